What follows belongs to an exercise in optimizing a design on an open flow for small area, a short achievable clock period and few clock cycles per item; a production flow would make more cautious choices.
RTL that was checked went through simulation tests only; none was proved equivalent to the original.
Runs are listed by start time; runs that overlapped did not see each other's results, and the first one shown may already differ from the original design.
Not every run is shown, and edits may drop behaviour that the tests do not exercise.
For runs 3, 5, 6, 8, 12, 14 and 16 to 19, only the layout was checked, not whether the RTL still works.
No activity file was given, so power comes from the tool's default toggle rates.

## run.sh

```bash
#!/bin/bash
# synth_recipe.tcl (not shown) runs the flow's synth.tcl, then flattens the netlist and writes it again
# the make line also repeats each setting of config.mk as NAME=value (left out here)
make -C /OpenROAD-flow-scripts/flow DESIGN_CONFIG=/design/flow/config.mk WORK_HOME=/design/flow/orfs CLKGATE_MAP_FILE= SYNTH_SCRIPT=/design/flow/synth_recipe.tcl finish
```

## constraint.sdc

```tcl
create_clock -name core_clock -period 8.0 [get_ports {clock}]
set_input_delay 1.6000 -clock core_clock [delete_from_list [all_inputs] [get_ports {clock}]]
set_output_delay 1.6000 -clock core_clock [all_outputs]
set_load 0.01 [all_outputs]
```

## config.mk

```make
export PLATFORM = sky130hd
export DESIGN_NAME = DIV
export DESIGN_NICKNAME = DIV
export VERILOG_FILES = /design/flow/design.v
export SDC_FILE = /design/flow/constraint.sdc
export NUM_CORES = 4
export LEC_CHECK = 0
export CAP_MARGIN = 20
export CORE_MARGIN = 2
export CORE_UTILIZATION = 40
export SLEW_MARGIN = 20
```

## design.v

```verilog
module DIV (
  input clock, reset,
  input flush,
  output in_ready,
  input in_valid,
  input in_sign,
  input [31:0] in_a, in_b,
  input out_ready,
  output out_valid,
  output [31:0] out_quot,
  output [31:0] out_rem
);
  parameter ST_HOLD = 6'b111111;
  parameter ST_IDLE = 6'd32;
  reg [5:0] state, state_next;
  wire st_hold = state == ST_HOLD;
  wire st_idle = state == ST_IDLE;
  reg [63:0] a, a_next;
  reg [31:0] b, b_next;
  reg qs, qs_next;
  reg rs, rs_next;
  reg [31:0] q, q_next;
  wire [32:0] rem = a[63:31] - {1'b0, b};
  always @(posedge clock) begin
    if (reset) begin
      state <= ST_IDLE;
    end else begin
      state <= state_next;
      a <= a_next;
      b <= b_next;
      qs <= qs_next;
      rs <= rs_next;
      q <= q_next;
    end
  end
  wire in_as = in_a[31] & in_sign;
  wire in_bs = in_b[31] & in_sign;
  always_comb begin
    state_next = state;
    a_next = a;
    b_next = b;
    qs_next = qs;
    rs_next = rs;
    q_next = q;
    if (in_ready & in_valid) begin
      state_next = flush ? ST_IDLE : 6'd31;
      a_next = {32'b0, ({32{in_as}} ^ in_a) + {31'b0, in_as}};
      b_next = ({32{in_bs}} ^ in_b) + {31'b0, in_bs};
      qs_next = (in_a[31] ^ in_b[31]) & in_sign;
      rs_next = in_a[31] & in_sign;
    end
    if (st_idle) begin
      if (in_valid) ;
    end else if (st_hold) begin
      if (flush | out_ready) begin
        state_next = ST_IDLE;
      end
    end else begin
      if (flush) begin
        state_next = ST_IDLE;
      end else begin
        state_next = state - 1;
        a_next = rem[32] ? {a[62:0], 1'b0} : {rem[31:0], a[30:0], 1'b0};
        q_next = {q[30:0], ~rem[32]};
      end
    end
  end
  assign in_ready = st_idle;
  assign out_valid = st_hold;
  assign out_quot = ({32{qs}} ^ q) + {31'b0, qs};
  assign out_rem  = ({32{rs}} ^ a[63:32]) + {31'b0, rs};
endmodule
```

==> reports/qor.csv, run 1 <==
metric,value,unit
status,no timing/DRC/antenna violations,
crit_type,register to output pin,
fmax,163,MHz
drc_errors,0,
crit_arrival,4.52,ns
hp-class,register to register,
end_kind,output pin,
cts_tree,built,
vias,10900,
powerDensity,366,nW/um^2
cp_max_fo,46,
seq_area_frac_synth,32.6,%
wl_per_cell,16.4,um
rsz0062_at_grt,false,
synth.cell_area,12300,um^2
ys_ff_latch,136,
grt_pass1_vias,10100,
synthArstFlopShare,0,%
antenna_cells,0,
cp.required,6.40,ns
numCtsBuffers,17,
avgSynthCellArea,8.58,um^2
synthTopCellsByArea,"edfxtp_1 32%, xnor2_1 9.4%, a21oi_1 5.1%",
drive_gt1_share,5.69,%
yosys_warnings,1,
dr.pass1.iters,5,
grt.overflow.total,0,
initial_core_util,40.4,%
fin_tns_setup,0,ns
final_nets,1630,
synth.distinct_cells,93,
io_pins,136,
dp.cells,1894,
drtIter0Drc,756,
clock_latency,0.42,ns
fin_crit,6.12,ns
via_per_inst,5.67,
post_cts_buffers,0,
p_leak,0.00529,uW
hold_viol_final,0,
post_cts_hold_buffer_count,0,
synthCells,1438,
cap_violations,0,
io_buffers,135,
cts_max_path_buffers,2,
ir_drop,0.174,mV
antenna_found_initial,0,
start_kind,register,
core-area,30500,um^2
post_cts_resized,0,
post-synth-top-count-cell,xnor2_1,
post-dp-hpwl,23600,um
fp.dieH,180,um
drtAntennaViolNets,0,
grt_pass1_wl,51800,um
yosys.area.top_type_share,31.7,%
stdcell_count,1926,
rows,64,
grt_start_max_net_pins,72,
htree_levels,4,
grt_usage,19.1,%
setup_viol,0,
yosysTopAreaCell,edfxtp_1,
synth_edf_count,130,
drv_slew,0,
period_share,76.5,%
yosys_most_used_dff,edfxtp_1,
tightest_slew,1.02,ns
slew_headroom,31.7,%
area_delta_synth_final,17.8,%
fin_skew,0.0132,ns
die_area,32300,um^2
wl,31600,um
cts.reportedPaths.clkPinSlew,0.06,ns
cts_root_buf,clkbuf_16,
routabilityCongestion,0.920,
ys_top_cells_by_count,"132 x xnor2_1, 130 x edfxtp_1, 125 x a21oi_1",
cts.sinks,136,
die_w,180,um
[area by class of cell]
| type | instances | area [um^2] |
|---|---|---|
| clock buffer | 17 | 425 |
| timing repair buffer | 149 | 1460 |
| clock inverter | 15 | 145 |
| fill | 2968 | 16000 |
| inverter | 71 | 267 |
| tap | 396 | 495 |
| sequential | 136 | 4020 |
| multi-input combinational | 1142 | 7710 |
[power by group]
| part | total [uW] | switching [uW] | internal [uW] |
|---|---|---|---|
| clock | 760 | 326 | 434 |
| combinational | 3050 | 1730 | 1330 |
| sequential | 1510 | 339 | 1170 |
| total | 5320 | 2390 | 2930 |
[worst max-delay path, stage by stage (launching register included)]
cell and delay [ns]:
edfxtp_1 0.78, buf_4 0.51, or4b_1 0.49, o22ai_2 0.18, nand4_1 0.30, nor2_2 0.27
o211ai_1 0.20, o31a_1 0.29, o22ai_1 0.21, xnor2_1 0.24, clkdlybuf4s50_1 0.61
[cell usage in the layout, fill, tap and decap left out, drive strengths merged, types with 28 or more instances in the layout]
| master | instances |
|---|---|
| o21ai | 68 |
| ha | 42 |
| a21oi | 125 |
| o22ai | 31 |
| xnor2 | 133 |
| xor2 | 63 |
| clkdlybuf4s50 | 135 |
| nor2 | 109 |
| inv | 74 |
| nand3 | 83 |
| nand2 | 96 |
| edfxtp | 130 |
| a31oi | 28 |
[layer usage]
metal	vias to the layer above	track usage (%)	share of wire, %	routed length (um)
met5	-	0	0	0
met4	0	4.03	1.2	364
met3	21	1.66	4.4	1390
met2	296	30.9	46	14400
met1	5162	27.9	49	15500
li1	5450	-	-	-
[path summary, 6_finish.rpt]
path	start	end	slack, ns	cells past startpoint
setup reg to reg	a[42]$_DFFE_PN_	a[55]$_DFFE_PN_	3.70	11
hold / removal	q[0]$_DFFE_PP_	q[1]$_DFFE_PP_	0.46	0
setup / recovery	rs$_DFFE_PP_	out_rem[30]	1.88	10
hold reg to reg	q[0]$_DFFE_PP_	q[1]$_DFFE_PP_	0.46	0
[per-stage QoR]
stage | cell area, um^2 | power, uW | utilization [%] | hold slack, ns | worst slack (ns)
2_1_floorplan | 12300 | 3530 | - | 0.424 | 3.40
3_3_place_gp | 14000 | 4510 | 45.7 | 0.436 | 2.43
3_5_place_dp | 14000 | 4560 | 45.7 | 0.440 | 2.35
4_1_cts | 14500 | 5330 | 47.6 | 0.460 | 1.88
5_1_grt | 14500 | 5730 | 47.6 | 0.475 | 1.62
6_report | 14500 | 5320 | 47.6 | 0.456 | 1.88
[registers in the layout, indices dropped and copies added, names as in the netlist]
signal / flops
state: 6
a: 64
qs: 1
b: 32
rs: 1
q: 32
[kinds of logic (layout without fill, tap and decap cells)]
family / Yosys count / in the layout / synth area share (%)
simple gates: 476 / 476 / 20.3
compound gates: 399 / 399 / 21.0
xor+xnor: 196 / 196 / 14.0
buf+inv: 160 / 252 / 5.03
fa+ha+maj: 43 / 43 / 4.42
mux: 28 / 28 / 2.59
flops: 136 / 136 / 32.6
Testbench counts, summed over its fixed seeds: cycles 13,056, items 384.
==> run 2: changes to the inputs <==
==> design.v (replaced) <==
module DIV (
  input clock, reset,
  input flush,
  output in_ready,
  input in_valid,
  input in_sign,
  input [31:0] in_a, in_b,
  input out_ready,
  output out_valid,
  output [31:0] out_quot,
  output [31:0] out_rem
);
  localparam [1:0] ST_IDLE = 2'd0, ST_PREP = 2'd1, ST_ITER = 2'd2, ST_DONE = 2'd3;
  reg [1:0] state;
  reg [31:0] r;      
  reg [32:0] e;      
  reg [31:0] q;
  reg [5:0] cnt;     
  reg bs, qs, rs;
  function automatic [5:0] clz32(input [31:0] x);
    reg [15:0] v1; reg [15:0] p1;
    reg [7:0] v2;  reg [15:0] p2;
    reg [3:0] v3;  reg [11:0] p3;
    reg [1:0] v4;  reg [7:0] p4;
    integer i;
    begin
      for (i = 0; i < 16; i = i + 1) begin
        v1[i] = x[2*i+1] | x[2*i];
        p1[i] = ~x[2*i+1];
      end
      for (i = 0; i < 8; i = i + 1) begin
        v2[i] = v1[2*i+1] | v1[2*i];
        p2[2*i+1] = ~v1[2*i+1];
        p2[2*i]   = v1[2*i+1] ? p1[2*i+1] : p1[2*i];
      end
      for (i = 0; i < 4; i = i + 1) begin
        v3[i] = v2[2*i+1] | v2[2*i];
        p3[3*i+2]  = ~v2[2*i+1];
        p3[3*i+:2] = v2[2*i+1] ? p2[4*i+2+:2] : p2[4*i+:2];
      end
      for (i = 0; i < 2; i = i + 1) begin
        v4[i] = v3[2*i+1] | v3[2*i];
        p4[4*i+3]  = ~v3[2*i+1];
        p4[4*i+:3] = v3[2*i+1] ? p3[6*i+3+:3] : p3[6*i+:3];
      end
      clz32[5] = ~(v4[1] | v4[0]);
      clz32[4] = ~v4[1] & v4[0];
      clz32[3:0] = v4[1] ? p4[7:4] : (p4[3:0] & {4{v4[0]}});
    end
  endfunction
  function automatic [31:0] cneg(input s, input [31:0] x);
    reg [31:0] p;
    begin
      p = x;
      p = p | (p << 1);
      p = p | (p << 2);
      p = p | (p << 4);
      p = p | (p << 8);
      p = p | (p << 16);
      cneg = x ^ ({32{s}} & {p[30:0], 1'b0});
    end
  endfunction
  function automatic [34:0] add35(input [34:0] a, input [34:0] b, input ci);
    reg [34:0] p, g, gg, pp, c;
    integer l, i, j;
    begin
      p = a ^ b;
      g = a & b;
      g[0] = g[0] | (p[0] & ci);
      gg = g; pp = p;
      for (l = 0; l < 6; l = l + 1)
        for (i = 34; i >= 0; i = i - 1)
          if (((i >> l) & 1) == 1) begin
            j = ((i >> l) << l) - 1;
            gg[i] = gg[i] | (pp[i] & gg[j]);
            pp[i] = pp[i] & pp[j];
          end
      c = {gg[33:0], ci};
      add35 = p ^ c;
    end
  endfunction
  wire st_idle = state == ST_IDLE;
  wire st_done = state == ST_DONE;
  assign in_ready = st_idle | (st_done & out_ready);
  assign out_valid = st_done;
  wire acc = in_ready & in_valid;
  wire in_as = in_a[31] & in_sign;
  wire in_bs = in_b[31] & in_sign;
  wire [31:0] absa = cneg(in_as, in_a);
  wire [31:0] bx = in_b ^ {32{in_bs}};
  wire [6:0] sh = {1'b0, clz32(bx)} - {1'b0, clz32(absa)};   
  reg [32:0] bsh;
  integer k;
  always @* begin
    bsh = {e[31:0], bs};
    for (k = 1; k < 6; k = k + 1)
      if (cnt[k]) bsh = (bsh << (1 << k)) | ({33{bs}} & ~({33{1'b1}} << (1 << k)));
  end
  wire cin = ~bs;
  wire [34:0] ex0 = {2'b11, e};
  wire [34:0] ex1 = {3'b111, e[32:1]};
  wire [34:0] ra = {3'b000, r};
  wire [34:0] d1 = add35(ra, ex0, cin);
  wire [34:0] d2 = add35(ra, ex1, cin);
  wire [34:0] cs_s = ra ^ ex0 ^ ex1;
  wire [34:0] cs_c = (ra & ex0) | (ra & ex1) | (ex0 & ex1);
  wire [34:0] d3 = add35(cs_s, {cs_c[33:0], cin}, cin);
  wire q1 = ~d1[34];
  wire q2 = q1 ? ~d3[34] : ~d2[34];
  wire [31:0] rn = q1 ? (q2 ? d3[31:0] : d1[31:0]) : (q2 ? d2[31:0] : r);
  always @(posedge clock) begin
    if (reset | flush) begin
      state <= ST_IDLE;
    end else if (acc) begin
      state <= sh[6] ? ST_DONE : ST_PREP;
      r <= absa;
      e <= {1'b0, bx};
      q <= 32'b0;
      cnt <= sh[5:0];
      bs <= in_bs;
      qs <= (in_a[31] ^ in_b[31]) & in_sign;
      rs <= in_as;
    end else begin
      case (state)
        ST_PREP: begin
          e <= ~bsh;
          cnt <= {1'b0, cnt[5:1]};
          state <= ST_ITER;
        end
        ST_ITER: begin
          r <= rn;
          q <= {q[29:0], q1, q2};
          e <= {2'b11, e[32:2]};
          cnt <= cnt - 6'd1;
          if (cnt == 6'd0) state <= ST_DONE;
        end
        ST_DONE: begin
          if (out_ready) state <= ST_IDLE;
        end
        default: ;
      endcase
    end
  end
  assign out_quot = cneg(qs, q);
  assign out_rem  = cneg(rs, r);
endmodule
==> run 2 against run 1 <==
Effect of this change:
- non-clock buffer count grew 9
- wire length grew 54%
- count of clock-buffer cells in the layout shrank 7
- first-iteration DRC count grew 42%
- cell area grew 15%
- combinational power shrank 63%
- critical path type unchanged
- sequential cell count shrank 28
- sequential share of layout area shrank 8.5 points
- setup slack lost 0.56 ns
- register-to-register slack lost 1.6 ns
==> reports/qor.csv, run 2 <==
metric,value,unit,change
status,no timing/DRC/antenna violations,,unchanged
fin_tns_setup,0,ns,unchanged
final_common_cell,nand2_1,,was clkdlybuf4s50_1
regToRegSetupSlack,2.12,ns,was 3.70 ns
crit_type,register to output pin,,unchanged
routabilityCongestion,0.981,,was 0.920
cts_max_path_buffers,2,,unchanged
stdcell_count,2325,,was 1926
post_cts_buffers,0,,unchanged
yosys.area.top_type_share,21.7,%,was 31.7%
cp_max_fo,8,,was 46
die_area,38300,um^2,was 32300 um^2
drtIter0Drc,1071,,was 756
p_leak,0.00627,uW,was 0.00529 uW
grt_usage,25.2,%,was 19.1%
htree_levels,3,,was 4
rsz0062_at_grt,false,,unchanged
synth.distinct_cells,78,,was 93
numCtsBuffers,9,,was 17
place_area,16500,um^2,was 14000 um^2
final_cell_mix,"169 x nand2_1, 151 x xnor2_1, 136 x o21ai_0",,"was 135 x clkdlybuf4s50_1, 132 x xnor2_1, 130 x edfxtp_1"
dr.pass1.iters,5,,unchanged
ff2ff_path_depth,15,,was 11
setup.worst_path.end,out_rem[29],,was out_rem[30]
reg.largest.list,"e: 33 flops, q: 32 flops, r: 32 flops",,"was a: 64 flops, b: 32 flops, q: 32 flops"
io_buffers,135,,unchanged
yosysTopAreaCell,edfxtp_1,,unchanged
start_kind,register,,unchanged
drive_gt1_share,4.37,%,was 5.69%
seq_area_frac_synth,21.9,%,was 32.6%
fmax,150,MHz,was 163 MHz
wl,48800,um,was 31600 um
via_per_inst,5.99,,was 5.67
cp.required,6.40,ns,about the same
tightest_slew,1.04,ns,was 1.02 ns
yosys_most_used_dff,edfxtp_1,,unchanged
wl_per_cell,21.0,um,was 16.4 um
antenna_found_initial,6,,was 0
post_cts_hold_buffer_count,0,,unchanged
power,2330,uW,was 5320 uW
synthCells,1770,,was 1438
largest_register_ff_count,33,,was 64
cts.sinks,108,,was 136
io_pins,136,,unchanged
setup_viol,0,,unchanged
grt.overflow.total,0,,unchanged
fp.dieH,196,um,was 180 um
top_register,e,,was a
hp-class,register to register,,unchanged
design_area,16800,um^2,was 14500 um^2
post-dp-hpwl,38000,um,was 23600 um
dp.cells,2304,,was 1894
slew_headroom,30.7,%,was 31.7%
synth.cell_area,14700,um^2,was 12300 um^2
setup.worst_path.start,r[2]$_DFFE_PP_,,was rs$_DFFE_PP_
rows,70,,was 64
drv_slew,0,,unchanged
postLayoutCoreUtil,46.2,%,was 47.6%
r2r_end,r[26]$_DFFE_PP_,,was a[55]$_DFFE_PN_
r2r-start,bs$_DFFE_PP_,,was a[42]$_DFFE_PN_
cts_tree,built,,unchanged
area_delta_synth_final,14.2,%,was 17.8%
final_nets,2071,,was 1630
post-synth-top-count-cell,nand2_1,,was xnor2_1
grt_pass1_vias,13000,,was 10.1k
synthTopCellsByArea,"edfxtp_1 22%, xnor2_1 9.0%, ha_1 8.8%",,"was edfxtp_1 32%, xnor2_1 9.4%, a21oi_1 5.1%"
cts_root_buf,clkbuf_16,,unchanged
die_w,196,um,was 180 um
synth_edf_count,106,,was 130
end_kind,output pin,,unchanged
fin_crit,6.68,ns,was 6.12 ns
fin_skew,0.0137,ns,was 0.0132 ns
clock_latency,0.37,ns,was 0.42 ns
synthArstFlopShare,0,%,unchanged
powerDensity,139,nW/um^2,was 366 nW/um^2
cts.reportedPaths.clkPinSlew,0.09,ns,was 0.06 ns
initial_core_util,40.4,%,about the same
grt_start_max_net_pins,54,,was 72
avgSynthCellArea,8.30,um^2,was 8.58 um^2
post_cts_resized,0,,unchanged
period_share,83.5,%,was 76.5%
ir_drop,0.0874,mV,was 0.174 mV
yosys_warnings,1,,unchanged
cap_violations,0,,unchanged
crit_arrival,5.08,ns,was 4.52 ns
vias,13900,,was 10.9k
ys_top_cells_by_count,"170 x nand2_1, 151 x xnor2_1, 136 x o21ai_0",,"was 132 x xnor2_1, 130 x edfxtp_1, 125 x a21oi_1"
hold_viol_final,0,,unchanged
grt_pass1_wl,74900,um,was 51800 um
ys_ff_latch,108,,was 136
drtAntennaViolNets,0,,unchanged
core-area,36300,um^2,was 30500 um^2
drc_errors,0,,unchanged
==> run 2: critical path: stages, from the launching register on <==
cell,delay [ns]
edfxtp_1,0.58
or4_1,0.66
nor4_2,0.35
nand4_1,0.24
nor4_1,0.80
nand2b_1,0.26
or4_1,0.65
o41ai_1,0.42
xnor2_1,0.17
clkdlybuf4s50_1,0.56
==> run 2: report_power, final <==
part / total, uW / leakage, uW / internal, uW / switching [uW]
clock: 466 / 0.000134 / 219 / 247
sequential: 744 / 0.000993 / 675 / 68.5
combinational: 1120 / 0.00515 / 477 / 640
total: 2330 / 0.00627 / 1370 / 955
==> run 2: cell type report <==
class | count | area [um^2]
clock buffer | 10 | 229
antenna | 4 | 10.0
multi-input combinational | 1488 | 10800
clock inverter | 6 | 60.1
inverter | 83 | 312
sequential | 108 | 3220
tap | 468 | 586
timing repair buffer | 158 | 1530
fill | 3570 | 19600
==> run 2: per-stage QoR <==
| step | hold WS (ns) | setup WS [ns] |
|---|---|---|
| 2_1_floorplan | 0.554 | 0.599 |
| 3_3_place_gp | 0.592 | 1.36 |
| 3_5_place_dp | 0.602 | 1.28 |
| 4_1_cts | 0.623 | 1.25 |
| 5_1_grt | 0.642 | 0.898 |
| 6_report | 0.614 | 1.32 |
==> run 2: logic make-up (layout without fill, tap and decap cells) <==
group / count (synthesis) / after routing / synth area share, %
mux: 70 / 70 / 5.28
simple gates: 549 / 549 / 18.2
other cells: 0 / 4 / 0
xor+xnor: 200 / 200 / 11.9
fa+ha+maj: 153 / 153 / 15.6
flops: 108 / 108 / 21.9
buf+inv: 174 / 257 / 4.51
compound gates: 516 / 516 / 22.5
==> run 2: how the worst min path moves through the flow <==
| stage | startpoint | end | slack (ns) | cells past startpoint |
|---|---|---|---|---|
| 6_report | q[10]$_SDFFCE_PP0P_ | q[12]$_SDFFCE_PP0P_ | 0.61 | 1 |
| 5_1_grt | q[29]$_SDFFCE_PP0P_ | q[31]$_SDFFCE_PP0P_ | 0.64 | 1 |
| 4_1_cts | q[10]$_SDFFCE_PP0P_ | q[12]$_SDFFCE_PP0P_ | 0.62 | 1 |
| 3_5_place_dp | q[10]$_SDFFCE_PP0P_ | q[12]$_SDFFCE_PP0P_ | 0.60 | 1 |
| 3_3_place_gp | q[29]$_SDFFCE_PP0P_ | q[31]$_SDFFCE_PP0P_ | 0.59 | 1 |
| 2_1_floorplan | state[0]$_SDFFE_PN0P_ | state[0]$_SDFFE_PN0P_ | 0.55 | 2 |
==> run 2: per-layer routing <==
metal	GRT usage, %	vias to the layer above	share of wire, %	wire (um)
met5	0	-	0	0
li1	-	6654	-	-
met1	35.5	6678	46	22400
met3	3.94	55	7.0	3410
met2	39.7	533	45	22000
met4	7.21	0	2.1	1020
Testbench counts for the RTL of run 2, summed over its fixed seeds: cycles 1,780, items 384.
==> run 3: changes to the inputs <==
--- a/design.v
+++ b/design.v
@@ -18,2 +18,3 @@
   reg [5:0] cnt;     
+  reg [5:0] lza;     
   reg bs, qs, rs;
@@ -90,3 +91,6 @@
   wire [31:0] bx = in_b ^ {32{in_bs}};
-  wire [6:0] sh = {1'b0, clz32(bx)} - {1'b0, clz32(absa)};   
+  wire [5:0] lzb_in = clz32(bx);
+  wire [5:0] lza_in = clz32(absa);
+  wire none = lzb_in < lza_in;     
+  wire [5:0] sh = cnt - lza;       
   reg [32:0] bsh;
@@ -96,3 +100,3 @@
     for (k = 1; k < 6; k = k + 1)
-      if (cnt[k]) bsh = (bsh << (1 << k)) | ({33{bs}} & ~({33{1'b1}} << (1 << k)));
+      if (sh[k]) bsh = (bsh << (1 << k)) | ({33{bs}} & ~({33{1'b1}} << (1 << k)));
   end
@@ -114,3 +118,3 @@
     end else if (acc) begin
-      state <= sh[6] ? ST_DONE : ST_PREP;
+      state <= none ? ST_DONE : ST_PREP;
       r <= absa;
@@ -118,3 +122,4 @@
       q <= 32'b0;
-      cnt <= sh[5:0];
+      cnt <= lzb_in;
+      lza <= lza_in;
       bs <= in_bs;
@@ -126,3 +131,3 @@
           e <= ~bsh;
-          cnt <= {1'b0, cnt[5:1]};
+          cnt <= {1'b0, sh[5:1]};
           state <= ST_ITER;
==> run 3 against run 2 <==
Effect of this change:
- still clean on timing, DRC and antenna
- core utilization increased by 1.3 points
- area after synthesis increased by 2.2%
- global-route usage increased by 0.31 points
- total power increased by 31%
- via count increased by 2.1%
- critical path type unchanged
- critical endpoint is now out_rem[28]
- highest routed layer unchanged
==> reports/qor.csv, run 3 <==
metric,value,unit,change
p_leak,0.00655,uW,was 0.00627 uW
grt_pass1_vias,13400,,was 13.0k
clock_latency,0.44,ns,was 0.37 ns
post_cts_buffers,0,,unchanged
synth.distinct_cells,72,,was 78
area_delta_synth_final,16.4,%,was 14.2%
synthTopCellsByArea,"edfxtp_1 22%, xnor2_1 8.9%, ha_1 8.8%",,"was edfxtp_1 22%, xnor2_1 9.0%, ha_1 8.8%"
grt_pass1_wl,76500,um,was 74900 um
grt.overflow.total,0,,unchanged
rsz0062_at_grt,false,,unchanged
final_common_cell,nand2_1,,unchanged
routabilityCongestion,0.921,,was 0.981
dr.pass1.iters,5,,unchanged
reg.largest.list,"e: 33 flops, q: 32 flops, r: 32 flops",,unchanged
synthArstFlopShare,0,%,unchanged
slowest_delay,0.62,ns,was 0.80 ns
slowest_stage,or4_4,,was nor4_1
wl_per_cell,21.0,um,about the same
ir_drop,0.165,mV,was 0.0874 mV
hp-class,register to register,,unchanged
yosys_warnings,1,,unchanged
cts_root_buf,clkbuf_16,,unchanged
drtAntennaViolNets,0,,unchanged
status,no timing/DRC/antenna violations,,unchanged
rows,70,,unchanged
synth.cell_area,15000,um^2,was 14700 um^2
fin_tns_setup,0,ns,unchanged
drv_slew,0,,unchanged
cp_max_fo,8,,unchanged
drtIter0Drc,1115,,was 1071
wl,49900,um,was 48800 um
slew_headroom,26.3,%,was 30.7%
cts.sinks,114,,was 108
fp.dieH,198,um,was 196 um
yosys.area.top_type_share,22.4,%,was 21.7%
hold_viol_final,0,,unchanged
powerDensity,175,nW/um^2,was 139 nW/um^2
antenna_found_initial,0,,was 6
crit_chain,or4_4 -> nor4_4 -> nand3_2 -> or4_4 -> or3_4 -> or4_4 -> or3_1 -> or3_1 -> o31ai_1 -> xnor2_1 -> clkdlybuf4s50_1,,was or4_1 -> nor4_2 -> nand4_1 -> nor4_1 -> nand2b_1 -> or4_1 -> o41ai_1 -> xnor2_1 -> clkdlybuf4s50_1
vias,14200,,was 13.9k
ys_top_cells_by_count,"177 x nand2_1, 152 x xnor2_1, 148 x a21oi_1",,"was 170 x nand2_1, 151 x xnor2_1, 136 x o21ai_0"
post-synth-top-count-cell,nand2_1,,unchanged
seq_area_frac_synth,22.7,%,was 21.9%
io_buffers,135,,unchanged
cts_max_path_buffers,2,,unchanged
antenna_cells,0,,was 4
via_per_inst,5.98,,was 5.99
avgSynthCellArea,8.31,um^2,was 8.30 um^2
start_kind,register,,unchanged
grt_start_max_net_pins,71,,was 54
yosysTopAreaCell,edfxtp_1,,unchanged
fmax,147,MHz,was 150 MHz
drive_gt1_share,5.40,%,was 4.37%
setup.worst_path.start,r[2]$_DFFE_PP_,,unchanged
post-dp-hpwl,38200,um,was 38000 um
r2r-start,bs$_DFFE_PP_,,unchanged
grt_usage,25.5,%,was 25.2%
post_cts_resized,0,,unchanged
largest_register_ff_count,33,,unchanged
power,3050,uW,was 2330 uW
tightest_slew,1.11,ns,was 1.04 ns
fin_skew,0.0132,ns,was 0.0137 ns
htree_levels,4,,was 3
hp-start,state[0]$_SDFFE_PN0P_,,was q[10]$_SDFFCE_PP0P_
final_cell_mix,"176 x nand2_1, 150 x xnor2_1, 147 x a21oi_1",,"was 169 x nand2_1, 151 x xnor2_1, 136 x o21ai_0"
io_pins,136,,unchanged
numCtsBuffers,17,,was 9
initial_core_util,40.8,%,was 40.4%
cap_violations,0,,unchanged
crit_arrival,5.19,ns,was 5.08 ns
setup_viol,0,,unchanged
fin_crit,6.79,ns,was 6.68 ns
die_area,39100,um^2,was 38300 um^2
die_w,198,um,was 196 um
synthCells,1806,,was 1770
core-area,36800,um^2,was 36300 um^2
top_register,e,,unchanged
cp.required,6.40,ns,about the same
synth_edf_count,112,,was 106
cts_tree,built,,unchanged
final_nets,2120,,was 2071
drc_errors,0,,unchanged
yosys_most_used_dff,edfxtp_1,,unchanged
postLayoutCoreUtil,47.5,%,was 46.2%
end_kind,output pin,,unchanged
ys_ff_latch,114,,was 108
period_share,84.9,%,was 83.5%
post_cts_hold_buffer_count,0,,unchanged
cts.reportedPaths.clkPinSlew,0.06,ns,was 0.09 ns
crit_type,register to output pin,,unchanged
crit_path_frequent_cell,or4_4,,was or4_1
run 3: cell count changes after synthesis, moves of 9 or more:
cell and change:
nor2_1 +16, a31oi_1 +10, o21ai_0 -25, nand3_1 +9
mux2i_1 -11, nor3b_1 +12, clkbuf_1 +14, buf_1 -13
o21a_1 +11, o221ai_1 +11, a21oi_1 +14
run 3: kinds of logic (layout without fill, tap and decap cells):
| group | count (synthesis) | count (layout) | synth area share (%) |
|---|---|---|---|
| AND/OR/NAND/NOR | 591 | 591 | 19.2 |
| adder cells (fa/ha/maj) | 156 | 156 | 15.5 |
| XOR/XNOR | 199 | 199 | 11.6 |
| buffers and inverters | 173 | 274 | 4.39 |
| flip-flops | 114 | 114 | 22.7 |
| multiplexers | 59 | 59 | 4.72 |
| AO/OA/AOI/OAI | 514 | 514 | 21.9 |
run 3: stage by stage:
step                worst slack [ns]  area (um^2)  hold slack (ns)  instances
floorplan                       2.34        15000            0.553       1806
global placement                1.35        16800            0.579       2341
detailed placement              1.21        16800            0.593       2341
CTS                             1.15        17400            0.606       2373
global route                   0.964        17500            0.625       2375
finish                          1.21        17500            0.603       2375
run 3: critical path: cells and delay by family (launching register included):
family | cells | cell delay, ns
compound gates | 1 | 0.28
xor+xnor | 1 | 0.15
buf+inv | 1 | 0.55
flops | 1 | 0.56
simple gates | 8 | 3.22
run 3: path summary, 6_finish.rpt:
path / end / cells past startpoint / slack (ns)
max: out_rem[28] / 11 / 1.21
min: state[0]$_SDFFE_PN0P_ / 2 / 0.60
max reg2reg: r[8]$_DFFE_PP_ / 14 / 2.25
min reg2reg: state[0]$_SDFFE_PN0P_ / 2 / 0.60
run 3: routing by layer:
| layer | up-vias | part of all wire (%) | global-route usage, % |
|---|---|---|---|
| met4 | 0 | 2.5 | 7.88 |
| met3 | 71 | 6.8 | 2.30 |
| met5 | - | 0 | 0 |
| li1 | 6792 | - | - |
| met2 | 568 | 45 | 40.7 |
| met1 | 6783 | 45 | 36.4 |
run 3: where the power goes:
part / internal, uW / switching, uW / total [uW]
clock network: 463 / 335 / 798
registers: 727 / 84.5 / 811
logic: 607 / 835 / 1440
total: 1800 / 1250 / 3050
run 3: layout make-up:
cell class / instances / area (um^2)
Clock buffer: 18 / 429
Tap cell: 468 / 586
Clock inverter: 14 / 153
Sequential cell: 114 / 3400
Fill cell: 3578 / 19300
Multi-Input combinational cell: 1519 / 11000
Timing Repair Buffer: 161 / 1570
Inverter: 81 / 304
==> run 4: changes to the inputs <==
--- a/design.v
+++ b/design.v
@@ -18,3 +18,2 @@
   reg [5:0] cnt;     
-  reg [5:0] lza;     
   reg bs, qs, rs;
@@ -91,6 +90,3 @@
   wire [31:0] bx = in_b ^ {32{in_bs}};
-  wire [5:0] lzb_in = clz32(bx);
-  wire [5:0] lza_in = clz32(absa);
-  wire none = lzb_in < lza_in;     
-  wire [5:0] sh = cnt - lza;       
+  wire [6:0] sh = {1'b0, clz32(bx)} - {1'b0, clz32(absa)};   
   reg [32:0] bsh;
@@ -100,3 +96,3 @@
     for (k = 1; k < 6; k = k + 1)
-      if (sh[k]) bsh = (bsh << (1 << k)) | ({33{bs}} & ~({33{1'b1}} << (1 << k)));
+      if (cnt[k]) bsh = (bsh << (1 << k)) | ({33{bs}} & ~({33{1'b1}} << (1 << k)));
   end
@@ -118,3 +114,3 @@
     end else if (acc) begin
-      state <= none ? ST_DONE : ST_PREP;
+      state <= sh[6] ? ST_DONE : ST_PREP;
       r <= absa;
@@ -122,4 +118,3 @@
       q <= 32'b0;
-      cnt <= lzb_in;
-      lza <= lza_in;
+      cnt <= sh[5:0];
       bs <= in_bs;
@@ -131,3 +126,3 @@
           e <= ~bsh;
-          cnt <= {1'b0, sh[5:1]};
+          cnt <= {1'b0, cnt[5:1]};
           state <= ST_ITER;
--- a/config.mk
+++ b/config.mk
@@ -10,2 +10,3 @@
 export CORE_UTILIZATION = 40
+export SETUP_SLACK_MARGIN = 3.5
 export SLEW_MARGIN = 20
==> run 4 against run 3 <==
Effect of this change:
- combinational power decreased by 12%
- via count increased by 2.0%
- cell area increased by 6.2%
- register-to-register slack improved by 1.3 ns
- still clean on timing, DRC and antenna
- total power decreased by 19%
- critical path depth decreased by 1
- non-clock buffer count increased by 107
==> reports/qor.csv, run 4 <==
metric,value,unit,change
cts_max_path_buffers,2,,unchanged
grt.overflow.total,0,,unchanged
ff2ff_path_depth,15,,was 14
seq_area,3220,um^2,was 3400 um^2
p_clk_share,18.8,%,was 26.1%
start_kind,register,,unchanged
core-area,36300,um^2,was 36800 um^2
cts_root_buf,clkbuf_16,,unchanged
p_switching,1030,uW,was 1250 uW
powerDensity,133,nW/um^2,was 175 nW/um^2
crit_arrival,3.74,ns,was 5.19 ns
yosys.area.top_type_share,21.7,%,was 22.4%
vias,14500,,was 14.2k
synth_edf_count,106,,was 112
drtIter0Drc,1258,,was 1115
met2_length,23900,um,was 22500 um
via_per_inst,5.96,,was 5.98
period_share,66.8,%,was 84.9%
area_delta_synth_final,26.3,%,was 16.4%
synthCells,1770,,was 1806
grt_start_max_net_pins,57,,was 71
io_buffers,135,,unchanged
die_area,38300,um^2,was 39100 um^2
power_frac_seq,29.8,%,was 26.6%
post-synth-top-count-cell,nand2_1,,unchanged
fillers,3423,,was 3578
ir_drop,0.0934,mV,was 0.165 mV
io_pins,136,,unchanged
multi_input_comb_area,11800,um^2,was 11000 um^2
yosysTopAreaCell,edfxtp_1,,unchanged
rows,70,,unchanged
hold_viol_final,0,,unchanged
die_w,196,um,was 198 um
ys_top_cells_by_count,"170 x nand2_1, 151 x xnor2_1, 136 x o21ai_0",,"was 177 x nand2_1, 152 x xnor2_1, 148 x a21oi_1"
cts.sinks,108,,was 114
clock_latency,0.39,ns,was 0.44 ns
setup_viol,0,,unchanged
status,no timing/DRC/antenna violations,,unchanged
post-dp-hpwl,38300,um,was 38200 um
wl_met3,3570,um,was 3410 um
cp.required,6.40,ns,about the same
grt_pass1_wl,79300,um,was 76500 um
avgSynthCellArea,8.30,um^2,was 8.31 um^2
final_nets,2182,,was 2120
yosys_most_used_dff,edfxtp_1,,unchanged
highest_layer,met4,,unchanged
cts_tree,built,,unchanged
p_leak,0.00711,uW,was 0.00655 uW
fp.dieH,196,um,was 198 um
crit_type,register to output pin,,unchanged
drtAntennaViolNets,0,,unchanged
grt_pass1_vias,13900,,was 13.4k
seq_area_frac_synth,21.9,%,was 22.7%
final_cell_mix,"156 x nand2_1, 146 x xnor2_1, 125 x nor2_1, 125 x a21oi_1, 111 x buf_4",,"was 176 x nand2_1, 150 x xnor2_1, 147 x a21oi_1"
wl,51700,um,was 49900 um
internal-power,1440,uW,was 1800 uW
fin_skew,0.0139,ns,was 0.0132 ns
cts.reportedPaths.clkPinSlew,0.09,ns,was 0.06 ns
drive_gt1_share,19.2,%,was 5.40%
synthArstFlopShare,0,%,unchanged
power,2470,uW,was 3050 uW
numCtsBuffers,9,,was 17
synth.distinct_cells,78,,was 72
drc_errors,0,,unchanged
grt_usage,26.6,%,was 25.5%
cp_max_fo,3,,was 8
fmax,187,MHz,was 147 MHz
tightest_slew,0.893,ns,was 1.11 ns
cap_violations,0,,unchanged
largest_register_ff_count,33,,unchanged
htree_levels,3,,was 4
drv_slew,0,,unchanged
p_comb_share,51.4,%,was 47.3%
end_kind,output pin,,unchanged
wl_met1,22700,um,about the same
top_register,e,,unchanged
reg.largest.list,"e: 33 flops, q: 32 flops, r: 32 flops",,unchanged
wl_per_cell,21.2,um,was 21.0 um
fin_tns_setup,0,ns,unchanged
hold_depth,1,,was 2
antenna_found_initial,1,,was 0
hp-class,register to register,,unchanged
rsz0062_at_grt,true,,was false
routabilityCongestion,0.943,,was 0.921
synthTopCellsByArea,"edfxtp_1 22%, xnor2_1 9.0%, ha_1 8.8%",,"was edfxtp_1 22%, xnor2_1 8.9%, ha_1 8.8%"
antenna_cells,0,,unchanged
synth.cell_area,14700,um^2,was 15000 um^2
swShare,41.6,%,was 41.1%
dr.pass1.iters,7,,was 5
yosys_warnings,1,,unchanged
ys_ff_latch,108,,was 114
slew_headroom,40.4,%,was 26.3%
final_common_cell,nand2_1,,unchanged
initial_core_util,40.4,%,was 40.8%
fin_crit,5.34,ns,was 6.79 ns
-- run 4: kinds of logic (layout without fill, tap and decap cells) --
| family | count (synthesis) | in the layout | share of synthesized area, % |
|---|---|---|---|
| DFF | 108 | 108 | 21.9 |
| muxes | 70 | 70 | 5.28 |
| and+or+nand+nor | 549 | 549 | 18.2 |
| buffers and inverters | 174 | 368 | 4.51 |
| AOI/OAI and AO/OA | 516 | 516 | 22.5 |
| adders and majority gates | 153 | 153 | 15.6 |
| xor gates and xnor gates | 200 | 200 | 11.9 |
-- run 4: worst paths after layout --
kind / startpoint / end / slack [ns]
max: q[2]$_SDFFCE_PP0P_ / out_quot[31] / 2.66
min: q[27]$_SDFFCE_PP0P_ / q[29]$_SDFFCE_PP0P_ / 0.61
min reg2reg: q[27]$_SDFFCE_PP0P_ / q[29]$_SDFFCE_PP0P_ / 0.61
max reg2reg: r[1]$_DFFE_PP_ / r[19]$_DFFE_PP_ / 3.53
-- run 4: power groups by stage --
| stage | logic, uW | registers (uW) | clock network (uW) |
|---|---|---|---|
| after CTS | 1200 | 737 | 471 |
| after floorplan | 778 | 726 | 0 |
| after global placement | 1090 | 755 | 0 |
| after detailed placement | 1100 | 755 | 0 |
| final | 1270 | 737 | 466 |
| after global routing | 1380 | 742 | 488 |
-- run 4: metrics by stage --
stage               std cells  hold slack, ns  setup WS [ns]  util (%)  area, um^2
floorplan                1770           0.554           2.96         -       14900
global placement         2302           0.588           1.65      45.7       16600
detailed placement       2302           0.596           1.40      45.7       16600
CTS                      2407           0.618           2.54      49.6       18000
global route             2432           0.648           2.50      51.0       18500
finish                   2432           0.615           2.66      51.0       18500
-- run 4: cell type report --
cell class              instances  area share (%)
clock inverters                 6           0.304
flip-flops and latches        108            17.4
well taps                     468            3.16
clock buffers                  10            1.23
repair inverters                1          0.0270
multi-input cells            1488            63.6
inverters                      83            1.79
repair buffers                268            12.5
-- run 4: timing repair --
item                                    CTS  global route
pin swaps                                68            57
setup buffers                            87            24
hold buffers                              0             0
endpoints found under the setup margin  114            98
gates cloned                              2             0
resized for setup                       355           109
-- run 4: per-layer routing --
| layer | up-vias | global-route usage [%] |
|---|---|---|
| met4 | 0 | 9.25 |
| met5 | - | 0 |
| li1 | 6880 | - |
| met2 | 517 | 43.2 |
| met3 | 84 | 4.97 |
| met1 | 7024 | 35.5 |
-- run 4: critical path: stages, from the launching register on --
cell and delay, ns:
edfxtp_1 0.43, or4_4 0.56, nor4_4 0.19, nand4_2 0.16
or4_4 0.46, nand2b_4 0.16, or4_4 0.55, or4_4 0.44
o21ai_2 0.14, xnor2_1 0.12, buf_2 0.14
Testbench counts for the RTL of run 4, summed over its fixed seeds: cycles 1,780, items 384.
==> run 5: changes to the inputs <==
--- a/design.v
+++ b/design.v
@@ -12,4 +12,5 @@
 );
-  localparam [1:0] ST_IDLE = 2'd0, ST_PREP = 2'd1, ST_ITER = 2'd2, ST_DONE = 2'd3;
-  reg [1:0] state;
+  localparam [2:0] ST_IDLE = 3'd0, ST_PREP = 3'd1, ST_ITER = 3'd2, ST_FIX = 3'd3,
+                   ST_DONE = 3'd4;
+  reg [2:0] state;
   reg [31:0] r;      
@@ -90,3 +91,4 @@
   wire [31:0] bx = in_b ^ {32{in_bs}};
-  wire [6:0] sh = {1'b0, clz32(bx)} - {1'b0, clz32(absa)};   
+  wire [31:0] va = in_as ? {~in_a[30:0], 1'b1} : in_a;
+  wire [6:0] sh = {1'b0, clz32(bx)} - {1'b0, clz32(va)};   
   reg [32:0] bsh;
@@ -115,3 +117,3 @@
       state <= sh[6] ? ST_DONE : ST_PREP;
-      r <= absa;
+      r <= sh[6] ? in_a : absa;
       e <= {1'b0, bx};
@@ -134,3 +136,8 @@
           cnt <= cnt - 6'd1;
-          if (cnt == 6'd0) state <= ST_DONE;
+          if (cnt == 6'd0) state <= (qs | rs) ? ST_FIX : ST_DONE;
+        end
+        ST_FIX: begin
+          q <= cneg(qs, q);
+          r <= cneg(rs, r);
+          state <= ST_DONE;
         end
@@ -143,4 +150,4 @@
   end
-  assign out_quot = cneg(qs, q);
-  assign out_rem  = cneg(rs, r);
+  assign out_quot = q;
+  assign out_rem  = r;
 endmodule
--- a/config.mk
+++ b/config.mk
@@ -10,3 +10,3 @@
 export CORE_UTILIZATION = 40
-export SETUP_SLACK_MARGIN = 3.5
+export SETUP_SLACK_MARGIN = 3.0
 export SLEW_MARGIN = 20
==> run 5 against run 4 <==
Effect of this change:
- still clean
- non-clock buffer count decreased by 57
- final cell count is 2.5% lower
- cell area decreased by 2.6%
- worst hold slack better by 0.043 ns
- count of clock-buffer cells in the layout shrank 1
- sequential power is 8.1% higher
- setup slack better by 0.090 ns
- sequential cell count grew 1
- critical path type is now primary input to register
- largest cell class unchanged
- largest power group unchanged
- highest routed layer unchanged
==> reports/qor.csv, run 5 <==
metric,value,unit,change
status,no timing/DRC/antenna violations,,unchanged
post_cts_hold_buffer_count,0,,unchanged
ys_ff_latch,109,,was 108
hp-class,register to register,,unchanged
stdcell_count,2371,,was 2432
fp.dieH,196,um,about the same
p_leak,0.00690,uW,was 0.00711 uW
cts_root_buf,clkbuf_16,,unchanged
drtAntennaViolNets,0,,unchanged
drtIter0Drc,1664,,was 1258
core-area,36400,um^2,was 36300 um^2
yosys.area.top_type_share,21.6,%,was 21.7%
yosysTopAreaCell,edfxtp_1,,unchanged
grt_usage,27.9,%,was 26.6%
drive_gt1_share,14.3,%,was 19.2%
largest_register_ff_count,33,,unchanged
tightest_slew,1.08,ns,was 0.893 ns
routabilityCongestion,0.999,,was 0.943
via_per_inst,6.34,,was 5.96
dr.pass1.iters,6,,was 7
wl,54800,um,was 51700 um
regToRegSetupSlack,3.12,ns,was 3.53 ns
post-dp-hpwl,39800,um,was 38300 um
period_share,65.7,%,was 66.8%
synth_edf_count,106,,unchanged
yosys_most_used_dff,edfxtp_1,,unchanged
synth.cell_area,14800,um^2,was 14700 um^2
rows,70,,unchanged
seq_area_frac_synth,22.0,%,was 21.9%
final_cell_mix,"148 x nand2_1, 140 x o21ai_0, 131 x a21oi_1",,"was 156 x nand2_1, 146 x xnor2_1, 125 x nor2_1, 125 x a21oi_1, 111 x buf_4"
fin_tns_setup,0,ns,unchanged
drv_slew,0,,unchanged
dp.cells,2296,,was 2302
slew_headroom,27.8,%,was 40.4%
drc_errors,0,,unchanged
powerDensity,146,nW/um^2,was 133 nW/um^2
crit_arrival,5.38,ns,was 3.74 ns
htree_levels,3,,unchanged
hold_depth,1,,unchanged
die_area,38400,um^2,was 38300 um^2
top_register,e,,unchanged
die_w,196,um,about the same
yosys_warnings,1,,unchanged
vias,15000,,was 14.5k
fillers,3446,,was 3423
fin_skew,0.0188,ns,was 0.0139 ns
grt.overflow.total,0,,unchanged
crit_path_frequent_cell,o21a_1,,was or4_4
ff2ff_path_depth,13,,was 15
start_kind,primary input,,was register
slowest_delay,0.48,ns,was 0.56 ns
synthCells,1758,,was 1770
ys_top_cells_by_count,"168 x o21ai_0, 158 x nand2_1, 141 x a21oi_1",,"was 170 x nand2_1, 151 x xnor2_1, 136 x o21ai_0"
area_delta_synth_final,22.5,%,was 26.3%
cts.sinks,109,,was 108
grt_pass1_wl,83200,um,was 79300 um
cp_max_fo,8,,was 3
antenna_found_initial,0,,was 1
hold_end,state[2]$_SDFFE_PN0P_,,was q[29]$_SDFFCE_PP0P_
r2r_end,r[14]$_DFFE_PP_,,was r[19]$_DFFE_PP_
end_kind,register,,was output pin
synthArstFlopShare,0,%,unchanged
grt_start_max_net_pins,65,,was 57
rsz0062_at_grt,true,,unchanged
cp.required,8.12,ns,was 6.40 ns
numCtsBuffers,9,,unchanged
reg.largest.list,"e: 33 flops, q: 32 flops, r: 32 flops",,unchanged
fin_crit,5.25,ns,was 5.34 ns
io_pins,136,,unchanged
cts_tree,built,,unchanged
cts.reportedPaths.clkPinSlew,0.10,ns,was 0.09 ns
slowest_stage,or4_1,,was or4_4
r2r-start,r[4]$_DFFE_PP_,,was r[1]$_DFFE_PP_
setup_viol,0,,unchanged
initial_core_util,40.5,%,was 40.4%
wl_per_cell,23.1,um,was 21.2 um
cts_max_path_buffers,2,,unchanged
final_common_cell,nand2_1,,unchanged
io_buffers,135,,unchanged
avgSynthCellArea,8.39,um^2,was 8.30 um^2
final_nets,2115,,was 2182
ir_drop,0.130,mV,was 0.0934 mV
post-synth-top-count-cell,o21ai_0,,was nand2_1
hold_viol_final,0,,unchanged
synth.distinct_cells,76,,was 78
cap_violations,0,,unchanged
clock_latency,0.38,ns,was 0.39 ns
grt_pass1_vias,14100,,was 13.9k
fmax,190,MHz,was 187 MHz
crit_type,primary input to register,,was register to output pin
synthTopCellsByArea,"edfxtp_1 22%, ha_1 8.3%, fa_1 6.8%",,"was edfxtp_1 22%, xnor2_1 9.0%, ha_1 8.8%"
hp-start,state[2]$_SDFFE_PN0P_,,was q[27]$_SDFFCE_PP0P_
[run 5: metrics by stage]
stage                     setup WS, ns  cell area (um^2)  utilization (%)  power (uW)  hold slack, ns
final                             2.75             18100             49.6        2640           0.657
after global routing              2.54             18100             49.6        2800           0.683
after CTS                         2.80             17500             48.1        2590           0.650
after detailed placement         0.920             16700             45.7        2060           0.632
after global placement           0.998             16700             45.7        2040           0.627
after floorplan                   2.93             14900                -        1670           0.564
[run 5: worst max-delay path, delay by kind of cell]
family / cells / cell delay, ns
adders and majority gates: 2 / 0.36
xor gates and xnor gates: 1 / 0.13
and+or+nand+nor: 7 / 1.03
AOI/OAI and AO/OA: 9 / 1.38
buffers and inverters: 6 / 0.86
[run 5: cells by family after synthesis]
logic type	share of synthesized area, %
adders and majority gates	15.1
and+or+nand+nor	16.4
AOI/OAI and AO/OA	25.8
buffers and inverters	4.20
muxes	5.11
xor gates and xnor gates	11.3
DFF	22.0
[run 5: what timing repair did]
action / CTS / global route
resized for setup: 167 / 101
setup endpoints to repair: 39 / 65
pin swaps: 57 / 46
setup buffers: 27 / 25
cloned: 5 / 1
[run 5: worst max path at each step]
stage	start	end	slack (ns)
CTS	in_a[10]	r[5]$_DFFE_PP_	2.80
finish	in_b[22]	r[5]$_DFFE_PP_	2.75
floorplan	in_a[8]	r[17]$_DFFE_PP_	2.93
global placement	in_b[31]	r[17]$_DFFE_PP_	1.0
detailed placement	in_b[31]	r[21]$_DFFE_PP_	0.92
global route	in_b[12]	r[5]$_DFFE_PP_	2.54
[run 5: final cells by class]
type | count | area (um^2) | area share, %
multi-input combinational | 1487 | 11500 | 63.9
sequential | 109 | 3240 | 17.9
timing repair buffer | 211 | 2030 | 11.2
tap | 468 | 586 | 3.24
inverter | 76 | 324 | 1.79
clock buffer | 9 | 225 | 1.25
clock inverter | 7 | 86.3 | 0.478
timing repair inverter | 3 | 33.8 | 0.187
antenna | 1 | 2.50 | 0.0138
[run 5: per-layer routing]
metal  track usage, %  wire, um  part of all wire, %
met5                0         0                    0
met4             9.18      1730                  3.2
met3             2.84      3750                  6.8
met2             45.3     25400                   46
met1             39.1     23900                   44
[run 5: power by group]
part           total [uW]  leakage, uW  switching [uW]  internal, uW
Sequential            797      0.00100             101           696
Clock                 501     0.000151             274           227
Combinational        1350      0.00575             767           578
==> run 6: changes to the inputs <==
--- a/design.v
+++ b/design.v
@@ -91,4 +91,3 @@
   wire [31:0] bx = in_b ^ {32{in_bs}};
-  wire [31:0] va = in_as ? {~in_a[30:0], 1'b1} : in_a;
-  wire [6:0] sh = {1'b0, clz32(bx)} - {1'b0, clz32(va)};   
+  wire [6:0] sh = {1'b0, clz32(bx)} - {1'b0, clz32(absa)};   
   reg [32:0] bsh;
==> run 6 against run 5 <==
Effect of this change:
- sequential share of layout area decreased by 0.49 points
- core utilization increased by 0.91 points
- wire length increased by 1.9%
- global-route usage increased by 0.28 points
- die area increased by 1.6%
- critical path type unchanged
- highest routed layer unchanged
==> reports/qor.csv, run 6 <==
metric,value,unit,change
status,no timing/DRC/antenna violations,,unchanged
drv_slew,0,,unchanged
fin_tns_setup,0,ns,unchanged
grt_usage,28.2,%,was 27.9%
power_frac_seq,30.4,%,was 30.2%
cts_root_buf,clkbuf_16,,unchanged
final_common_cell,o21ai_0,,was nand2_1
hp-class,register to register,,unchanged
drtIter0Drc,1465,,was 1664
synthTopCellsByArea,"edfxtp_1 21%, ha_1 8.2%, xnor2_1 6.8%",,"was edfxtp_1 22%, ha_1 8.3%, fa_1 6.8%"
wl,55900,um,was 54800 um
critPathBufInv,5,,was 6
post_cts_hold_buffer_count,0,,unchanged
die_w,198,um,was 196 um
io_pins,136,,unchanged
setup_viol,0,,unchanged
highest_layer,met4,,unchanged
grt_pass1_wl,84700,um,was 83200 um
yosys_warnings,1,,unchanged
initial_core_util,40.7,%,was 40.5%
cap_violations,0,,unchanged
synth_edf_count,106,,unchanged
dr.pass1.iters,6,,unchanged
fmax,163,MHz,was 190 MHz
met2_length,26200,um,was 25400 um
yosys.area.top_type_share,21.2,%,was 21.6%
yosysTopAreaCell,edfxtp_1,,unchanged
fin_crit,6.12,ns,was 5.25 ns
grt_start_max_net_pins,76,,was 65
wl_met1,23900,um,about the same
ir_drop,0.120,mV,was 0.130 mV
rsz0062_at_grt,true,,unchanged
internal-power,1450,uW,was 1500 uW
cts.reportedPaths.clkPinSlew,0.09,ns,was 0.10 ns
slowest_stage,or4_4,,was or4_1
avgSynthCellArea,8.10,um^2,was 8.39 um^2
seq_area_frac_synth,21.6,%,was 22.0%
place_area,16800,um^2,was 16700 um^2
area_delta_synth_final,24.0,%,was 22.5%
p_leak,0.00707,uW,was 0.00690 uW
powerDensity,134,nW/um^2,was 146 nW/um^2
wl_per_cell,22.6,um,was 23.1 um
cts.sinks,109,,unchanged
swShare,42.1,%,was 43.2%
synthCells,1849,,was 1758
io_buffers,135,,unchanged
largest_register_ff_count,33,,unchanged
slowest_delay,0.59,ns,was 0.48 ns
cts_tree,built,,unchanged
numCtsBuffers,9,,unchanged
synthArstFlopShare,0,%,unchanged
ys_ff_latch,109,,unchanged
drive_gt1_share,15.6,%,was 14.3%
core-area,36800,um^2,was 36400 um^2
start_kind,primary input,,unchanged
die_area,39000,um^2,was 38400 um^2
wl_met3,3660,um,was 3750 um
cp_max_fo,8,,unchanged
tightest_slew,1.10,ns,was 1.08 ns
drc_errors,0,,unchanged
grt_pass1_vias,14500,,was 14.1k
p_comb_share,50.4,%,was 50.9%
antenna_found_initial,0,,unchanged
synth.distinct_cells,79,,was 76
end_kind,register,,unchanged
crit_path_frequent_cell,nor2_4,,was o21a_1
clock_latency,0.40,ns,was 0.38 ns
fin_skew,0.0128,ns,was 0.0188 ns
hold_viol_final,0,,unchanged
yosys_most_used_dff,edfxtp_1,,unchanged
post-dp-hpwl,41400,um,was 39800 um
post-synth-top-count-cell,o21ai_0,,unchanged
cp_top_family,compound AO/OA/AOI/OAI gates,,unchanged
grt.overflow.total,0,,unchanged
fp.dieH,198,um,was 196 um
postLayoutCoreUtil,50.5,%,was 49.6%
via_per_inst,6.18,,was 6.34
cp.required,8.15,ns,was 8.12 ns
crit_type,primary input to register,,unchanged
drtAntennaViolNets,0,,unchanged
top_register,e,,unchanged
cts_max_path_buffers,2,,unchanged
rows,70,,unchanged
ys_top_cells_by_count,"186 x o21ai_0, 165 x nand2_1, 153 x nor2_1",,"was 168 x o21ai_0, 158 x nand2_1, 141 x a21oi_1"
synth.cell_area,15000,um^2,was 14800 um^2
final_nets,2218,,was 2115
period_share,76.6,%,was 65.7%
routabilityCongestion,0.926,,was 0.999
antenna_cells,0,,was 1
p_clk_share,19.2,%,was 18.9%
p_switching,1050,uW,was 1140 uW
crit_arrival,6.27,ns,was 5.38 ns
htree_levels,3,,unchanged
final_cell_mix,"166 x o21ai_0, 153 x nand2_1, 129 x nor2_1",,"was 148 x nand2_1, 140 x o21ai_0, 131 x a21oi_1"
slew_headroom,26.4,%,was 27.8%
vias,15300,,was 15.0k
reg.largest.list,"e: 33 flops, q: 32 flops, r: 32 flops",,unchanged
design_area,18600,um^2,was 18100 um^2
-- run 6: cell count changes in the layout (fill, tap and decap cells not counted), sizes merged, moves of 8 or more --
cell           before  now
dlymetal6s2s       14    1
o21ai             172  189
o31a                9    1
nor2              117  153
mux4               17    5
inv                79   67
o22ai              27   35
dlygate4sd2        14    5
buf                83  124
clkdlybuf4s50      83  108
nor3               39   52
-- run 6: area by class of cell --
cell class	instances	area (um^2)
fill	3530	18200
multi-input combinational	1564	11900
sequential	109	3240
timing repair buffer	248	2320
tap	468	586
inverter	67	255
clock buffer	9	225
clock inverter	7	51.3
timing repair inverter	1	5.00
-- run 6: logic make-up after synthesis --
kind of cell	after synthesis	share of synthesized area, %
simple gates	559	18.0
mux	47	3.62
compound gates	611	25.8
buf+inv	176	4.43
flops	109	21.6
xor+xnor	198	11.6
fa+ha+maj	149	14.9
-- run 6: timing repair --
| item | CTS | global route |
|---|---|---|
| gates cloned | 3 | 0 |
| buffers inserted | 48 | 34 |
| endpoints found under the setup margin | 60 | 40 |
| pin swaps | 59 | 44 |
| endpoints found under the hold margin | 0 | 0 |
| resized for setup | 193 | 84 |
-- run 6: routing by layer --
metal,global-route usage [%],vias up
met5,0,-
met4,11.2,0
met3,4.06,124
met2,46.9,638
met1,36.9,7384
li1,-,7126
-- run 6: power by group through the flow --
stage | Sequential (uW) | Clock [uW] | Combinational [uW]
global route | 764 | 503 | 1370
global placement | 775 | 0 | 1100
floorplan | 749 | 0 | 778
detailed placement | 775 | 0 | 1110
CTS | 761 | 484 | 1180
finish | 759 | 481 | 1260
-- run 6: tightest hold or removal path, delay by kind of cell, from the launching register on --
kind,cells,cell delay (ns)
simple gates,1,0.06
compound gates,1,0.06
flops,1,0.41
-- run 6: worst paths after layout --
check                                    startpoint             endpoint  slack (ns)  cells after the start
worst max-delay path                       in_a[11]       r[1]$_DFFE_PP_        1.88                     26
worst min-delay path            q[23]$_SDFFCE_PP0P_  q[25]$_SDFFCE_PP0P_        0.64                      2
worst max register to register       e[1]$_DFFE_PP_      r[11]$_DFFE_PP_        2.79                     15
worst min register to register  q[23]$_SDFFCE_PP0P_  q[25]$_SDFFCE_PP0P_        0.64                      2
-- run 6: metrics by stage --
stage | cells | total power, uW | hold slack (ns) | worst slack [ns]
after CTS | 2438 | 2420 | 0.643 | 2.03
after global routing | 2473 | 2630 | 0.677 | 1.70
final | 2473 | 2500 | 0.641 | 1.88
after floorplan | 1849 | 1530 | 0.559 | 1.71
after detailed placement | 2371 | 1890 | 0.627 | 0.468
after global placement | 2371 | 1870 | 0.621 | 0.574
==> run 7: changes to the inputs <==
--- a/design.v
+++ b/design.v
@@ -12,5 +12,4 @@
 );
-  localparam [2:0] ST_IDLE = 3'd0, ST_PREP = 3'd1, ST_ITER = 3'd2, ST_FIX = 3'd3,
-                   ST_DONE = 3'd4;
-  reg [2:0] state;
+  localparam [1:0] ST_IDLE = 2'd0, ST_PREP = 2'd1, ST_ITER = 2'd2, ST_DONE = 2'd3;
+  reg [1:0] state;
   reg [31:0] r;      
@@ -116,3 +115,3 @@
       state <= sh[6] ? ST_DONE : ST_PREP;
-      r <= sh[6] ? in_a : absa;
+      r <= absa;
       e <= {1'b0, bx};
@@ -135,8 +134,3 @@
           cnt <= cnt - 6'd1;
-          if (cnt == 6'd0) state <= (qs | rs) ? ST_FIX : ST_DONE;
-        end
-        ST_FIX: begin
-          q <= cneg(qs, q);
-          r <= cneg(rs, r);
-          state <= ST_DONE;
+          if (cnt == 6'd0) state <= ST_DONE;
         end
@@ -149,4 +143,4 @@
   end
-  assign out_quot = q;
-  assign out_rem  = r;
+  assign out_quot = cneg(qs, q);
+  assign out_rem  = cneg(rs, r);
 endmodule
--- a/config.mk
+++ b/config.mk
@@ -10,3 +10,3 @@
 export CORE_UTILIZATION = 40
-export SETUP_SLACK_MARGIN = 3.0
+export SETUP_SLACK_MARGIN = 2.5
 export SLEW_MARGIN = 20
==> run 7 against run 6 <==
Effect of this change:
- global-route usage decreased by 2.8 points
- register-to-register slack worse by 0.09 ns
- final cell count fell by 4.7%
- total power fell by 6.0%
- core utilization is 2.9 points lower
- via count is 7.6% lower
- largest power group unchanged
==> reports/qor.csv, run 7 <==
metric,value,unit,change
rows,70,,unchanged
ys_top_cells_by_count,"170 x nand2_1, 151 x xnor2_1, 136 x o21ai_0",,"was 186 x o21ai_0, 165 x nand2_1, 153 x nor2_1"
wl,49100,um,was 55900 um
rsz0062_at_grt,true,,unchanged
yosys.area.top_type_share,21.7,%,was 21.2%
grt_pass1_vias,13200,,was 14.5k
tightest_slew,0.940,ns,was 1.10 ns
crit_arrival,3.84,ns,was 6.27 ns
p_leak,0.00665,uW,was 0.00707 uW
dr.pass1.iters,5,,was 6
post-dp-hpwl,37700,um,was 41400 um
cap_violations,0,,unchanged
top_register,e,,unchanged
status,no timing/DRC/antenna violations,,unchanged
via_per_inst,5.99,,was 6.18
hold_viol_final,0,,unchanged
cts_root_buf,clkbuf_16,,unchanged
core-area,36300,um^2,was 36800 um^2
fin_skew,0.0108,ns,was 0.0128 ns
largest_register_ff_count,33,,unchanged
die_area,38300,um^2,was 39000 um^2
fin_crit,5.44,ns,was 6.12 ns
vias,14100,,was 15.3k
cp.required,6.40,ns,was 8.15 ns
clock_latency,0.38,ns,was 0.40 ns
synth.cell_area,14700,um^2,was 15000 um^2
synthArstFlopShare,0,%,unchanged
post_cts_hold_buffer_count,0,,unchanged
cts_max_path_buffers,2,,unchanged
fillers,3551,,was 3530
ys_ff_latch,108,,was 109
cts.reportedPaths.clkPinSlew,0.08,ns,was 0.09 ns
synthTopCellsByArea,"edfxtp_1 22%, xnor2_1 9.0%, ha_1 8.8%",,"was edfxtp_1 21%, ha_1 8.2%, xnor2_1 6.8%"
powerDensity,136,nW/um^2,was 134 nW/um^2
ir_drop,0.134,mV,was 0.120 mV
seq_area_frac_synth,21.9,%,was 21.6%
cts.sinks,108,,was 109
area_delta_synth_final,17.8,%,was 24.0%
io_pins,136,,unchanged
post-synth-top-count-cell,nand2_1,,was o21ai_0
postLayoutCoreUtil,47.6,%,was 50.5%
reg.largest.list,"e: 33 flops, q: 32 flops, r: 32 flops",,unchanged
grt_start_max_net_pins,60,,was 76
start_kind,register,,was primary input
cts_tree,built,,unchanged
setup_viol,0,,unchanged
antenna_found_initial,0,,unchanged
io_buffers,135,,unchanged
fmax,184,MHz,was 163 MHz
numCtsBuffers,9,,unchanged
grt_usage,25.4,%,was 28.2%
htree_levels,3,,unchanged
period_share,67.9,%,was 76.6%
initial_core_util,40.4,%,was 40.7%
grt_pass1_wl,76000,um,was 84700 um
crit_type,register to output pin,,was primary input to register
synthCells,1770,,was 1849
drc_errors,0,,unchanged
avgSynthCellArea,8.30,um^2,was 8.10 um^2
routabilityCongestion,0.987,,was 0.926
fin_tns_setup,0,ns,unchanged
grt.overflow.total,0,,unchanged
final_common_cell,nand2_1,,was o21ai_0
fp.dieH,196,um,was 198 um
final_nets,2106,,was 2218
wl_per_cell,20.8,um,was 22.6 um
drtAntennaViolNets,0,,unchanged
drv_slew,0,,unchanged
die_w,196,um,was 198 um
slew_headroom,37.3,%,was 26.4%
synth_edf_count,106,,unchanged
drive_gt1_share,8.53,%,was 15.6%
hp-class,register to register,,unchanged
drtIter0Drc,1307,,was 1465
yosys_warnings,1,,unchanged
yosysTopAreaCell,edfxtp_1,,unchanged
end_kind,output pin,,was register
final_cell_mix,"168 x nand2_1, 149 x xnor2_1, 131 x a21oi_1",,"was 166 x o21ai_0, 153 x nand2_1, 129 x nor2_1"
cp_max_fo,6,,was 8
synth.distinct_cells,78,,was 79
yosys_most_used_dff,edfxtp_1,,unchanged
## run 7: cell count changes after synthesis, moves of 24 or more
cell,delta
clkbuf_1,-24
o21ai_0,-50
nor2_1,-24
xor2_1,-33
and2_1,+26
xnor2_1,+35
o22ai_1,-29
## run 7: per-layer routing
layer / global-route usage (%) / part of all wire (%)
met3: 1.78 / 6.2
met2: 41.9 / 47
met1: 36.6 / 45
met4: 5.06 / 1.4
met5: 0 / 0
## run 7: critical path, stage by stage (launching register included)
cell and delay [ns]:
edfxtp_1 0.45, or4_4 0.60, nor4_4 0.31, nand4_1 0.13, buf_4 0.17, nor4_4 0.32, nand2b_1 0.15, or4_4 0.49
buf_4 0.16, o31ai_2 0.24, xnor2_1 0.14, dlygate4sd2_1 0.28
## run 7: cell type report
cell class	count	area [um^2]	share of cell area [%]
Multi-Input combinational cell	1488	11100	64.1
Sequential cell	108	3220	18.6
Timing Repair Buffer	192	1790	10.3
Tap cell	468	586	3.38
Inverter	83	320	1.85
Clock buffer	10	229	1.32
Clock inverter	6	56.3	0.325
Timing Repair inverter	1	5.00	0.0289
Antenna cell	1	2.50	0.0145
## run 7: logic make-up after synthesis
group	synth area share (%)
buffers and inverters	4.51
AND/OR/NAND/NOR	18.2
AO/OA/AOI/OAI	22.5
multiplexers	5.28
adder cells (fa/ha/maj)	15.6
XOR/XNOR	11.9
flip-flops	21.9
## run 7: power by group
part | switching (uW) | internal [uW] | leakage, uW | total [uW]
sequential | 64.6 | 675 | 0.000993 | 740
clock | 252 | 219 | 0.000137 | 471
combinational | 655 | 484 | 0.00552 | 1140
## run 7: worst paths after layout
kind / startpoint / end / slack [ns] / depth (start not counted)
setup reg to reg: r[1]$_DFFE_PP_ / r[26]$_DFFE_PP_ / 2.70 / 16
hold reg to reg: q[10]$_SDFFCE_PP0P_ / q[12]$_SDFFCE_PP0P_ / 0.62 / 1
setup / recovery: r[1]$_DFFE_PP_ / out_rem[28] / 2.56 / 11
hold / removal: q[10]$_SDFFCE_PP0P_ / q[12]$_SDFFCE_PP0P_ / 0.62 / 1
## run 7: per-stage QoR
step	hold WS [ns]	std cells	power [uW]	worst slack, ns	area, um^2
after CTS	0.618	2339	2330	2.34	17000
after detailed placement	0.604	2306	1850	1.26	16500
after floorplan	0.554	1770	1500	2.50	14700
final	0.615	2357	2350	2.56	17300
after global routing	0.654	2356	2500	2.36	17300
after global placement	0.585	2306	1840	1.34	16500
## run 7: repair_timing
action,CTS,global route
pin swaps,12,23
hold endpoints to repair,0,0
setup endpoints to repair,45,21
setup buffers,16,16
cloned,1,0
resized for setup,64,40
Testbench counts for the RTL of run 7, summed over its fixed seeds: cycles 1,780, items 384.
==> run 8: changes to the inputs <==
--- a/design.v
+++ b/design.v
@@ -114,7 +114,7 @@
     end else if (acc) begin
-      state <= sh[6] ? ST_DONE : ST_PREP;
+      state <= sh[6] ? ST_DONE : (sh[5:1] == 5'd0) ? ST_ITER : ST_PREP;
       r <= absa;
-      e <= {1'b0, bx};
+      e <= (sh[5:1] == 5'd0) ? ~{1'b0, bx, in_bs} : {1'b0, bx};
       q <= 32'b0;
-      cnt <= sh[5:0];
+      cnt <= (sh[5:1] == 5'd0) ? 6'd0 : sh[5:0];
       bs <= in_bs;
==> flow/run.sh (new file) <==
#!/bin/bash
# The standard layout, with the port buffers made from buf_4 cells instead of
# the resizer's default choice (a slow delay buffer), so that the fixed input
# and output delays are not lengthened further by the port buffers.
set -euo pipefail
export BUFFER_PORTS_ARGS="-buffer_cell sky130_fd_sc_hd__buf_4"
bash standard.sh > standard.log 2>&1
==> standard.sh (new file) <==
#!/bin/bash
# synth_recipe.tcl (not shown) runs the flow's synth.tcl, then flattens the netlist and writes it again
# the make line also repeats each setting of config.mk as NAME=value (left out here)
make -C /OpenROAD-flow-scripts/flow DESIGN_CONFIG=/design/flow/config.mk WORK_HOME=/design/flow/orfs CLKGATE_MAP_FILE= SYNTH_SCRIPT=/design/flow/synth_recipe.tcl "${@:-finish}"
removed: run.sh
==> run 8 against run 7 <==
Effect of this change:
- still clean
- die area up 1.2%
- cell area increased by 2.3%
- setup slack got worse by 1.1 ns
- wire length up 5.7%
- worst hold slack got worse by 0.042 ns
- count of clock-buffer cells in the layout decreased by 1
- first-iteration DRC count rose by 2.4%
- sequential power rose by 3.0%
- area after synthesis is 1.2% higher
==> reports/qor.csv, run 8 <==
metric,value,unit,change
status,no timing/DRC/antenna violations,,unchanged
initial_core_util,40.6,%,was 40.4%
period_share,82.0,%,was 67.9%
via_per_inst,6.14,,was 5.99
io_pins,136,,unchanged
hp-class,register to register,,unchanged
rsz0062_at_grt,true,,unchanged
swShare,42.2,%,was 41.3%
dr.pass1.iters,6,,was 5
die_w,197,um,was 196 um
setup_viol,0,,unchanged
cts_max_path_buffers,2,,unchanged
cts.sinks,108,,unchanged
ff2ff_path_depth,15,,was 16
routabilityCongestion,0.915,,was 0.987
grt_start_max_net_pins,58,,was 60
fmax,152,MHz,was 184 MHz
cp.required,8.23,ns,was 6.40 ns
grt_pass1_vias,13600,,was 13.2k
start_kind,primary input,,was register
post_cts_hold_buffer_count,0,,unchanged
top_register,e,,unchanged
ys_ff_latch,108,,unchanged
cts_tree,built,,unchanged
fin_crit,6.56,ns,was 5.44 ns
post-synth-top-count-cell,nand2_1,,unchanged
vias,14600,,was 14.1k
place_area,16400,um^2,was 16500 um^2
synth.distinct_cells,72,,was 78
io_buffers,135,,unchanged
design_area,17700,um^2,was 17300 um^2
final_common_cell,buf_4,,was nand2_1
yosysTopAreaCell,edfxtp_1,,unchanged
cap_violations,0,,unchanged
postLayoutCoreUtil,48.4,%,was 47.6%
p_comb_share,50.3,%,was 48.5%
hold_viol_final,0,,unchanged
core-area,36600,um^2,was 36300 um^2
ys_top_cells_by_count,"152 x nand2_1, 150 x o21ai_0, 132 x nor2_1",,"was 170 x nand2_1, 151 x xnor2_1, 136 x o21ai_0"
antenna_cells,0,,was 1
synth.cell_area,14900,um^2,was 14700 um^2
cp_max_fo,6,,unchanged
synthTopCellsByArea,"edfxtp_1 21%, ha_1 8.7%, xnor2_1 7.1%",,"was edfxtp_1 22%, xnor2_1 9.0%, ha_1 8.8%"
synthCells,1775,,was 1770
drtIter0Drc,1339,,was 1307
reg.largest.list,"e: 33 flops, q: 32 flops, r: 32 flops",,unchanged
hold_depth,2,,was 1
ir_drop,0.0975,mV,was 0.134 mV
yosys.area.top_type_share,21.4,%,was 21.7%
powerDensity,146,nW/um^2,was 136 nW/um^2
cts.reportedPaths.clkPinSlew,0.09,ns,was 0.08 ns
seq_area_frac_synth,21.7,%,was 21.9%
slew_headroom,31.4,%,was 37.3%
final_cell_mix,"194 x buf_4, 148 x nand2_1, 131 x o21ai_0",,"was 168 x nand2_1, 149 x xnor2_1, 131 x a21oi_1"
synthArstFlopShare,0,%,unchanged
p_clk_share,20.3,%,was 20.0%
wl,51900,um,was 49100 um
grt_usage,26.1,%,was 25.4%
largest_register_ff_count,33,,unchanged
drv_slew,0,,unchanged
internal-power,1500,uW,was 1380 uW
fin_skew,0.0172,ns,was 0.0108 ns
synth_edf_count,106,,unchanged
p_switching,1090,uW,was 971 uW
cts_root_buf,clkbuf_16,,unchanged
end_kind,register,,was output pin
clock_latency,0.38,ns,about the same
power_frac_seq,29.5,%,was 31.5%
wl_per_cell,21.8,um,was 20.8 um
crit_type,primary input to register,,was register to output pin
die_area,38700,um^2,was 38300 um^2
crit_arrival,6.79,ns,was 3.84 ns
post-dp-hpwl,39300,um,was 37700 um
rows,70,,unchanged
antenna_found_initial,0,,unchanged
drc_errors,0,,unchanged
area_delta_synth_final,19.1,%,was 17.8%
avgSynthCellArea,8.38,um^2,was 8.30 um^2
fp.dieH,197,um,was 196 um
timing.hold.ws,0.573,ns,was 0.615 ns
yosys_warnings,1,,unchanged
yosys_most_used_dff,edfxtp_1,,unchanged
tightest_slew,1.03,ns,was 0.940 ns
grt_pass1_wl,78900,um,was 76000 um
htree_levels,3,,unchanged
fin_tns_setup,0,ns,unchanged
p_leak,0.00698,uW,was 0.00665 uW
drtAntennaViolNets,0,,unchanged
drive_gt1_share,18.3,%,was 8.53%
final_nets,2129,,was 2106
grt.overflow.total,0,,unchanged
numCtsBuffers,9,,unchanged
run 8: power groups by stage:
stage	Sequential (uW)	Clock [uW]	Combinational (uW)
2_1_floorplan	737	0	851
3_3_place_gp	777	0	1170
3_5_place_dp	777	0	1180
4_1_cts	762	531	1240
5_1_grt	767	541	1420
6_report	762	524	1300
run 8: cell type report:
| class | count | area [um^2] |
|---|---|---|
| clock buffer | 9 | 225 |
| clock inverter | 7 | 108 |
| fill | 3547 | 18900 |
| inverter | 70 | 263 |
| multi-input combinational | 1508 | 11600 |
| sequential | 108 | 3220 |
| tap | 468 | 586 |
| timing repair buffer | 209 | 1720 |
run 8: path summary, 6_finish.rpt:
| check | end | slack [ns] | start |
|---|---|---|---|
| worst min register to register | state[0]$_SDFFE_PN0P_ | 0.57 | state[0]$_SDFFE_PN0P_ |
| worst max register to register | r[4]$_DFFE_PP_ | 2.74 | bs$_DFFE_PP_ |
| worst max-delay path | e[7]$_DFFE_PP_ | 1.44 | in_a[13] |
| worst min-delay path | state[0]$_SDFFE_PN0P_ | 0.57 | state[0]$_SDFFE_PN0P_ |
run 8: logic make-up (layout without fill, tap and decap cells):
group                    after synthesis  count (layout)  synth area share [%]
AO/OA/AOI/OAI                        535             535                  22.9
multiplexers                         115             115                  8.20
flip-flops                           108             108                  21.7
XOR/XNOR                             171             171                  10.1
buffers and inverters                159             295                  4.09
adder cells (fa/ha/maj)              153             153                  15.4
AND/OR/NAND/NOR                      534             534                  17.7
run 8: critical path: stages:
cell      delay [ns]
buf_8           0.09
or4_4           0.54
or4_4           0.55
buf_4           0.16
buf_4           0.13
nor4_4          0.33
a21oi_1         0.16
xnor2_2         0.21
nand3_1         0.22
nor2_2          0.21
o211ai_1        0.17
a22o_1          0.22
ha_1            0.30
nor2b_4         0.13
o21ai_2         0.15
a21boi_2        0.09
o21ai_2         0.17
a21boi_2        0.11
o21ai_4         0.31
buf_12          0.19
mux2i_2         0.23
mux2_2          0.36
a31oi_1         0.13
run 8: metal layers:
metal | up-vias | routed length [um] | part of all wire, % | track usage [%]
met4 | 0 | 1280 | 2.5 | 7.94
met1 | 7071 | 23000 | 44 | 36.3
met3 | 83 | 3730 | 7.2 | 3.49
met2 | 588 | 23900 | 46 | 42.3
met5 | - | 0 | 0 | 0
li1 | 6864 | - | - | -
run 8: what timing repair did:
action,CTS,global route
endpoints found under the setup margin,46,45
gates cloned,2,1
endpoints found under the hold margin,0,0
buffers inserted,35,11
resized for setup,42,59
pin swaps,18,14
run 8: per-stage QoR:
stage,setup WS [ns],total power (uW),instances
floorplan,1.49,1590,1775
global placement,0.894,1950,2313
detailed placement,0.735,1960,2313
CTS,1.58,2530,2366
global route,1.32,2730,2379
finish,1.44,2590,2379
==> run 9: changes to the inputs <==
--- a/design.v
+++ b/design.v
@@ -114,7 +114,7 @@
     end else if (acc) begin
-      state <= sh[6] ? ST_DONE : (sh[5:1] == 5'd0) ? ST_ITER : ST_PREP;
+      state <= sh[6] ? ST_DONE : ST_PREP;
       r <= absa;
-      e <= (sh[5:1] == 5'd0) ? ~{1'b0, bx, in_bs} : {1'b0, bx};
+      e <= {1'b0, bx};
       q <= 32'b0;
-      cnt <= (sh[5:1] == 5'd0) ? 6'd0 : sh[5:0];
+      cnt <= sh[5:0];
       bs <= in_bs;
--- a/config.mk
+++ b/config.mk
@@ -10,3 +10,3 @@
 export CORE_UTILIZATION = 40
-export SETUP_SLACK_MARGIN = 2.5
+export SETUP_SLACK_MARGIN = 3.0
 export SLEW_MARGIN = 20
==> run 9 against run 8 <==
Effect of this change:
- total power fell by 7.6%
- sequential share of layout area grew 0.18 points
- clock skew fell by 0.0025 ns
- core utilization down 0.13 points
- critical path depth fell by 13
==> reports/qor.csv, run 9 <==
metric,value,unit,change
drc_errors,0,,unchanged
final_common_cell,buf_4,,unchanged
seq_area_frac_synth,21.9,%,was 21.7%
end_kind,output pin,,was register
clock_latency,0.38,ns,about the same
rows,70,,unchanged
io_buffers,135,,unchanged
cts_root_buf,clkbuf_16,,unchanged
cts.reportedPaths.clkPinSlew,0.08,ns,was 0.09 ns
drive_gt1_share,18.6,%,was 18.3%
dr.pass1.iters,5,,was 6
fin_tns_setup,0,ns,unchanged
crit_type,register to output pin,,was primary input to register
io_pins,136,,unchanged
start_kind,register,,was primary input
setup.worst_path.end,out_quot[31],,was e[7]$_DFFE_PP_
ff2ff_path_depth,15,,unchanged
cp_max_fo,4,,was 6
avgSynthCellArea,8.30,um^2,was 8.38 um^2
r2r_end,r[26]$_DFFE_PP_,,was r[4]$_DFFE_PP_
grt.overflow.total,0,,unchanged
ir_drop,0.102,mV,was 0.0975 mV
grt_usage,25.0,%,was 26.1%
internal-power,1420,uW,was 1500 uW
p_switching,971,uW,was 1090 uW
area_delta_synth_final,19.4,%,was 19.1%
yosys_most_used_dff,edfxtp_1,,unchanged
grt_start_max_net_pins,77,,was 58
regToRegSetupSlack,3.21,ns,was 2.74 ns
p_leak,0.00689,uW,was 0.00698 uW
dp.cells,2299,,was 2313
wl_met3,3120,um,was 3730 um
routabilityCongestion,0.954,,was 0.915
cts_tree,built,,unchanged
via_per_inst,5.94,,was 6.14
ys_ff_latch,108,,unchanged
ys_top_cells_by_count,"170 x nand2_1, 151 x xnor2_1, 136 x o21ai_0",,"was 152 x nand2_1, 150 x o21ai_0, 132 x nor2_1"
crit_arrival,3.68,ns,was 6.79 ns
hold_viol_final,0,,unchanged
power,2390,uW,was 2590 uW
design_area,17500,um^2,was 17700 um^2
wl_met1,22200,um,was 23000 um
timing.hold.ws,0.628,ns,was 0.573 ns
period_share,66.0,%,was 82.0%
stdcell_count,2392,,was 2379
powerDensity,136,nW/um^2,was 146 nW/um^2
slowest_stage,or4_4,,unchanged
tightest_slew,0.966,ns,was 1.03 ns
wl_per_cell,20.5,um,was 21.8 um
fp.dieH,196,um,was 197 um
post_cts_hold_buffer_count,0,,unchanged
die_area,38300,um^2,was 38700 um^2
largest_register_ff_count,33,,unchanged
core-area,36300,um^2,was 36600 um^2
swShare,40.6,%,was 42.2%
r2r-start,r[0]$_DFFE_PP_,,was bs$_DFFE_PP_
synth.distinct_cells,78,,was 72
cts.sinks,108,,unchanged
power_frac_seq,30.9,%,was 29.5%
drv_slew,0,,unchanged
slew_headroom,35.6,%,was 31.4%
yosysTopAreaCell,edfxtp_1,,unchanged
p_comb_share,48.1,%,was 50.3%
initial_core_util,40.4,%,was 40.6%
hp-class,register to register,,unchanged
wl,48900,um,was 51900 um
antenna_cells,0,,unchanged
antenna_found_initial,0,,unchanged
vias,14200,,was 14.6k
slowest_delay,0.57,ns,was 0.55 ns
final_nets,2142,,was 2129
met2_length,22300,um,was 23900 um
rsz0062_at_grt,true,,unchanged
setup_viol,0,,unchanged
fmax,189,MHz,was 152 MHz
post-dp-hpwl,37200,um,was 39300 um
synth_edf_count,106,,unchanged
cp.required,6.40,ns,was 8.23 ns
path_depth,10,,was 23
place_area,16200,um^2,was 16400 um^2
status,no timing/DRC/antenna violations,,unchanged
crit_chain,or4_4 -> nor4_4 -> nand4_2 -> or4_4 -> nand2b_4 -> or4_4 -> or4_4 -> o21ai_2 -> xnor2_1 -> buf_4,,was buf_8 -> or4_4 -> or4_4 -> buf_4 -> buf_4 -> nor4_4 -> a21oi_1 -> xnor2_2 -> nand3_1 -> nor2_2 -> o211ai_1 -> a22o_1 -> ha_1 -> nor2b_4 -> o21ai_2 -> a21boi_2 -> o21ai_2 -> a21boi_2 -> o21ai_4 -> buf_12 -> mux2i_2 -> mux2_2 -> a31oi_1
fin_crit,5.28,ns,was 6.56 ns
critPathBufInv,1,,was 4
post-synth-top-count-cell,nand2_1,,unchanged
highest_layer,met4,,unchanged
reg.largest.list,"e: 33 flops, q: 32 flops, r: 32 flops",,unchanged
crit_path_frequent_cell,or4_4,,
yosys_warnings,1,,unchanged
die_w,196,um,was 197 um
drtIter0Drc,1210,,was 1339
p_clk_share,21.0,%,was 20.3%
numCtsBuffers,9,,unchanged
cts_max_path_buffers,2,,unchanged
drtAntennaViolNets,0,,unchanged
cp_top_family,simple AND/OR/NAND/NOR gates,,unchanged
yosys.area.top_type_share,21.7,%,was 21.4%
synthCells,1770,,was 1775
setup.worst_path.start,q[2]$_SDFFCE_PP0P_,,was in_a[13]
synthArstFlopShare,0,%,unchanged
synth.cell_area,14700,um^2,was 14900 um^2
htree_levels,3,,unchanged
fin_skew,0.0147,ns,was 0.0172 ns
synthTopCellsByArea,"edfxtp_1 22%, xnor2_1 9.0%, ha_1 8.8%",,"was edfxtp_1 21%, ha_1 8.7%, xnor2_1 7.1%"
cap_violations,0,,unchanged
final_cell_mix,"218 x buf_4, 163 x nand2_1, 146 x xnor2_1",,"was 194 x buf_4, 148 x nand2_1, 131 x o21ai_0"
grt_pass1_wl,75500,um,was 78900 um
grt_pass1_vias,13300,,was 13.6k
top_register,e,,unchanged
==> run 9: changes by cell type after synthesis, sizes merged, moves of 8 or more <==
cell	delta
xnor2	+31
a211oi	-9
nor2b	-11
or4	-8
nor4	+8
inv	+13
mux2i	-39
nor3	-8
nand3	+15
o21ai	-14
nand2	+18
o22ai	-10
==> run 9: cell type report <==
| class | instances | area, um^2 |
|---|---|---|
| sequential | 108 | 3220 |
| clock inverter | 7 | 88.8 |
| multi-input combinational | 1488 | 11300 |
| clock buffer | 9 | 225 |
| tap | 468 | 586 |
| timing repair buffer | 228 | 1770 |
| inverter | 83 | 324 |
| fill | 3563 | 18800 |
| timing repair inverter | 1 | 5.00 |
==> run 9: layer usage <==
metal	up-vias	GRT usage, %
li1	6806	-
met1	6815	35.6
met2	506	39.6
met3	79	2.99
met4	0	8.06
met5	-	0
==> run 9: cell families (layout without fill, tap and decap cells) <==
group	count (synthesis)	after routing	share of synthesized area (%)
XOR/XNOR	200	200	11.9
adder cells (fa/ha/maj)	153	153	15.6
AO/OA/AOI/OAI	516	516	22.5
buffers and inverters	174	328	4.51
flip-flops	108	108	21.9
multiplexers	70	70	5.28
AND/OR/NAND/NOR	549	549	18.2
==> run 9: how the worst min path moves through the flow <==
stage,start,endpoint,slack [ns],depth (start not counted)
finish,q[29]$_SDFFCE_PP0P_,q[31]$_SDFFCE_PP0P_,0.63,1
global route,q[29]$_SDFFCE_PP0P_,q[31]$_SDFFCE_PP0P_,0.66,1
CTS,q[27]$_SDFFCE_PP0P_,q[29]$_SDFFCE_PP0P_,0.63,1
detailed placement,q[24]$_SDFFCE_PP0P_,q[26]$_SDFFCE_PP0P_,0.61,1
global placement,q[27]$_SDFFCE_PP0P_,q[29]$_SDFFCE_PP0P_,0.59,1
floorplan,state[0]$_SDFFE_PN0P_,state[0]$_SDFFE_PN0P_,0.55,2
==> run 9: power by group through the flow <==
| stage | clock network (uW) | registers, uW | logic, uW |
|---|---|---|---|
| 2_1_floorplan | 0 | 725 | 776 |
| 3_3_place_gp | 0 | 756 | 1060 |
| 3_5_place_dp | 0 | 757 | 1070 |
| 4_1_cts | 506 | 741 | 1100 |
| 5_1_grt | 525 | 743 | 1270 |
| 6_report | 501 | 739 | 1150 |
==> run 9: through the flow <==
stage	setup WS, ns	utilization (%)
floorplan	2.95	-
global placement	1.81	44.5
detailed placement	1.70	44.5
CTS	2.54	46.7
global route	2.57	48.3
finish	2.72	48.3
==> run 9: repair_timing <==
action	in CTS	in global routing
endpoints found under the hold margin	0	0
pin swaps	32	47
endpoints found under the setup margin	88	43
cloned	1	0
gates resized for setup	48	55
setup buffers	34	40
==> run 9: worst register-to-register path: stages, from the launching register on <==
cell      delay (ns)
edfxtp_1        0.47
buf_4           0.22
fa_1            0.43
fa_1            0.47
a211oi_1        0.30
o211ai_1        0.26
a22oi_2         0.23
buf_4           0.17
a31oi_2         0.19
a41oi_2         0.36
o21a_1          0.20
buf_6           0.25
mux2i_4         0.31
buf_12          0.22
mux2_2          0.39
o221ai_1        0.15
Testbench counts for the RTL of run 9, summed over its fixed seeds: cycles 1,780, items 384.
==> run 10: changes to the inputs <==
--- a/config.mk
+++ b/config.mk
@@ -10,3 +10,3 @@
 export CORE_UTILIZATION = 40
-export SETUP_SLACK_MARGIN = 3.0
+export SETUP_SLACK_MARGIN = 2.0
 export SLEW_MARGIN = 20
==> run 10 against run 9 <==
Effect of this change:
- die area is the same
- total power shrank 3.3%
- largest cell class unchanged
- wire length is 0.66% lower
- clock power is 6.0% lower
- critical path depth rose by 7
- final cell count is 2.9% lower
- cell area decreased by 6.0%
- via count down 2.0%
- core utilization shrank 2.9 points
- global-route usage is 0.20 points higher
- combinational power shrank 4%
==> reports/qor.csv, run 10 <==
metric,value,unit,change
status,no timing/DRC/antenna violations,,unchanged
synth_edf_count,106,,unchanged
cap_violations,0,,unchanged
cts_tree,built,,unchanged
p_leak,0.00640,uW,was 0.00689 uW
final_nets,2072,,was 2142
grt_start_max_net_pins,52,,was 77
final_cell_mix,"167 x nand2_1, 157 x buf_4, 151 x xnor2_1",,"was 218 x buf_4, 163 x nand2_1, 146 x xnor2_1"
dr.pass1.iters,5,,unchanged
grt.overflow.total,0,,unchanged
fin_crit,5.66,ns,was 5.28 ns
yosys.area.top_type_share,21.7,%,unchanged
ys_top_cells_by_count,"170 x nand2_1, 151 x xnor2_1, 136 x o21ai_0",,unchanged
numCtsBuffers,9,,unchanged
tightest_slew,1.07,ns,was 0.966 ns
cts_max_path_buffers,2,,unchanged
via_per_inst,5.99,,was 5.94
final_common_cell,nand2_1,,was buf_4
place_area,16100,um^2,was 16200 um^2
regToRegSetupSlack,2.53,ns,was 3.21 ns
post-dp-hpwl,37600,um,was 37200 um
drc_errors,0,,unchanged
end_kind,register,,was output pin
grt_pass1_vias,13200,,was 13.3k
drtIter0Drc,1278,,was 1210
routabilityCongestion,0.925,,was 0.954
avgSynthCellArea,8.30,um^2,unchanged
ir_drop,0.0826,mV,was 0.102 mV
period_share,70.8,%,was 66.0%
antenna_found_initial,1,,was 0
yosys_most_used_dff,edfxtp_1,,unchanged
fmax,177,MHz,was 189 MHz
powerDensity,140,nW/um^2,was 136 nW/um^2
fin_tns_setup,0,ns,unchanged
drtAntennaViolNets,0,,unchanged
design_area,16500,um^2,was 17500 um^2
grt_pass1_wl,75600,um,was 75500 um
cts.sinks,108,,unchanged
vias,13900,,was 14.2k
grt_usage,25.2,%,was 25.0%
cp_max_fo,8,,was 4
synthTopCellsByArea,"edfxtp_1 22%, xnor2_1 9.0%, ha_1 8.8%",,unchanged
top_register,e,,unchanged
fin_skew,0.0110,ns,was 0.0147 ns
ys_ff_latch,108,,unchanged
post-synth-top-count-cell,nand2_1,,unchanged
io_buffers,135,,unchanged
synth.cell_area,14700,um^2,unchanged
crit_arrival,5.77,ns,was 3.68 ns
core-area,36300,um^2,unchanged
area_delta_synth_final,12.3,%,was 19.4%
yosys_warnings,1,,unchanged
die_w,196,um,unchanged
drv_slew,0,,unchanged
initial_core_util,40.4,%,unchanged
hp-class,register to register,,unchanged
fp.dieH,196,um,unchanged
hold_viol_final,0,,unchanged
wl,48600,um,was 48900 um
rows,70,,unchanged
reg.largest.list,"e: 33 flops, q: 32 flops, r: 32 flops",,unchanged
wl_per_cell,20.9,um,was 20.5 um
htree_levels,3,,unchanged
cp.required,8.11,ns,was 6.40 ns
slew_headroom,28.4,%,was 35.6%
synth.distinct_cells,78,,unchanged
die_area,38300,um^2,unchanged
yosysTopAreaCell,edfxtp_1,,unchanged
crit_type,primary input to register,,was register to output pin
largest_register_ff_count,33,,unchanged
setup_viol,0,,unchanged
cts_root_buf,clkbuf_16,,unchanged
io_pins,136,,unchanged
synthArstFlopShare,0,%,unchanged
cts.reportedPaths.clkPinSlew,0.08,ns,about the same
start_kind,primary input,,was register
rsz0062_at_grt,true,,unchanged
clock_latency,0.37,ns,was 0.38 ns
drive_gt1_share,12.1,%,was 18.6%
post_cts_hold_buffer_count,0,,unchanged
synthCells,1770,,unchanged
seq_area_frac_synth,21.9,%,unchanged
-- run 10: cell types whose count changed in the layout (fill, tap and decap cells not counted), sizes merged --
cell,before,now
diode,0,1
inv,84,85
bufinv,1,0
buf,228,158
-- run 10: per-stage QoR --
step	power (uW)	std cells	utilization (%)	setup WS [ns]	hold WS, ns
2_1_floorplan	1500	1770	-	2.05	0.554
3_3_place_gp	1820	2300	44.3	1.74	0.585
3_5_place_dp	1830	2300	44.3	1.64	0.593
4_1_cts	2300	2316	45.1	2.02	0.613
5_1_grt	2450	2322	45.4	2.00	0.641
6_report	2310	2323	45.4	2.34	0.610
-- run 10: final timing paths --
kind,start,cells after the start,endpoint
max,in_a[2],17,cnt[5]$_DFFE_PP_
min,q[27]$_SDFFCE_PP0P_,1,q[29]$_SDFFCE_PP0P_
max reg2reg,bs$_DFFE_PP_,13,r[5]$_DFFE_PP_
min reg2reg,q[27]$_SDFFCE_PP0P_,1,q[29]$_SDFFCE_PP0P_
-- run 10: cells by family after synthesis --
| family | count (synthesis) | synth area share [%] |
|---|---|---|
| compound gates | 516 | 22.5 |
| xor+xnor | 200 | 11.9 |
| mux | 70 | 5.28 |
| buf+inv | 174 | 4.51 |
| flops | 108 | 21.9 |
| simple gates | 549 | 18.2 |
| fa+ha+maj | 153 | 15.6 |
-- run 10: repair_timing --
action,4_1_cts,5_1_grt
cloned,0,1
endpoints found under the setup margin,7,14
gates resized for setup,1,8
pin swaps,0,3
setup buffers,0,4
-- run 10: worst max-delay path: stages --
cell	delay, ns
buf_4	0.15
nor4_4	0.44
nand4_1	0.34
o41ai_1	0.49
xor2_1	0.36
o21ai_0	0.19
nor2_1	0.29
nand3_1	0.17
a41o_1	0.28
a21oi_1	0.26
ha_1	0.29
a21o_1	0.16
a21o_1	0.19
a21o_1	0.17
a21oi_1	0.16
xor2_1	0.15
o21ai_0	0.08
-- run 10: cell type report --
class | count | area [um^2]
antenna | 1 | 2.50
multi-input combinational | 1488 | 10900
clock inverter | 7 | 66.3
fill | 3580 | 19900
clock buffer | 9 | 225
sequential | 108 | 3220
timing repair inverter | 1 | 5.00
tap | 468 | 586
inverter | 83 | 319
timing repair buffer | 158 | 1190
-- run 10: power by group --
part / switching, uW / internal (uW)
clock network: 251 / 220
registers: 68.1 / 675
logic: 638 / 459
total: 957 / 1350
-- run 10: routing by layer --
metal | vias to the layer above | part of all wire, % | global-route usage (%)
met5 | - | 0 | 0
li1 | 6657 | - | -
met1 | 6635 | 45 | 36.1
met2 | 556 | 46 | 40.6
met3 | 74 | 6.8 | 2.52
met4 | 0 | 2.2 | 7.01
==> run 11: changes to the inputs <==
--- a/config.mk
+++ b/config.mk
@@ -9,4 +9,5 @@
 export CORE_MARGIN = 2
-export CORE_UTILIZATION = 40
-export SETUP_SLACK_MARGIN = 2.0
+export CORE_UTILIZATION = 60
+export PLACE_DENSITY = 0.75
+export SETUP_SLACK_MARGIN = 2.5
 export SLEW_MARGIN = 20
==> run 11 against run 10 <==
Effect of this change:
- combinational power about the same
- highest routed layer is now met5
- critical endpoint is now state[1]$_SDFFE_PN0P_
- critical path depth increased by 1
- synthesized cell count is the same
- setup slack improved by 0.25 ns
- sequential cell count is the same
- maximum frequency grew 4.5%
- cell area rose by 1.1%
- die area down 33%
==> reports/qor.csv, run 11 <==
metric,value,unit,change
grt_usage,35.6,%,was 25.2%
r2r_end,r[19]$_DFFE_PP_,,was r[5]$_DFFE_PP_
final_cell_mix,"179 x buf_4, 167 x nand2_1, 151 x xnor2_1",,"was 167 x nand2_1, 157 x buf_4, 151 x xnor2_1"
dp.cells,2156,,was 2300
multi_input_comb_area,11000,um^2,was 10900 um^2
cts.reportedPaths.clkPinSlew,0.09,ns,was 0.08 ns
grt.overflow.total,0,,unchanged
via_per_inst,6.54,,was 5.99
reg.largest.list,"e: 33 flops, q: 32 flops, r: 32 flops",,unchanged
die_area,25700,um^2,was 38300 um^2
routabilityCongestion,0.971,,was 0.925
synthArstFlopShare,0,%,unchanged
status,no timing/DRC/antenna violations,,unchanged
crit_type,primary input to register,,unchanged
cp_max_fo,7,,was 8
hp-class,register to register,,unchanged
top_register,e,,unchanged
cap_violations,0,,unchanged
hold_depth,1,,unchanged
drive_gt1_share,14.5,%,was 12.1%
start_kind,primary input,,unchanged
synth_edf_count,106,,unchanged
grt_pass1_wl,73100,um,was 75600 um
synth.cell_area,14700,um^2,unchanged
post-synth-top-count-cell,nand2_1,,unchanged
cts_max_path_buffers,2,,unchanged
yosys.area.top_type_share,21.7,%,unchanged
synthCells,1770,,unchanged
setup_viol,0,,unchanged
cts.sinks,108,,unchanged
fin_tns_setup,0,ns,unchanged
fp.dieH,160,um,was 196 um
timing.hold.ws,0.624,ns,was 0.610 ns
stdcell_count,2204,,was 2323
seq_area,3220,um^2,unchanged
tightest_slew,0.979,ns,was 1.07 ns
wl,46600,um,was 48600 um
cts_root_buf,clkbuf_16,,unchanged
fmax,185,MHz,was 177 MHz
final_nets,2097,,was 2072
initial_core_util,60.8,%,was 40.4%
io_buffers,135,,unchanged
grt_pass1_vias,13500,,was 13.2k
hold_viol_final,0,,unchanged
drv_slew,0,,unchanged
clock_latency,0.38,ns,was 0.37 ns
drtAntennaViolNets,0,,unchanged
largest_register_ff_count,33,,unchanged
post-dp-hpwl,35500,um,was 37600 um
drc_errors,0,,unchanged
slew_headroom,34.7,%,was 28.4%
ir_drop,0.116,mV,was 0.0826 mV
core-area,24200,um^2,was 36300 um^2
die_w,160,um,was 196 um
numCtsBuffers,9,,unchanged
synthTopCellsByArea,"edfxtp_1 22%, xnor2_1 9.0%, ha_1 8.8%",,unchanged
final_common_cell,buf_4,,was nand2_1
postLayoutCoreUtil,69.0,%,was 45.4%
yosysTopAreaCell,edfxtp_1,,unchanged
cts_tree,built,,unchanged
io_pins,136,,unchanged
vias,14400,,was 13.9k
period_share,67.7,%,was 70.8%
hp-start,q[17]$_SDFFCE_PP0P_,,was q[27]$_SDFFCE_PP0P_
r2r-start,r[8]$_DFFE_PP_,,was bs$_DFFE_PP_
powerDensity,139,nW/um^2,was 140 nW/um^2
yosys_warnings,1,,unchanged
fin_skew,0.0121,ns,was 0.0110 ns
power,2320,uW,was 2310 uW
ff2ff_path_depth,14,,was 13
crit_arrival,5.71,ns,was 5.77 ns
dr.pass1.iters,5,,unchanged
grt_start_max_net_pins,50,,was 52
fillers,2037,,was 3580
htree_levels,3,,unchanged
p_leak,0.00656,uW,was 0.00640 uW
wl_per_cell,21.2,um,was 20.9 um
post_cts_hold_buffer_count,0,,unchanged
fin_crit,5.42,ns,was 5.66 ns
ys_ff_latch,108,,unchanged
antenna_found_initial,3,,was 1
cp.required,8.30,ns,was 8.11 ns
regToRegSetupSlack,2.69,ns,was 2.53 ns
ys_top_cells_by_count,"170 x nand2_1, 151 x xnor2_1, 136 x o21ai_0",,unchanged
end_kind,register,,unchanged
rows,57,,was 70
area_delta_synth_final,13.5,%,was 12.3%
seq_area_frac_synth,21.9,%,unchanged
avgSynthCellArea,8.30,um^2,unchanged
synth.distinct_cells,78,,unchanged
hold_end,q[19]$_SDFFCE_PP0P_,,was q[29]$_SDFFCE_PP0P_
yosys_most_used_dff,edfxtp_1,,unchanged
drtIter0Drc,1619,,was 1278
rsz0062_at_grt,true,,unchanged
-- run 11: cell counts after synthesis --
No cell type changed its count.
-- run 11: layout make-up --
| cell class | instances | area share, % |
|---|---|---|
| tap | 324 | 2.43 |
| inverter | 83 | 1.91 |
| multi-input combinational | 1489 | 66.2 |
| timing repair inverter | 1 | 0.0300 |
| timing repair buffer | 182 | 8.36 |
| clock inverter | 7 | 0.413 |
| clock buffer | 9 | 1.35 |
| antenna | 1 | 0.0150 |
| sequential | 108 | 19.3 |
-- run 11: layer usage --
metal	vias up	GRT usage [%]	part of all wire [%]
met1	6893	48.7	42
met4	4	12.0	3.1
met5	-	0	0.056
li1	6728	-	-
met2	682	57.8	46
met3	107	5.58	9.0
-- run 11: per-stage QoR --
step,cell area [um^2],setup slack (ns)
4_1_cts,16400,2.50
6_report,16700,2.58
5_1_grt,16700,2.36
2_1_floorplan,14700,2.50
3_5_place_dp,15900,1.71
3_3_place_gp,15900,1.79
-- run 11: how the worst max path moves through the flow --
stage,start,to,slack (ns),cells past startpoint
2_1_floorplan,in_a[10],cnt[4]$_DFFE_PP_,2.50,17
3_3_place_gp,in_a[10],cnt[5]$_DFFE_PP_,1.79,17
3_5_place_dp,in_a[10],cnt[5]$_DFFE_PP_,1.71,17
4_1_cts,in_a[2],state[1]$_SDFFE_PN0P_,2.50,18
5_1_grt,in_a[0],cnt[5]$_DFFE_PP_,2.36,17
6_report,in_a[0],state[1]$_SDFFE_PN0P_,2.58,18
-- run 11: logic make-up after synthesis --
family	Yosys count	share of synthesized area, %
adders and majority gates	153	15.6
and+or+nand+nor	549	18.2
buffers and inverters	174	4.51
muxes	70	5.28
xor gates and xnor gates	200	11.9
DFF	108	21.9
AOI/OAI and AO/OA	516	22.5
-- run 11: power by group --
| group | total, uW | switching, uW | internal, uW |
|---|---|---|---|
| registers | 739 | 64.1 | 675 |
| logic | 1110 | 645 | 466 |
| clock network | 468 | 247 | 221 |
| total | 2320 | 956 | 1360 |
-- run 11: what timing repair did --
action | 4_1_cts | 5_1_grt
cloned | 1 | 1
buffers inserted | 13 | 14
setup endpoints to repair | 20 | 29
pin swaps | 7 | 11
gates resized for setup | 14 | 22
-- run 11: worst max-delay path: stages --
cell       delay, ns
buf_4           0.16
nor4_4          0.41
and4_4          0.33
o21ai_0         0.11
o22a_1          0.26
nor4_2          0.35
o221a_2         0.27
o2111ai_1       0.20
a221oi_2        0.35
ha_1            0.20
inv_1           0.06
fa_1            0.40
a21o_1          0.20
a21oi_1         0.23
nor2b_1         0.08
o21ai_0         0.22
a22oi_1         0.12
nor3_1          0.19
==> run 12: changes to the inputs <==
--- a/design.v
+++ b/design.v
@@ -91,8 +91,8 @@
   wire [6:0] sh = {1'b0, clz32(bx)} - {1'b0, clz32(absa)};   
-  reg [32:0] bsh;
+  reg [32:0] esh;
   integer k;
   always @* begin
-    bsh = {e[31:0], bs};
-    for (k = 1; k < 6; k = k + 1)
-      if (cnt[k]) bsh = (bsh << (1 << k)) | ({33{bs}} & ~({33{1'b1}} << (1 << k)));
+    esh = e;
+    for (k = 0; k < 5; k = k + 1)
+      if (cnt[k]) esh = (esh << (2 << k)) | ({33{~bs}} & ~({33{1'b1}} << (2 << k)));
   end
@@ -114,7 +114,7 @@
     end else if (acc) begin
-      state <= sh[6] ? ST_DONE : ST_PREP;
+      state <= sh[6] ? ST_DONE : (sh[5:1] == 5'd0) ? ST_ITER : ST_PREP;
       r <= absa;
-      e <= {1'b0, bx};
+      e <= ~{bx, in_bs};
       q <= 32'b0;
-      cnt <= sh[5:0];
+      cnt <= {1'b0, sh[5:1]};
       bs <= in_bs;
@@ -125,4 +125,3 @@
         ST_PREP: begin
-          e <= ~bsh;
-          cnt <= {1'b0, cnt[5:1]};
+          e <= esh;
           state <= ST_ITER;
--- a/config.mk
+++ b/config.mk
@@ -9,4 +9,3 @@
 export CORE_MARGIN = 2
-export CORE_UTILIZATION = 60
-export PLACE_DENSITY = 0.75
+export CORE_UTILIZATION = 40
 export SETUP_SLACK_MARGIN = 2.5
==> run 12 against run 11 <==
Effect of this change:
- sequential cell count stayed put
- largest power group unchanged
- synthesized cell count increased by 1.1%
- still clean
- total power is 12% higher
- maximum frequency fell by 9.3%
- count of clock-buffer cells in the layout unchanged
- largest cell class unchanged
- non-clock buffer count increased by 9
- first-iteration DRC count shrank 17%
- wire length grew 8.0%
==> reports/qor.csv, run 12 <==
metric,value,unit,change
final_nets,2103,,was 2097
ys_top_cells_by_count,"154 x xnor2_1, 137 x nand2_1, 136 x a21oi_1",,"was 170 x nand2_1, 151 x xnor2_1, 136 x o21ai_0"
powerDensity,151,nW/um^2,was 139 nW/um^2
grt_start_max_net_pins,67,,was 50
wl,50400,um,was 46600 um
p_switching,1120,uW,was 956 uW
routabilityCongestion,0.956,,was 0.971
period_share,74.7,%,was 67.7%
post-dp-hpwl,38300,um,was 35500 um
cap_violations,0,,unchanged
cts.reportedPaths.clkPinSlew,0.08,ns,was 0.09 ns
tightest_slew,0.985,ns,was 0.979 ns
fmax,167,MHz,was 185 MHz
final_common_cell,buf_4,,unchanged
wl_per_cell,21.4,um,was 21.2 um
fillers,3631,,was 2037
setup.worst_path.start,q[2]$_SDFFCE_PP0P_,,was in_a[0]
synthArstFlopShare,0,%,unchanged
antenna_found_initial,0,,was 3
clock_latency,0.38,ns,about the same
cts_root_buf,clkbuf_16,,unchanged
synth.cell_area,14900,um^2,was 14700 um^2
fin_crit,5.97,ns,was 5.42 ns
die_w,197,um,was 160 um
cp.required,6.40,ns,was 8.30 ns
grt_pass1_wl,77600,um,was 73100 um
hp-class,register to register,,unchanged
p_leak,0.00663,uW,was 0.00656 uW
cp_max_fo,3,,was 7
slowest_stage,or4_4,,was nor4_4
met2_usage,40.5,%,was 57.8%
cts_max_path_buffers,2,,unchanged
drtAntennaViolNets,0,,unchanged
path_depth,11,,was 18
busiest_layer,met2,,unchanged
crit_chain,or4_4 -> nor4_4 -> or3b_4 -> or4_4 -> or3_4 -> or4_4 -> or2_4 -> or3_4 -> o31ai_4 -> xnor2_1 -> buf_4,,was buf_4 -> nor4_4 -> and4_4 -> o21ai_0 -> o22a_1 -> nor4_2 -> o221a_2 -> o2111ai_1 -> a221oi_2 -> ha_1 -> inv_1 -> fa_1 -> a21o_1 -> a21oi_1 -> nor2b_1 -> o21ai_0 -> a22oi_1 -> nor3_1
io_pins,136,,unchanged
htree_levels,3,,unchanged
critPathBufInv,1,,was 2
slowest_delay,0.57,ns,was 0.41 ns
synth.distinct_cells,84,,was 78
io_buffers,135,,unchanged
grt_util_met1,37.1,%,was 48.7%
p_comb_share,51.3,%,was 47.9%
setup.worst_path.end,out_quot[31],,was state[1]$_SDFFE_PN0P_
yosysTopAreaCell,edfxtp_1,,unchanged
ff2ff_path_depth,15,,was 14
area_delta_synth_final,14.9,%,was 13.5%
power_frac_seq,30.1,%,was 31.9%
final_cell_mix,"187 x buf_4, 152 x xnor2_1, 136 x a21oi_1",,"was 179 x buf_4, 167 x nand2_1, 151 x xnor2_1"
r2r_end,r[15]$_DFFE_PP_,,was r[19]$_DFFE_PP_
dp.cells,2304,,was 2156
p_clk_share,18.7,%,was 20.2%
yosys_most_used_dff,edfxtp_1,,unchanged
power,2590,uW,was 2320 uW
numCtsBuffers,9,,unchanged
post-synth-top-count-cell,xnor2_1,,was nand2_1
fin_tns_setup,0,ns,unchanged
die_area,38900,um^2,was 25700 um^2
regToRegSetupSlack,2.67,ns,was 2.69 ns
r2r-start,bs$_DFFE_PP_,,was r[8]$_DFFE_PP_
setup_viol,0,,unchanged
place_area,16300,um^2,was 15900 um^2
rows,70,,was 57
yosys_warnings,1,,unchanged
top_register,e,,unchanged
start_kind,register,,was primary input
reg.largest.list,"e: 33 flops, q: 32 flops, r: 32 flops",,unchanged
synth_edf_count,106,,unchanged
design_area,17200,um^2,was 16700 um^2
cts.sinks,108,,unchanged
use_met3,2.99,%,was 5.58%
seq_area_frac_synth,21.6,%,was 21.9%
swShare,43.3,%,was 41.2%
internal-power,1470,uW,was 1360 uW
hold_viol_final,0,,unchanged
via_per_inst,6.12,,was 6.54
timing.hold.ws,0.619,ns,was 0.624 ns
crit_path_frequent_cell,or4_4,,was o21ai_0
largest_register_ff_count,33,,unchanged
core-area,36700,um^2,was 24200 um^2
crit_arrival,4.37,ns,was 5.71 ns
ys_ff_latch,108,,unchanged
vias,14400,,about the same
drtIter0Drc,1347,,was 1619
rsz0062_at_grt,true,,unchanged
initial_core_util,40.7,%,was 60.8%
avgSynthCellArea,8.35,um^2,was 8.30 um^2
synthTopCellsByArea,"edfxtp_1 21%, xnor2_1 9.0%, ha_1 8.5%",,"was edfxtp_1 22%, xnor2_1 9.0%, ha_1 8.8%"
status,no timing/DRC/antenna violations,,unchanged
cp_top_family,simple AND/OR/NAND/NOR gates,,was compound AO/OA/AOI/OAI gates
drc_errors,0,,unchanged
yosys.area.top_type_share,21.3,%,was 21.7%
grt.overflow.total,0,,unchanged
fp.dieH,197,um,was 160 um
crit_type,register to output pin,,was primary input to register
synthCells,1789,,was 1770
grt_usage,25.7,%,was 35.6%
slew_headroom,32.6,%,was 34.7%
end_kind,output pin,,was register
fin_skew,0.0126,ns,was 0.0121 ns
drive_gt1_share,15.7,%,was 14.5%
drv_slew,0,,unchanged
dr.pass1.iters,6,,was 5
stdcell_count,2355,,was 2204
grt_pass1_vias,13500,,about the same
cts_tree,built,,unchanged
antenna_cells,0,,was 1
ir_drop,0.0826,mV,was 0.116 mV
-- run 12: cell types whose count changed after synthesis, sizes merged, moves of 11 or more --
cell / before / now
a21o: 24 / 49
o21ai: 138 / 127
or4: 8 / 19
o22ai: 6 / 19
mux2i: 58 / 34
inv: 82 / 53
a31oi: 16 / 28
nand2: 170 / 137
clkbuf: 72 / 89
-- run 12: logic make-up (layout without fill, tap and decap cells) --
logic type,Yosys count,after routing,synth area share (%)
AO/OA/AOI/OAI,589,589,25.9
XOR/XNOR,198,198,11.6
adder cells (fa/ha/maj),151,151,15.2
buffers and inverters,163,261,4.15
flip-flops,108,108,21.6
multiplexers,46,46,3.41
AND/OR/NAND/NOR,534,534,18.2
-- run 12: how the worst min path moves through the flow --
| stage | start | to | cells past startpoint |
|---|---|---|---|
| finish | q[17]$_SDFFCE_PP0P_ | q[19]$_SDFFCE_PP0P_ | 1 |
| global route | q[17]$_SDFFCE_PP0P_ | q[19]$_SDFFCE_PP0P_ | 1 |
| CTS | q[17]$_SDFFCE_PP0P_ | q[19]$_SDFFCE_PP0P_ | 1 |
| detailed placement | q[17]$_SDFFCE_PP0P_ | q[19]$_SDFFCE_PP0P_ | 1 |
| global placement | q[17]$_SDFFCE_PP0P_ | q[19]$_SDFFCE_PP0P_ | 1 |
| floorplan | q[21]$_SDFFCE_PP0P_ | q[23]$_SDFFCE_PP0P_ | 1 |
-- run 12: repair_timing --
action	CTS	global route
resized for setup	27	31
hold buffers	0	0
endpoints found under the setup margin	44	52
gates cloned	0	0
buffers inserted	22	12
pin swaps	9	14
-- run 12: stage by stage --
stage          utilization, %  setup WS, ns
6_report                 46.8          2.03
3_5_place_dp             44.5          1.59
4_1_cts                  46.1          2.02
2_1_floorplan               -          2.51
5_1_grt                  46.8          1.89
3_3_place_gp             44.5          1.71
-- run 12: cell type report --
class                   count  area [um^2]  share of cell area [%]
clock inverters             7         78.8                   0.459
inverters                  54          208                    1.21
multi-input cells        1518        11400                    66.4
clock buffers               9          225                    1.31
flip-flops and latches    108         3220                    18.8
repair buffers            191         1450                    8.46
well taps                 468          586                    3.41
-- run 12: power groups by stage --
stage	Sequential, uW	Combinational, uW	Clock [uW]
finish	779	1330	484
global route	785	1460	508
global placement	793	1270	0
floorplan	753	928	0
detailed placement	794	1280	0
CTS	778	1300	490
-- run 12: layer usage --
metal | vias up | part of all wire (%)
met5 | - | 0
met1 | 6969 | 46
met2 | 530 | 45
met3 | 44 | 6.6
met4 | 0 | 1.9
li1 | 6868 | -
==> run 13: changes to the inputs <==
--- a/design.v
+++ b/design.v
@@ -91,8 +91,8 @@
   wire [6:0] sh = {1'b0, clz32(bx)} - {1'b0, clz32(absa)};   
-  reg [32:0] esh;
+  reg [32:0] bsh;
   integer k;
   always @* begin
-    esh = e;
-    for (k = 0; k < 5; k = k + 1)
-      if (cnt[k]) esh = (esh << (2 << k)) | ({33{~bs}} & ~({33{1'b1}} << (2 << k)));
+    bsh = {e[31:0], bs};
+    for (k = 1; k < 6; k = k + 1)
+      if (cnt[k]) bsh = (bsh << (1 << k)) | ({33{bs}} & ~({33{1'b1}} << (1 << k)));
   end
@@ -114,7 +114,7 @@
     end else if (acc) begin
-      state <= sh[6] ? ST_DONE : (sh[5:1] == 5'd0) ? ST_ITER : ST_PREP;
+      state <= sh[6] ? ST_DONE : ST_PREP;
       r <= absa;
-      e <= ~{bx, in_bs};
+      e <= {1'b0, bx};
       q <= 32'b0;
-      cnt <= {1'b0, sh[5:1]};
+      cnt <= sh[5:0];
       bs <= in_bs;
@@ -125,3 +125,4 @@
         ST_PREP: begin
-          e <= esh;
+          e <= ~bsh;
+          cnt <= {1'b0, cnt[5:1]};
           state <= ST_ITER;
==> run 13 against run 12 <==
Effect of this change:
- largest cell class unchanged
- largest power group unchanged
- clock skew is 0.0064 ns lower
- register-to-register slack better by 0.13 ns
- wire length shrank 2.1%
- area after synthesis fell by 1.7%
- final cell count down 0.64%
- count of clock-buffer cells in the layout up 1
- critical path type unchanged
- critical endpoint unchanged
- cell area decreased by 2.3%
- first-iteration DRC count decreased by 14%
- maximum frequency increased by 12%
==> reports/qor.csv, run 13 <==
metric,value,unit,change
status,no timing/DRC/antenna violations,,unchanged
setup_viol,0,,unchanged
slowest_stage,or4_4,,unchanged
yosys_warnings,1,,unchanged
drc_errors,0,,unchanged
wl_per_cell,21.1,um,was 21.4 um
synthTopCellsByArea,"edfxtp_1 22%, xnor2_1 9.0%, ha_1 8.8%",,"was edfxtp_1 21%, xnor2_1 9.0%, ha_1 8.5%"
yosys.area_share.simple,18.2,%,about the same
crit_arrival,3.74,ns,was 4.37 ns
post-dp-hpwl,38000,um,was 38300 um
hold_viol_final,0,,unchanged
drtIter0Drc,1153,,was 1347
drv_slew,0,,unchanged
crit_chain,or4_4 -> nor4_4 -> nand4_2 -> or4_4 -> nand2b_4 -> or4_4 -> or4_4 -> o21ai_2 -> xnor2_1 -> buf_4,,was or4_4 -> nor4_4 -> or3b_4 -> or4_4 -> or3_4 -> or4_4 -> or2_4 -> or3_4 -> o31ai_4 -> xnor2_1 -> buf_4
fin_tns_setup,0,ns,unchanged
initial_core_util,40.4,%,was 40.7%
core-area,36300,um^2,was 36700 um^2
cp_top_family,simple AND/OR/NAND/NOR gates,,unchanged
final_cell_mix,"173 x buf_4, 166 x nand2_1, 150 x xnor2_1",,"was 187 x buf_4, 152 x xnor2_1, 136 x a21oi_1"
grt_pass1_vias,13300,,was 13.5k
design_area,16800,um^2,was 17200 um^2
synthMuxAreaShare,5.28,%,was 3.41%
cap_violations,0,,unchanged
r2r_end,r[1]$_DFFE_PP_,,was r[15]$_DFFE_PP_
r2r-start,bs$_DFFE_PP_,,unchanged
grt_start_max_net_pins,72,,was 67
area_delta_synth_final,14.2,%,was 14.9%
fin_skew,0.00620,ns,was 0.0126 ns
seq_area_frac_synth,21.9,%,was 21.6%
cts.reportedPaths.clkPinSlew,0.08,ns,about the same
htree_levels,3,,unchanged
synth.distinct_cells,78,,was 84
tightest_slew,0.867,ns,was 0.985 ns
synth_top_family_by_area,compound AO/OA/AOI/OAI gates,,unchanged
fp.dieH,196,um,was 197 um
antenna_cells,0,,unchanged
place_area,16100,um^2,was 16300 um^2
antenna_found_initial,0,,unchanged
period_share,66.8,%,was 74.7%
drive_gt1_share,14.0,%,was 15.7%
wl,49300,um,was 50400 um
die_w,196,um,was 197 um
die_area,38300,um^2,was 38900 um^2
met2_usage,41.2,%,was 40.5%
rows,70,,unchanged
cp.required,6.40,ns,about the same
power,2330,uW,was 2590 uW
rsz0062_at_grt,false,,was true
drtAntennaViolNets,0,,unchanged
end_kind,output pin,,unchanged
via_per_inst,5.96,,was 6.12
dr.pass1.iters,7,,was 6
yosys_most_used_dff,edfxtp_1,,unchanged
powerDensity,139,nW/um^2,was 151 nW/um^2
yosysTopAreaCell,edfxtp_1,,unchanged
timing.hold.ws,0.603,ns,was 0.619 ns
crit_type,register to output pin,,unchanged
ff2ff_path_depth,13,,was 15
yosys.area.top_type_share,21.7,%,was 21.3%
final_common_cell,buf_4,,unchanged
synth_compound_area_share,22.5,%,was 25.9%
cts_max_path_buffers,2,,unchanged
slew_headroom,42.2,%,was 32.6%
start_kind,register,,unchanged
cts.sinks,108,,unchanged
clock_latency,0.38,ns,about the same
crit_path_frequent_cell,or4_4,,unchanged
final_nets,2090,,was 2103
hp-start,state[0]$_SDFFE_PN0P_,,was q[17]$_SDFFCE_PP0P_
synth_edf_count,106,,unchanged
ir_drop,0.0705,mV,was 0.0826 mV
ys_ff_latch,108,,unchanged
cts_tree,built,,unchanged
reg.largest.list,"e: 33 flops, q: 32 flops, r: 32 flops",,unchanged
use_met3,4.75,%,was 2.99%
fillers,3567,,was 3631
critPathBufInv,1,,unchanged
io_buffers,135,,unchanged
vias,13900,,was 14.4k
io_pins,136,,unchanged
synthArstFlopShare,0,%,unchanged
synth_xor_area_share,11.9,%,was 11.6%
synth.cell_area,14700,um^2,was 14900 um^2
post_cts_hold_buffer_count,0,,unchanged
busiest_layer,met2,,unchanged
routabilityCongestion,0.973,,was 0.956
largest_register_ff_count,33,,unchanged
fmax,187,MHz,was 167 MHz
grt_util_met1,34.7,%,was 37.1%
grt_pass1_wl,75800,um,was 77600 um
fin_crit,5.34,ns,was 5.97 ns
synthAdderAreaFrac,15.6,%,was 15.2%
ys_top_cells_by_count,"170 x nand2_1, 151 x xnor2_1, 136 x o21ai_0",,"was 154 x xnor2_1, 137 x nand2_1, 136 x a21oi_1"
grt.overflow.total,0,,unchanged
synthCells,1770,,was 1789
cp_max_fo,6,,was 3
numCtsBuffers,9,,unchanged
cts_root_buf,clkbuf_16,,unchanged
slowest_delay,0.59,ns,was 0.57 ns
hold_end,state[0]$_SDFFE_PN0P_,,was q[19]$_SDFFCE_PP0P_
top_register,e,,unchanged
p_leak,0.00653,uW,was 0.00663 uW
post-synth-top-count-cell,nand2_1,,was xnor2_1
regToRegSetupSlack,2.80,ns,was 2.67 ns
hold_depth,2,,was 1
avgSynthCellArea,8.30,um^2,was 8.35 um^2
hp-class,register to register,,unchanged
grt_usage,25.4,%,was 25.7%
==> run 13: worst max path at each step <==
stage	start	end	cells after the start
after floorplan	in_a[10]	cnt[4]$_DFFE_PP_	17
after global placement	in_sign	cnt[5]$_DFFE_PP_	17
after detailed placement	in_sign	state[1]$_SDFFE_PN0P_	20
after CTS	q[3]$_SDFFCE_PP0P_	out_quot[31]	10
after global routing	q[3]$_SDFFCE_PP0P_	out_quot[31]	10
final	q[3]$_SDFFCE_PP0P_	out_quot[31]	10
==> run 13: cells by family after synthesis <==
logic type,after synthesis
XOR/XNOR,200
multiplexers,70
buffers and inverters,174
AND/OR/NAND/NOR,549
adder cells (fa/ha/maj),153
AO/OA/AOI/OAI,516
flip-flops,108
==> run 13: metal layers <==
metal	vias to the layer above	part of all wire [%]
li1	6680	-
met1	6668	44
met2	532	46
met3	69	7.6
met4	0	2.0
met5	-	0
==> run 13: where the power goes <==
part           leakage, uW  switching, uW  internal, uW
logic              0.00540            651           466
registers         0.000993           68.7           675
clock network     0.000136            250           219
==> run 13: tightest hold or removal path, cell delays in order, from the launching register on <==
cell	delay [ns]
dfxtp_1	0.36
o22ai_1	0.12
a211oi_1	0.08
==> run 13: metrics by stage <==
step	setup slack (ns)	util [%]	instances
after floorplan	2.50	-	1770
after global placement	1.74	44.3	2300
after detailed placement	1.68	44.3	2300
after CTS	2.49	45.6	2331
after global routing	2.51	46.1	2340
final	2.66	46.1	2340
==> run 13: area by class of cell <==
cell class / count / area, um^2 / share of cell area, %
Tap cell: 468 / 586 / 3.49
Clock inverter: 6 / 58.8 / 0.351
Timing Repair inverter: 2 / 10.0 / 0.0597
Timing Repair Buffer: 175 / 1330 / 7.92
Multi-Input combinational cell: 1488 / 11000 / 65.7
Clock buffer: 10 / 229 / 1.37
Sequential cell: 108 / 3220 / 19.2
Inverter: 83 / 320 / 1.91
==> run 13: repair_timing <==
action | in CTS | in global routing
resized for setup | 13 | 23
pin swaps | 9 | 5
cloned | 0 | 2
setup endpoints to repair | 57 | 62
buffers inserted | 15 | 5
Testbench counts for the RTL of run 13, summed over its fixed seeds: cycles 1,780, items 384.
==> run 14: changes to the inputs <==
--- a/design.v
+++ b/design.v
@@ -12,4 +12,5 @@
 );
-  localparam [1:0] ST_IDLE = 2'd0, ST_PREP = 2'd1, ST_ITER = 2'd2, ST_DONE = 2'd3;
-  reg [1:0] state;
+  localparam [2:0] ST_IDLE = 3'd0, ST_PREP = 3'd1, ST_ITER = 3'd2, ST_FIX = 3'd3,
+                   ST_DONE = 3'd4;
+  reg [2:0] state;
   reg [31:0] r;      
@@ -91,8 +92,8 @@
   wire [6:0] sh = {1'b0, clz32(bx)} - {1'b0, clz32(absa)};   
-  reg [32:0] bsh;
+  reg [32:0] esh;
   integer k;
   always @* begin
-    bsh = {e[31:0], bs};
-    for (k = 1; k < 6; k = k + 1)
-      if (cnt[k]) bsh = (bsh << (1 << k)) | ({33{bs}} & ~({33{1'b1}} << (1 << k)));
+    esh = e;
+    for (k = 0; k < 5; k = k + 1)
+      if (cnt[k]) esh = (esh << (2 << k)) | ({33{~bs}} & ~({33{1'b1}} << (2 << k)));
   end
@@ -114,7 +115,7 @@
     end else if (acc) begin
-      state <= sh[6] ? ST_DONE : ST_PREP;
+      state <= sh[6] ? (in_as ? ST_FIX : ST_DONE) : (sh[5:1] == 5'd0) ? ST_ITER : ST_PREP;
       r <= absa;
-      e <= {1'b0, bx};
+      e <= ~{bx, in_bs};
       q <= 32'b0;
-      cnt <= sh[5:0];
+      cnt <= {1'b0, sh[5:1]};
       bs <= in_bs;
@@ -125,4 +126,3 @@
         ST_PREP: begin
-          e <= ~bsh;
-          cnt <= {1'b0, cnt[5:1]};
+          e <= esh;
           state <= ST_ITER;
@@ -134,3 +134,8 @@
           cnt <= cnt - 6'd1;
-          if (cnt == 6'd0) state <= ST_DONE;
+          if (cnt == 6'd0) state <= (qs | rs) ? ST_FIX : ST_DONE;
+        end
+        ST_FIX: begin
+          q <= cneg(qs, q);
+          r <= cneg(rs, r);
+          state <= ST_DONE;
         end
@@ -143,4 +148,4 @@
   end
-  assign out_quot = cneg(qs, q);
-  assign out_rem  = cneg(rs, r);
+  assign out_quot = q;
+  assign out_rem  = r;
 endmodule
==> run 14 against run 13 <==
Effect of this change:
- still clean
- final cell count increased by 4.1%
- area after synthesis increased by 4.0%
- clock power rose by 11%
- setup slack lost 0.049 ns
- via count is 10% higher
- wire length rose by 14%
- critical path type is now register to register
==> reports/qor.csv, run 14 <==
metric,value,unit,change
grt_usage,28.1,%,was 25.4%
io_pins,136,,unchanged
yosys_most_used_dff,edfxtp_1,,unchanged
met2_length,26200,um,was 22800 um
vias,15400,,was 13.9k
wl_met3,3490,um,was 3750 um
hp-class,register to register,,unchanged
rsz0062_at_grt,true,,was false
wl_met1,23400,um,was 21800 um
synth.cell_area,15300,um^2,was 14700 um^2
numCtsBuffers,9,,unchanged
largest_register_ff_count,33,,unchanged
p_leak,0.00657,uW,was 0.00653 uW
start_kind,register,,unchanged
grt_start_max_net_pins,69,,was 72
dr.pass1.iters,5,,was 7
final_cell_mix,"172 x buf_4, 159 x a21oi_1, 152 x nand2_1",,"was 173 x buf_4, 166 x nand2_1, 150 x xnor2_1"
wl_per_cell,23.0,um,was 21.1 um
crit_path_frequent_cell,a21o_1,,was or4_4
p_comb_share,51.8,%,was 47.9%
hold_viol_final,0,,unchanged
die_area,39800,um^2,was 38300 um^2
internal-power,1580,uW,was 1360 uW
routabilityCongestion,0.934,,was 0.973
slowest_delay,0.96,ns,was 0.59 ns
post_cts_hold_buffer_count,0,,unchanged
cp.required,8.21,ns,was 6.40 ns
synthTopCellsByArea,"edfxtp_1 21%, ha_1 7.9%, fa_1 6.6%",,"was edfxtp_1 22%, xnor2_1 9.0%, ha_1 8.8%"
timing.hold.ws,0.597,ns,was 0.603 ns
avgSynthCellArea,8.25,um^2,was 8.30 um^2
final_common_cell,buf_4,,unchanged
synthCells,1851,,was 1770
clock_latency,0.39,ns,was 0.38 ns
fp.dieH,199,um,was 196 um
fmax,185,MHz,was 187 MHz
via_per_inst,6.31,,was 5.96
status,no timing/DRC/antenna violations,,unchanged
drc_errors,0,,unchanged
p_switching,1180,uW,was 969 uW
cap_violations,0,,unchanged
crit_type,register to register,,was register to output pin
initial_core_util,40.6,%,was 40.4%
yosys.area.top_type_share,20.8,%,was 21.7%
cts.reportedPaths.clkPinSlew,0.07,ns,was 0.08 ns
drtIter0Drc,1532,,was 1153
core-area,37700,um^2,was 36300 um^2
slowest_stage,o21ai_1,,was or4_4
tightest_slew,1.20,ns,was 0.867 ns
cts_root_buf,clkbuf_16,,unchanged
cts.sinks,109,,was 108
grt.overflow.total,0,,unchanged
wl,56100,um,was 49300 um
die_w,199,um,was 196 um
seq_area_frac_synth,21.2,%,was 21.9%
cp_max_fo,16,,was 6
drive_gt1_share,14.4,%,was 14.0%
synth_edf_count,106,,unchanged
fin_crit,5.39,ns,was 5.34 ns
fin_tns_setup,0,ns,unchanged
post-synth-top-count-cell,a21oi_1,,was nand2_1
grt_pass1_vias,14600,,was 13.3k
reg.largest.list,"e: 33 flops, q: 32 flops, r: 32 flops",,unchanged
post-dp-hpwl,42100,um,was 38000 um
crit_arrival,5.60,ns,was 3.74 ns
rows,71,,was 70
top_register,e,,unchanged
synth.distinct_cells,85,,was 78
end_kind,register,,was output pin
io_buffers,135,,unchanged
crit_chain,ha_1 -> a21o_1 -> a21o_1 -> a221o_1 -> a221oi_1 -> a21boi_0 -> o21ai_1 -> nand2_1 -> a2111oi_0 -> a211oi_1 -> a22oi_1,,was or4_4 -> nor4_4 -> nand4_2 -> or4_4 -> nand2b_4 -> or4_4 -> or4_4 -> o21ai_2 -> xnor2_1 -> buf_4
ys_ff_latch,109,,was 108
cts_max_path_buffers,2,,unchanged
final_nets,2137,,was 2090
drv_slew,0,,unchanged
swShare,42.8,%,was 41.6%
period_share,67.4,%,was 66.8%
cts_tree,built,,unchanged
regToRegSetupSlack,2.61,ns,was 2.80 ns
power,2760,uW,was 2330 uW
setup_viol,0,,unchanged
drtAntennaViolNets,0,,unchanged
synthArstFlopShare,0,%,unchanged
yosysTopAreaCell,edfxtp_1,,unchanged
p_clk_share,18.8,%,was 20.1%
ir_drop,0.119,mV,was 0.0705 mV
htree_levels,3,,unchanged
slew_headroom,19.5,%,was 42.2%
antenna_cells,0,,unchanged
powerDensity,159,nW/um^2,was 139 nW/um^2
power_frac_seq,29.4,%,was 31.9%
grt_pass1_wl,85300,um,was 75800 um
antenna_found_initial,1,,was 0
area_delta_synth_final,13.2,%,was 14.2%
yosys_warnings,1,,unchanged
ys_top_cells_by_count,"161 x a21oi_1, 155 x nand2_1, 135 x nor2_1",,"was 170 x nand2_1, 151 x xnor2_1, 136 x o21ai_0"
fin_skew,0.0167,ns,was 0.00620 ns
highest_layer,met4,,unchanged
-- run 14: worst max-delay path: cells and delay by family, from the launching register on --
family / cells / cell delay (ns)
AO/OA/AOI/OAI: 9 / 3.21
AND/OR/NAND/NOR: 1 / 0.83
flip-flops: 1 / 0.75
adder cells (fa/ha/maj): 1 / 0.41
-- run 14: final timing paths --
kind,to,startpoint,depth (start not counted)
hold reg to reg,state[2]$_SDFFE_PN0P_,state[2]$_SDFFE_PN0P_,2
hold / removal,state[2]$_SDFFE_PN0P_,state[2]$_SDFFE_PN0P_,2
setup / recovery,r[10]$_DFFE_PP_,e[17]$_DFFE_PP_,11
setup reg to reg,r[10]$_DFFE_PP_,e[17]$_DFFE_PP_,11
-- run 14: area by class of cell --
class | instances | area, um^2
Clock buffer | 9 | 225
Inverter | 56 | 219
Fill cell | 3783 | 20400
Sequential cell | 109 | 3240
Tap cell | 511 | 639
Multi-Input combinational cell | 1571 | 11600
Timing Repair inverter | 1 | 5.00
Clock inverter | 7 | 87.6
Timing Repair Buffer | 173 | 1300
-- run 14: logic make-up after synthesis --
group / synth area share [%]
xor gates and xnor gates: 9.92
DFF: 21.2
buffers and inverters: 4.28
and+or+nand+nor: 18.4
AOI/OAI and AO/OA: 28.2
adders and majority gates: 14.4
muxes: 3.62
-- run 14: per-layer routing --
layer | vias to the layer above | GRT usage (%)
met3 | 128 | 3.19
met4 | 0 | 13.9
li1 | 7151 | -
met1 | 7473 | 35.9
met5 | - | 0
met2 | 623 | 47.1
-- run 14: metrics by stage --
step | worst slack [ns] | std cells | instance area (um^2) | utilization (%)
2_1_floorplan | 2.50 | 1851 | 15300 | -
3_3_place_gp | 1.85 | 2406 | 16700 | 44.3
3_5_place_dp | 1.80 | 2406 | 16700 | 44.3
4_1_cts | 2.56 | 2427 | 17100 | 45.3
5_1_grt | 2.42 | 2437 | 17300 | 45.9
6_report | 2.61 | 2437 | 17300 | 45.9
-- run 14: what timing repair did --
item / CTS / global route
endpoints found under the hold margin: 0 / 0
pin swaps: 4 / 14
cloned: 0 / 3
gates resized for setup: 6 / 41
buffers inserted: 5 / 7
endpoints found under the setup margin: 3 / 6
-- run 14: power groups by stage --
stage / Sequential (uW) / Combinational (uW) / Clock (uW)
after CTS: 809 / 1400 / 522
final: 811 / 1430 / 519
after global routing: 819 / 1570 / 541
after floorplan: 786 / 986 / 0
after detailed placement: 822 / 1390 / 0
after global placement: 821 / 1370 / 0
==> run 15: changes to the inputs <==
--- a/design.v
+++ b/design.v
@@ -12,5 +12,4 @@
 );
-  localparam [2:0] ST_IDLE = 3'd0, ST_PREP = 3'd1, ST_ITER = 3'd2, ST_FIX = 3'd3,
-                   ST_DONE = 3'd4;
-  reg [2:0] state;
+  localparam [1:0] ST_IDLE = 2'd0, ST_PREP = 2'd1, ST_ITER = 2'd2, ST_DONE = 2'd3;
+  reg [1:0] state;
   reg [31:0] r;      
@@ -92,8 +91,8 @@
   wire [6:0] sh = {1'b0, clz32(bx)} - {1'b0, clz32(absa)};   
-  reg [32:0] esh;
+  reg [32:0] bsh;
   integer k;
   always @* begin
-    esh = e;
-    for (k = 0; k < 5; k = k + 1)
-      if (cnt[k]) esh = (esh << (2 << k)) | ({33{~bs}} & ~({33{1'b1}} << (2 << k)));
+    bsh = {e[31:0], bs};
+    for (k = 1; k < 6; k = k + 1)
+      if (cnt[k]) bsh = (bsh << (1 << k)) | ({33{bs}} & ~({33{1'b1}} << (1 << k)));
   end
@@ -115,7 +114,7 @@
     end else if (acc) begin
-      state <= sh[6] ? (in_as ? ST_FIX : ST_DONE) : (sh[5:1] == 5'd0) ? ST_ITER : ST_PREP;
+      state <= sh[6] ? ST_DONE : ST_PREP;
       r <= absa;
-      e <= ~{bx, in_bs};
+      e <= {1'b0, bx};
       q <= 32'b0;
-      cnt <= {1'b0, sh[5:1]};
+      cnt <= sh[5:0];
       bs <= in_bs;
@@ -126,3 +125,4 @@
         ST_PREP: begin
-          e <= esh;
+          e <= ~bsh;
+          cnt <= {1'b0, cnt[5:1]};
           state <= ST_ITER;
@@ -134,8 +134,3 @@
           cnt <= cnt - 6'd1;
-          if (cnt == 6'd0) state <= (qs | rs) ? ST_FIX : ST_DONE;
-        end
-        ST_FIX: begin
-          q <= cneg(qs, q);
-          r <= cneg(rs, r);
-          state <= ST_DONE;
+          if (cnt == 6'd0) state <= ST_DONE;
         end
@@ -148,4 +143,4 @@
   end
-  assign out_quot = q;
-  assign out_rem  = r;
+  assign out_quot = cneg(qs, q);
+  assign out_rem  = cneg(rs, r);
 endmodule
--- a/config.mk
+++ b/config.mk
@@ -7,3 +7,3 @@
 export LEC_CHECK = 0
-export CAP_MARGIN = 20
+export CAP_MARGIN = 5
 export CORE_MARGIN = 2
@@ -11,2 +11,2 @@
 export SETUP_SLACK_MARGIN = 2.5
-export SLEW_MARGIN = 20
+export SLEW_MARGIN = 5
==> run 15 against run 14 <==
Effect of this change:
- non-clock buffer count up 1
- combinational power down 22%
- register-to-register slack better by 0.20 ns
- total power down 16%
- critical path type is now register to output pin
- die area down 3.8%
- sequential share of layout area up 0.48 points
- synthesized cell count down 4.4%
- still clean
- clock skew down 0.0092 ns
- sequential power down 8.0%
- global-route usage down 2.7 points
==> reports/qor.csv, run 15 <==
metric,value,unit,change
synth_xor_area_share,11.9,%,was 9.92%
synth.distinct_cells,78,,was 85
via_per_inst,5.97,,was 6.31
setup_viol,0,,unchanged
busiest_layer,met2,,unchanged
seq_area,3220,um^2,was 3240 um^2
final_common_cell,buf_4,,unchanged
synthAdderAreaFrac,15.6,%,was 14.4%
final_nets,2089,,was 2137
drive_gt1_share,14.0,%,was 14.4%
vias,14000,,was 15.4k
io_buffers,135,,unchanged
grt_util_met1,34.7,%,was 35.9%
r2r-start,bs$_DFFE_PP_,,was e[17]$_DFFE_PP_
ys_top_cells_by_count,"170 x nand2_1, 151 x xnor2_1, 136 x o21ai_0",,"was 161 x a21oi_1, 155 x nand2_1, 135 x nor2_1"
grt_usage,25.4,%,was 28.1%
wl_per_cell,21.1,um,was 23.0 um
synth.cell_area,14700,um^2,was 15300 um^2
powerDensity,139,nW/um^2,was 159 nW/um^2
status,no timing/DRC/antenna violations,,unchanged
fmax,187,MHz,was 185 MHz
cts_root_buf,clkbuf_16,,unchanged
numCtsBuffers,9,,unchanged
rows,70,,was 71
ir_drop,0.0708,mV,was 0.119 mV
synth_compound_area_share,22.5,%,was 28.2%
core-area,36300,um^2,was 37700 um^2
cp_max_fo,6,,was 16
end_kind,output pin,,was register
cap_violations,0,,unchanged
antenna_cells,0,,unchanged
cts.reportedPaths.clkPinSlew,0.08,ns,was 0.07 ns
setup.worst_path.start,q[3]$_SDFFCE_PP0P_,,was e[17]$_DFFE_PP_
drtIter0Drc,1172,,was 1532
die_w,196,um,was 199 um
synthCells,1770,,was 1851
synth_edf_count,106,,unchanged
initial_core_util,40.4,%,was 40.6%
cp_top_family,simple AND/OR/NAND/NOR gates,,was compound AO/OA/AOI/OAI gates
crit_type,register to output pin,,was register to register
grt_pass1_vias,13300,,was 14.6k
synthTopCellsByArea,"edfxtp_1 22%, xnor2_1 9.0%, ha_1 8.8%",,"was edfxtp_1 21%, ha_1 7.9%, fa_1 6.6%"
hp-class,register to register,,unchanged
cts_tree,built,,unchanged
die_area,38300,um^2,was 39800 um^2
ys_ff_latch,108,,was 109
synth_top_family_by_area,compound AO/OA/AOI/OAI gates,,unchanged
io_pins,136,,unchanged
hold_viol_final,0,,unchanged
final_cell_mix,"174 x buf_4, 166 x nand2_1, 150 x xnor2_1",,"was 172 x buf_4, 159 x a21oi_1, 152 x nand2_1"
start_kind,register,,unchanged
yosys_warnings,1,,unchanged
reg.largest.list,"e: 33 flops, q: 32 flops, r: 32 flops",,unchanged
use_met3,4.75,%,was 3.19%
htree_levels,3,,unchanged
critPathBufInv,1,,was 0
yosys.area.top_type_share,21.7,%,was 20.8%
cp.required,6.40,ns,was 8.21 ns
slew_headroom,24.6,%,was 19.5%
clock_latency,0.38,ns,was 0.39 ns
rsz0062_at_grt,false,,was true
cts_max_path_buffers,2,,unchanged
dr.pass1.iters,5,,unchanged
fp.dieH,196,um,was 199 um
dp_slack,1.68,ns,was 1.80 ns
seq_area_frac_synth,21.9,%,was 21.2%
multi_input_comb_area,11000,um^2,was 11600 um^2
post-synth-top-count-cell,nand2_1,,was a21oi_1
crit_path_frequent_cell,or4_4,,was a21o_1
yosysTopAreaCell,edfxtp_1,,unchanged
crit_arrival,3.75,ns,was 5.60 ns
drv_slew,0,,unchanged
area_delta_synth_final,14.0,%,was 13.2%
period_share,66.8,%,was 67.4%
post-dp-hpwl,38000,um,was 42100 um
synthMuxAreaShare,5.28,%,was 3.62%
drtAntennaViolNets,0,,unchanged
top_register,e,,unchanged
grt_start_max_net_pins,72,,was 69
largest_register_ff_count,33,,unchanged
setup_slack,2.65,ns,was 2.61 ns
yosys.area_share.simple,18.2,%,was 18.4%
p_leak,0.00652,uW,was 0.00657 uW
grt.overflow.total,0,,unchanged
post_cts_hold_buffer_count,0,,unchanged
fin_crit,5.35,ns,was 5.39 ns
routabilityCongestion,0.973,,was 0.934
cts.sinks,108,,was 109
yosys_most_used_dff,edfxtp_1,,unchanged
wl,49400,um,was 56100 um
fin_skew,0.00758,ns,was 0.0167 ns
fillers,3572,,was 3783
synthArstFlopShare,0,%,unchanged
hp-start,state[0]$_SDFFE_PN0P_,,was state[2]$_SDFFE_PN0P_
crit_chain,or4_4 -> nor4_4 -> nand4_2 -> or4_4 -> nand2b_4 -> or4_4 -> or4_4 -> o21ai_2 -> xnor2_1 -> buf_4,,was ha_1 -> a21o_1 -> a21o_1 -> a221o_1 -> a221oi_1 -> a21boi_0 -> o21ai_1 -> nand2_1 -> a2111oi_0 -> a211oi_1 -> a22oi_1
slowest_stage,or4_4,,was o21ai_1
tightest_slew,1.13,ns,was 1.20 ns
slowest_delay,0.59,ns,was 0.96 ns
fin_tns_setup,0,ns,unchanged
avgSynthCellArea,8.30,um^2,was 8.25 um^2
grt_pass1_wl,75800,um,was 85300 um
drc_errors,0,,unchanged
antenna_found_initial,0,,was 1
met2_usage,41.2,%,was 47.1%
run 15: cell types whose count changed after synthesis, moves of 17 or more:
cell      change
and2_1       +27
mux2i_1      +22
a21oi_1      -27
xor2_1       -27
o22ai_1      -21
clkbuf_1     -22
xnor2_1      +54
a22oi_1      -17
inv_1        +25
run 15: logic make-up (layout without fill, tap and decap cells):
kind of cell	Yosys count	after routing
compound gates	516	516
flops	108	108
simple gates	549	549
fa+ha+maj	153	153
xor+xnor	200	200
mux	70	70
buf+inv	174	275
run 15: worst register-to-register path, cell delays in order (launching register included):
cell and delay, ns:
edfxtp_1 0.58, inv_1 0.30, fa_1 0.47, fa_1 0.48
a211oi_1 0.30, o211ai_1 0.23, a22oi_2 0.39, a31oi_1 0.33
a41oi_2 0.39, o21a_1 0.24, mux2i_2 0.40, buf_4 0.36
mux2i_1 0.30, o221ai_1 0.15
run 15: area by class of cell:
class	count	share of cell area [%]
timing repair inverter	2	0.0598
multi-input combinational	1488	65.8
inverter	83	1.91
clock buffer	10	1.37
clock inverter	6	0.351
timing repair buffer	174	7.80
tap	468	3.50
sequential	108	19.2
run 15: final timing paths:
check,endpoint,slack [ns],cells past startpoint
worst max register to register,r[1]$_DFFE_PP_,2.81,13
worst min register to register,state[0]$_SDFFE_PN0P_,0.61,2
worst max-delay path,out_quot[31],2.65,10
worst min-delay path,state[0]$_SDFFE_PN0P_,0.61,2
run 15: power by group:
group,internal (uW),total [uW],switching (uW),leakage (uW)
Clock,219,469,250,0.000136
Combinational,465,1110,648,0.00539
Sequential,675,746,70.8,0.000993
Total,1360,2330,970,0.00652
run 15: routing by layer:
metal	up-vias	share of wire (%)
met5	-	0
met4	0	1.9
met3	62	7.6
met2	526	46
met1	6687	44
li1	6681	-
run 15: through the flow:
stage / utilization [%] / hold WS [ns] / power (uW) / cell area, um^2 / instances
after global placement: 44.3 / 0.588 / 1820 / 16100 / 2300
after detailed placement: 44.3 / 0.590 / 1830 / 16100 / 2300
after CTS: 45.6 / 0.609 / 2310 / 16600 / 2331
final: 46.1 / 0.606 / 2330 / 16700 / 2339
after global routing: 46.1 / 0.639 / 2470 / 16700 / 2339
after floorplan: - / 0.554 / 1500 / 14700 / 1770
run 15: timing repair:
item,CTS,global route
resized for setup,13,23
pin swaps,9,5
setup buffers,15,6
hold endpoints to repair,0,0
endpoints found under the setup margin,57,62
gates cloned,0,2
Testbench counts for the RTL of run 15, summed over its fixed seeds: cycles 1,780, items 384.
==> run 16: changes to the inputs <==
--- a/design.v
+++ b/design.v
@@ -12,4 +12,5 @@
 );
-  localparam [1:0] ST_IDLE = 2'd0, ST_PREP = 2'd1, ST_ITER = 2'd2, ST_DONE = 2'd3;
-  reg [1:0] state;
+  localparam [2:0] ST_IDLE = 3'd0, ST_PREP = 3'd1, ST_ITER = 3'd2, ST_FIX = 3'd3,
+                   ST_DONE = 3'd4;
+  reg [2:0] state;
   reg [31:0] r;      
@@ -91,8 +92,8 @@
   wire [6:0] sh = {1'b0, clz32(bx)} - {1'b0, clz32(absa)};   
-  reg [32:0] bsh;
+  reg [32:0] esh;
   integer k;
   always @* begin
-    bsh = {e[31:0], bs};
-    for (k = 1; k < 6; k = k + 1)
-      if (cnt[k]) bsh = (bsh << (1 << k)) | ({33{bs}} & ~({33{1'b1}} << (1 << k)));
+    esh = e;
+    for (k = 0; k < 5; k = k + 1)
+      if (cnt[k]) esh = (esh << (2 << k)) | ({33{~bs}} & ~({33{1'b1}} << (2 << k)));
   end
@@ -114,7 +115,7 @@
     end else if (acc) begin
-      state <= sh[6] ? ST_DONE : ST_PREP;
+      state <= sh[6] ? (in_as ? ST_FIX : ST_DONE) : (sh[5:1] == 5'd0) ? ST_ITER : ST_PREP;
       r <= absa;
-      e <= {1'b0, bx};
+      e <= ~{bx, in_bs};
       q <= 32'b0;
-      cnt <= sh[5:0];
+      cnt <= {1'b0, sh[5:1]};
       bs <= in_bs;
@@ -125,4 +126,3 @@
         ST_PREP: begin
-          e <= ~bsh;
-          cnt <= {1'b0, cnt[5:1]};
+          e <= esh;
           state <= ST_ITER;
@@ -134,3 +134,8 @@
           cnt <= cnt - 6'd1;
-          if (cnt == 6'd0) state <= ST_DONE;
+          if (cnt == 6'd0) state <= (qs | rs) ? ST_FIX : ST_DONE;
+        end
+        ST_FIX: begin
+          q <= cneg(qs, q);
+          r <= cneg(rs, r);
+          state <= ST_DONE;
         end
@@ -143,4 +148,4 @@
   end
-  assign out_quot = cneg(qs, q);
-  assign out_rem  = cneg(rs, r);
+  assign out_quot = q;
+  assign out_rem  = r;
 endmodule
--- a/config.mk
+++ b/config.mk
@@ -7,6 +7,6 @@
 export LEC_CHECK = 0
-export CAP_MARGIN = 5
+export CAP_MARGIN = 20
 export CORE_MARGIN = 2
 export CORE_UTILIZATION = 40
-export SETUP_SLACK_MARGIN = 2.5
-export SLEW_MARGIN = 5
+export SETUP_SLACK_MARGIN = 3.25
+export SLEW_MARGIN = 20
==> run 16 against run 15 <==
Effect of this change:
- clock power down 3%
- sequential power up 7.9%
- area after synthesis up 4.0%
==> reports/qor.csv, run 16 <==
metric,value,unit,change
status,no timing/DRC/antenna violations,,unchanged
cp.required,8.28,ns,was 6.40 ns
p_comb_share,55.1,%,was 47.8%
synthArstFlopShare,0,%,unchanged
via_per_inst,6.31,,was 5.97
core-area,37700,um^2,was 36300 um^2
post-dp-hpwl,41900,um,was 38000 um
crit_type,primary input to register,,was register to output pin
antenna_cells,0,,unchanged
fin_crit,4.96,ns,was 5.35 ns
p_leak,0.00705,uW,was 0.00652 uW
drv_slew,0,,unchanged
die_area,39800,um^2,was 38300 um^2
vias,15900,,was 14.0k
yosysTopAreaCell,edfxtp_1,,unchanged
ys_top_cells_by_count,"161 x a21oi_1, 155 x nand2_1, 135 x nor2_1",,"was 170 x nand2_1, 151 x xnor2_1, 136 x o21ai_0"
start_kind,primary input,,was register
seq_area_frac_synth,21.2,%,was 21.9%
yosys_warnings,1,,unchanged
dp_slack,1.61,ns,was 1.68 ns
rows,71,,was 70
drc_errors,0,,unchanged
numCtsBuffers,9,,unchanged
grt_usage,29.0,%,was 25.4%
powerDensity,152,nW/um^2,was 139 nW/um^2
final_common_cell,buf_4,,unchanged
fmax,202,MHz,was 187 MHz
yosys.area.top_type_share,20.8,%,was 21.7%
setup_viol,0,,unchanged
hold_viol_final,0,,unchanged
io_buffers,135,,unchanged
cts_tree,built,,unchanged
cts.reportedPaths.clkPinSlew,0.08,ns,about the same
cts_max_path_buffers,2,,unchanged
multi_input_comb_area,12000,um^2,was 11000 um^2
final_cell_mix,"221 x buf_4, 156 x a21oi_1, 148 x nand2_1",,"was 174 x buf_4, 166 x nand2_1, 150 x xnor2_1"
routabilityCongestion,0.983,,was 0.973
htree_levels,3,,unchanged
grt.overflow.total,0,,unchanged
synth_edf_count,106,,unchanged
largest_register_ff_count,33,,unchanged
rsz0062_at_grt,true,,was false
grt_pass1_vias,15100,,was 13.3k
p_clk_share,16.2,%,was 20.1%
swShare,43.8,%,was 41.6%
wl,58400,um,was 49400 um
period_share,62.0,%,was 66.8%
ys_ff_latch,109,,was 108
cap_violations,0,,unchanged
drtAntennaViolNets,0,,unchanged
ir_drop,0.0975,mV,was 0.0708 mV
cts_root_buf,clkbuf_16,,unchanged
antenna_found_initial,0,,unchanged
cts.sinks,109,,was 108
crit_arrival,5.24,ns,was 3.75 ns
fin_tns_setup,0,ns,unchanged
tightest_slew,0.996,ns,was 1.13 ns
seq_area,3240,um^2,was 3220 um^2
synth.cell_area,15300,um^2,was 14700 um^2
hp-class,register to register,,unchanged
internal-power,1580,uW,was 1360 uW
die_w,199,um,was 196 um
cp_max_fo,6,,unchanged
initial_core_util,40.6,%,was 40.4%
drtIter0Drc,1487,,was 1172
synthCells,1851,,was 1770
end_kind,register,,was output pin
clock_latency,0.39,ns,was 0.38 ns
area_delta_synth_final,20.7,%,was 14.0%
post_cts_hold_buffer_count,0,,unchanged
final_nets,2215,,was 2089
post-synth-top-count-cell,a21oi_1,,was nand2_1
drive_gt1_share,20.1,%,was 14.0%
p_switching,1230,uW,was 970 uW
fin_skew,0.0207,ns,was 0.00758 ns
io_pins,136,,unchanged
fillers,3719,,was 3572
fp.dieH,199,um,was 196 um
setup_slack,3.04,ns,was 2.65 ns
grt_pass1_wl,88300,um,was 75800 um
synthTopCellsByArea,"edfxtp_1 21%, ha_1 7.9%, fa_1 6.6%",,"was edfxtp_1 22%, xnor2_1 9.0%, ha_1 8.8%"
slew_headroom,33.6,%,was 24.6%
power_frac_seq,28.7,%,was 32.0%
top_register,e,,unchanged
wl_per_cell,23.2,um,was 21.1 um
avgSynthCellArea,8.25,um^2,was 8.30 um^2
synth.distinct_cells,85,,was 78
dr.pass1.iters,6,,was 5
grt_start_max_net_pins,75,,was 72
reg.largest.list,"e: 33 flops, q: 32 flops, r: 32 flops",,unchanged
yosys_most_used_dff,edfxtp_1,,unchanged
-- run 16: layout make-up --
class,instances,share of cell area (%)
inverters,56,1.23
flip-flops and latches,109,17.6
clock inverters,6,0.204
multi-input cells,1574,65.1
well taps,511,3.47
clock buffers,10,1.24
repair buffers,249,11.1
-- run 16: power groups by stage --
| stage | clock network, uW | logic, uW | registers, uW |
|---|---|---|---|
| final | 455 | 1550 | 805 |
| after global routing | 481 | 1690 | 812 |
| after CTS | 464 | 1480 | 807 |
| after detailed placement | 0 | 1390 | 828 |
| after global placement | 0 | 1370 | 829 |
| after floorplan | 0 | 991 | 786 |
-- run 16: metal layers --
metal  up-vias  track usage (%)  share of wire [%]
met3       123             3.38                6.1
met4         0             12.6                4.0
li1       7323                -                  -
met1      7771             36.7                 41
met2       664             49.9                 49
met5         -                0                  0
-- run 16: timing repair --
action | 4_1_cts | 5_1_grt
gates resized for setup | 107 | 39
setup endpoints to repair | 72 | 37
cloned | 3 | 0
pin swaps | 53 | 23
buffers inserted | 68 | 25
-- run 16: cell families (layout without fill, tap and decap cells) --
| logic type | Yosys count | in the layout | share of synthesized area (%) |
|---|---|---|---|
| AOI/OAI and AO/OA | 643 | 643 | 28.2 |
| xor gates and xnor gates | 173 | 173 | 9.92 |
| adders and majority gates | 146 | 146 | 14.4 |
| and+or+nand+nor | 560 | 563 | 18.4 |
| DFF | 109 | 109 | 21.2 |
| muxes | 49 | 49 | 3.62 |
| buffers and inverters | 171 | 321 | 4.28 |
-- run 16: path summary, 6_finish.rpt --
check                                             end  slack [ns]  cells after the start                   from
worst max register to register        r[27]$_DFFE_PP_        3.38                     14         e[4]$_DFFE_PP_
worst max-delay path            state[0]$_SDFFE_PN0P_        3.04                     20                in_a[1]
worst min register to register  state[2]$_SDFFE_PN0P_        0.60                      2  state[2]$_SDFFE_PN0P_
worst min-delay path            state[2]$_SDFFE_PN0P_        0.60                      2  state[2]$_SDFFE_PN0P_
-- run 16: critical path, stage by stage --
cell and delay (ns):
buf_12 0.11, nor4_4 0.26, buf_4 0.19, nand4_1 0.11, buf_6 0.17, or4_1 0.43
o21a_1 0.18, o22ai_1 0.20, o21ai_2 0.12, a2111o_1 0.45, nand2_1 0.10, fa_2 0.21
nor2b_2 0.05, o21ai_2 0.14, buf_4 0.15, nand3_4 0.08, nand2b_4 0.08, nand4b_1 0.11
or3_1 0.33, o21a_1 0.18
-- run 16: per-stage QoR --
stage	instance area [um^2]	power, uW	cells	hold WS [ns]	utilization (%)
2_1_floorplan	15400	1780	1851	0.539	-
3_3_place_gp	16700	2200	2402	0.583	44.3
3_5_place_dp	16700	2220	2403	0.591	44.3
4_1_cts	18000	2750	2490	0.609	47.9
5_1_grt	18400	2980	2515	0.628	48.9
6_report	18400	2810	2515	0.600	48.9
==> run 17: changes to the inputs <==
--- a/design.v
+++ b/design.v
@@ -12,5 +12,4 @@
 );
-  localparam [2:0] ST_IDLE = 3'd0, ST_PREP = 3'd1, ST_ITER = 3'd2, ST_FIX = 3'd3,
-                   ST_DONE = 3'd4;
-  reg [2:0] state;
+  localparam [1:0] ST_IDLE = 2'd0, ST_PREP = 2'd1, ST_ITER = 2'd2, ST_DONE = 2'd3;
+  reg [1:0] state;
   reg [31:0] r;      
@@ -115,3 +114,3 @@
     end else if (acc) begin
-      state <= sh[6] ? (in_as ? ST_FIX : ST_DONE) : (sh[5:1] == 5'd0) ? ST_ITER : ST_PREP;
+      state <= sh[6] ? ST_DONE : (sh[5:1] == 5'd0) ? ST_ITER : ST_PREP;
       r <= absa;
@@ -134,8 +133,3 @@
           cnt <= cnt - 6'd1;
-          if (cnt == 6'd0) state <= (qs | rs) ? ST_FIX : ST_DONE;
-        end
-        ST_FIX: begin
-          q <= cneg(qs, q);
-          r <= cneg(rs, r);
-          state <= ST_DONE;
+          if (cnt == 6'd0) state <= ST_DONE;
         end
@@ -148,4 +142,4 @@
   end
-  assign out_quot = q;
-  assign out_rem  = r;
+  assign out_quot = cneg(qs, q);
+  assign out_rem  = cneg(rs, r);
 endmodule
--- a/config.mk
+++ b/config.mk
@@ -10,3 +10,3 @@
 export CORE_UTILIZATION = 40
-export SETUP_SLACK_MARGIN = 3.25
+export SETUP_SLACK_MARGIN = 3.0
 export SLEW_MARGIN = 20
==> run 17 against run 16 <==
Effect of this change:
- critical path depth decreased by 9
- first-iteration DRC count down 2.0%
- combinational power decreased by 11%
- critical path type is now register to output pin
- register-to-register slack got worse by 0.28 ns
- still clean on timing, DRC and antenna
- largest cell class unchanged
- final cell count decreased by 5.2%
- worst hold slack gained 0.018 ns
- sequential cell count fell by 1
==> reports/qor.csv, run 17 <==
metric,value,unit,change
drtAntennaViolNets,0,,unchanged
yosys.area.top_type_share,21.3,%,was 20.8%
synthTopCellsByArea,"edfxtp_1 21%, xnor2_1 9.0%, ha_1 8.5%",,"was edfxtp_1 21%, ha_1 7.9%, fa_1 6.6%"
period_share,73.6,%,was 62.0%
drv_slew,0,,unchanged
p_switching,1150,uW,was 1230 uW
wl_per_cell,21.8,um,was 23.2 um
hold_viol_final,0,,unchanged
synth.cell_area,14900,um^2,was 15300 um^2
htree_levels,3,,unchanged
slew_headroom,35.5,%,was 33.6%
p_comb_share,52.3,%,was 55.1%
post-dp-hpwl,38700,um,was 41900 um
place_area,16400,um^2,was 16700 um^2
powerDensity,148,nW/um^2,was 152 nW/um^2
setup_viol,0,,unchanged
power_frac_seq,29.5,%,was 28.7%
crit_type,register to output pin,,was primary input to register
ys_ff_latch,108,,was 109
fin_tns_setup,0,ns,unchanged
seq_area_frac_synth,21.6,%,was 21.2%
cp_top_family,simple AND/OR/NAND/NOR gates,,unchanged
yosys_warnings,1,,unchanged
routabilityCongestion,0.950,,was 0.983
die_area,38900,um^2,was 39800 um^2
crit_chain,or4_4 -> nor4_4 -> or3b_4 -> or3_4 -> or4_4 -> nand2b_4 -> or4_4 -> or3_4 -> o31ai_4 -> xnor2_1 -> buf_4,,was buf_12 -> nor4_4 -> buf_4 -> nand4_1 -> buf_6 -> or4_1 -> o21a_1 -> o22ai_1 -> o21ai_2 -> a2111o_1 -> nand2_1 -> fa_2 -> nor2b_2 -> o21ai_2 -> buf_4 -> nand3_4 -> nand2b_4 -> nand4b_1 -> or3_1 -> o21a_1
end_kind,output pin,,was register
core-area,36700,um^2,was 37700 um^2
synthArstFlopShare,0,%,unchanged
post-synth-top-count-cell,xnor2_1,,was a21oi_1
crit_path_frequent_cell,or4_4,,
initial_core_util,40.7,%,was 40.6%
tightest_slew,0.965,ns,was 0.996 ns
hp-class,register to register,,unchanged
design_area,17800,um^2,was 18400 um^2
grt_usage,26.2,%,was 29.0%
slowest_stage,or4_4,,was a2111o_1
drc_errors,0,,unchanged
fp.dieH,197,um,was 199 um
drive_gt1_share,19.5,%,was 20.1%
via_per_inst,6.18,,was 6.31
synthCells,1789,,was 1851
cp_max_fo,4,,was 6
area_delta_synth_final,19.3,%,was 20.7%
numCtsBuffers,9,,unchanged
antenna_found_initial,1,,was 0
wl,52000,um,was 58400 um
yosysTopAreaCell,edfxtp_1,,unchanged
final_nets,2130,,was 2215
top_register,e,,unchanged
fin_crit,5.89,ns,was 4.96 ns
largest_register_ff_count,33,,unchanged
dr.pass1.iters,5,,was 6
ys_top_cells_by_count,"154 x xnor2_1, 137 x nand2_1, 136 x a21oi_1",,"was 161 x a21oi_1, 155 x nand2_1, 135 x nor2_1"
drtIter0Drc,1458,,was 1487
rsz0062_at_grt,true,,unchanged
reg.largest.list,"e: 33 flops, q: 32 flops, r: 32 flops",,unchanged
p_leak,0.00688,uW,was 0.00705 uW
stdcell_count,2383,,was 2515
ir_drop,0.0872,mV,was 0.0975 mV
fin_skew,0.0177,ns,was 0.0207 ns
synth_edf_count,106,,unchanged
io_buffers,135,,unchanged
start_kind,register,,was primary input
cts.reportedPaths.clkPinSlew,0.08,ns,about the same
rows,70,,was 71
crit_arrival,4.29,ns,was 5.24 ns
fmax,170,MHz,was 202 MHz
die_w,197,um,was 199 um
dp.cells,2300,,was 2403
cts_tree,built,,unchanged
slowest_delay,0.57,ns,was 0.45 ns
cts.sinks,108,,was 109
status,no timing/DRC/antenna violations,,unchanged
grt_pass1_wl,78900,um,was 88300 um
cts_root_buf,clkbuf_16,,unchanged
grt_start_max_net_pins,70,,was 75
clock_latency,0.38,ns,was 0.39 ns
cap_violations,0,,unchanged
final_cell_mix,"200 x buf_4, 146 x xnor2_1, 134 x a21oi_1",,"was 221 x buf_4, 156 x a21oi_1, 148 x nand2_1"
io_pins,136,,unchanged
cts_max_path_buffers,2,,unchanged
critPathBufInv,1,,was 4
synth.distinct_cells,84,,was 85
avgSynthCellArea,8.35,um^2,was 8.25 um^2
vias,14700,,was 15.9k
grt_pass1_vias,13700,,was 15.1k
final_common_cell,buf_4,,unchanged
internal-power,1490,uW,was 1580 uW
p_clk_share,18.2,%,was 16.2%
cp.required,6.40,ns,was 8.28 ns
yosys_most_used_dff,edfxtp_1,,unchanged
grt.overflow.total,0,,unchanged
swShare,43.5,%,was 43.8%
==> run 17: cell types whose count changed in the layout (fill, tap and decap cells not counted), sizes merged, moves of 18 or more <==
cell    change
xnor2      +57
and2       +29
buf        -33
a21oi      -25
o211ai     +20
nand2      -19
xor2       -32
a21o       +18
==> run 17: layout make-up <==
class                           count  area, um^2
Clock buffer                        9         225
Inverter                           54         219
Antenna cell                        1        2.50
Tap cell                          468         586
Timing Repair inverter              2        12.5
Clock inverter                      7        83.8
Multi-Input combinational cell   1518       11800
Sequential cell                   108        3220
Timing Repair Buffer              216        1720
Fill cell                        3587       18900
==> run 17: timing repair <==
item	4_1_cts	5_1_grt
gates cloned	1	1
resized for setup	67	73
setup buffers	35	27
pin swaps	43	45
setup endpoints to repair	99	89
hold buffers	0	0
==> run 17: logic make-up after synthesis <==
family                   share of synthesized area (%)
AO/OA/AOI/OAI                                     25.9
AND/OR/NAND/NOR                                   18.2
XOR/XNOR                                          11.6
buffers and inverters                             4.15
adder cells (fa/ha/maj)                           15.2
flip-flops                                        21.6
multiplexers                                      3.41
==> run 17: final timing paths <==
kind	start	end	slack [ns]	depth (start not counted)
max reg2reg	e[3]$_DFFE_PP_	r[9]$_DFFE_PP_	3.10	12
min	q[19]$_SDFFCE_PP0P_	q[21]$_SDFFCE_PP0P_	0.62	1
min reg2reg	q[19]$_SDFFCE_PP0P_	q[21]$_SDFFCE_PP0P_	0.62	1
max	r[3]$_DFFE_PP_	out_rem[31]	2.11	11
==> run 17: power by group through the flow <==
stage	combinational (uW)	clock, uW	sequential (uW)
2_1_floorplan	935	0	753
3_3_place_gp	1280	0	795
3_5_place_dp	1290	0	796
4_1_cts	1330	491	781
5_1_grt	1510	504	786
6_report	1380	480	780
==> run 17: stage by stage <==
step	worst slack [ns]	util [%]	hold WS, ns	power (uW)
after floorplan	2.57	-	0.563	1690
after global placement	1.77	44.7	0.597	2080
after detailed placement	1.64	44.7	0.602	2090
after CTS	2.03	47.0	0.622	2600
after global routing	1.98	48.6	0.645	2800
final	2.11	48.6	0.618	2640
==> run 17: routing by layer <==
metal  GRT usage (%)  up-vias  wire length, um
met1            37.4     7047            23100
met5               0        -                0
met2            39.7      683            23000
met3            3.93       92             4140
met4            10.5        0             1790
li1                -     6913                -
==> run 18: changes to the inputs <==
==> design.v (replaced) <==
module DIV (
  input clock, reset,
  input flush,
  output in_ready,
  input in_valid,
  input in_sign,
  input [31:0] in_a, in_b,
  input out_ready,
  output out_valid,
  output [31:0] out_quot,
  output [31:0] out_rem
);
  localparam [1:0] ST_IDLE = 2'd0, ST_PREP = 2'd1, ST_ITER = 2'd2, ST_DONE = 2'd3;
  reg [1:0] state;
  reg [31:0] r;      
  reg [32:0] e;      
  reg [31:0] q;
  reg [5:0] cnt;     
  reg cin, qs, rs;   
  wire st_idle = state == ST_IDLE;
  wire st_done = state == ST_DONE;
  assign in_ready = st_idle | (st_done & out_ready);
  assign out_valid = st_done;
  wire acc = in_ready & in_valid;
  wire in_as, in_bs;
  wire [31:0] absa, bx;
  wire [6:0] sh;     
  DIV_pre pre (.sign(in_sign), .a(in_a), .b(in_b), .as(in_as), .bs(in_bs),
               .absa(absa), .bx(bx), .sh(sh));
  wire [32:0] esh;
  DIV_align align (.e(e), .k(cnt[4:0]), .fill(cin), .y(esh));
  wire q1, q2;
  wire [31:0] rn;
  DIV_step step (.r(r), .e(e), .cin(cin), .q1(q1), .q2(q2), .rn(rn));
  always @(posedge clock) begin
    if (reset | flush) begin
      state <= ST_IDLE;
    end else if (acc) begin
      state <= sh[6] ? ST_DONE : (sh[5:1] == 5'd0) ? ST_ITER : ST_PREP;
      r <= absa;
      e <= ~{bx, in_bs};
      q <= 32'b0;
      cnt <= {1'b0, sh[5:1]};
      cin <= ~in_bs;
      qs <= (in_a[31] ^ in_b[31]) & in_sign;
      rs <= in_as;
    end else begin
      case (state)
        ST_PREP: begin
          e <= esh;
          state <= ST_ITER;
        end
        ST_ITER: begin
          r <= rn;
          q <= {q[29:0], q1, q2};
          e <= {2'b11, e[32:2]};
          cnt <= cnt - 6'd1;
          if (cnt == 6'd0) state <= ST_DONE;
        end
        ST_DONE: begin
          if (out_ready) state <= ST_IDLE;
        end
        default: ;
      endcase
    end
  end
  DIV_cneg neg_quot (.s(qs), .x(q), .y(out_quot));
  DIV_cneg neg_rem  (.s(rs), .x(r), .y(out_rem));
endmodule
module DIV_cneg (
  input s,
  input [31:0] x,
  output [31:0] y
);
  reg [31:0] p;
  always @* begin
    p = x;
    p = p | (p << 1);
    p = p | (p << 2);
    p = p | (p << 4);
    p = p | (p << 8);
    p = p | (p << 16);
  end
  assign y = x ^ ({32{s}} & {p[30:0], 1'b0});
endmodule
module DIV_clz (
  input [31:0] x,
  output [5:0] n
);
  reg [15:0] v1; reg [15:0] p1;
  reg [7:0] v2;  reg [15:0] p2;
  reg [3:0] v3;  reg [11:0] p3;
  reg [1:0] v4;  reg [7:0] p4;
  integer i;
  always @* begin
    for (i = 0; i < 16; i = i + 1) begin
      v1[i] = x[2*i+1] | x[2*i];
      p1[i] = ~x[2*i+1];
    end
    for (i = 0; i < 8; i = i + 1) begin
      v2[i] = v1[2*i+1] | v1[2*i];
      p2[2*i+1] = ~v1[2*i+1];
      p2[2*i]   = v1[2*i+1] ? p1[2*i+1] : p1[2*i];
    end
    for (i = 0; i < 4; i = i + 1) begin
      v3[i] = v2[2*i+1] | v2[2*i];
      p3[3*i+2]  = ~v2[2*i+1];
      p3[3*i+:2] = v2[2*i+1] ? p2[4*i+2+:2] : p2[4*i+:2];
    end
    for (i = 0; i < 2; i = i + 1) begin
      v4[i] = v3[2*i+1] | v3[2*i];
      p4[4*i+3]  = ~v3[2*i+1];
      p4[4*i+:3] = v3[2*i+1] ? p3[6*i+3+:3] : p3[6*i+:3];
    end
  end
  assign n[5] = ~(v4[1] | v4[0]);
  assign n[4] = ~v4[1] & v4[0];
  assign n[3:0] = v4[1] ? p4[7:4] : (p4[3:0] & {4{v4[0]}});
endmodule
module DIV_pre (
  input sign,
  input [31:0] a, b,
  output as, bs,
  output [31:0] absa,    
  output [31:0] bx,      
  output [6:0] sh        
);
  assign as = a[31] & sign;
  assign bs = b[31] & sign;
  DIV_cneg neg_a (.s(as), .x(a), .y(absa));
  assign bx = b ^ {32{bs}};
  wire [5:0] lza, lzb;
  DIV_clz clz_a (.x(absa), .n(lza));
  DIV_clz clz_b (.x(bx), .n(lzb));
  assign sh = {1'b0, lzb} - {1'b0, lza};
endmodule
module DIV_align (
  input [32:0] e,
  input [4:0] k,
  input fill,
  output reg [32:0] y
);
  integer i;
  always @* begin
    y = e;
    for (i = 0; i < 5; i = i + 1)
      if (k[i]) y = (y << (2 << i)) | ({33{fill}} & ~({33{1'b1}} << (2 << i)));
  end
endmodule
module DIV_add (
  input [34:0] a, b,
  input ci,
  output [34:0] s
);
  reg [34:0] gg, pp;
  wire [34:0] p = a ^ b;
  wire [34:0] g = (a & b) | {34'b0, p[0] & ci};
  integer l, i, j;
  always @* begin
    gg = g; pp = p;
    for (l = 0; l < 6; l = l + 1)
      for (i = 34; i >= 0; i = i - 1)
        if (((i >> l) & 1) == 1) begin
          j = ((i >> l) << l) - 1;
          gg[i] = gg[i] | (pp[i] & gg[j]);
          pp[i] = pp[i] & pp[j];
        end
  end
  assign s = p ^ {gg[33:0], ci};
endmodule
module DIV_step (
  input [31:0] r,
  input [32:0] e,
  input cin,
  output q1, q2,
  output [31:0] rn
);
  wire [34:0] ex0 = {2'b11, e};
  wire [34:0] ex1 = {3'b111, e[32:1]};
  wire [34:0] ra = {3'b000, r};
  wire [34:0] d1, d2, d3;
  wire [34:0] cs_s = ra ^ ex0 ^ ex1;
  wire [34:0] cs_c = (ra & ex0) | (ra & ex1) | (ex0 & ex1);
  DIV_add add1 (.a(ra), .b(ex0), .ci(cin), .s(d1));
  DIV_add add2 (.a(ra), .b(ex1), .ci(cin), .s(d2));
  DIV_add add3 (.a(cs_s), .b({cs_c[33:0], cin}), .ci(cin), .s(d3));
  assign q1 = ~d1[34];
  assign q2 = q1 ? ~d3[34] : ~d2[34];
  assign rn = q1 ? (q2 ? d3[31:0] : d1[31:0]) : (q2 ? d2[31:0] : r);
endmodule
--- a/config.mk
+++ b/config.mk
@@ -12 +12,2 @@
 export SLEW_MARGIN = 20
+export SYNTH_HIERARCHICAL = 1
==> run 18 against run 17 <==
Effect of this change:
- sequential cell count did not move
- sequential share of layout area fell by 0.86 points
- maximum frequency rose by 6.7%
- critical endpoint is now state[0]$_SDFFE_PN0P_
- die area rose by 8.2%
- first-iteration DRC count fell by 40%
- sequential power rose by 7.2%
- largest cell class unchanged
- final cell count rose by 2.9%
- non-clock buffer count fell by 25
==> reports/qor.csv, run 18 <==
metric,value,unit,change
met2_length,22400,um,was 23000 um
r2r_end,r[2]$_DFFE_PP_,,was r[9]$_DFFE_PP_
cts.reportedPaths.clkPinSlew,0.09,ns,was 0.08 ns
antenna_found_initial,1,,unchanged
fillers,3873,,was 3587
drtIter0Drc,871,,was 1458
hp-class,register to register,,unchanged
cts.sinks,108,,unchanged
die_w,205,um,was 197 um
cap_violations,0,,unchanged
routabilityCongestion,0.896,,was 0.950
htree_levels,3,,unchanged
crit_chain,buf_8 -> nor4_4 -> buf_4 -> nand4b_1 -> o41ai_2 -> xnor2_2 -> nor4_2 -> nand4_1 -> or4_4 -> o2bb2ai_4 -> inv_2 -> ha_4 -> nor2b_4 -> o21a_1 -> o2111ai_2 -> nand4_1 -> or4_4 -> nor2_4 -> nand3b_1 -> o2111a_1,,was or4_4 -> nor4_4 -> or3b_4 -> or3_4 -> or4_4 -> nand2b_4 -> or4_4 -> or3_4 -> o31ai_4 -> xnor2_1 -> buf_4
post-dp-hpwl,36300,um,was 38700 um
cts_max_path_buffers,2,,unchanged
fmax,181,MHz,was 170 MHz
post_cts_hold_buffer_count,0,,unchanged
grt.overflow.total,0,,unchanged
slew_headroom,27.3,%,was 35.5%
antenna_cells,0,,was 1
grt_pass1_vias,13900,,was 13.7k
drv_slew,0,,unchanged
ff2ff_path_depth,19,,was 12
final_cell_mix,"182 x buf_4, 180 x nand2_1, 142 x xnor2_1",,"was 200 x buf_4, 146 x xnor2_1, 134 x a21oi_1"
swShare,44.3,%,was 43.5%
vias,14300,,was 14.7k
slowest_delay,0.46,ns,was 0.57 ns
p_clk_share,15.4,%,was 18.2%
wl_met3,2280,um,was 4140 um
fin_skew,0.0268,ns,was 0.0177 ns
io_pins,136,,unchanged
reg.largest.list,"e: 33 flops, q: 32 flops, r: 32 flops",,unchanged
core-area,39800,um^2,was 36700 um^2
drtAntennaViolNets,0,,unchanged
setup_slack,2.48,ns,was 2.11 ns
cts_root_buf,clkbuf_16,,unchanged
dp.cells,2394,,was 2300
via_per_inst,5.82,,was 6.18
final_common_cell,buf_4,,unchanged
setup.worst_path.start,in_a[3],,was r[3]$_DFFE_PP_
numCtsBuffers,9,,unchanged
fin_crit,5.52,ns,was 5.89 ns
regToRegSetupSlack,3.31,ns,was 3.10 ns
initial_core_util,40.6,%,was 40.7%
yosys_warnings,11,,was 1
ir_drop,0.0961,mV,was 0.0872 mV
end_kind,register,,was output pin
grt_pass1_wl,76000,um,was 78900 um
die_area,42100,um^2,was 38900 um^2
crit_type,primary input to register,,was register to output pin
wl,48200,um,was 52000 um
powerDensity,170,nW/um^2,was 148 nW/um^2
clock_latency,0.39,ns,was 0.38 ns
crit_arrival,5.79,ns,was 4.29 ns
final_nets,2151,,was 2130
period_share,69.0,%,was 73.6%
avgSynthCellArea,9.03,um^2,was 8.35 um^2
area_delta_synth_final,15.7,%,was 19.3%
rows,73,,was 70
slowest_stage,o41ai_2,,was or4_4
fin_tns_setup,0,ns,unchanged
r2r-start,e[0]$_DFFE_PP_,,was e[3]$_DFFE_PP_
drc_errors,0,,unchanged
start_kind,primary input,,was register
fp.dieH,205,um,was 197 um
internal-power,1770,uW,was 1490 uW
p_leak,0.00741,uW,was 0.00688 uW
synth.cell_area,16200,um^2,was 14900 um^2
grt_start_max_net_pins,105,,was 70
cts_tree,built,,unchanged
synthCells,1792,,was 1789
wl_per_cell,19.7,um,was 21.8 um
io_buffers,135,,unchanged
setup_viol,0,,unchanged
setup.worst_path.end,state[0]$_SDFFE_PN0P_,,was out_rem[31]
top_register,e,,unchanged
rsz0062_at_grt,true,,unchanged
highest_layer,met5,,was met4
dr.pass1.iters,5,,unchanged
cp_max_fo,3,,was 4
power_frac_seq,26.2,%,was 29.5%
status,no timing/DRC/antenna violations,,unchanged
drive_gt1_share,19.8,%,was 19.5%
stdcell_count,2452,,was 2383
p_comb_share,58.4,%,was 52.3%
hold_viol_final,0,,unchanged
tightest_slew,1.09,ns,was 0.965 ns
largest_register_ff_count,33,,unchanged
grt_usage,22.9,%,was 26.2%
dp_slack,1.54,ns,was 1.64 ns
cp.required,8.28,ns,was 6.40 ns
wl_met1,21900,um,was 23100 um
p_switching,1410,uW,was 1150 uW
## run 18: per-stage QoR
step / utilization (%) / total power, uW / hold slack, ns / cell area (um^2)
after global routing: 47.0 / 3430 / 0.651 / 18700
after detailed placement: 44.1 / 2620 / 0.603 / 17600
after global placement: 44.1 / 2590 / 0.593 / 17600
after CTS: 46.2 / 3160 / 0.624 / 18400
after floorplan: - / 2200 / 0.565 / 16300
final: 47.0 / 3180 / 0.622 / 18700
## run 18: worst min path at each step
stage / start / to / slack, ns / cells past startpoint
detailed placement: q[12]$_SDFFCE_PP0P_ / q[14]$_SDFFCE_PP0P_ / 0.60 / 1
CTS: q[12]$_SDFFCE_PP0P_ / q[14]$_SDFFCE_PP0P_ / 0.62 / 1
finish: q[12]$_SDFFCE_PP0P_ / q[14]$_SDFFCE_PP0P_ / 0.62 / 1
global placement: q[12]$_SDFFCE_PP0P_ / q[14]$_SDFFCE_PP0P_ / 0.59 / 1
global route: q[17]$_SDFFCE_PP0P_ / q[19]$_SDFFCE_PP0P_ / 0.65 / 1
floorplan: state[0]$_SDFFE_PN0P_ / state[0]$_SDFFE_PN0P_ / 0.56 / 1
## run 18: final cells by class
type	count	area, um^2	share of cell area (%)
inverters	81	307	1.64
clock buffers	9	225	1.20
flip-flops and latches	108	3220	17.2
well taps	525	657	3.51
repair buffers	191	1480	7.90
clock inverters	7	88.8	0.475
multi-input cells	1531	12700	68.1
## run 18: routing by layer
| layer | up-vias | track usage (%) |
|---|---|---|
| met5 | - | 0 |
| met1 | 6951 | 30.4 |
| met2 | 371 | 37.5 |
| met3 | 77 | 3.66 |
| li1 | 6867 | - |
| met4 | 2 | 8.61 |
## run 18: timing repair
action / in CTS / in global routing
resized for setup: 55 / 40
buffers inserted: 27 / 14
pin swaps: 18 / 19
gates cloned: 1 / 0
endpoints found under the setup margin: 8 / 37
## run 18: power by group through the flow
stage          sequential [uW]  combinational (uW)  clock (uW)
3_3_place_gp               849                1740           0
6_report                   836                1860         489
5_1_grt                    845                2070         519
4_1_cts                    837                1820         504
3_5_place_dp               850                1770           0
2_1_floorplan              798                1410           0
## run 18: critical path, delay by kind of cell
kind            cells  cell delay (ns)
fa+ha+maj           1             0.23
buf+inv             3             0.34
compound gates      5             1.18
simple gates       10             2.30
xor+xnor            1             0.14
==> run 19: changes to the inputs <==
--- a/config.mk
+++ b/config.mk
@@ -10,3 +10,3 @@
 export CORE_UTILIZATION = 40
-export SETUP_SLACK_MARGIN = 3.0
+export SETUP_SLACK_MARGIN = 2.5
 export SLEW_MARGIN = 20
==> run 19 against run 18 <==
Effect of this change:
- via count down 0.62%
- cell area is 0.97% lower
- sequential cell count did not move
- synthesized cell count unchanged
- count of clock-buffer cells in the layout did not move
- highest routed layer is now met4
- critical path type unchanged
- largest cell class unchanged
- sequential share of layout area increased by 0.17 points
- worst hold slack got worse by 0.015 ns
==> reports/qor.csv, run 19 <==
metric,value,unit,change
status,no timing/DRC/antenna violations,,unchanged
dp.cells,2395,,was 2394
power,3130,uW,was 3180 uW
dr.pass1.iters,6,,was 5
design_area,18500,um^2,was 18700 um^2
wl_per_cell,19.6,um,was 19.7 um
wl,48000,um,was 48200 um
grt_start_max_net_pins,105,,unchanged
power_frac_seq,26.9,%,was 26.2%
internal-power,1750,uW,was 1770 uW
cts_root_buf,clkbuf_16,,unchanged
fin_skew,0.0123,ns,was 0.0268 ns
final_common_cell,nand2_1,,was buf_4
synth.cell_area,16200,um^2,unchanged
critPathBufInv,4,,was 3
use_met3,3.95,%,was 3.66%
p_switching,1380,uW,was 1410 uW
clock_latency,0.39,ns,about the same
p_comb_share,58.5,%,was 58.4%
vias,14200,,was 14.3k
r2r_end,r[3]$_DFFE_PP_,,was r[2]$_DFFE_PP_
fmax,181,MHz,about the same
hp-class,register to register,,unchanged
grt.overflow.total,0,,unchanged
r2r-start,e[1]$_DFFE_PP_,,was e[0]$_DFFE_PP_
grt_util_met1,30.0,%,was 30.4%
busiest_layer,met2,,unchanged
final_nets,2142,,was 2151
post_cts_hold_buffer_count,0,,unchanged
reg.largest.list,"e: 33 flops, q: 32 flops, r: 32 flops",,unchanged
synthCells,1792,,unchanged
drtAntennaViolNets,0,,unchanged
ir_drop,0.101,mV,was 0.0961 mV
cts_tree,built,,unchanged
start_kind,primary input,,unchanged
antenna_found_initial,0,,was 1
fin_crit,5.51,ns,was 5.52 ns
cp_max_fo,7,,was 3
slew_headroom,29.8,%,was 27.3%
rsz0062_at_grt,true,,unchanged
area_delta_synth_final,14.6,%,was 15.7%
hold_depth,1,,unchanged
yosys_warnings,11,,unchanged
end_kind,register,,unchanged
swShare,44.1,%,was 44.3%
fillers,3899,,was 3873
powerDensity,169,nW/um^2,was 170 nW/um^2
cts.reportedPaths.clkPinSlew,0.08,ns,was 0.09 ns
fin_tns_setup,0,ns,unchanged
grt_pass1_vias,13900,,about the same
period_share,68.9,%,was 69.0%
cp.required,8.28,ns,about the same
via_per_inst,5.80,,was 5.82
seq_area,3220,um^2,unchanged
slowest_delay,0.53,ns,was 0.46 ns
place_area,17600,um^2,about the same
crit_type,primary input to register,,unchanged
grt_pass1_wl,75300,um,was 76000 um
final_cell_mix,"181 x nand2_1, 173 x buf_4, 146 x xnor2_1",,"was 182 x buf_4, 180 x nand2_1, 142 x xnor2_1"
drive_gt1_share,18.4,%,was 19.8%
tightest_slew,1.05,ns,was 1.09 ns
die_w,205,um,unchanged
hp-start,q[17]$_SDFFCE_PP0P_,,was q[12]$_SDFFCE_PP0P_
cap_violations,0,,unchanged
p_clk_share,14.7,%,was 15.4%
fp.dieH,205,um,unchanged
drc_errors,0,,unchanged
multi_input_comb_area,12700,um^2,about the same
die_area,42100,um^2,unchanged
drv_slew,0,,unchanged
numCtsBuffers,9,,unchanged
rows,73,,unchanged
hold_end,q[19]$_SDFFCE_PP0P_,,was q[14]$_SDFFCE_PP0P_
antenna_cells,0,,unchanged
crit_arrival,5.79,ns,about the same
met2_usage,37.1,%,was 37.5%
ff2ff_path_depth,19,,unchanged
core-area,39800,um^2,unchanged
cp_top_family,simple AND/OR/NAND/NOR gates,,unchanged
initial_core_util,40.6,%,unchanged
cts_max_path_buffers,2,,unchanged
stdcell_count,2443,,was 2452
post-dp-hpwl,36300,um,about the same
grt_usage,22.8,%,was 22.9%
avgSynthCellArea,9.03,um^2,unchanged
io_buffers,135,,unchanged
hold_viol_final,0,,unchanged
largest_register_ff_count,33,,unchanged
setup_viol,0,,unchanged
io_pins,136,,unchanged
routabilityCongestion,0.887,,was 0.896
htree_levels,3,,unchanged
drtIter0Drc,865,,was 871
p_leak,0.00733,uW,was 0.00741 uW
crit_chain,buf_8 -> nor4_4 -> buf_6 -> nand2_8 -> buf_4 -> o41ai_4 -> xnor2_2 -> nor4_4 -> nand4_1 -> or4_4 -> o2bb2ai_4 -> inv_1 -> ha_1 -> nor2b_4 -> o21a_1 -> nor3_1 -> nor2_1 -> or4_4 -> nor2_4 -> nand3b_1 -> o2111a_1,,was buf_8 -> nor4_4 -> buf_4 -> nand4b_1 -> o41ai_2 -> xnor2_2 -> nor4_2 -> nand4_1 -> or4_4 -> o2bb2ai_4 -> inv_2 -> ha_4 -> nor2b_4 -> o21a_1 -> o2111ai_2 -> nand4_1 -> or4_4 -> nor2_4 -> nand3b_1 -> o2111a_1
cts.sinks,108,,unchanged
top_register,e,,unchanged
path_depth,21,,was 20
regToRegSetupSlack,3.03,ns,was 3.31 ns
slowest_stage,or4_4,,was o41ai_2
[run 19: per-layer routing]
layer  routed length (um)  vias up
met5                    0        -
met3                 2710       84
met1                21300     6873
li1                     -     6849
met2                22300      374
met4                 1680        0
[run 19: worst max path at each step]
| stage | startpoint | to |
|---|---|---|
| final | in_a[1] | state[0]$_SDFFE_PN0P_ |
| after global routing | in_a[1] | state[0]$_SDFFE_PN0P_ |
| after floorplan | in_a[1] | state[1]$_SDFFE_PN0P_ |
| after detailed placement | in_a[12] | state[0]$_SDFFE_PN0P_ |
| after CTS | in_a[2] | state[0]$_SDFFE_PN0P_ |
| after global placement | in_a[12] | state[0]$_SDFFE_PN0P_ |
[run 19: repair_timing]
action	in CTS	in global routing
pin swaps	13	20
gates resized for setup	24	45
setup endpoints to repair	3	2
cloned	0	1
buffers inserted	13	18
[run 19: power groups by stage]
stage / logic (uW) / clock network, uW / registers, uW
after detailed placement: 1760 / 0 / 852
after floorplan: 1400 / 0 / 799
after CTS: 1790 / 473 / 840
after global placement: 1740 / 0 / 851
final: 1830 / 459 / 840
after global routing: 2030 / 492 / 850
[run 19: area by class of cell]
class                           instances  area share [%]
Sequential cell                       108            17.4
Clock buffer                            9            1.21
Tap cell                              525            3.54
Clock inverter                          7           0.317
Inverter                               81            1.64
Multi-Input combinational cell       1531            68.3
Timing Repair Buffer                  182            7.64
[run 19: worst register-to-register path, cell delays in order (launching register included)]
cell and delay (ns):
edfxtp_1 0.71, fa_1 0.51, inv_1 0.09, fa_1 0.17, inv_1 0.05, fa_1 0.43, a211oi_2 0.28, nor3_2 0.10
o21ai_1 0.22, a21oi_2 0.12, o211ai_2 0.23, a21o_1 0.20, o211a_1 0.18, nor2_1 0.08, a211oi_4 0.21, buf_4 0.54
mux2i_1 0.36, mux2i_1 0.12, nand2_1 0.08, nand2_1 0.06
[run 19: metrics by stage]
step	util, %	hold slack (ns)	setup WS, ns
floorplan	-	0.565	2.40
global placement	44.1	0.587	1.62
detailed placement	44.1	0.594	1.50
CTS	45.4	0.614	2.48
global route	46.6	0.643	2.29
finish	46.6	0.608	2.49
==> run 20: changes to the inputs <==
--- a/design.v
+++ b/design.v
@@ -17,3 +17,4 @@
   reg [31:0] q;
-  reg [5:0] cnt;     
+  reg [4:0] cnt;     
+  reg [5:0] lza, lzb;   
   reg cin, qs, rs;   
@@ -26,7 +27,9 @@
   wire [31:0] absa, bx;
-  wire [6:0] sh;     
+  wire none, few;    
+  wire [5:0] lza_in, lzb_in;
   DIV_pre pre (.sign(in_sign), .a(in_a), .b(in_b), .as(in_as), .bs(in_bs),
-               .absa(absa), .bx(bx), .sh(sh));
+               .absa(absa), .bx(bx), .none(none), .few(few), .lza(lza_in), .lzb(lzb_in));
+  wire [6:0] sh = {1'b0, lzb} - {1'b0, lza};    
   wire [32:0] esh;
-  DIV_align align (.e(e), .k(cnt[4:0]), .fill(cin), .y(esh));
+  DIV_align align (.e(e), .k(sh[5:1]), .fill(cin), .y(esh));
   wire q1, q2;
@@ -38,3 +41,3 @@
     end else if (acc) begin
-      state <= sh[6] ? ST_DONE : (sh[5:1] == 5'd0) ? ST_ITER : ST_PREP;
+      state <= none ? ST_DONE : few ? ST_ITER : ST_PREP;
       r <= absa;
@@ -42,3 +45,5 @@
       q <= 32'b0;
-      cnt <= {1'b0, sh[5:1]};
+      cnt <= 5'd0;
+      lza <= lza_in;
+      lzb <= lzb_in;
       cin <= ~in_bs;
@@ -50,3 +55,4 @@
           e <= esh;
-          state <= ST_ITER;
+          cnt <= sh[5:1];
+          state <= sh[6] ? ST_DONE : ST_ITER;
         end
@@ -56,4 +62,4 @@
           e <= {2'b11, e[32:2]};
-          cnt <= cnt - 6'd1;
-          if (cnt == 6'd0) state <= ST_DONE;
+          cnt <= cnt - 5'd1;
+          if (cnt == 5'd0) state <= ST_DONE;
         end
@@ -125,3 +131,6 @@
   output [31:0] bx,      
-  output [6:0] sh        
+  output none,           
+  output few,            
+  output [5:0] lza,      
+  output [5:0] lzb       
 );
@@ -131,6 +140,16 @@
   assign bx = b ^ {32{bs}};
-  wire [5:0] lza, lzb;
   DIV_clz clz_a (.x(absa), .n(lza));
   DIV_clz clz_b (.x(bx), .n(lzb));
-  assign sh = {1'b0, lzb} - {1'b0, lza};
+  wire [31:0] ua = as ? {~a[30:0], 1'b1} : a;
+  reg [31:0] ma;
+  always @* begin
+    ma = ua;
+    ma = ma | (ma >> 1);
+    ma = ma | (ma >> 2);
+    ma = ma | (ma >> 4);
+    ma = ma | (ma >> 8);
+    ma = ma | (ma >> 16);
+  end
+  assign none = |(bx & ~ma);
+  assign few = |(bx & ~{2'b00, ma[31:2]});
 endmodule
--- a/config.mk
+++ b/config.mk
@@ -10,3 +10,3 @@
 export CORE_UTILIZATION = 40
-export SETUP_SLACK_MARGIN = 2.5
+export SETUP_SLACK_MARGIN = 4.0
 export SLEW_MARGIN = 20
==> run 20 against run 19 <==
Effect of this change:
- global-route usage up 3.0 points
- largest power group unchanged
- count of clock-buffer cells in the layout up 8
- highest routed layer is now met5
- sequential share of layout area down 1.1 points
- total power up 22%
- still clean
- via count up 21%
==> reports/qor.csv, run 20 <==
metric,value,unit,change
place_area,19300,um^2,was 17600 um^2
setup_viol,0,,unchanged
wl,62600,um,was 48000 um
die_w,216,um,was 205 um
post_cts_hold_buffer_count,0,,unchanged
drtAntennaViolNets,0,,unchanged
end_kind,register,,unchanged
p_leak,0.00871,uW,was 0.00733 uW
antenna_found_initial,2,,was 0
internal-power,2190,uW,was 1750 uW
power_frac_seq,22.3,%,was 26.9%
fin_crit,4.25,ns,was 5.51 ns
io_buffers,135,,unchanged
swShare,42.7,%,was 44.1%
grt_pass1_wl,94600,um,was 75300 um
power,3820,uW,was 3130 uW
slowest_stage,fa_1,,was or4_4
cp.required,8.17,ns,was 8.28 ns
initial_core_util,40.5,%,was 40.6%
slowest_delay,0.52,ns,was 0.53 ns
p_clk_share,20.0,%,was 14.7%
fillers,4175,,was 3899
cp_top_family,compound AO/OA/AOI/OAI gates,,was simple AND/OR/NAND/NOR gates
top_register,e,,unchanged
crit_chain,fa_1 -> inv_2 -> fa_2 -> inv_2 -> fa_2 -> a211oi_2 -> nor3_2 -> o21ai_2 -> a21oi_2 -> o211ai_2 -> a21o_1 -> o211a_1 -> nor2_2 -> a211oi_4 -> buf_6 -> buf_12 -> buf_16 -> mux2i_1 -> mux2i_1 -> nand2_1 -> nand2_1,,was buf_8 -> nor4_4 -> buf_6 -> nand2_8 -> buf_4 -> o41ai_4 -> xnor2_2 -> nor4_4 -> nand4_1 -> or4_4 -> o2bb2ai_4 -> inv_1 -> ha_1 -> nor2b_4 -> o21a_1 -> nor3_1 -> nor2_1 -> or4_4 -> nor2_4 -> nand3b_1 -> o2111a_1
dr.pass1.iters,6,,unchanged
rsz0062_at_grt,true,,unchanged
reg.largest.list,"e: 33 flops, q: 32 flops, r: 32 flops",,unchanged
wl_per_cell,22.1,um,was 19.6 um
core-area,44200,um^2,was 39800 um^2
cts.reportedPaths.clkPinSlew,0.06,ns,was 0.08 ns
vias,17100,,was 14.2k
tightest_slew,1.17,ns,was 1.05 ns
yosys_warnings,12,,was 11
hold_viol_final,0,,unchanged
powerDensity,175,nW/um^2,was 169 nW/um^2
fin_skew,0.0140,ns,was 0.0123 ns
status,no timing/DRC/antenna violations,,unchanged
final_cell_mix,"267 x buf_4, 197 x nand2_1, 148 x xnor2_1",,"was 181 x nand2_1, 173 x buf_4, 146 x xnor2_1"
final_nets,2457,,was 2142
design_area,21800,um^2,was 18500 um^2
cts.sinks,119,,was 108
drive_gt1_share,24.7,%,was 18.4%
p_comb_share,57.8,%,was 58.5%
rows,77,,was 73
grt.overflow.total,0,,unchanged
multi_input_comb_area,14100,um^2,was 12700 um^2
ir_drop,0.152,mV,was 0.101 mV
die_area,46500,um^2,was 42100 um^2
via_per_inst,6.04,,was 5.80
avgSynthCellArea,8.98,um^2,was 9.03 um^2
cts_root_buf,clkbuf_16,,unchanged
cts_tree,built,,unchanged
numCtsBuffers,17,,was 9
start_kind,register,,was primary input
slew_headroom,21.3,%,was 29.8%
grt_start_max_net_pins,74,,was 105
drtIter0Drc,1483,,was 865
seq_area,3550,um^2,was 3220 um^2
cap_violations,0,,unchanged
htree_levels,4,,was 3
dp_slack,2.88,ns,was 1.50 ns
hp-class,register to register,,unchanged
p_switching,1630,uW,was 1380 uW
cts_max_path_buffers,2,,unchanged
synthCells,1995,,was 1792
drc_errors,0,,unchanged
io_pins,136,,unchanged
fmax,235,MHz,was 181 MHz
drv_slew,0,,unchanged
area_delta_synth_final,21.9,%,was 14.6%
synth.cell_area,17900,um^2,was 16200 um^2
timing.hold.ws,0.641,ns,was 0.608 ns
clock_latency,0.43,ns,was 0.39 ns
largest_register_ff_count,33,,unchanged
setup_slack,3.75,ns,was 2.49 ns
critPathBufInv,5,,was 4
final_common_cell,buf_4,,was nand2_1
fp.dieH,216,um,was 205 um
period_share,53.1,%,was 68.9%
crit_type,register to register,,was primary input to register
cp_max_fo,6,,was 7
post-dp-hpwl,44500,um,was 36300 um
fin_tns_setup,0,ns,unchanged
crit_arrival,4.42,ns,was 5.79 ns
antenna_cells,0,,unchanged
grt_pass1_vias,16200,,was 13.9k
routabilityCongestion,0.924,,was 0.887
grt_usage,25.8,%,was 22.8%
==> run 20: power groups by stage <==
stage / logic (uW) / registers, uW / clock network (uW)
detailed placement: 1870 / 899 / 0
CTS: 2070 / 868 / 775
finish: 2210 / 851 / 763
global route: 2390 / 857 / 801
global placement: 1840 / 898 / 0
floorplan: 1460 / 851 / 0
==> run 20: path summary, 6_finish.rpt <==
check	startpoint	to	slack, ns	cells after the start
max	e[1]$_DFFE_PP_	r[23]$_DFFE_PP_	3.75	21
min	q[17]$_SDFFCE_PP0P_	q[19]$_SDFFCE_PP0P_	0.64	1
min reg2reg	q[17]$_SDFFCE_PP0P_	q[19]$_SDFFCE_PP0P_	0.64	1
max reg2reg	e[1]$_DFFE_PP_	r[23]$_DFFE_PP_	3.75	21
==> run 20: repair_timing <==
item                       4_1_cts  5_1_grt
pin swaps                       41       47
setup endpoints to repair      117       81
buffers inserted                78       61
cloned                           6        3
resized for setup               76       56
==> run 20: cell type report <==
class / count / share of cell area (%)
repair inverters: 1 / 0.0401
clock buffers: 17 / 1.95
repair buffers: 296 / 11.6
multi-input cells: 1709 / 64.6
inverters: 86 / 1.55
flip-flops and latches: 119 / 16.3
clock inverters: 15 / 0.676
well taps: 592 / 3.39
==> run 20: routing by layer <==
| layer | track usage (%) | share of wire [%] |
|---|---|---|
| met2 | 42.5 | 47 |
| met4 | 9.36 | 3.4 |
| met3 | 3.81 | 6.7 |
| met5 | 0 | 0.040 |
| met1 | 34.2 | 43 |
==> run 20: metrics by stage <==
stage,util (%),instances
2_1_floorplan,-,2007
5_1_grt,49.4,2835
4_1_cts,47.4,2770
3_5_place_dp,43.6,2654
3_3_place_gp,43.6,2654
6_report,49.4,2835
Testbench counts for the RTL of run 20, summed over its fixed seeds: cycles 1,688, items 384.
==> run 21: changes to the inputs <==
--- a/config.mk
+++ b/config.mk
@@ -10,3 +10,3 @@
 export CORE_UTILIZATION = 40
-export SETUP_SLACK_MARGIN = 4.0
+export SETUP_SLACK_MARGIN = 3.5
 export SLEW_MARGIN = 20
==> run 21 against run 20 <==
Effect of this change:
- sequential cell count stayed put
- first-iteration DRC count decreased by 11%
- synthesized cell count is the same
- sequential power increased by 2.5%
- final cell count shrank 3.8%
- total power down 3.7%
- die area is the same
- register-to-register slack worse by 0.07 ns
- critical path depth is 15 lower
- wire length fell by 5.1%
- area after synthesis unchanged
- maximum frequency decreased by 2.7%
==> reports/qor.csv, run 21 <==
metric,value,unit,change
status,no timing/DRC/antenna violations,,unchanged
cp_top_family,simple AND/OR/NAND/NOR gates,,was compound AO/OA/AOI/OAI gates
grt_start_max_net_pins,74,,unchanged
yosys_warnings,12,,unchanged
antenna_found_initial,1,,was 2
fin_tns_setup,0,ns,unchanged
crit_arrival,2.77,ns,was 4.42 ns
cts.reportedPaths.clkPinSlew,0.07,ns,was 0.06 ns
hp-class,register to register,,unchanged
dr.pass1.iters,7,,was 6
routabilityCongestion,0.937,,was 0.924
slew_headroom,15.0,%,was 21.3%
grt_usage,25.0,%,was 25.8%
crit_chain,buf_4 -> nor4_4 -> nand2_2 -> o41ai_1 -> xnor2_1 -> buf_4,,was fa_1 -> inv_2 -> fa_2 -> inv_2 -> fa_2 -> a211oi_2 -> nor3_2 -> o21ai_2 -> a21oi_2 -> o211ai_2 -> a21o_1 -> o211a_1 -> nor2_2 -> a211oi_4 -> buf_6 -> buf_12 -> buf_16 -> mux2i_1 -> mux2i_1 -> nand2_1 -> nand2_1
dp_slack,2.96,ns,was 2.88 ns
grt.overflow.total,0,,unchanged
wl_per_cell,21.8,um,was 22.1 um
io_pins,136,,unchanged
antenna_cells,0,,unchanged
critPathBufInv,2,,was 5
clock_latency,0.44,ns,was 0.43 ns
hold_depth,1,,unchanged
core-area,44200,um^2,unchanged
drv_slew,0,,unchanged
setup_slack,3.63,ns,was 3.75 ns
power,3680,uW,was 3820 uW
io_buffers,135,,unchanged
cp.required,6.40,ns,was 8.17 ns
synth.cell_area,17900,um^2,unchanged
avgSynthCellArea,8.98,um^2,unchanged
ff2ff_path_depth,17,,was 21
post_cts_hold_buffer_count,0,,unchanged
top_register,e,,unchanged
ir_drop,0.156,mV,was 0.152 mV
drtIter0Drc,1323,,was 1483
period_share,54.6,%,was 53.1%
grt_pass1_vias,15800,,was 16.2k
drive_gt1_share,18.1,%,was 24.7%
cts_root_buf,clkbuf_16,,unchanged
numCtsBuffers,17,,unchanged
drtAntennaViolNets,0,,unchanged
hp-start,q[17]$_SDFFCE_PP0P_,,unchanged
largest_register_ff_count,33,,unchanged
area_delta_synth_final,13.4,%,was 21.9%
design_area,20300,um^2,was 21800 um^2
reg.largest.list,"e: 33 flops, q: 32 flops, r: 32 flops",,unchanged
htree_levels,4,,unchanged
crit_type,register to output pin,,was register to register
p_leak,0.00795,uW,was 0.00871 uW
synthCells,1995,,unchanged
cts.sinks,119,,unchanged
crit_path_frequent_cell,buf_4,,
initial_core_util,40.5,%,unchanged
drc_errors,0,,unchanged
cts_tree,built,,unchanged
wl,59400,um,was 62600 um
setup.worst_path.start,r[1]$_DFFE_PP_,,was e[1]$_DFFE_PP_
post-dp-hpwl,44000,um,was 44500 um
final_common_cell,nand2_1,,was buf_4
hold_viol_final,0,,unchanged
end_kind,output pin,,was register
path_depth,6,,was 21
place_area,19300,um^2,about the same
fin_skew,0.0138,ns,was 0.0140 ns
via_per_inst,6.01,,was 6.04
setup_viol,0,,unchanged
powerDensity,181,nW/um^2,was 175 nW/um^2
rsz0062_at_grt,true,,unchanged
cp_max_fo,15,,was 6
start_kind,register,,unchanged
die_area,46500,um^2,unchanged
final_nets,2350,,was 2457
r2r-start,e[9]$_DFFE_PP_,,was e[1]$_DFFE_PP_
fmax,229,MHz,was 235 MHz
slowest_delay,0.50,ns,was 0.52 ns
cap_violations,0,,unchanged
rows,77,,unchanged
tightest_slew,1.27,ns,was 1.17 ns
regToRegSetupSlack,3.68,ns,was 3.75 ns
final_cell_mix,"200 x nand2_1, 187 x buf_4, 153 x xnor2_1",,"was 267 x buf_4, 197 x nand2_1, 148 x xnor2_1"
cts_max_path_buffers,2,,unchanged
hold_end,q[19]$_SDFFCE_PP0P_,,unchanged
r2r_end,r[2]$_DFFE_PP_,,was r[23]$_DFFE_PP_
grt_pass1_wl,91700,um,was 94600 um
die_w,216,um,unchanged
fp.dieH,216,um,unchanged
vias,16400,,was 17.1k
slowest_stage,edfxtp_1,,was fa_1
fin_crit,4.37,ns,was 4.25 ns
[run 21: cell count changes in the layout (fill, tap and decap cells not counted), moves of 5 or more]
cell,delta
o31ai_1,+11
buf_6,-12
buf_16,-6
buf_4,-80
nor4_2,-5
o31ai_2,-7
o41ai_1,+11
o41ai_2,-6
xnor2_1,+5
nor4_1,+5
o41ai_4,-5
buf_12,-6
[run 21: worst reg2reg max path, cell delays in order (launching register included)]
cell	delay, ns
edfxtp_1	0.68
fa_1	0.52
ha_1	0.37
a21oi_1	0.19
o21ai_0	0.12
a32oi_1	0.29
a21oi_2	0.15
o211ai_2	0.25
a21o_1	0.20
o211a_1	0.18
nor2_2	0.06
a211oi_4	0.22
buf_4	0.20
buf_12	0.19
mux2i_1	0.23
mux2i_1	0.10
nand2_1	0.10
nand2_1	0.06
[run 21: repair_timing]
item	CTS	global route
endpoints found under the hold margin	0	0
gates resized for setup	6	15
buffers inserted	4	33
endpoints found under the setup margin	33	41
pin swaps	1	11
cloned	0	1
[run 21: metal layers]
layer	up-vias	global-route usage, %	wire (um)
li1	7742	-	-
met1	8027	34.1	26600
met2	546	41.5	28000
met3	77	3.30	3680
met4	2	6.97	1150
met5	-	0	12
[run 21: metrics by stage]
| step | hold slack [ns] | instances | util, % |
|---|---|---|---|
| 6_report | 0.626 | 2728 | 45.9 |
| 5_1_grt | 0.648 | 2728 | 45.9 |
| 4_1_cts | 0.636 | 2694 | 45.1 |
| 3_5_place_dp | 0.611 | 2658 | 43.6 |
| 3_3_place_gp | 0.612 | 2658 | 43.6 |
| 2_1_floorplan | 0.574 | 2007 | - |
[run 21: worst max path at each step]
stage / endpoint / slack (ns)
finish: out_rem[25] / 3.63
global route: out_rem[19] / 3.49
CTS: r[0]$_DFFE_PP_ / 3.50
detailed placement: lza[1]$_DFFE_PP_ / 2.96
global placement: lza[1]$_DFFE_PP_ / 2.95
floorplan: cnt[0]$_SDFFCE_PP0P_ / 3.80
[run 21: where the power goes]
group | internal [uW] | switching [uW] | total, uW
clock network | 473 | 354 | 827
logic | 861 | 1120 | 1980
registers | 770 | 102 | 872
total | 2100 | 1580 | 3680
[run 21: cell type report]
cell class | count | area (um^2)
tap | 592 | 741
inverter | 86 | 330
clock inverter | 15 | 183
sequential | 119 | 3550
multi-input combinational | 1708 | 13600
fill | 4249 | 23900
timing repair buffer | 191 | 1490
clock buffer | 17 | 425
==> run 22: changes to the inputs <==
--- a/config.mk
+++ b/config.mk
@@ -10,3 +10,3 @@
 export CORE_UTILIZATION = 40
-export SETUP_SLACK_MARGIN = 3.5
+export SETUP_SLACK_MARGIN = 3.0
 export SLEW_MARGIN = 20
==> run 22 against run 21 <==
Effect of this change:
- setup slack got worse by 0.41 ns
- maximum frequency shrank 8.6%
- synthesized cell count unchanged
- worst hold slack lost 0.0082 ns
- clock skew down 0.0042 ns
- combinational power is 3% lower
- global-route usage is 0.13 points lower
- first-iteration DRC count increased by 11%
- critical path type is now register to register
- critical endpoint is now r[13]$_DFFE_PP_
- largest cell class unchanged
==> reports/qor.csv, run 22 <==
metric,value,unit,change
status,no timing/DRC/antenna violations,,unchanged
p_leak,0.00773,uW,was 0.00795 uW
fp.dieH,216,um,unchanged
via_per_inst,6.04,,was 6.01
wl_per_cell,21.8,um,about the same
vias,16300,,was 16.4k
setup_slack,3.22,ns,was 3.63 ns
fin_crit,4.78,ns,was 4.37 ns
hp-class,register to register,,unchanged
r2r_end,r[13]$_DFFE_PP_,,was r[2]$_DFFE_PP_
final_nets,2313,,was 2350
hold_viol_final,0,,unchanged
stdcell_count,2691,,was 2728
yosys_warnings,12,,unchanged
avgSynthCellArea,8.98,um^2,unchanged
drv_slew,0,,unchanged
rsz0062_at_grt,false,,was true
wl,58600,um,was 59400 um
clock_latency,0.44,ns,about the same
grt_usage,24.9,%,was 25.0%
hp-start,q[17]$_SDFFCE_PP0P_,,unchanged
fin_skew,0.00967,ns,was 0.0138 ns
reg.largest.list,"e: 33 flops, q: 32 flops, r: 32 flops",,unchanged
dp_slack,2.91,ns,was 2.96 ns
grt.overflow.total,0,,unchanged
top_register,e,,unchanged
synthCells,1995,,unchanged
ir_drop,0.161,mV,was 0.156 mV
cap_violations,0,,unchanged
cp_max_fo,33,,was 15
period_share,59.7,%,was 54.6%
numCtsBuffers,17,,unchanged
setup.worst_path.start,cin$_DFFE_PP_,,was r[1]$_DFFE_PP_
ff2ff_path_depth,18,,was 17
setup_viol,0,,unchanged
htree_levels,4,,unchanged
multi_input_comb_area,13500,um^2,was 13600 um^2
regToRegSetupSlack,3.22,ns,was 3.68 ns
cp.required,8.19,ns,was 6.40 ns
slew_headroom,21.4,%,was 15.0%
fmax,209,MHz,was 229 MHz
dp.cells,2655,,was 2658
final_cell_mix,"201 x nand2_1, 156 x xnor2_1, 153 x buf_4",,"was 200 x nand2_1, 187 x buf_4, 153 x xnor2_1"
fin_tns_setup,0,ns,unchanged
tightest_slew,1.17,ns,was 1.27 ns
die_w,216,um,unchanged
post_cts_hold_buffer_count,0,,unchanged
setup.worst_path.end,r[13]$_DFFE_PP_,,was out_rem[25]
powerDensity,184,nW/um^2,was 181 nW/um^2
cts.sinks,119,,unchanged
r2r-start,cin$_DFFE_PP_,,was e[9]$_DFFE_PP_
cts_root_buf,clkbuf_16,,unchanged
routabilityCongestion,0.958,,was 0.937
drc_errors,0,,unchanged
start_kind,register,,unchanged
end_kind,register,,was output pin
hold_depth,1,,unchanged
area_delta_synth_final,11.3,%,was 13.4%
die_area,46500,um^2,unchanged
antenna_found_initial,0,,was 1
synth.cell_area,17900,um^2,unchanged
cts_tree,built,,unchanged
grt_pass1_wl,91400,um,was 91700 um
fillers,4259,,was 4249
cts_max_path_buffers,2,,unchanged
crit_type,register to register,,was register to output pin
antenna_cells,0,,unchanged
crit_arrival,4.97,ns,was 2.77 ns
initial_core_util,40.5,%,unchanged
drtAntennaViolNets,0,,unchanged
power,3660,uW,was 3680 uW
final_common_cell,nand2_1,,unchanged
grt_pass1_vias,15700,,was 15.8k
rows,77,,unchanged
post-dp-hpwl,44500,um,was 44000 um
largest_register_ff_count,33,,unchanged
io_buffers,135,,unchanged
dr.pass1.iters,5,,was 7
core-area,44200,um^2,unchanged
timing.hold.ws,0.618,ns,was 0.626 ns
drive_gt1_share,16.2,%,was 18.1%
grt_start_max_net_pins,74,,unchanged
drtIter0Drc,1473,,was 1323
cts.reportedPaths.clkPinSlew,0.07,ns,about the same
io_pins,136,,unchanged
seq_area,3550,um^2,unchanged
[run 22: cell types whose count changed in the layout (fill, tap and decap cells not counted), moves of 2 or more]
cell / before / now
buf_12: 3 / 0
buf_4: 187 / 153
nand2_4: 2 / 0
xnor2_1: 153 / 156
xnor2_2: 4 / 1
o41ai_1: 13 / 15
o41ai_2: 8 / 6
[run 22: final cells by class]
cell class	count	area share [%]
multi-input cells	1708	67.8
inverters	86	1.63
well taps	592	3.71
repair buffers	154	5.83
flip-flops and latches	119	17.8
clock buffers	17	2.13
clock inverters	15	1.04
[run 22: layer usage]
metal,wire (um),share of wire [%],GRT usage [%]
met1,26100,45,34.3
met2,27000,46,40.2
met3,3770,6.4,3.20
met4,1690,2.9,8.41
met5,0,0,0
[run 22: worst min path at each step]
stage,slack (ns),endpoint
global route,0.67,q[19]$_SDFFCE_PP0P_
CTS,0.62,q[19]$_SDFFCE_PP0P_
floorplan,0.57,q[19]$_SDFFCE_PP0P_
detailed placement,0.60,q[19]$_SDFFCE_PP0P_
finish,0.62,q[19]$_SDFFCE_PP0P_
global placement,0.61,q[14]$_SDFFCE_PP0P_
[run 22: timing repair]
item                       CTS  global route
pin swaps                    0             1
gates resized for setup      1             4
setup buffers                0             4
setup endpoints to repair   15            32
[run 22: critical path: stages, from the launching register on]
cell      delay [ns]
edfxtp_1        0.75
inv_1           0.21
fa_1            0.20
inv_1           0.06
fa_1            0.41
a211oi_2        0.26
nor3_2          0.10
o21ai_1         0.25
a21oi_2         0.15
o211ai_2        0.22
a21o_1          0.23
o211a_1         0.18
nor2_1          0.07
a211oi_4        0.20
buf_4           0.52
mux2i_1         0.42
mux2i_1         0.12
nand2_1         0.08
nand2_1         0.06
[run 22: report_power, final]
| group | switching [uW] | internal [uW] |
|---|---|---|
| combinational | 1090 | 830 |
| clock | 348 | 506 |
| sequential | 117 | 770 |
| total | 1560 | 2110 |
[run 22: through the flow]
step,instance area (um^2),utilization (%)
floorplan,18000,-
global placement,19300,43.6
detailed placement,19300,43.6
CTS,19900,45.0
global route,19900,45.1
finish,19900,45.1
==> run 23: changes to the inputs <==
--- a/config.mk
+++ b/config.mk
@@ -9,4 +9,4 @@
 export CORE_MARGIN = 2
-export CORE_UTILIZATION = 40
-export SETUP_SLACK_MARGIN = 3.0
+export CORE_UTILIZATION = 55
+export SETUP_SLACK_MARGIN = 3.5
 export SLEW_MARGIN = 20
==> run 23 against run 22 <==
Effect of this change:
- still clean
- die area is 27% lower
- final cell count is 4.5% lower
- combinational power is 3% higher
- cell area is 0.29% higher
- clock skew is 0.0051 ns higher
- total power is 0.68% lower
- critical endpoint is now out_rem[31]
==> reports/qor.csv, run 23 <==
metric,value,unit,change
status,no timing/DRC/antenna violations,,unchanged
drtIter0Drc,1527,,was 1473
area_delta_synth_final,11.7,%,was 11.3%
antenna_found_initial,2,,was 0
cts_root_buf,clkbuf_16,,unchanged
regToRegSetupSlack,3.61,ns,was 3.22 ns
reg.largest.list,"e: 33 flops, q: 32 flops, r: 32 flops",,unchanged
io_buffers,135,,unchanged
grt_pass1_vias,15300,,was 15.7k
powerDensity,182,nW/um^2,was 184 nW/um^2
fillers,2834,,was 4259
io_pins,136,,unchanged
top_register,e,,unchanged
slowest_stage,or4_1,,was edfxtp_1
crit_chain,nor3_2 -> nand4_1 -> or4_1 -> nand4_1 -> buf_4,,was inv_1 -> fa_1 -> inv_1 -> fa_1 -> a211oi_2 -> nor3_2 -> o21ai_1 -> a21oi_2 -> o211ai_2 -> a21o_1 -> o211a_1 -> nor2_1 -> a211oi_4 -> buf_4 -> mux2i_1 -> mux2i_1 -> nand2_1 -> nand2_1
crit_path_frequent_cell,nand4_1,,
final_cell_mix,"201 x nand2_1, 176 x buf_4, 156 x xnor2_1",,"was 201 x nand2_1, 156 x xnor2_1, 153 x buf_4"
core-area,32300,um^2,was 44200 um^2
p_switching,1600,uW,was 1560 uW
grt.overflow.total,0,,unchanged
cts.sinks,119,,unchanged
drtAntennaViolNets,0,,unchanged
period_share,54.9,%,was 59.7%
multi_input_comb_area,13600,um^2,was 13500 um^2
tightest_slew,1.07,ns,was 1.17 ns
cts_max_path_buffers,2,,unchanged
seq_area,3550,um^2,unchanged
ir_drop,0.155,mV,was 0.161 mV
stdcell_count,2570,,was 2691
drc_errors,0,,unchanged
initial_core_util,55.5,%,was 40.5%
clock_latency,0.44,ns,about the same
post_cts_hold_buffer_count,0,,unchanged
setup_viol,0,,unchanged
hold_viol_final,0,,unchanged
post-dp-hpwl,43300,um,was 44500 um
busiest_layer,met2,,unchanged
start_kind,register,,unchanged
p_leak,0.00785,uW,was 0.00773 uW
fp.dieH,184,um,was 216 um
wl_per_cell,22.4,um,was 21.8 um
slew_headroom,28.7,%,was 21.4%
hp-class,register to register,,unchanged
fin_skew,0.0147,ns,was 0.00967 ns
routabilityCongestion,0.958,,about the same
wl,57500,um,was 58600 um
slowest_delay,0.66,ns,was 0.75 ns
fin_crit,4.39,ns,was 4.78 ns
p_comb_share,54.5,%,was 52.5%
cts_tree,built,,unchanged
final_common_cell,nand2_1,,unchanged
die_w,184,um,was 216 um
die_area,34000,um^2,was 46500 um^2
drv_slew,0,,unchanged
r2r_end,r[30]$_DFFE_PP_,,was r[13]$_DFFE_PP_
yosys_warnings,12,,unchanged
crit_type,register to output pin,,was register to register
numCtsBuffers,17,,unchanged
grt_start_max_net_pins,74,,unchanged
crit_arrival,2.79,ns,was 4.97 ns
setup_slack,3.61,ns,was 3.22 ns
met2_usage,53.2,%,was 40.2%
final_nets,2341,,was 2313
grt_util_met1,47.8,%,was 34.3%
cts.reportedPaths.clkPinSlew,0.07,ns,about the same
grt_usage,33.4,%,was 24.9%
setup.worst_path.start,r[8]$_DFFE_PP_,,was cin$_DFFE_PP_
dr.pass1.iters,9,,was 5
drive_gt1_share,17.4,%,was 16.2%
grt_pass1_wl,88200,um,was 91400 um
avgSynthCellArea,8.98,um^2,unchanged
synthCells,1995,,unchanged
rows,66,,was 77
swShare,43.8,%,was 42.5%
cp.required,6.40,ns,was 8.19 ns
setup.worst_path.end,out_rem[31],,was r[13]$_DFFE_PP_
dp_slack,2.72,ns,was 2.91 ns
rsz0062_at_grt,true,,was false
synth.cell_area,17900,um^2,unchanged
fin_tns_setup,0,ns,unchanged
cp_max_fo,9,,was 33
p_clk_share,21.3,%,was 23.3%
power_frac_seq,24.1,%,was 24.2%
internal-power,2040,uW,was 2110 uW
via_per_inst,6.44,,was 6.04
timing.hold.ws,0.635,ns,was 0.618 ns
end_kind,output pin,,was register
largest_register_ff_count,33,,unchanged
dp.cells,2502,,was 2655
r2r-start,e[1]$_DFFE_PP_,,was cin$_DFFE_PP_
use_met3,3.87,%,was 3.20%
cap_violations,0,,unchanged
fmax,228,MHz,was 209 MHz
htree_levels,4,,unchanged
ff2ff_path_depth,19,,was 18
vias,16600,,was 16.3k
## run 23: power by group through the flow
stage,combinational [uW],sequential [uW],clock (uW)
final,1980,879,776
after detailed placement,1870,899,0
after global placement,1850,897,0
after global routing,2160,886,806
after CTS,1900,882,781
after floorplan,1460,852,0
## run 23: critical path: cells and delay by family (launching register included)
family                 cells  cell delay (ns)
and+or+nand+nor            4             1.66
DFF                        1             0.55
buffers and inverters      1             0.12
## run 23: final cells by class
class,count,area share [%]
diodes,1,0.0125
clock buffers,17,2.13
clock inverters,15,0.738
inverters,86,1.65
multi-input cells,1708,67.8
flip-flops and latches,119,17.8
well taps,442,2.76
repair buffers,182,7.12
## run 23: metal layers
layer	vias to the layer above	routed length (um)
met1	8059	26000
li1	7739	-
met2	661	26400
met3	94	3720
met5	-	13
met4	2	1360
## run 23: repair_timing
| item | in CTS | in global routing |
|---|---|---|
| setup endpoints to repair | 36 | 43 |
| resized for setup | 8 | 11 |
| buffers inserted | 8 | 25 |
| gates cloned | 0 | 2 |
| pin swaps | 1 | 7 |
## run 23: how the worst min path moves through the flow
stage,slack [ns],startpoint,cells after the start,end
4_1_cts,0.64,q[12]$_SDFFCE_PP0P_,1,q[14]$_SDFFCE_PP0P_
3_5_place_dp,0.62,q[12]$_SDFFCE_PP0P_,1,q[14]$_SDFFCE_PP0P_
2_1_floorplan,0.57,q[17]$_SDFFCE_PP0P_,1,q[19]$_SDFFCE_PP0P_
5_1_grt,0.65,q[12]$_SDFFCE_PP0P_,1,q[14]$_SDFFCE_PP0P_
3_3_place_gp,0.61,q[12]$_SDFFCE_PP0P_,1,q[14]$_SDFFCE_PP0P_
6_report,0.63,q[12]$_SDFFCE_PP0P_,1,q[14]$_SDFFCE_PP0P_
## run 23: stage by stage
step,area (um^2),total power (uW),util (%)
2_1_floorplan,18000,2310,-
3_3_place_gp,19100,2740,59.1
3_5_place_dp,19100,2770,59.1
4_1_cts,19700,3570,61.1
5_1_grt,20000,3850,61.9
6_report,20000,3640,62.0
==> run 24: changes to the inputs <==
--- a/config.mk
+++ b/config.mk
@@ -9,4 +9,4 @@
 export CORE_MARGIN = 2
-export CORE_UTILIZATION = 55
-export SETUP_SLACK_MARGIN = 3.5
+export CORE_UTILIZATION = 40
+export SETUP_SLACK_MARGIN = 3.75
 export SLEW_MARGIN = 20
==> run 24 against run 23 <==
Effect of this change:
- still clean on timing, DRC and antenna
- sequential share of layout area is 0.77 points lower
- via count increased by 0.68%
- clock skew is 0.0011 ns lower
- cell area is 4.5% higher
- die area is 37% higher
- highest routed layer is now met4
==> reports/qor.csv, run 24 <==
metric,value,unit,change
grt_usage,25.7,%,was 33.4%
r2r_end,r[25]$_DFFE_PP_,,was r[30]$_DFFE_PP_
drive_gt1_share,20.6,%,was 17.4%
post_cts_hold_buffer_count,0,,unchanged
slew_headroom,14.5,%,was 28.7%
numCtsBuffers,17,,unchanged
rsz0062_at_grt,true,,unchanged
area_delta_synth_final,16.7,%,was 11.7%
core-area,44200,um^2,was 32300 um^2
vias,16700,,was 16.6k
avgSynthCellArea,8.98,um^2,unchanged
fillers,4171,,was 2834
synthCells,1995,,unchanged
tightest_slew,1.27,ns,was 1.07 ns
powerDensity,184,nW/um^2,was 182 nW/um^2
drv_slew,0,,unchanged
largest_register_ff_count,33,,unchanged
crit_type,register to register,,was register to output pin
drtAntennaViolNets,0,,unchanged
antenna_cells,0,,was 1
regToRegSetupSlack,3.77,ns,was 3.61 ns
cp_max_fo,5,,was 9
hold_viol_final,0,,unchanged
cts_max_path_buffers,2,,unchanged
fp.dieH,216,um,was 184 um
r2r-start,r[0]$_DFFE_PP_,,was e[1]$_DFFE_PP_
postLayoutCoreUtil,47.3,%,was 62.0%
top_register,e,,unchanged
cts_tree,built,,unchanged
routabilityCongestion,0.937,,was 0.958
grt.overflow.total,0,,unchanged
io_pins,136,,unchanged
die_area,46500,um^2,was 34000 um^2
grt_start_max_net_pins,74,,unchanged
cts_root_buf,clkbuf_16,,unchanged
end_kind,register,,was output pin
period_share,52.9,%,was 54.9%
fin_skew,0.0136,ns,was 0.0147 ns
multi_input_comb_area,13800,um^2,was 13600 um^2
wl_per_cell,22.4,um,about the same
setup_viol,0,,unchanged
start_kind,register,,unchanged
clock_latency,0.43,ns,was 0.44 ns
seq_area,3550,um^2,unchanged
reg.largest.list,"e: 33 flops, q: 32 flops, r: 32 flops",,unchanged
via_per_inst,6.05,,was 6.44
drtIter0Drc,1436,,was 1527
setup.worst_path.start,r[0]$_DFFE_PP_,,was r[8]$_DFFE_PP_
die_w,216,um,was 184 um
synth.cell_area,17900,um^2,unchanged
drc_errors,0,,unchanged
fmax,236,MHz,was 228 MHz
antenna_found_initial,0,,was 2
rows,77,,was 66
cp.required,8.19,ns,was 6.40 ns
ir_drop,0.151,mV,was 0.155 mV
io_buffers,135,,unchanged
crit_arrival,4.43,ns,was 2.79 ns
ff2ff_path_depth,21,,was 19
fin_tns_setup,0,ns,unchanged
p_leak,0.00816,uW,was 0.00785 uW
yosys_warnings,12,,unchanged
cts.reportedPaths.clkPinSlew,0.07,ns,about the same
final_nets,2377,,was 2341
final_cell_mix,"202 x buf_4, 199 x nand2_1, 153 x xnor2_1",,"was 201 x nand2_1, 176 x buf_4, 156 x xnor2_1"
post-dp-hpwl,44000,um,was 43300 um
cts.sinks,119,,unchanged
grt_pass1_wl,93800,um,was 88200 um
final_common_cell,buf_4,,was nand2_1
timing.hold.ws,0.622,ns,was 0.635 ns
hp-class,register to register,,unchanged
initial_core_util,40.5,%,was 55.5%
cap_violations,0,,unchanged
dr.pass1.iters,5,,was 9
grt_pass1_vias,16100,,was 15.3k
wl,61600,um,was 57500 um
fin_crit,4.23,ns,was 4.39 ns
setup.worst_path.end,r[25]$_DFFE_PP_,,was out_rem[31]
status,no timing/DRC/antenna violations,,unchanged
htree_levels,4,,unchanged
-- run 24: metrics by stage --
step / setup WS (ns) / instances / total power [uW] / cell area, um^2
after floorplan: 3.80 / 2007 / 2310 / 18000
after detailed placement: 2.96 / 2658 / 2770 / 19300
final: 3.77 / 2755 / 3840 / 20900
after global routing: 3.63 / 2755 / 4070 / 20900
after global placement: 2.95 / 2658 / 2740 / 19300
after CTS: 3.73 / 2729 / 3700 / 20400
-- run 24: critical path, cell delays in order, from the launching register on --
cell	delay [ns]
edfxtp_1	0.41
buf_6	0.15
buf_4	0.13
inv_2	0.04
fa_2	0.17
inv_1	0.05
fa_2	0.39
a211oi_4	0.32
nor3_4	0.07
o21ai_2	0.24
a21oi_4	0.10
o211ai_2	0.26
a21o_1	0.23
o211a_1	0.21
nor2_2	0.06
a211oi_4	0.23
buf_6	0.21
buf_12	0.18
mux2i_1	0.30
mux2i_1	0.13
nand2_1	0.07
nand2_1	0.05
-- run 24: worst min-delay path by stage --
stage	startpoint	endpoint	slack (ns)	cells after the start
6_report	q[17]$_SDFFCE_PP0P_	q[19]$_SDFFCE_PP0P_	0.62	1
5_1_grt	q[17]$_SDFFCE_PP0P_	q[19]$_SDFFCE_PP0P_	0.65	1
4_1_cts	q[17]$_SDFFCE_PP0P_	q[19]$_SDFFCE_PP0P_	0.64	1
3_5_place_dp	q[12]$_SDFFCE_PP0P_	q[14]$_SDFFCE_PP0P_	0.61	1
3_3_place_gp	q[17]$_SDFFCE_PP0P_	q[19]$_SDFFCE_PP0P_	0.61	1
2_1_floorplan	q[17]$_SDFFCE_PP0P_	q[19]$_SDFFCE_PP0P_	0.57	1
-- run 24: cell type report --
type	instances	area share, %
Clock buffer	17	2.03
Clock inverter	15	0.874
Inverter	86	1.72
Multi-Input combinational cell	1708	66.1
Sequential cell	119	17.0
Tap cell	592	3.54
Timing Repair Buffer	218	8.75
-- run 24: layer usage --
| metal | global-route usage, % | part of all wire, % | vias to the layer above |
|---|---|---|---|
| met1 | 34.9 | 43 | 8131 |
| met2 | 42.6 | 47 | 669 |
| li1 | - | - | 7786 |
| met4 | 7.72 | 2.5 | 0 |
| met5 | 0 | 0 | - |
| met3 | 3.11 | 7.1 | 81 |
-- run 24: timing repair --
item / CTS / global route
pin swaps: 16 / 44
cloned: 3 / 4
buffers inserted: 36 / 22
endpoints found under the setup margin: 50 / 48
resized for setup: 28 / 54
hold endpoints to repair: 0 / 0
-- run 24: power breakdown --
group | switching [uW] | total, uW | internal (uW)
clock network | 353 | 826 | 473
registers | 100 | 870 | 770
logic | 1200 | 2150 | 950
total | 1650 | 3840 | 2190

## separate check: timing with driven ports
The flow's constraints put no driver on any port. The routed layouts listed below were extracted and timed again, unchanged, in two steps.
Step 1, drivers: a clkbuf_16 drives clock and a buf_2 each remaining input, both assumed.
Step 2 adds t to the input delays and takes it off the output delays; t is the mean of the earliest and latest rising clock arrival at the registers after step 1. Input paths then give back, and output paths get back, about the clock's delay inside the block.
Three values: ideal, step 1, step 2; two values: the first two.
| run | shift t [ns] | setup WS [ns] | hold slack, ns | worst setup path at the end | worst slew at a driven data input, ns |
|---|---|---|---|---|---|
| run 1 | 0.463 | 1.879 / 1.830 / 2.293 | 0.456 / 0.456 / 0.456 | register to output | 0.05 |
| run 2 | 0.414 | 1.321 / 1.271 / 1.247 | 0.614 / 0.614 / 0.614 | input to register | 0.04 |
| run 3 | 0.485 | 1.209 / 1.156 / 1.182 | 0.603 / 0.603 / 0.603 | input to register | 0.04 |
| run 4 | 0.436 | 2.656 / 2.603 / 2.621 | 0.615 / 0.615 / 0.615 | input to register | 0.06 |
| run 5 | 0.418 | 2.746 / 2.743 / 2.325 | 0.657 / 0.657 / 0.657 | input to register | 0.07 |
| run 6 | 0.453 | 1.875 / 1.895 / 1.442 | 0.641 / 0.641 / 0.641 | input to register | 0.07 |
| run 7 | 0.424 | 2.564 / 2.514 / 2.229 | 0.615 / 0.615 / 0.615 | input to register | 0.04 |
| run 8 | 0.424 | 1.438 / 1.450 / 1.025 | 0.573 / 0.573 / 0.573 | input to register | 0.05 |
| run 9 | 0.418 | 2.721 / 2.672 / 2.476 | 0.628 / 0.628 / 0.628 | input to register | 0.06 |
| run 10 | 0.415 | 2.338 / 2.321 / 1.945 | 0.610 / 0.610 / 0.610 | input to register | 0.04 |
| run 11 | 0.419 | 2.584 / 2.606 / 2.192 | 0.624 / 0.624 / 0.624 | input to register | 0.04 |
| run 12 | 0.429 | 2.026 / 1.971 / 2.349 | 0.619 / 0.619 / 0.619 | input to register | 0.05 |
| run 13 | 0.423 | 2.655 / 2.605 / 2.369 | 0.603 / 0.603 / 0.603 | input to register | 0.04 |
| run 14 | 0.429 | 2.606 / 2.606 / 2.343 | 0.597 / 0.597 / 0.597 | input to register | 0.06 |
| run 15 | 0.425 | 2.654 / 2.602 / 2.376 | 0.606 / 0.606 / 0.606 | input to register | 0.04 |
| run 16 | 0.433 | 3.040 / 3.043 / 2.609 | 0.600 / 0.600 / 0.600 | input to register | 0.07 |
| run 17 | 0.429 | 2.112 / 2.056 / 2.485 | 0.618 / 0.618 / 0.618 | register to output | 0.06 |
| run 18 | 0.430 | 2.482 / 2.494 / 2.064 | 0.622 / 0.622 / 0.622 | input to register | 0.05 |
| run 19 | 0.441 | 2.490 / 2.507 / 2.066 | 0.608 / 0.608 / 0.608 | input to register | 0.05 |
| run 20 | 0.476 | 3.749 / 3.749 / 3.603 | 0.641 / 0.641 / 0.641 | input to register | 0.04 |
| run 21 | 0.483 | 3.630 / 3.577 / 3.236 | 0.626 / 0.626 / 0.626 | input to register | 0.04 |
| run 22 | 0.482 | 3.220 / 3.220 / 2.844 | 0.618 / 0.618 / 0.618 | input to register | 0.04 |
| run 23 | 0.486 | 3.611 / 3.557 / 3.251 | 0.635 / 0.635 / 0.635 | input to register | 0.04 |
| run 24 | 0.480 | 3.766 / 3.766 / 3.327 | 0.622 / 0.622 / 0.622 | input to register | 0.04 |
After both steps every run listed still meets setup and hold. For run 24, which loses most, drivers alone change the setup slack by 0.000 ns; drivers and shift together by -0.439 ns.
